What follows belongs to an exercise in optimizing a design on an open flow for small area; a production flow would make more cautious choices. Where RTL was checked, it was by simulation tests only, not by an equivalence proof against the original. Runs are listed by start time; runs that overlapped did not see each other's results, and the first one shown may already differ from the original design. Not every run is shown, and edits may drop behaviour that the tests do not exercise. Function not checked in runs 3 to 5: the RTL went through the layout flow alone. The flow treats the clock pin as an ideal source, which a real chip does not have. Power is estimated from default activity; no workload was simulated.

==> design/flow/design.v <==
module uart_rx #(
    parameter  CLK_FREQ  = 50_000_000,    
    parameter  BAUD_RATE = 115200,        
    parameter  PARITY    = "NONE"         
)
(
      input             clk     ,
      input             rstn    ,         
      input             uart_rx ,
      output [7:0]      rx_data ,
      output            rx_en   ,
      output            rx_busy
);
localparam  BAUD_CYCLES      = ( (CLK_FREQ*10*2 + BAUD_RATE) / (BAUD_RATE*2) ) / 10 ;
localparam  BAUD_CYCLES_FRAC = ( (CLK_FREQ*10*2 + BAUD_RATE) / (BAUD_RATE*2) ) % 10 ;
localparam           HALF_BAUD_CYCLES =  BAUD_CYCLES    / 2;
localparam  THREE_QUARTER_BAUD_CYCLES = (BAUD_CYCLES*3) / 4;
localparam [9:0] ADDITION_CYCLES = (BAUD_CYCLES_FRAC == 0) ? 10'b0000000000 :
                                   (BAUD_CYCLES_FRAC == 1) ? 10'b0000010000 :
                                   (BAUD_CYCLES_FRAC == 2) ? 10'b0010000100 :
                                   (BAUD_CYCLES_FRAC == 3) ? 10'b0010010010 :
                                   (BAUD_CYCLES_FRAC == 4) ? 10'b0101001010 :
                                   (BAUD_CYCLES_FRAC == 5) ? 10'b0101010101 :
                                   (BAUD_CYCLES_FRAC == 6) ? 10'b1010110101 :
                                   (BAUD_CYCLES_FRAC == 7) ? 10'b1101101101 :
                                   (BAUD_CYCLES_FRAC == 8) ? 10'b1101111011 :
                                    10'b1111101111 ;
wire [31:0] cycles [9:0];
assign cycles[0] = BAUD_CYCLES + (ADDITION_CYCLES[0] ? 1 : 0);
assign cycles[1] = BAUD_CYCLES + (ADDITION_CYCLES[1] ? 1 : 0);
assign cycles[2] = BAUD_CYCLES + (ADDITION_CYCLES[2] ? 1 : 0);
assign cycles[3] = BAUD_CYCLES + (ADDITION_CYCLES[3] ? 1 : 0);
assign cycles[4] = BAUD_CYCLES + (ADDITION_CYCLES[4] ? 1 : 0);
assign cycles[5] = BAUD_CYCLES + (ADDITION_CYCLES[5] ? 1 : 0);
assign cycles[6] = BAUD_CYCLES + (ADDITION_CYCLES[6] ? 1 : 0);
assign cycles[7] = BAUD_CYCLES + (ADDITION_CYCLES[7] ? 1 : 0);
assign cycles[8] = BAUD_CYCLES + (ADDITION_CYCLES[8] ? 1 : 0);
assign cycles[9] = BAUD_CYCLES + (ADDITION_CYCLES[9] ? 1 : 0);
reg        rx_d1;
always @ (posedge clk)
    if (~rstn)
        rx_d1 <= 1'b0;
    else
        rx_d1 <= uart_rx;
reg [31:0] count1;
always @ (posedge clk)
    if (~rstn) begin
        count1 <= 0;
    end else begin
        if (rx_d1)
            count1 <= (count1 < 'hFFFFFFFF) ? (count1 + 1) : count1;
        else
            count1 <= 0;
    end
localparam [ 3:0] TOTAL_BITS_MINUS1 = (PARITY == "ODD" || PARITY == "EVEN") ? 4'd9 : 4'd8;
localparam [ 1:0] S_IDLE     = 2'd0 ,
                  S_RX       = 2'd1 ,
                  S_STOP_BIT = 2'd2 ;
reg        [ 1:0] state;
reg        [ 8:0] rxbits;
reg        [ 3:0] rxcnt;
reg        [31:0] cycle;
reg        [32:0] countp;        
wire              rxbit   = countp[32];             
wire [ 7:0] rbyte   = (PARITY == "ODD" ) ? rxbits[7:0] : 
                      (PARITY == "EVEN") ? rxbits[7:0] : 
                      rxbits[8:1] ;
wire parity_correct = (PARITY == "ODD" ) ? ((~(^(rbyte))) == rxbits[8]) : 
                      (PARITY == "EVEN") ? (  (^(rbyte))  == rxbits[8]) : 
                           1'b1                    ;
always @ (posedge clk)
    if (~rstn) begin
        state    <= S_IDLE;
        rxbits   <= 9'b0;
        rxcnt    <= 4'd0;
        cycle    <= 1;
        countp   <= 33'h1_0000_0000;
    end else begin
        case (state)
            S_IDLE : begin
                if ((count1 >= THREE_QUARTER_BAUD_CYCLES) && (rx_d1 == 1'b0))   
                    state <= S_RX;
                rxcnt  <= 4'd0;
                cycle  <= 2;                                                    
                countp <= (33'h1_0000_0000 - 33'd1);                            
            end
            S_RX :
                if ( cycle < cycles[rxcnt] ) begin                              
                    cycle  <= cycle + 1;
                    countp <= rx_d1 ? (countp + 33'd1) : (countp - 33'd1);
                end else begin
                    cycle  <= 1;                                                
                    countp <= 33'h1_0000_0000;                                  
                    if ( rxcnt < TOTAL_BITS_MINUS1 ) begin                      
                        rxcnt <= rxcnt + 4'd1;
                        if ((rxcnt == 4'd0) && (rxbit == 1'b1))                 
                            state <= S_IDLE;                                    
                    end else begin
                        rxcnt <= 4'd0;
                        state <= S_STOP_BIT;
                    end
                    rxbits <= {rxbit, rxbits[8:1]};                             
                end
            default :   
                if ( cycle < THREE_QUARTER_BAUD_CYCLES) begin                   
                    cycle <= cycle + 1;
                end else begin
                    cycle <= 1;                                                 
                    state <= S_IDLE;                                            
                end
        endcase
    end
reg       f_tvalid;
reg [7:0] f_tdata;
always @ (posedge clk)
    if (~rstn) begin
        f_tvalid <= 1'b0;
        f_tdata  <= 8'h0;
    end else begin
        if (state == S_IDLE) begin
            f_tvalid <= 1'b0;
        end 
        else if (state == S_RX) begin
            f_tvalid <= 1'b0;
            f_tdata  <= 8'h0;
        end 
        else if (state == S_STOP_BIT) begin
            if ( cycle < THREE_QUARTER_BAUD_CYCLES) begin
            end else begin
                if ((count1 >= HALF_BAUD_CYCLES) && parity_correct) begin   
                    f_tvalid <= 1'b1;
                    f_tdata  <= rbyte;                                      
                end
            end
        end
    end
assign rx_en   = f_tvalid;
assign rx_data = f_tdata;
assign rx_busy = (state == S_IDLE) ? 1'b0 : 1'b1;
endmodule
`timescale 1ns / 1ps
module uart_tx #(
    parameter           CLK_FREQ  = 50_000_000,    
    parameter           BAUD_RATE = 115200,        
    parameter           BPS_NUM  = 16'd434
)
(
    input          clk,          
    input          rstn,         
    input [7:0]    tx_data,      
    input          tx_pluse,     
    output reg     uart_tx,
    output         tx_busy          
);
    reg             tx_pluse_reg;
    reg	[2:0]	    tx_bit_cnt;	 
    reg	[2:0]	    tx_state;		 
    reg	[2:0]	    tx_state_n;	 
    reg	[3:0]	    pluse_delay_cnt;
    reg             tx_en;
    localparam  IDLE	   = 4'h0;	 
    localparam  SEND_START = 4'h1;	 
    localparam  SEND_DATA  = 4'h2;	 
    localparam  SEND_STOP  = 4'h3;	 
    localparam  SEND_END   = 4'h4;	 
    reg	[15:0]	  clk_div_cnt;	 
    assign tx_busy = (tx_state != IDLE);
    always @(posedge clk)
    begin
        tx_pluse_reg <=  tx_pluse;
    end
    always @(posedge clk)
    begin
        if (~rstn) 
            tx_en <= 1'b0;
        else if(~tx_pluse_reg & tx_pluse)
            tx_en <= 1'b1;
        else if(tx_state == SEND_END)
            tx_en <= 1'b0;
    end
    always @ (posedge clk)
    begin
        if (~rstn) begin
            clk_div_cnt   <=  16'h0;
        end 
        else if(clk_div_cnt == BPS_NUM || (~tx_pluse_reg & tx_pluse))
            clk_div_cnt   <=  16'h0;
        else
            clk_div_cnt   <=  clk_div_cnt + 16'h1;
    end
    always @ (posedge clk)
    begin
        if (~rstn)
            tx_bit_cnt    <=  3'h0;
        else if(!tx_en)
            tx_bit_cnt    <=  3'h0;
        else if((tx_bit_cnt == 3'h7) && (clk_div_cnt == BPS_NUM))
            tx_bit_cnt    <=  3'h0;
        else if((tx_state == SEND_DATA) && (clk_div_cnt == BPS_NUM))
            tx_bit_cnt    <=  tx_bit_cnt + 3'h1;
        else 
            tx_bit_cnt    <=  tx_bit_cnt;
    end
    always @(posedge clk)
    begin
        if (~rstn)
            tx_state <= IDLE;
        else 
            tx_state <= tx_state_n;
    end
    always @ (*)
    begin
      case(tx_state)
        IDLE   	:  
        begin
            if(~tx_pluse_reg & tx_pluse)    
    	        tx_state_n = SEND_START;
    	    else
    	        tx_state_n = tx_state;
    	end
        SEND_START	:  
        begin
            if(clk_div_cnt == BPS_NUM)                
    	        tx_state_n = SEND_DATA;
    	    else
    		    tx_state_n = tx_state;
    	end
        SEND_DATA	:  
        begin
            if(tx_bit_cnt == 3'h7 && clk_div_cnt == BPS_NUM)     
    	        tx_state_n = SEND_STOP;
    	    else
    		    tx_state_n = tx_state;
    	end
        SEND_STOP	:  
        begin
            if(clk_div_cnt == BPS_NUM)               
    	        tx_state_n = SEND_END;
    	    else
    		    tx_state_n = tx_state;
        end
        SEND_END	:  tx_state_n = IDLE;
        default	:  tx_state_n = IDLE;
      endcase
    end
    always @ (posedge clk)
    begin
      if (~rstn) begin
          uart_tx <=  1'h1;
      end 
      else if(tx_en)
      begin
          case(tx_state)
              IDLE       :  uart_tx  <=  1'h1;            
              SEND_START :  uart_tx  <=  1'h0;            
              SEND_DATA  :                                   
              begin
                  case(tx_bit_cnt)
                      3'h0  :  uart_tx  <=  tx_data[0];
                      3'h1  :  uart_tx  <=  tx_data[1];
                      3'h2  :  uart_tx  <=  tx_data[2];
                      3'h3  :  uart_tx  <=  tx_data[3];
                      3'h4  :  uart_tx  <=  tx_data[4];
                      3'h5  :  uart_tx  <=  tx_data[5];
                      3'h6  :  uart_tx  <=  tx_data[6];
                      3'h7  :  uart_tx  <=  tx_data[7];
                      default: uart_tx  <=  1'h1;
                  endcase
              end
              SEND_STOP  :  uart_tx  <=  1'h1;           
              default    :  uart_tx  <=  1'h1;           
          endcase
      end
      else
          uart_tx <=  1'h1;
    end
endmodule
module UartWrapper #(
   parameter CLK_FREQ = 50_000_000,
   parameter BAUD_RATE = 115200,
   parameter BPS_NUM = 16'd434  
) (
   input                            clk,
   input                            rstn,
   input                            uart_rx,
   output                           uart_tx,
   input                            bram_wr_start,
   output                           bram_wr_en,
   output      [9:0]                bram_wr_addr,
   output      [7:0]                bram_wr_data
);
reg bram_wr_start_d1;
always @(posedge clk) begin
   bram_wr_start_d1 <= (~rstn) ? 1'b0 : bram_wr_start; 
end
wire bram_wr_new_request;
assign bram_wr_new_request = (~bram_wr_start_d1) & bram_wr_start;
reg [9:0] uart_tx_data_idx;
wire [4:0] uart_tx_data_row;
wire [4:0] uart_tx_data_col;
assign uart_tx_data_row = uart_tx_data_idx[9:5];
assign uart_tx_data_col = uart_tx_data_idx[4:0];
wire uart_tx_packet_end;
assign uart_tx_packet_end = (uart_tx_data_idx == 10'h3ff) ? 1'b1 : 1'b0;
wire [7:0]     rx_data;         
wire           rx_en;           
reg            rx_en_d1;        
wire           rx_busy;         
uart_rx #(
   .CLK_FREQ            (  CLK_FREQ      ),
   .BAUD_RATE           (  BAUD_RATE     )
)
u_uart_rx (                        
   .clk                 (  clk           ), 
   .rstn                (  rstn          ), 
   .uart_rx             (  uart_rx       ), 
   .rx_data             (  rx_data       ), 
   .rx_en               (  rx_en         ), 
   .rx_busy             (  rx_busy       )  
);
always @(posedge clk) begin
   rx_en_d1 <= (~rstn) ? 1'b0 : rx_en;
end 
wire uart_new_received;
assign uart_new_received = (~rx_en_d1) & rx_en;
wire           tx_busy;          
reg            tx_busy_d1;       
reg     [7:0]  tx_data;          
reg            tx_en;     
uart_tx #(
   .CLK_FREQ            (  CLK_FREQ       ),
   .BPS_NUM             (  BPS_NUM        )
) 
u_uart_tx(
   .clk                 (  clk           ),   
   .rstn                (  rstn          ),   
   .tx_data             (  tx_data       ),   
   .tx_pluse            (  tx_en         ),   
   .uart_tx             (  uart_tx       ),   
   .tx_busy             (  tx_busy       )    
);   
always @(posedge clk) begin
   tx_busy_d1 <= (~rstn) ? 1'b0 : tx_busy;
end 
wire uart_tx_finished;
assign uart_tx_finished = (~tx_busy) & tx_busy_d1;
parameter UART_ENCODE_TX_ROW = 3'b000;
parameter UART_ENCODE_TX_COL = 3'b100;
parameter UART_ENCODE_TX_WAIT = 3'b111;
reg [2:0] uart_tx_cur_state;
reg [2:0] uart_tx_nxt_state;
always @(posedge clk) begin
   if (~rstn) begin
      uart_tx_cur_state <= UART_ENCODE_TX_WAIT;
   end 
   else begin
      uart_tx_cur_state <= uart_tx_nxt_state;
   end 
end 
always @(*) begin
   if (~rstn) begin
      uart_tx_nxt_state = UART_ENCODE_TX_WAIT;
   end 
   else begin
      case (uart_tx_cur_state)
         UART_ENCODE_TX_ROW: begin
            uart_tx_nxt_state = uart_tx_finished ? UART_ENCODE_TX_COL : UART_ENCODE_TX_ROW;
         end 
         UART_ENCODE_TX_COL: begin
            uart_tx_nxt_state = uart_tx_finished ? UART_ENCODE_TX_WAIT : UART_ENCODE_TX_COL;
         end 
         UART_ENCODE_TX_WAIT: begin
            if (bram_wr_new_request) uart_tx_nxt_state = UART_ENCODE_TX_ROW;
            else if (uart_new_received && (~uart_tx_packet_end)) uart_tx_nxt_state = UART_ENCODE_TX_ROW;
            else uart_tx_nxt_state = UART_ENCODE_TX_WAIT;
         end
         default: begin
            uart_tx_nxt_state = UART_ENCODE_TX_WAIT;
         end 
      endcase 
   end 
end 
always @(posedge clk) begin
   if (~rstn || bram_wr_new_request) begin
      uart_tx_data_idx <= 10'b0;
   end 
   else if (uart_new_received && (~uart_tx_packet_end)) begin 
      uart_tx_data_idx <= uart_tx_data_idx + 10'b1;
   end 
end 
always @(posedge clk) begin
   if ((~rstn) || (~bram_wr_start)) begin
      tx_data <= 8'b0;
   end 
   else if (uart_tx_cur_state == UART_ENCODE_TX_ROW) begin
      tx_data <= {UART_ENCODE_TX_ROW, uart_tx_data_row};
   end 
   else if (uart_tx_cur_state == UART_ENCODE_TX_COL) begin 
      tx_data <= {UART_ENCODE_TX_COL, uart_tx_data_col};
   end
end 
reg [7:0] uart_wait_cnt;
always @(posedge clk) begin
   if (~rstn) begin
      tx_en <= 1'b0;
      uart_wait_cnt <= 8'b1;
   end  
   else if (bram_wr_new_request || uart_tx_finished) begin
      tx_en <= 1'b0;
      uart_wait_cnt <= 8'b1;
   end 
   else begin
      if (uart_wait_cnt != 8'b0) begin
         tx_en <= 1'b0;
         uart_wait_cnt <= uart_wait_cnt + 8'b1;
      end  
      else begin
         tx_en <= (uart_tx_cur_state != UART_ENCODE_TX_WAIT) ? 1'b1 : 1'b0;
         uart_wait_cnt <= 8'b0;
      end 
   end
end 
reg         bram_wr_en_r;
reg [9:0]   bram_wr_addr_r;
reg [7:0]   bram_wr_data_r;
always @(posedge clk) begin
   if ((~rstn) || (~bram_wr_start)) begin
      bram_wr_en_r <= 1'b0;
      bram_wr_addr_r <= 10'b0;
      bram_wr_data_r <= 8'b0;
   end 
   else begin
      if (uart_new_received && bram_wr_start) begin
         bram_wr_en_r <= 1'b1;
         bram_wr_addr_r <= {uart_tx_data_row, uart_tx_data_col};
         bram_wr_data_r <= rx_data;
      end 
   end 
end
assign bram_wr_en = bram_wr_en_r;
assign bram_wr_data = bram_wr_data_r;
assign bram_wr_addr = bram_wr_addr_r;
endmodule
module KeyDebounce #(
    parameter CLK_FREQ = 50_000_000,   
    parameter KEY_CNT = 8              
) (
    input clk,
    input rstn,
    input [KEY_CNT-1:0] keys,          
    output reg [KEY_CNT-1:0] keys_stable
);
parameter STATE_IDLE     = 1'b0;       
parameter STATE_SAMPLING = 1'b1;       
reg current_state;
reg next_state;
parameter KEY_CLK_MAX = CLK_FREQ * 20 / 1000 - 1;   
reg [31:0] key_clk_cnt;
wire key_sampling_finished;                        
assign key_sampling_finished = (key_clk_cnt >= KEY_CLK_MAX);   
reg [KEY_CNT-1:0] key_prev;
wire [KEY_CNT-1:0] key_change;                     
assign key_change = keys ^ key_prev;                
always @(posedge clk) begin
    if (~rstn) current_state <= STATE_IDLE;
    else current_state <= next_state;                    
end
always @(*) begin
    case (current_state)
        STATE_IDLE: begin
            if (|key_change) begin                  
                next_state = STATE_SAMPLING;        
            end
            else begin
                next_state = STATE_IDLE;            
            end
        end
        STATE_SAMPLING: begin
            if (key_sampling_finished) begin        
                next_state = STATE_IDLE;            
            end
            else begin
                next_state = STATE_SAMPLING;        
            end
        end
        default: begin
            next_state = STATE_IDLE;                
        end
    endcase
end
always @(posedge clk) begin
    if (~rstn || current_state == STATE_IDLE || (|key_change)) begin
        key_clk_cnt <= 32'b0;
    end
    else if (current_state == STATE_SAMPLING) begin
        key_clk_cnt <= key_clk_cnt + 32'b1;
    end
end
always @(posedge clk) begin
    if (~rstn) key_prev <= {KEY_CNT{1'b1}};
    else key_prev <= keys;                              
end
always @(posedge clk) begin
    if (~rstn) begin
        keys_stable <= {KEY_CNT{1'b1}};
    end
    else if (current_state == STATE_SAMPLING && next_state == STATE_IDLE) begin
        keys_stable <= key_prev;                    
    end
end
endmodule
module Control #(
    parameter CLK_FREQ = 50_000_000
)
(
    input               clk,
    input               rstn,
    input               sw,
    input   [6:0]       keys,
    output  [7:0]       led,
    output              detect_start,
    input               detect_finish,
    input   [2:0]       detect_peak_num,
    output  [12:0]      detect_time,  
    output  [1:0]       disp_mode, 
    output  [2:0]       disp_peak_idx, 
    output              bram_wr_start
);
reg  [15:0] ms_cnt;         
wire        ms_tick;        
assign ms_tick = (ms_cnt == (CLK_FREQ/1000 - 1));
always @(posedge clk) begin
    if (~rstn) begin
        ms_cnt <= 16'b0;
    end 
    else if (ms_tick) begin
        ms_cnt <= 16'b0;
    end 
    else begin 
        ms_cnt <= ms_cnt + 16'b1;
    end 
end
reg  [5:0]  us_cnt;          
wire        us_tick;         
assign us_tick = (us_cnt == (CLK_FREQ/1000000 - 1));
always @(posedge clk) begin
    if (~rstn) begin
        us_cnt <= 6'b0;
    end 
    else if (ms_tick) begin
        us_cnt <= 6'b0;
    end 
    else begin 
        us_cnt <= us_cnt + 6'b1;
    end 
end
wire [7:0] keys_stable;
reg  [7:0] keys_d1;  
always @(posedge clk) begin
   keys_d1 <= keys_stable;
end
wire pressed_dw_key0      = keys_d1[0] & (~keys_stable[0]);
wire pressed_dw_key1      = keys_d1[1] & (~keys_stable[1]);
wire pressed_dw_key2      = keys_d1[2] & (~keys_stable[2]);
wire pressed_dw_key3      = keys_d1[3] & (~keys_stable[3]);
wire pressed_dw_key4      = keys_d1[4] & (~keys_stable[4]);
wire pressed_dw_key5      = keys_d1[5] & (~keys_stable[5]);
wire pressed_dw_key6      = keys_d1[6] & (~keys_stable[6]);
wire switch_on_loading;
assign switch_on_loading = ~keys_stable[7]; 
KeyDebounce #(
   .CLK_FREQ(CLK_FREQ),
   .KEY_CNT(8)
) u_key (
   .clk(clk), 
   .rstn(rstn),
   .keys({~sw, keys}),
   .keys_stable(keys_stable)
);
localparam STATE_INITED     = 3'b000;
localparam STATE_LOADING    = 3'b001;
localparam STATE_PENDING    = 3'b010;
localparam STATE_RUNNING    = 3'b011;
localparam STATE_DONE       = 3'b100;
reg [2:0] current_state;
reg [2:0] next_state;
always @(posedge clk) begin
    if (~rstn) begin
        current_state <= STATE_INITED;
    end 
    else begin 
        current_state <= next_state;
    end 
end
always @(*) begin 
    if (~rstn) next_state = STATE_INITED;
    else begin 
        case (current_state)
            STATE_INITED: begin
                next_state = STATE_PENDING;
            end 
            STATE_LOADING: begin
                next_state = switch_on_loading ? STATE_LOADING : STATE_PENDING;
            end 
            STATE_PENDING: begin
                if (switch_on_loading) next_state = STATE_LOADING;
                else next_state = pressed_dw_key0 ? STATE_RUNNING : STATE_PENDING;
            end 
            STATE_RUNNING: begin
                next_state = detect_finish ? STATE_DONE : STATE_RUNNING;
            end 
            STATE_DONE: begin
                if (pressed_dw_key0) next_state = STATE_PENDING;
                else next_state = STATE_DONE;
            end 
            default: begin
                next_state = STATE_INITED;
            end 
        endcase
    end 
end
assign bram_wr_start = (current_state == STATE_LOADING);
assign detect_start = (current_state == STATE_RUNNING);
reg [12:0] detect_time_us;
always @(posedge clk) begin
    if (~rstn || (current_state <= STATE_PENDING)) begin
        detect_time_us <= 13'b0;
    end 
    else if (us_tick && (current_state == STATE_RUNNING)) begin
        detect_time_us <= (detect_time_us < 13'h1fff) 
                        ? detect_time_us + 13'b1 : detect_time_us;
    end 
end 
assign detect_time = detect_time_us;
localparam SEG_MODE_NONE      = 2'b00; 
localparam SEG_MODE_TIME      = 2'b01; 
localparam SEG_MODE_POS       = 2'b10; 
localparam SEG_MODE_VAL       = 2'b11; 
reg [1:0] disp_mode_r;
reg [2:0] disp_peak_idx_r;
assign disp_mode = disp_mode_r;
assign disp_peak_idx = disp_peak_idx_r;
reg state_change;
always @(posedge clk) begin
    if (~rstn) begin 
        disp_mode_r <= SEG_MODE_NONE;
        disp_peak_idx_r <= 3'b111;
        state_change<=1'b0;
    end
    else if(rstn) begin
        if (current_state == STATE_DONE && next_state == STATE_DONE && !state_change) begin
            state_change <= 1'b1;
            disp_mode_r <= SEG_MODE_TIME;  
            disp_peak_idx_r <= 3'b000;     
        end
        else if (current_state != STATE_DONE) begin
            state_change <= 1'b0;
            disp_mode_r <= SEG_MODE_NONE;
            disp_peak_idx_r <= 3'b111;
        end
        else if (current_state == STATE_DONE) begin
            if (pressed_dw_key1) begin 
                disp_peak_idx_r <= 3'd0;
                disp_mode_r <= (disp_mode_r == SEG_MODE_POS) ? SEG_MODE_VAL : SEG_MODE_POS;
            end
            else if (pressed_dw_key2) begin 
                disp_peak_idx_r <= 3'd1;
                disp_mode_r <= (disp_mode_r == SEG_MODE_POS) ? SEG_MODE_VAL : SEG_MODE_POS;
            end
            else if (pressed_dw_key3) begin 
                disp_peak_idx_r <= 3'd2;
                disp_mode_r <= (disp_mode_r == SEG_MODE_POS) ? SEG_MODE_VAL : SEG_MODE_POS;
            end
            else if (pressed_dw_key4) begin 
                disp_peak_idx_r <= 3'd3;
                disp_mode_r <= (disp_mode_r == SEG_MODE_POS) ? SEG_MODE_VAL : SEG_MODE_POS;
            end
            else if (pressed_dw_key5) begin 
                disp_peak_idx_r <= 3'd4;
                disp_mode_r <= (disp_mode_r == SEG_MODE_POS) ? SEG_MODE_VAL : SEG_MODE_POS;
            end
            else if (pressed_dw_key6) begin 
                disp_peak_idx_r <= 3'd5;
                disp_mode_r <= (disp_mode_r == SEG_MODE_POS) ? SEG_MODE_VAL : SEG_MODE_POS;
            end
        end
    end
end 
reg [8:0] blink_ms;  
always @(posedge clk) begin
    if (~rstn) begin
        blink_ms <= 9'b0;
    end 
    else if (ms_tick) begin
        blink_ms <= (blink_ms < 9'd500)? blink_ms + 9'b1 : 9'b0;
    end
end
reg led7;
always @(posedge clk) begin
    if (~rstn) begin
        led7 <= 1'b0;
    end 
    else if (current_state == STATE_LOADING) begin
        led7 <= ((blink_ms == 9'd500) && ms_tick) ? ~led7 : led7;
    end 
    else begin
        led7 <= 1'b1;
    end
end
reg led0;
always @(posedge clk) begin
    if (~rstn) begin
        led0 <= 1'b0;
    end 
    else begin
        case (current_state)
            STATE_INITED: begin
                led0 <= 1'b0;
            end 
            STATE_LOADING: begin
                led0 <= 1'b0;
            end 
            STATE_PENDING: begin
                led0 <= 1'b0;
            end 
            STATE_RUNNING: begin
                if(ms_tick && (blink_ms == 9'd500)) begin
                    led0 <= ~led0;
                end
                else begin
                led0 <= 1'b1;
                end 
            end
            STATE_DONE: begin
                led0 <= 1'b1;
            end 
            default: begin
                led0 <= 1'b0;
            end
        endcase
    end
end
reg [5:0] peak_led;  
always @(posedge clk) begin
    if(~rstn)begin 
        peak_led<=6'b000_000;
    end
    else begin
        if(current_state==STATE_DONE)begin
            case(detect_peak_num)
                3'd0: peak_led<=6'b000_000;
                3'd1: peak_led<=6'b000_001;
                3'd2: peak_led<=6'b000_011;
                3'd3: peak_led<=6'b000_111;
                3'd4: peak_led<=6'b001_111;
                3'd5: peak_led<=6'b011_111;
                3'd6: peak_led<=6'b111_111;
                default: peak_led<=6'b000_000;
            endcase
        end
    end
end
assign led = {led7, peak_led, led0};
endmodule
module SegWrapper #(
   parameter CLK_FREQ = 50_000_000,
   parameter SEG_FLASH_DUR = 49_999
) (
   input                            clk,
   input                            rstn,
   input      [1:0]                 disp_mode, 
   input      [12:0]                detect_time,
   input      [2:0]                 disp_peak_idx,
   input      [4:0]                 disp_peak_row,
   input      [4:0]                 disp_peak_col,
   input      [7:0]                 disp_peak_val,
   output  reg[3:0]                 seg_sel,
   output  reg[7:0]                 seg_data
);
reg[19:0]scan_cnt;
always @(posedge clk) begin
   if(~rstn)begin 
      scan_cnt<=20'd0;
   end
   else if(scan_cnt==SEG_FLASH_DUR) begin
      scan_cnt<=20'd0;
   end
   else begin
      scan_cnt<=scan_cnt+20'd1;
   end
end
always @(posedge clk) begin 
   if(~rstn)begin
      seg_sel<=4'b0001;
   end
   else if(scan_cnt==SEG_FLASH_DUR) begin
      seg_sel<={seg_sel[2:0],seg_sel[3]};
   end
end
reg[3:0]display_numbers[0:3]; 
always @(*) begin
   case (disp_mode)
      2'b00: begin  
         display_numbers[0] = 4'd0;
         display_numbers[1] = 4'd0;
         display_numbers[2] = 4'd0;
         display_numbers[3] = 4'd0;
      end
      2'b01: begin  
         display_numbers[0] = detect_time/1000;            
         display_numbers[1] = (detect_time%1000)/100;   
         display_numbers[2] = (detect_time%100)/10;     
         display_numbers[3] = detect_time%10;             
      end
      2'b10: begin  
         display_numbers[0] = disp_peak_row / 10;   
         display_numbers[1] = disp_peak_row % 10;   
         display_numbers[2] = disp_peak_col / 10;   
         display_numbers[3] = disp_peak_col % 10;   
      end
      2'b11: begin  
         display_numbers[0] = disp_peak_val/1000; 
         display_numbers[1] = (disp_peak_val/100)%10;            
         display_numbers[2] = (disp_peak_val%100)/10;     
         display_numbers[3] = disp_peak_val%10;             
      end
      default: begin
         display_numbers[0] = 4'd0;
         display_numbers[1] = 4'd0;
         display_numbers[2] = 4'd0;
         display_numbers[3] = 4'd0;
      end
   endcase 
end
wire[7:0]seg_table[0:15];
assign seg_table[0] = 8'h3f;
assign seg_table[1] = 8'h06;
assign seg_table[2] = 8'h5b;
assign seg_table[3] = 8'h4f;
assign seg_table[4] = 8'h66;
assign seg_table[5] = 8'h6d;
assign seg_table[6] = 8'h7d;
assign seg_table[7] = 8'h07;
assign seg_table[8] = 8'h7f;
assign seg_table[9] = 8'h6f;
assign seg_table[10] = 8'h77;
assign seg_table[11] = 8'h7c;
assign seg_table[12] = 8'h39;
assign seg_table[13] = 8'h5e;
assign seg_table[14] = 8'h79;
assign seg_table[15] = 8'h71;
always @(posedge clk) begin
   if (~rstn) begin
      seg_data <= 8'h00;
   end 
   else begin
      case (seg_sel)
         4'b0001: seg_data <= seg_table[display_numbers[0]];
         4'b0010: seg_data <= seg_table[display_numbers[1]];
         4'b0100: seg_data <= seg_table[display_numbers[2]];
         4'b1000: seg_data <= seg_table[display_numbers[3]];
         default: seg_data <= 8'h00;
      endcase
   end
end
endmodule
module Core(
   input               clk,
   input               rstn,
   output  [9:0]       bram_rd_addr,
   input   [7:0]       bram_rd_data,
   input               detect_start,
   output              detect_finish,
   output  [2:0]       detect_peak_num,
   input   [2:0]       disp_peak_idx,
   output  [4:0]       disp_peak_row,
   output  [4:0]       disp_peak_col,  
   output  [7:0]       disp_peak_val
);
reg detect_start_d1;  
always @(posedge clk) begin
   if (~rstn) begin
      detect_start_d1 <= 1'b0;
   end 
   else begin
      detect_start_d1 <= detect_start;
   end 
end
wire detect_new_request;
assign detect_new_request = detect_start & (~detect_start_d1);
reg [15:0] wait_cnt;
always @(posedge clk) begin
   if (~rstn || detect_new_request) begin
      wait_cnt <= 16'b0;
   end 
   else if (detect_start && wait_cnt != 16'hff_ff) begin
      wait_cnt <= wait_cnt + 16'd1;
   end 
end 
assign detect_finish = (wait_cnt == 16'hff_ff); 
assign detect_peak_num = detect_finish ? 3'd6 : 3'b0; 
reg  [4:0]       disp_peak_row_r;
reg  [4:0]       disp_peak_col_r;
reg  [7:0]       disp_peak_val_r;
assign disp_peak_row = disp_peak_row_r;
assign disp_peak_col = disp_peak_col_r;
assign disp_peak_val = disp_peak_val_r;
always @(*) begin
   if (~rstn || ~detect_finish) begin
      disp_peak_row_r <= 5'b0;
      disp_peak_col_r <= 5'b0;
      disp_peak_val_r <= 8'b0;
   end 
   else begin
      case (disp_peak_idx)
         3'd0: begin
            disp_peak_row_r <= 5'd10;
            disp_peak_col_r <= 5'd15;
            disp_peak_val_r <= 8'd120;
         end 
         3'd1: begin
            disp_peak_row_r <= 5'd12;
            disp_peak_col_r <= 5'd18;
            disp_peak_val_r <= 8'd100;
         end 
         3'd2: begin
            disp_peak_row_r <= 5'd14;
            disp_peak_col_r <= 5'd20;
            disp_peak_val_r <= 8'd80;
         end 
         3'd3: begin
            disp_peak_row_r <= 5'd16;
            disp_peak_col_r <= 5'd25;
            disp_peak_val_r <= 8'd60;
         end 
         3'd4: begin
            disp_peak_row_r <= 5'd18;
            disp_peak_col_r <= 5'd30;
            disp_peak_val_r <= 8'd40;
         end 
         3'd5: begin
            disp_peak_row_r <= 5'd10;
            disp_peak_col_r <= 5'd31;
            disp_peak_val_r <= 8'd99;
         end
         default: begin
            disp_peak_row_r <= 5'b0;
            disp_peak_col_r <= 5'b0;
            disp_peak_val_r <= 8'b0;
         end 
      endcase
   end 
end 
assign bram_rd_addr = 10'b0; 
endmodule
module Top #(
    parameter CLK_FREQ = 32'd2_000_000
) (
    input             clk,
    input             rstn,
    input             sw,
    input      [6:0]  keys, 
    input             uart_rx,
    output            uart_tx,
    output     [7:0]  led,
    output     [3:0]  seg_sel,
    output     [7:0]  seg_data,
    output            bram_wr_en,
    output     [9:0]  bram_wr_addr,
    output     [7:0]  bram_wr_data
);
wire core_clk;
assign core_clk = clk;
wire sys_rstn;
assign sys_rstn = rstn;
wire detect_start;
wire detect_finish;
wire [2:0] detect_peak_num;
wire [12:0] detect_time;
wire [1:0] disp_mode;
wire [2:0] disp_peak_idx;
wire [4:0] disp_peak_row;
wire [4:0] disp_peak_col;
wire [7:0] disp_peak_val;
wire bram_wr_start;
Control #(
    .CLK_FREQ(CLK_FREQ)
) u_control (
    .clk    (clk),
    .rstn   (sys_rstn),
    .sw     (sw),
    .keys   (keys),
    .led    (led),
    .detect_start   (detect_start),
    .detect_finish  (detect_finish),
    .detect_peak_num(detect_peak_num),
    .detect_time    (detect_time),  
    .disp_mode      (disp_mode), 
    .disp_peak_idx  (disp_peak_idx),
    .bram_wr_start  (bram_wr_start)
);
wire [7:0] bram_rd_data;
wire [9:0] bram_rd_addr;
assign bram_rd_data = 8'b0;
SegWrapper #(
  .CLK_FREQ (CLK_FREQ),
  .SEG_FLASH_DUR (CLK_FREQ/1000 - 1)
) u_seg (
    .clk            (clk),
    .rstn           (sys_rstn),
    .disp_mode      (disp_mode), 
    .detect_time    (detect_time),
    .disp_peak_idx  (disp_peak_idx),
    .disp_peak_row  (disp_peak_row),
    .disp_peak_col  (disp_peak_col),
    .disp_peak_val  (disp_peak_val),
    .seg_sel        (seg_sel),
    .seg_data       (seg_data)
);
UartWrapper #(
   .CLK_FREQ (CLK_FREQ),
   .BPS_NUM  (CLK_FREQ/115200)
) u_uart_wrapper (
   .clk            (clk),
   .rstn           (sys_rstn),
   .uart_rx        (uart_rx),
   .uart_tx        (uart_tx),
   .bram_wr_start  (bram_wr_start),
   .bram_wr_en     (bram_wr_en),
   .bram_wr_addr   (bram_wr_addr),
   .bram_wr_data   (bram_wr_data)
);
reg [1:0] detect_start_d;
always @(posedge core_clk) begin
    if (~sys_rstn) begin
        detect_start_d <= 2'b0;
    end 
    else begin
        detect_start_d <= {detect_start_d[0], detect_start};
    end 
end
wire detect_finish_w;
reg [1:0] detect_finish_d;
assign detect_finish = detect_finish_d[1];
always @(posedge clk) begin
    if (~sys_rstn) begin
        detect_finish_d <= 2'b0;
    end 
    else begin
        detect_finish_d <= {detect_finish_d[0], detect_finish_w};
    end 
end
reg [2:0] detect_peak_num_d0;
reg [2:0] detect_peak_num_d1;
wire [2:0] detect_peak_num_w;
assign detect_peak_num = detect_peak_num_d1;
always @(posedge clk) begin
    if (~sys_rstn) begin
        detect_peak_num_d0 <= 3'b0;
        detect_peak_num_d1 <= 3'b0;
    end 
    else begin
        detect_peak_num_d0 <= detect_peak_num_w;
        detect_peak_num_d1 <= detect_peak_num_d0;
    end
end
reg [2:0] disp_peak_idx_d0;
reg [2:0] disp_peak_idx_d1;
always @(posedge core_clk) begin
    if (~sys_rstn) begin
        disp_peak_idx_d0 <= 3'b0;
        disp_peak_idx_d1 <= 3'b0;
    end 
    else begin
        disp_peak_idx_d0 <= disp_peak_idx;
        disp_peak_idx_d1 <= disp_peak_idx_d0;
    end
end
wire [5:0] disp_peak_row_w;
wire [5:0] disp_peak_col_w;
wire [7:0] disp_peak_val_w;
reg [5:0] disp_peak_row_d0;
reg [5:0] disp_peak_col_d0;
reg [7:0] disp_peak_val_d0;
reg [5:0] disp_peak_row_d1;
reg [5:0] disp_peak_col_d1;
reg [7:0] disp_peak_val_d1;
assign disp_peak_row = disp_peak_row_d1;
assign disp_peak_col = disp_peak_col_d1;
assign disp_peak_val = disp_peak_val_d1;
always @(posedge clk) begin
    if (~sys_rstn) begin
        disp_peak_row_d0 <= 6'b0;
        disp_peak_col_d0 <= 6'b0;
        disp_peak_val_d0 <= 8'b0;
        disp_peak_row_d1 <= 6'b0;
        disp_peak_col_d1 <= 6'b0;
        disp_peak_val_d1 <= 8'b0;
    end 
    else begin
        disp_peak_row_d0 <= disp_peak_row_w;
        disp_peak_col_d0 <= disp_peak_col_w;
        disp_peak_val_d0 <= disp_peak_val_w;
        disp_peak_row_d1 <= disp_peak_row_d0;
        disp_peak_col_d1 <= disp_peak_col_d0;
        disp_peak_val_d1 <= disp_peak_val_d0;
    end
end
Core u_core (
   .clk               (core_clk),
   .rstn              (sys_rstn),
   .bram_rd_addr      (bram_rd_addr),
   .bram_rd_data      (bram_rd_data),
   .detect_start      (detect_start_d[1]),
   .detect_finish     (detect_finish_w),
   .detect_peak_num   (detect_peak_num_w),
   .disp_peak_idx     (disp_peak_idx_d1),
   .disp_peak_row     (disp_peak_row_w),
   .disp_peak_col     (disp_peak_col_w),  
   .disp_peak_val     (disp_peak_val_w)
);  
endmodule
==> design/flow/run.sh <==
#!/bin/bash
# synth_recipe.tcl (not shown) runs the flow's synth.tcl, then flattens the netlist and writes it again
# the make line also repeats each setting of config.mk as NAME=value (left out here)
make -C /OpenROAD-flow-scripts/flow DESIGN_CONFIG=/design/flow/config.mk WORK_HOME=/design/flow/orfs CLKGATE_MAP_FILE= SYNTH_SCRIPT=/design/flow/synth_recipe.tcl finish
==> design/flow/config.mk <==
export PLATFORM = sky130hd
export DESIGN_NAME = Top
export DESIGN_NICKNAME = Top
export VERILOG_FILES = /design/flow/design.v
export SDC_FILE = /design/flow/constraint.sdc
export NUM_CORES = 4
export LEC_CHECK = 0
export CAP_MARGIN = 20
export CORE_MARGIN = 2
export CORE_UTILIZATION = 40
export SLEW_MARGIN = 20
==> design/flow/constraint.sdc <==
create_clock -name core_clock -period 12.0 [get_ports {clk}]
set_input_delay 2.4000 -clock core_clock [delete_from_list [all_inputs] [get_ports {clk}]]
set_output_delay 2.4000 -clock core_clock [all_outputs]
set_load 0.01 [all_outputs]
==> flow_summary.ini, run 1 <==
[yosys]
async_reset_ff_share_pct = 0
yosys_most_used_dff = dfxtp_1
synth.area.mux_share_pct = 2.77
synth_top_family_by_area = simple AND/OR/NAND/NOR gates
synthTopCellsByArea = dfxtp_1, nor2_1, nand2_1, xnor2_1, o21ai_0
ys_ff_latch = 391
yosys_warnings = 11
synth_top_cell_by_area = dfxtp_1
synth.yosys.seq_area_share_pct = 34.0
yosysUniqueCellTypes = 104
synth_edf_count = 0
synthXorXnorAreaFrac_pct = 8.39
netlist_instances = 2933
yosys.area_share.simple_pct = 26.0
yosysTopAreaCellShare_pct = 34.0
synthAdderAreaFrac_pct = 4.41
synth_compound_area_share_pct = 20.4
postSynthAreaPerCell_um2 = 7.85
synth.cell_area_um2 = 23000

[critical_path]
r2r_end = u_seg.seg_data[0]$_SDFF_PN0_
cp_max_fo = 14
arrival_ns = 11.76
reg2reg_from = u_control.detect_time_us[8]$_SDFFE_PP0P_
cp_slowest_cell = or4_4
reg2reg_depth = 42
cp-startpoint = u_control.detect_time_us[8]$_SDFFE_PP0P_
end_kind = flip-flop
required_ns = 12.42
rrSetupSlack_ns = 0.67
cp-endpoint = u_seg.seg_data[0]$_SDFF_PN0_
startpoint_type = flip-flop
crit_type = reg2reg
max_stage_delay_ns = 0.60
crit_path_frequent_cell = ha_1

[die]
initial_core_util_pct = 40.7
row_count = 87
die_h_um = 244
die_x_um = 244
dieArea_um2 = 59500
io_pins = 51
coreArea_um2 = 56600

[placed_design]
port_buffers = 49
dp_cells = 3659
gp_congestion = 0.903
hpwlAfterDp_um = 40600

[global_route]
grt_pass1_wl_um = 94800
grt_overflow = 0
grt_max_degree = 76
grt_pass1_vias = 19628
grt_antenna_before_repair = 0
grtUsageTotal_pct = 18.5

[final_layout]
largest_reg_flops = 33
fillers = 5718
insertedDiodeCount = 0
largest-register = u_uart_wrapper.u_uart_rx.countp
fin_util_pct = 45.1
area_delta_synth_final_pct = 11.0
final_cells = 3731
drive_above_1_share_pct = 5.24
fin_nets = 3031

[detailed_routing]
wl_per_cell_um = 15.0
via_per_inst = 5.54
remaining_drc_errors = 0
vias = 20670
finalWirelength_um = 56100
drtIter0Drc = 1224
drtAntennaViolNets = 0
first_pass_iters = 5

[power_and_ir_drop]
power_density_nw_per_um2 = 104
peakVddDrop_v = 0.000103
p_leak_nw = 9.37

[timing]
rsz0062_at_grt = no
drv_slew = 0
timing.final.crit_share_pct = 94.4
finClkSkew_ns = 0.0122
timing.fmax_mhz = 88.2
tns_ns = 0
hold_violations = 0
timing.slew.headroom_pct = 30.5
tightest_slew_ns = 1.04
finalSetupViolCount = 0
min_period_ns = 11.33

[clocking]
clock_sinks = 391
clk_latency_ns = 0.54
post_cts_buffers = 0
path_clk_slew_ns = 0.06
ctsLongestPathBuffers = 3
ctsHoldBuffers = 0
root_buffer = clkbuf_16
cts_inserted_buffers = 39
cts_tree = built
htreeDepth = 2

[status]
status = finished clean

[worst_hold_path]
hp-class = reg2reg

[run]
cap_violations = 0
==> through the flow <==
| stage | hold WS [ns] | setup WS [ns] | area (µm²) | total power [mW] |
|---|---|---|---|---|
| global placement | 0.334 | 1.03 | 24200 | 1.49 |
| floorplan | 0.324 | 1.46 | 23100 | 1.46 |
| detailed placement | 0.332 | 0.836 | 24200 | 1.49 |
| global route | 0.359 | 0.0596 | 25500 | 2.78 |
| finish | 0.351 | 0.667 | 25500 | 2.67 |
| CTS | 0.352 | 0.809 | 25500 | 2.71 |
==> critical path: cells and delay by family (launching register included) <==
kind	cells	cell delay (ns)
fa+ha+maj	3	0.75
flops	1	0.33
simple gates	12	3.90
mux	2	0.53
compound gates	22	5.34
buf+inv	3	0.39
==> area by class of cell <==
class	instances	area (µm²)	share of cell area, %
Multi-Input combinational cell	2341	14400	56.4
Sequential cell	391	7830	30.7
Clock buffer	64	1200	4.70
Tap cell	756	946	3.70
Timing Repair Buffer	81	743	2.91
Inverter	91	342	1.34
Clock inverter	7	75.1	0.294
==> power breakdown <==
group	switching, mW	total [mW]	internal [mW]
combinational	0.0701	0.125	0.0551
sequential	0.0156	1.34	1.32
clock	0.499	1.21	0.707
==> repair_timing <==
action	in CTS	in global routing
hold endpoints to repair	0	0
resized for setup	0	2
endpoints found under the setup margin	0	3
==> worst min path at each step <==
stage / depth (start not counted) / end / slack [ns] / start
finish: 0 / u_uart_wrapper.u_uart_tx.tx_pluse_reg$_DFF_P_ / 0.35 / u_uart_wrapper.tx_en$_SDFF_PP0_
global route: 0 / u_uart_wrapper.u_uart_tx.tx_pluse_reg$_DFF_P_ / 0.36 / u_uart_wrapper.tx_en$_SDFF_PP0_
floorplan: 0 / u_uart_wrapper.u_uart_tx.tx_pluse_reg$_DFF_P_ / 0.32 / u_uart_wrapper.tx_en$_SDFF_PP0_
global placement: 0 / u_uart_wrapper.u_uart_tx.tx_pluse_reg$_DFF_P_ / 0.33 / u_uart_wrapper.tx_en$_SDFF_PP0_
detailed placement: 0 / u_uart_wrapper.u_uart_tx.tx_pluse_reg$_DFF_P_ / 0.33 / u_uart_wrapper.tx_en$_SDFF_PP0_
CTS: 0 / u_uart_wrapper.u_uart_tx.tx_pluse_reg$_DFF_P_ / 0.35 / u_uart_wrapper.tx_en$_SDFF_PP0_
==> cells in the mapped netlist (all sizes together), types with 16 or more instances <==
master,number
dfxtp,391
and2,52
and3,58
nand4,42
buf,32
a21o,22
nor3,81
xnor2,113
a21oi,185
ha,74
nor2b,30
nand3,111
a211oi,37
o21ai,199
nor2,382
and4,16
o211ai,26
or3,34
xor2,105
inv,89
mux2i,51
nor4,40
a21boi,32
nand2b,34
a31oi,23
clkbuf,105
nand2,295
or2,16
o31ai,23
==> metal layers <==
metal / part of all wire (%) / GRT usage, % / vias to the layer above
met5: 0 / 0 / -
met4: 1.7 / 4.39 / 0
met3: 4.4 / 2.78 / 71
met2: 46 / 31.0 / 423
met1: 48 / 24.8 / 9761
li1: - / - / 10415
==> kinds of logic after synthesis <==
family          count (synthesis)
xor+xnor                      219
buf+inv                       228
other cells                     1
fa+ha+maj                      82
compound gates                715
simple gates                 1235
mux                            62
flops                         391
==> placed cells by master (no fill, tap or decap), types with 51 or more instances in the layout <==
| master | Yosys | routed |
|---|---|---|
| inv_1 | 89 | 89 |
| xor2_1 | 105 | 105 |
| o21ai_0 | 188 | 188 |
| nor3_1 | 78 | 78 |
| and3_1 | 57 | 57 |
| nor2_1 | 382 | 382 |
| mux2i_1 | 51 | 51 |
| nand3_1 | 110 | 110 |
| dfxtp_1 | 391 | 391 |
| ha_1 | 74 | 74 |
| and2_1 | 52 | 52 |
| xnor2_1 | 113 | 113 |
| a21oi_1 | 184 | 184 |
| nand2_1 | 295 | 295 |
==> run 2: changes to the inputs <==
==> design/flow/design.v (replaced) <==
module Top #(
    parameter CLK_FREQ = 32'd2_000_000
) (
    input             clk,
    input             rstn,
    input             sw,
    input      [6:0]  keys,
    input             uart_rx,
    output            uart_tx,
    output     [7:0]  led,
    output     [3:0]  seg_sel,
    output     [7:0]  seg_data,
    output            bram_wr_en,
    output     [9:0]  bram_wr_addr,
    output     [7:0]  bram_wr_data
);
wire rst = ~rstn;
reg  [10:0] ms_cnt;
wire ms_tick = &{ms_cnt[10:6], ms_cnt[3:0]};
wire us_tick = (ms_cnt[5:0] == 6'd1);
always @(posedge clk) begin
    if (rst | ms_tick) ms_cnt <= 11'd0;
    else               ms_cnt <= ms_cnt + 11'd1;
end
reg  [8:0] blink_ms;
wire blink_end = &{blink_ms[8:4], blink_ms[2]};    
wire blink_tick = blink_end & ms_tick;
always @(posedge clk) begin
    if (rst)          blink_ms <= 9'd0;
    else if (ms_tick) blink_ms <= blink_end ? 9'd0 : blink_ms + 9'd1;
end
wire [7:0] kin = {~sw, keys};
reg  [7:0] kprev;
reg  [7:0] kstab;
reg        ksamp;
reg [15:0] kcnt;
wire [7:0] kchg = kin ^ kprev;
wire       kany = |kchg;
wire       kfin = ksamp & (&{kcnt[15], kcnt[12:10], kcnt[5:0]});
always @(posedge clk) begin
    if (rst) begin
        ksamp <= 1'b0;
        kprev <= 8'hff;
        kstab <= 8'hff;
    end else begin
        ksamp <= ksamp ? ~kfin : kany;
        kprev <= kin;
        if (kfin) kstab <= kprev;
    end
end
always @(posedge clk) begin
    if (rst | ~ksamp | kany) kcnt <= 16'd0;
    else                     kcnt <= kcnt + 16'd1;
end
wire [6:0] kfall = {7{kfin}} & kstab[6:0] & ~kprev[6:0];
reg        press0;
reg  [2:0] pressk;        
always @(posedge clk) begin
    if (rst) begin
        press0 <= 1'b0;
        pressk <= 3'd0;
    end else begin
        press0 <= kfall[0];
        pressk <= kfall[1] ? 3'd1 : kfall[2] ? 3'd2 : kfall[3] ? 3'd3 :
                  kfall[4] ? 3'd4 : kfall[5] ? 3'd5 : kfall[6] ? 3'd6 : 3'd0;
    end
end
wire sw_on = ~kstab[7];
localparam S_PEND = 3'd0;
localparam S_LD1  = 3'd1;
localparam S_LD   = 3'd3;
localparam S_RUN  = 3'd2;
localparam S_DN1  = 3'd6;
localparam S_DN   = 3'd4;
reg  [2:0] state;
wire st_ld   = (state == S_LD1) | (state == S_LD);
wire st_run  = (state == S_RUN);
wire st_dn1  = (state == S_DN1);
wire st_dn   = (state == S_DN1) | (state == S_DN);
wire st_idle = (state == S_PEND) | st_ld;       
wire detect_finish;
always @(posedge clk) begin
    if (rst) state <= S_PEND;
    else case (state)
        S_PEND:       state <= sw_on ? S_LD1 : press0 ? S_RUN : S_PEND;
        S_LD1, S_LD:  state <= sw_on ? S_LD : S_PEND;
        S_RUN:        state <= detect_finish ? S_DN1 : S_RUN;
        default:      state <= press0 ? S_PEND : S_DN;
    endcase
end
reg       dt_th;
reg [3:0] dt_h, dt_t, dt_o;
always @(posedge clk) begin
    if (rst | st_idle) begin
        dt_th <= 1'b0; dt_h <= 4'd0; dt_t <= 4'd0; dt_o <= 4'd0;
    end else if (us_tick & st_run) begin
        if (dt_o != 4'd9) dt_o <= dt_o + 4'd1;
        else begin
            dt_o <= 4'd0;
            if (dt_t != 4'd9) dt_t <= dt_t + 4'd1;
            else begin
                dt_t <= 4'd0;
                if (dt_h != 4'd9) dt_h <= dt_h + 4'd1;
                else begin
                    dt_h <= 4'd0;
                    dt_th <= 1'b1;
                end
            end
        end
    end
end
reg [1:0] disp_mode;
reg [2:0] disp_idx;
always @(posedge clk) begin
    if (rst) begin
        disp_mode <= 2'b00;
        disp_idx  <= 3'b111;
    end else if (st_dn1 & ~press0) begin
        disp_mode <= 2'b01;
        disp_idx  <= 3'b000;
    end else if (~st_dn) begin
        disp_mode <= 2'b00;
        disp_idx  <= 3'b111;
    end else if (pressk != 3'd0) begin
        disp_idx  <= pressk - 3'd1;
        disp_mode <= (disp_mode == 2'b10) ? 2'b11 : 2'b10;
    end
end
reg led7, led0, peak;
always @(posedge clk) begin
    if (rst) begin
        led7 <= 1'b0;
        led0 <= 1'b0;
        peak <= 1'b0;
    end else begin
        led7 <= st_ld ? (led7 ^ blink_tick) : 1'b1;
        led0 <= st_run ? ~(blink_tick & led0) : st_dn;
        if (st_dn) peak <= detect_finish;
    end
end
assign led = {led7, {6{peak}}, led0};
reg        ds0, ds1, ds2;
reg [15:0] wait_cnt;
reg        fd0, fd1;
wire       new_req = ds1 & ~ds2;
wire       fin_w = &wait_cnt;
always @(posedge clk) begin
    if (rst) begin
        ds0 <= 1'b0; ds1 <= 1'b0; ds2 <= 1'b0;
        fd0 <= 1'b0; fd1 <= 1'b0;
    end else begin
        ds0 <= st_run; ds1 <= ds0; ds2 <= ds1;
        fd0 <= fin_w;  fd1 <= fd0;
    end
end
always @(posedge clk) begin
    if (rst | new_req)       wait_cnt <= 16'd0;
    else if (ds1 & ~fin_w)   wait_cnt <= wait_cnt + 16'd1;
end
assign detect_finish = fd1;
reg [2:0] ip0, ip1, ip2, ip3;
always @(posedge clk) begin
    ip0 <= disp_idx; ip1 <= ip0; ip2 <= ip1; ip3 <= ip2;
end
wire [2:0] pk = detect_finish ? ip3 : 3'd7;
reg [1:0] scan;
always @(posedge clk) begin
    if (rst)          scan <= 2'd0;
    else if (ms_tick) scan <= scan + 2'd1;
end
assign seg_sel = {scan == 2'd3, scan == 2'd2, scan == 2'd1, scan == 2'd0};
reg [3:0] pos_d, val_d;
always @(*) begin
    pos_d = 4'd0;
    val_d = 4'd0;
    case (pk)
        3'd0: begin pos_d = (scan==0)?4'd1:(scan==1)?4'd0:(scan==2)?4'd1:4'd5;
                    val_d = (scan==1)?4'd1:(scan==2)?4'd2:4'd0; end
        3'd1: begin pos_d = (scan==0)?4'd1:(scan==1)?4'd2:(scan==2)?4'd1:4'd8;
                    val_d = (scan==1)?4'd1:4'd0; end
        3'd2: begin pos_d = (scan==0)?4'd1:(scan==1)?4'd4:(scan==2)?4'd2:4'd0;
                    val_d = (scan==2)?4'd8:4'd0; end
        3'd3: begin pos_d = (scan==0)?4'd1:(scan==1)?4'd6:(scan==2)?4'd2:4'd5;
                    val_d = (scan==2)?4'd6:4'd0; end
        3'd4: begin pos_d = (scan==0)?4'd1:(scan==1)?4'd8:(scan==2)?4'd3:4'd0;
                    val_d = (scan==2)?4'd4:4'd0; end
        3'd5: begin pos_d = (scan==0)?4'd1:(scan==1)?4'd0:(scan==2)?4'd3:4'd1;
                    val_d = (scan==2)?4'd9:(scan==3)?4'd9:4'd0; end
        default: ;
    endcase
end
wire [3:0] time_d = (scan == 2'd0) ? {3'd0, dt_th} :
                    (scan == 2'd1) ? dt_h : (scan == 2'd2) ? dt_t : dt_o;
wire [3:0] digit = (disp_mode == 2'b01) ? time_d :
                   (disp_mode == 2'b10) ? pos_d :
                   (disp_mode == 2'b11) ? val_d : 4'd0;
reg [7:0] seg_pat;
always @(*) begin
    case (digit)
        4'd0: seg_pat = 8'h3f;
        4'd1: seg_pat = 8'h06;
        4'd2: seg_pat = 8'h5b;
        4'd3: seg_pat = 8'h4f;
        4'd4: seg_pat = 8'h66;
        4'd5: seg_pat = 8'h6d;
        4'd6: seg_pat = 8'h7d;
        4'd7: seg_pat = 8'h07;
        4'd8: seg_pat = 8'h7f;
        default: seg_pat = 8'h6f;
    endcase
end
reg [7:0] seg_q;
always @(posedge clk) begin
    if (rst) seg_q <= 8'h00;
    else     seg_q <= seg_pat;
end
assign seg_data = seg_q;
localparam R_IDLE = 2'd0;
localparam R_RX   = 2'd1;
localparam R_STOP = 2'd2;
localparam R_VAL  = 2'd3;      
reg        rx_d1;
reg  [3:0] ones;               
reg  [1:0] rstate;
reg  [3:0] rxcnt;
reg  [4:0] rcyc;
reg  [3:0] zeros;              
reg  [7:0] rbits;
wire rx_en = (rstate == R_VAL);
wire rxbit = ~(zeros[3] & zeros[0]);
wire long_bit = (rxcnt == 4'd1) | (rxcnt == 4'd3) | (rxcnt == 4'd6) | (rxcnt == 4'd8);
wire bit_end = long_bit ? (rcyc == 5'd18) : (rcyc == 5'd17);
always @(posedge clk) begin
    if (rst) begin
        rx_d1 <= 1'b0;
        ones  <= 4'd0;
    end else begin
        rx_d1 <= uart_rx;
        ones  <= ~rx_d1 ? 4'd0 : (ones[3] & ones[2]) ? ones : ones + 4'd1;
    end
end
always @(posedge clk) begin
    if (rst) rstate <= R_IDLE;
    else case (rstate)
        R_RX: begin
            if (bit_end) begin
                if (rxcnt == 4'd8)                 rstate <= R_STOP;
                else if ((rxcnt == 4'd0) & rxbit) rstate <= R_IDLE;
            end
        end
        R_STOP: begin
            if (rcyc[3] & rcyc[2]) rstate <= ones[3] ? R_VAL : R_IDLE;
        end
        default: begin
            if (ones[3] & ones[2] & ~rx_d1) rstate <= R_RX;
            else                            rstate <= R_IDLE;
        end
    endcase
end
always @(posedge clk) begin
    case (rstate)
        R_RX: begin
            if (bit_end) begin
                rcyc  <= 5'd1;
                zeros <= 4'd0;
                rxcnt <= (rxcnt == 4'd8) ? 4'd0 : rxcnt + 4'd1;
                rbits <= {rxbit, rbits[7:1]};
            end else begin
                rcyc  <= rcyc + 5'd1;
                zeros <= (~rx_d1 & ~(zeros[3] & zeros[0])) ? zeros + 4'd1 : zeros;
            end
        end
        R_STOP: begin
            rcyc <= (rcyc[3] & rcyc[2]) ? 5'd1 : rcyc + 5'd1;
        end
        default: begin
            rxcnt <= 4'd0;
            rcyc  <= 5'd2;
            zeros <= 4'd1;
        end
    endcase
end
wire bram_start = st_ld;
wire bram_new   = (state == S_LD1);
reg  [9:0] req_idx;
wire       req_end = &req_idx;
always @(posedge clk) begin
    if (rst | bram_new)         req_idx <= 10'd0;
    else if (rx_en & ~req_end)  req_idx <= req_idx + 10'd1;
end
reg       wr_en;
reg [9:0] wr_addr;
reg [7:0] wr_data;
always @(posedge clk) begin
    if (rst | ~bram_start) wr_en <= 1'b0;
    else if (rx_en)        wr_en <= 1'b1;
end
always @(posedge clk) begin
    if (rx_en & bram_start) begin
        wr_addr <= req_idx;
        wr_data <= rbits;
    end
end
assign bram_wr_en   = wr_en;
assign bram_wr_addr = wr_addr;
assign bram_wr_data = wr_data;
localparam E_WAIT = 2'd0;
localparam E_ROW  = 2'd1;
localparam E_COL  = 2'd2;
localparam T_IDLE = 3'd0;
localparam T_FIN  = 3'd1;    
localparam T_PRE  = 3'd2;    
localparam T_STRT = 3'd3;
localparam T_DATA = 3'd4;
localparam T_STOP = 3'd5;
localparam T_END  = 3'd6;
reg  [1:0] estate;
reg  [2:0] tstate;
reg  [7:0] wcnt;
reg  [4:0] dcnt;
reg  [2:0] bcnt;
reg        tbit;
reg        tx_q;
wire tx_fin  = (tstate == T_FIN);
wire d_end   = (dcnt == 5'd17);
wire tx_cond = ~bram_new & ~tx_fin & (wcnt == 8'd0) & (estate != E_WAIT);
always @(posedge clk) begin
    if (rst) estate <= E_WAIT;
    else case (estate)
        E_ROW:   if (tx_fin) estate <= E_COL;
        E_COL:   if (tx_fin) estate <= E_WAIT;
        default: if (bram_new | (rx_en & ~req_end)) estate <= E_ROW;
    endcase
end
always @(posedge clk) begin
    if (rst | bram_new | tx_fin) wcnt <= 8'd1;
    else if (wcnt != 8'd0)       wcnt <= wcnt + 8'd1;
end
always @(posedge clk) begin
    if (rst) tstate <= T_IDLE;
    else case (tstate)
        T_IDLE:  if (tx_cond) tstate <= T_PRE;
        T_FIN:   tstate <= T_IDLE;
        T_PRE:   tstate <= T_STRT;
        T_STRT:  if (d_end) tstate <= T_DATA;
        T_DATA:  if (d_end & (bcnt == 3'd7)) tstate <= T_STOP;
        T_STOP:  if (d_end) tstate <= T_END;
        default: tstate <= T_FIN;
    endcase
end
always @(posedge clk) begin
    if ((tstate == T_PRE) | d_end) dcnt <= 5'd0;
    else                           dcnt <= dcnt + 5'd1;
end
wire [2:0] bcnt_n = bcnt + {2'd0, (tstate == T_DATA) & d_end};
always @(posedge clk) begin
    if (rst) bcnt <= 3'd0;
    else     bcnt <= bcnt_n;
end
wire       is_col = (estate == E_COL);
wire [7:0] req_byte = {is_col, 2'b00, is_col ? req_idx[4:0] : req_idx[9:5]};
always @(posedge clk) begin
    tbit <= bram_start & req_byte[bcnt_n];
end
always @(posedge clk) begin
    if (rst) tx_q <= 1'b1;
    else     tx_q <= (tstate == T_STRT) ? 1'b0 : (tstate == T_DATA) ? tbit : 1'b1;
end
assign uart_tx = tx_q;
endmodule
==> run 2 against run 1 <==
Still clean on timing, DRC and antenna. Die area fell by 60%. Worst setup slack better by 6.8 ns. Critical endpoint is now seg_sel[2]. Count of clock-buffer cells in the layout fell by 33. Largest power group is now the clock network. Final cell count is 66% lower. Clock skew decreased by 0.0044 ns. Sequential share of layout area rose by 11 points. Largest cell class is now registers. Critical path type is now reg2out.
==> flow_summary.ini, run 2 <==
[die]
dieArea_um2 = 24000
die_h_um = 155
die_x_um = 155
initial_core_util_pct = 40.4
row_count = 55
io_pins = 51
coreArea_um2 = 22500

[final_layout]
insertedDiodeCount = 0
fin_nets = 1033
largestRegisters = kcnt (16), wait_cnt (16), ms_cnt (11)
final_cell_mix = dfxtp_1, nor2_1, nand2_1
final_common_cell = dfxtp_1
area_delta_synth_final_pct = 16.5
final_cells = 1284
drive_above_1_share_pct = 7.11

[critical_path]
cp_max_fo = 12
required_ns = 9.60
timing.critical_path.cells = inv_1 -> ha_1 -> clkdlybuf4s50_1
max_stage_delay_ns = 0.63
r2r_end = seg_q[4]$_SDFF_PN0_
end_kind = primary output
arrival_ns = 2.13
startpoint_type = flip-flop
crit_type = reg2out
cp_top_family = buffers and inverters
reg2reg_from = scan[0]$_SDFFE_PN0P_
critPathBufInv = 2
cp_slowest_cell = clkdlybuf4s50_1
reg2reg_depth = 12
rrSetupSlack_ns = 9.04

[timing]
rsz0062_at_grt = no
timing.final.crit_share_pct = 37.8
timing.slew.headroom_pct = 51.4
min_period_ns = 4.53
finClkSkew_ns = 0.00779
timing.fmax_mhz = 221
drv_slew = 0
tns_ns = 0
hold_violations = 0
finalSetupViolCount = 0
tightest_slew_ns = 0.723

[clocking]
cts_inserted_buffers = 24
root_buffer = clkbuf_16
cts_tree = built
post_cts_buffers = 0
htreeDepth = 1
clk_latency_ns = 0.51
path_clk_slew_ns = 0.06
ctsHoldBuffers = 0
clock_sinks = 203
ctsLongestPathBuffers = 3
postCtsResizedCells = 0

[power_and_ir_drop]
clock_power_share_pct = 47.4
finalPower_mw = 1.55
pwr-share-comb_pct = 5.5
peakVddDrop_v = 0.0000982
power_density_nw_per_um2 = 146
switchingPower_mw = 0.343
p_int_mw = 1.21
p_leak_nw = 3.76
power_frac_seq_pct = 47.1
netSwitchingFraction_pct = 22.1

[yosys]
ys_ff_latch = 203
synth.cell_area_um2 = 9090
yosys_warnings = 1
yosysMostFrequentCell = dfxtp_1
synth_edf_count = 34
postSynthAreaPerCell_um2 = 9.76
yosys_most_used_dff = dfxtp_1
synthTopCellsByArea = dfxtp_1, edfxtp_1, ha_1, nor2_1, xor2_1
netlist_instances = 932
yosysUniqueCellTypes = 80
synth.yosys.seq_area_share_pct = 48.4
synth_top_cell_by_area = dfxtp_1
synth_common_cells = dfxtp_1, nor2_1, nand2_1
async_reset_ff_share_pct = 0
yosysTopAreaCellShare_pct = 37.2

[placed_design]
gp_congestion = 0.758
dp_cells = 1240
port_buffers = 49
hpwlAfterDp_um = 11500

[worst_hold_path]
min_delay_worst_endpoint = ip1[2]$_DFF_P_
hp-class = reg2reg
hold_start = ip0[2]$_DFF_P_
whs_path_depth = 0

[detailed_routing]
remaining_drc_errors = 0
via_per_inst = 5.00
finalWirelength_um = 16800
wl_per_cell_um = 13.0
drtIter0Drc = 314
drtAntennaViolNets = 0
vias = 6426
first_pass_iters = 4

[global_route]
grt_pass1_vias = 5977
grt_overflow = 0
grt_max_degree = 43
grtUsageTotal_pct = 13.9
grt_pass1_wl_um = 28400
grt_antenna_before_repair = 0

[run]
cap_violations = 0

[status]
status = finished clean
## run 2: cell count changes after synthesis, moves of 56 or more
cell,before,now
a21oi_1,184,40
clkbuf_1,105,12
dfxtp_1,391,169
nand2_1,295,62
nand3_1,110,47
nor2_1,382,128
nor3_1,78,18
o21ai_0,188,24
xnor2_1,113,34
xor2_1,105,49
## run 2: worst max-delay path by stage
stage                         start                   end  slack (ns)  cells past startpoint
3_3_place_gp                keys[4]    kcnt[8]$_SDFF_PP0_        7.88                      6
4_1_cts        scan[0]$_SDFFE_PN0P_            seg_sel[2]        7.44                      3
3_5_place_dp                     sw   kcnt[11]$_SDFF_PP0_        7.83                      6
2_1_floorplan                  rstn  pressk[2]$_SDFF_PP0_        8.57                      3
6_report       scan[0]$_SDFFE_PN0P_            seg_sel[2]        7.47                      3
5_1_grt        scan[0]$_SDFFE_PN0P_            seg_sel[2]        7.35                      3
## run 2: kinds of logic after synthesis
group	count (synthesis)	synth area share, %
AOI/OAI and AO/OA	119	8.64
xor gates and xnor gates	83	8.00
buffers and inverters	68	3.61
adders and majority gates	41	5.64
muxes	28	3.43
other	1	0.0412
and+or+nand+nor	389	22.2
DFF	203	48.4
## run 2: power by group through the flow
stage	combinational, mW	sequential [mW]	clock [mW]
after global routing	0.0994	0.735	0.785
after floorplan	0.0671	0.740	0
after CTS	0.0870	0.731	0.756
after detailed placement	0.0869	0.746	0
after global placement	0.0855	0.745	0
final	0.0856	0.731	0.735
## run 2: per-layer routing
layer  vias to the layer above  track usage (%)  wire length (µm)
li1                       3335                -                 -
met1                      2987             19.3              8510
met2                        78             22.3              7310
met3                        26             2.63               624
met4                         0             3.88               309
met5                         -                0                 0
## run 2: metrics by stage
stage                     hold WS [ns]  area [µm²]  setup WS, ns  utilization (%)
after global routing             0.333       10600          7.35             47.1
after global placement           0.310        9780          7.88             43.5
final                            0.323       10600          7.47             47.1
after floorplan                  0.310        9090          8.57                -
after detailed placement         0.312        9780          7.83             43.5
after CTS                        0.322       10600          7.44             47.1
## run 2: area by class of cell
| cell class | instances | area (µm²) |
|---|---|---|
| timing repair buffer | 54 | 523 |
| fill | 2103 | 11900 |
| clock inverter | 13 | 139 |
| sequential | 203 | 4400 |
| multi-input combinational | 661 | 4360 |
| clock buffer | 31 | 669 |
| tap | 285 | 357 |
| inverter | 37 | 139 |
==> run 3: changes to the inputs <==
--- a/design/flow/design.v
+++ b/design/flow/design.v
@@ -141,21 +141,10 @@
 assign led = {led7, {6{peak}}, led0};
-reg        ds0, ds1, ds2;
-reg [15:0] wait_cnt;
-reg        fd0, fd1;
-wire       new_req = ds1 & ~ds2;
-wire       fin_w = &wait_cnt;
+reg  [16:0] run_cnt;
+wire        run_post = run_cnt[16] & (run_cnt[3] | (run_cnt[2] & run_cnt[1]));   
+wire        run_last = run_cnt[16] & run_cnt[3] & run_cnt[0];                     
 always @(posedge clk) begin
-    if (rst) begin
-        ds0 <= 1'b0; ds1 <= 1'b0; ds2 <= 1'b0;
-        fd0 <= 1'b0; fd1 <= 1'b0;
-    end else begin
-        ds0 <= st_run; ds1 <= ds0; ds2 <= ds1;
-        fd0 <= fin_w;  fd1 <= fd0;
-    end
+    if (rst | run_last)        run_cnt <= 17'd0;
+    else if (st_run | run_post) run_cnt <= run_cnt + 17'd1;
 end
-always @(posedge clk) begin
-    if (rst | new_req)       wait_cnt <= 16'd0;
-    else if (ds1 & ~fin_w)   wait_cnt <= wait_cnt + 16'd1;
-end
-assign detect_finish = fd1;
+assign detect_finish = run_cnt[16] & (run_cnt[3] | run_cnt[2]);
 reg [2:0] ip0, ip1, ip2, ip3;
@@ -196,23 +185,13 @@
                    (disp_mode == 2'b11) ? val_d : 4'd0;
-reg [7:0] seg_pat;
-always @(*) begin
-    case (digit)
-        4'd0: seg_pat = 8'h3f;
-        4'd1: seg_pat = 8'h06;
-        4'd2: seg_pat = 8'h5b;
-        4'd3: seg_pat = 8'h4f;
-        4'd4: seg_pat = 8'h66;
-        4'd5: seg_pat = 8'h6d;
-        4'd6: seg_pat = 8'h7d;
-        4'd7: seg_pat = 8'h07;
-        4'd8: seg_pat = 8'h7f;
-        default: seg_pat = 8'h6f;
-    endcase
-end
-reg [7:0] seg_q;
+reg [3:0] dq;
 always @(posedge clk) begin
-    if (rst) seg_q <= 8'h00;
-    else     seg_q <= seg_pat;
+    if (rst) dq <= 4'd15;
+    else     dq <= digit;
 end
-assign seg_data = seg_q;
+wire [7:0] seg_pat = (dq == 4'd0) ? 8'h3f : (dq == 4'd1) ? 8'h06 :
+                     (dq == 4'd2) ? 8'h5b : (dq == 4'd3) ? 8'h4f :
+                     (dq == 4'd4) ? 8'h66 : (dq == 4'd5) ? 8'h6d :
+                     (dq == 4'd6) ? 8'h7d : (dq == 4'd7) ? 8'h07 :
+                     (dq == 4'd8) ? 8'h7f : (dq == 4'd9) ? 8'h6f : 8'h00;
+assign seg_data = seg_pat;
 localparam R_IDLE = 2'd0;
@@ -318,10 +297,12 @@
 reg  [2:0] tstate;
-reg  [7:0] wcnt;
-reg  [4:0] dcnt;
-reg  [2:0] bcnt;
+reg  [8:0] tcnt;
 reg        tbit;
 reg        tx_q;
-wire tx_fin  = (tstate == T_FIN);
-wire d_end   = (dcnt == 5'd17);
-wire tx_cond = ~bram_new & ~tx_fin & (wcnt == 8'd0) & (estate != E_WAIT);
+wire [4:0] dcnt   = tcnt[4:0];
+wire [2:0] bcnt   = tcnt[7:5];
+wire       d_end  = &dcnt;
+wire       w_done = &tcnt;
+wire       tx_fin = (tstate == T_FIN);
+wire       tx_cond = ~bram_new & w_done & (estate != E_WAIT);
+wire [8:0] tcnt_inc = d_end ? {tcnt[8:5] + 4'd1, 5'd14} : {tcnt[8:5], dcnt + 5'd1};
 always @(posedge clk) begin
@@ -335,6 +316,2 @@
 always @(posedge clk) begin
-    if (rst | bram_new | tx_fin) wcnt <= 8'd1;
-    else if (wcnt != 8'd0)       wcnt <= wcnt + 8'd1;
-end
-always @(posedge clk) begin
     if (rst) tstate <= T_IDLE;
@@ -345,3 +322,3 @@
         T_STRT:  if (d_end) tstate <= T_DATA;
-        T_DATA:  if (d_end & (bcnt == 3'd7)) tstate <= T_STOP;
+        T_DATA:  if (d_end & (bcnt == 3'd0)) tstate <= T_STOP;
         T_STOP:  if (d_end) tstate <= T_END;
@@ -350,15 +327,11 @@
 end
-always @(posedge clk) begin
-    if ((tstate == T_PRE) | d_end) dcnt <= 5'd0;
-    else                           dcnt <= dcnt + 5'd1;
-end
-wire [2:0] bcnt_n = bcnt + {2'd0, (tstate == T_DATA) & d_end};
-always @(posedge clk) begin
-    if (rst) bcnt <= 3'd0;
-    else     bcnt <= bcnt_n;
-end
+wire [8:0] tcnt_n = (rst | tx_fin | ((tstate == T_IDLE) & bram_new)) ? {1'b0, 3'd1, 5'd28} :
+                    (tstate == T_PRE) ? {4'd0, 5'd14} :
+                    ((tstate == T_IDLE) & w_done) ? tcnt : tcnt_inc;
+always @(posedge clk) tcnt <= tcnt_n;
 wire       is_col = (estate == E_COL);
 wire [7:0] req_byte = {is_col, 2'b00, is_col ? req_idx[4:0] : req_idx[9:5]};
+wire [7:0] req_rot  = {req_byte[6:0], req_byte[7]};
 always @(posedge clk) begin
-    tbit <= bram_start & req_byte[bcnt_n];
+    tbit <= bram_start & req_rot[tcnt_n[7:5]];
 end
==> run 3 against run 2 <==
Power decreased by 18%. Combinational power decreased by 41%. Sequential cell count decreased by 14. Clock power decreased by 24%. First-iteration DRC count decreased by 7.3%. Area after synthesis decreased by 7.7%. Synthesized cell count decreased by 3.3%. Global-route usage increased by 0.48 points. Hold slack improved by 0.0044 ns. Fmax decreased by 4.0%. Worst setup slack got worse by 0.19 ns. Die area decreased by 7.5%. Largest cell class unchanged.
==> flow_summary.ini, run 3 <==
[timing]
finalSetupViolCount = 0
rsz0062_at_grt = no
tightest_slew_ns = 0.940
hold_violations = 0
timing.fmax_mhz = 212
min_period_ns = 4.72
hold-worst-slack_ns = 0.328
timing.slew.headroom_pct = 36.9
finClkSkew_ns = 0.0104
tns_ns = 0
setup_ws_ns = 7.28
timing.final.crit_share_pct = 39.3
drv_slew = 0

[critical_path]
crit_type = in2reg
timing.critical_path.cells = buf_2 -> buf_4 -> clkinv_1 -> o31a_1 -> a211oi_2 -> mux4_2 -> nand3b_1 -> a31oi_1
startpoint_type = input pin
required_ns = 12.32
cp_slowest_cell = clkinv_1
cp_max_fo = 40
max_stage_delay_ns = 0.60
end_kind = flip-flop
r2r_end = tbit$_DFF_P_
reg2reg_depth = 8
reg2reg_from = tcnt[1]$_SDFFE_PP0P_
rrSetupSlack_ns = 9.47
arrival_ns = 5.03

[final_layout]
area_delta_synth_final_pct = 15.0
insertedDiodeCount = 0
fin_util_pct = 47.2
final_common_cell = dfxtp_1
fillers = 1990
final_cells = 1219
final_cell_mix = dfxtp_1, nor2_1, nand2_1
multi_input_area_um2 = 3970
largestRegisters = run_cnt (17), kcnt (16), ms_cnt (11)
final_design_area_no_fill_um2 = 9650
largest_reg_flops = 17
fin_nets = 976
largest-register = run_cnt
drive_above_1_share_pct = 5.16
register_area_um2 = 4120

[power_and_ir_drop]
p_leak_nw = 3.34
power_density_nw_per_um2 = 131
finalPower_mw = 1.27
peakVddDrop_v = 0.0000829

[clocking]
root_buffer = clkbuf_16
cts_inserted_buffers = 17
postCtsResizedCells = 0
clock_sinks = 189
post_cts_buffers = 0
htreeDepth = 4
ctsHoldBuffers = 0
ctsLongestPathBuffers = 2
clk_latency_ns = 0.43
path_clk_slew_ns = 0.07
cts_tree = built

[placed_design]
pre_cts_ws_ns = 6.84
place_area_um2 = 9060
gp_congestion = 0.775
port_buffers = 49
dp_cells = 1187
hpwlAfterDp_um = 10700

[global_route]
grt_pass1_wl_um = 26100
grt_pass1_vias = 5547
grtUsageTotal_pct = 14.4
grt_overflow = 0
grt_max_degree = 41
grt_antenna_before_repair = 0

[die]
dieArea_um2 = 22200
row_count = 52
coreArea_um2 = 20400
die_h_um = 149
die_x_um = 149
initial_core_util_pct = 41.1
io_pins = 51

[detailed_routing]
remaining_drc_errors = 0
via_per_inst = 4.97
finalWirelength_um = 15400
drtIter0Drc = 291
first_pass_iters = 5
vias = 6063
drtAntennaViolNets = 0
wl_per_cell_um = 12.6

[worst_hold_path]
whs_path_depth = 0
hp-class = reg2reg
hold_start = ip2[2]$_DFF_P_
min_delay_worst_endpoint = ip3[2]$_DFF_P_

[yosys]
netlist_instances = 901
synthTopCellsByArea = dfxtp_1, edfxtp_1, nor2_1, ha_1, xnor2_1
synth_common_cells = dfxtp_1, nor2_1, nand2_1
synth.cell_area_um2 = 8390
synth_edf_count = 34
yosysUniqueCellTypes = 66
yosys_warnings = 1
synth.yosys.seq_area_share_pct = 49.1
async_reset_ff_share_pct = 0
yosys_most_used_dff = dfxtp_1
yosysTopAreaCellShare_pct = 37.0
yosysMostFrequentCell = dfxtp_1
synth_top_cell_by_area = dfxtp_1
ys_ff_latch = 189
postSynthAreaPerCell_um2 = 9.32

[status]
status = finished clean

[run]
cap_violations = 0
run 3: cell count changes after synthesis, moves of 10 or more:
| cell | previous run | this run |
|---|---|---|
| nand2_1 | 62 | 76 |
| a21oi_1 | 40 | 52 |
| nand3_1 | 47 | 37 |
| mux2i_1 | 24 | 14 |
| clkbuf_1 | 12 | 25 |
| xor2_1 | 49 | 35 |
| o21ai_0 | 24 | 41 |
| nor2_1 | 128 | 118 |
| ha_1 | 41 | 29 |
| dfxtp_1 | 169 | 155 |
run 3: how the worst max path moves through the flow:
stage	from	endpoint
floorplan	rstn	tbit$_DFF_P_
global placement	rstn	tbit$_DFF_P_
detailed placement	rstn	tbit$_DFF_P_
CTS	rstn	tbit$_DFF_P_
global route	rstn	tbit$_DFF_P_
finish	rstn	tbit$_DFF_P_
run 3: routing by layer:
| metal | vias up | GRT usage [%] | routed length [µm] |
|---|---|---|---|
| li1 | 3184 | - | - |
| met1 | 2798 | 20.4 | 8080 |
| met2 | 70 | 22.2 | 6780 |
| met3 | 11 | 3.39 | 397 |
| met4 | 0 | 3.86 | 132 |
| met5 | - | 0 | 0 |
run 3: layout make-up:
type / count / area share (%)
clock buffer: 19 / 4.75
inverter: 34 / 1.32
timing repair buffer: 52 / 5.27
multi-input combinational: 642 / 41.1
clock inverter: 13 / 1.32
tap: 270 / 3.50
sequential: 189 / 42.7
run 3: where the power goes:
| group | total, mW | switching, mW | leakage, nW | internal, mW |
|---|---|---|---|---|
| sequential | 0.661 | 0.00977 | 1.51 | 0.651 |
| combinational | 0.0506 | 0.0266 | 1.56 | 0.0241 |
| clock | 0.557 | 0.252 | 0.280 | 0.305 |
run 3: cell families after synthesis:
| kind of cell | after synthesis | share of synthesized area, % |
|---|---|---|
| buffers and inverters | 70 | 3.62 |
| multiplexers | 17 | 2.37 |
| adder cells (fa/ha/maj) | 29 | 4.32 |
| flip-flops | 189 | 49.1 |
| other | 1 | 0.0447 |
| AO/OA/AOI/OAI | 151 | 11.1 |
| AND/OR/NAND/NOR | 372 | 21.9 |
| XOR/XNOR | 72 | 7.51 |
run 3: critical path: cells and delay by family:
family | cells | cell delay [ns]
compound gates | 3 | 0.90
buf+inv | 3 | 1.09
mux | 1 | 0.54
simple gates | 1 | 0.09
==> run 4: changes to the inputs <==
--- a/design/flow/design.v
+++ b/design/flow/design.v
@@ -25,3 +25,3 @@
 reg  [8:0] blink_ms;
-wire blink_end = &{blink_ms[8:4], blink_ms[2]};    
+wire blink_end = (blink_ms == 9'd67);
 wire blink_tick = blink_end & ms_tick;
@@ -29,3 +29,3 @@
     if (rst)          blink_ms <= 9'd0;
-    else if (ms_tick) blink_ms <= blink_end ? 9'd0 : blink_ms + 9'd1;
+    else if (ms_tick) blink_ms <= blink_end ? 9'd0 : {blink_ms[7:0], ~(blink_ms[8] ^ blink_ms[4])};
 end
@@ -38,3 +38,3 @@
 wire       kany = |kchg;
-wire       kfin = ksamp & (&{kcnt[15], kcnt[12:10], kcnt[5:0]});
+wire       kfin = ksamp & (kcnt == 16'hff2f);
 always @(posedge clk) begin
@@ -52,3 +52,3 @@
     if (rst | ~ksamp | kany) kcnt <= 16'd0;
-    else                     kcnt <= kcnt + 16'd1;
+    else                     kcnt <= {kcnt[14:0], ~(kcnt[15] ^ kcnt[13] ^ kcnt[12] ^ kcnt[10])};
 end
--- a/design/flow/config.mk
+++ b/design/flow/config.mk
@@ -10,2 +10,3 @@
 export CORE_UTILIZATION = 40
+export CTS_BUF_LIST = sky130_fd_sc_hd__clkbuf_8
 export SLEW_MARGIN = 20
==> run 4 against run 3 <==
Area after synthesis down 1.0%. Die area down 0.99%. Final cell count down 2.4%. Still clean. Critical path depth down 2. Synthesized cell count down 2.7%. Sequential cell count unchanged. Sequential share of layout area up 1.2 points. Fmax up 4.1%. Count of clock-buffer cells in the layout down 1. Non-clock buffer count up 2.
==> flow_summary.ini, run 4 <==
[timing]
min_period_ns = 4.53
rsz0062_at_grt = no
timing.fmax_mhz = 221
drv_slew = 0
hold-worst-slack_ns = 0.333
timing.final.crit_share_pct = 37.8
tightest_slew_ns = 0.831
tns_ns = 0
hold_violations = 0
timing.slew.headroom_pct = 44.6
finClkSkew_ns = 0.0169
finalSetupViolCount = 0

[clocking]
cts_tree = built
root_buffer = clkbuf_8
ctsHoldBuffers = 0
postCtsResizedCells = 0
clk_latency_ns = 0.46
clock_sinks = 189
path_clk_slew_ns = 0.10
cts_inserted_buffers = 17
ctsLongestPathBuffers = 2
htreeDepth = 4
post_cts_buffers = 0

[detailed_routing]
drtAntennaViolNets = 0
vias = 5894
drtIter0Drc = 278
remaining_drc_errors = 0
wl_per_cell_um = 12.7
via_per_inst = 4.95
finalWirelength_um = 15100
first_pass_iters = 6

[yosys]
async_reset_ff_share_pct = 0
synthTopCellsByArea = dfxtp_1, edfxtp_1, ha_1, nor2_1, xnor2_1
synth_edf_count = 34
ys_ff_latch = 189
yosys_warnings = 1
synth.cell_area_um2 = 8310
netlist_instances = 877
yosysMostFrequentCell = dfxtp_1
synth.yosys.seq_area_share_pct = 49.6
synth_common_cells = dfxtp_1, nor2_1, nand2_1
yosysUniqueCellTypes = 61
postSynthAreaPerCell_um2 = 9.47
synth_top_cell_by_area = dfxtp_1
yosys_most_used_dff = dfxtp_1
yosysTopAreaCellShare_pct = 37.3

[critical_path]
max_stage_delay_ns = 0.55
cp_max_fo = 12
reg2reg_from = tcnt[0]$_SDFFE_PP0N_
required_ns = 9.60
arrival_ns = 2.13
end_kind = primary output
r2r_end = tbit$_DFF_P_
timing.critical_path.cells = or2_2 -> nor2_1 -> a21oi_1 -> a21oi_1 -> a21oi_1 -> clkdlybuf4s50_1
rrSetupSlack_ns = 9.37
crit_path_frequent_cell = a21oi_1
cp_slowest_cell = clkdlybuf4s50_1
crit_type = reg2out
reg2reg_depth = 9
startpoint_type = flip-flop

[run]
cap_violations = 0

[final_layout]
final_cells = 1190
drive_above_1_share_pct = 5.00
largest-register = run_cnt
largest_reg_flops = 17
final_common_cell = dfxtp_1
final_cell_mix = dfxtp_1, nor2_1, nand2_1
final_design_area_no_fill_um2 = 9380
area_delta_synth_final_pct = 12.9
insertedDiodeCount = 0
largestRegisters = run_cnt (17), kcnt (16), ms_cnt (11)
fin_nets = 945
fillers = 1993

[global_route]
grt_max_degree = 65
grt_overflow = 0
grt_pass1_vias = 5363
grtUsageTotal_pct = 14.2
grt_pass1_wl_um = 25700
grt_antenna_before_repair = 0

[die]
die_h_um = 148
coreArea_um2 = 20300
initial_core_util_pct = 40.9
dieArea_um2 = 21900
die_x_um = 148
row_count = 52
io_pins = 51

[placed_design]
port_buffers = 49
place_area_um2 = 8980
dp_cells = 1158
hpwlAfterDp_um = 10300
gp_congestion = 0.790

[power_and_ir_drop]
power_density_nw_per_um2 = 119
finalPower_mw = 1.11
peakVddDrop_v = 0.0000880
p_leak_nw = 3.23

[worst_hold_path]
hold_start = ip2[0]$_DFF_P_
whs_path_depth = 0
min_delay_worst_endpoint = ip3[0]$_DFF_P_
hp-class = reg2reg

[status]
status = finished clean
run 4: metrics by stage:
step | worst slack [ns] | util (%)
after detailed placement | 7.57 | 44.2
after floorplan | 8.25 | -
after global routing | 7.30 | 46.2
after global placement | 7.35 | 44.2
final | 7.47 | 46.2
after CTS | 7.42 | 46.2
run 4: layer usage:
metal,track usage (%),up-vias,share of wire [%]
met4,3.71,0,1.0
met3,4.45,11,4.2
met2,21.1,86,43
li1,-,3101,-
met5,0,-,0
met1,20.2,2696,52
run 4: layout make-up:
cell class | instances | area [µm²] | area share (%)
well taps | 270 | 338 | 3.60
multi-input cells | 613 | 3880 | 41.4
repair buffers | 54 | 523 | 5.58
clock buffers | 18 | 248 | 2.64
flip-flops and latches | 189 | 4120 | 44.0
clock inverters | 14 | 143 | 1.52
inverters | 32 | 120 | 1.28
run 4: kinds of logic (layout without fill, tap and decap cells):
group	Yosys count	after routing	synth area share [%]
mux	28	28	3.55
xor+xnor	57	57	6.01
flops	189	189	49.6
buf+inv	75	118	3.83
simple gates	356	356	22.2
other cells	1	1	0.0451
compound gates	144	144	10.7
fa+ha+maj	27	27	4.07
run 4: where the power goes:
| part | switching, mW | internal [mW] |
|---|---|---|
| sequential | 0.00782 | 0.649 |
| combinational | 0.0214 | 0.0204 |
| clock | 0.222 | 0.191 |
| total | 0.252 | 0.860 |
run 4: worst max-delay path by stage:
stage / slack, ns / to / depth (start not counted) / from
floorplan: 8.25 / tbit$_DFF_P_ / 6 / rstn
global placement: 7.35 / kcnt[0]$_SDFF_PP0_ / 5 / sw
detailed placement: 7.57 / tbit$_DFF_P_ / 7 / rstn
CTS: 7.42 / seg_data[3] / 6 / dq[2]$_SDFF_PN1_
global route: 7.30 / seg_data[3] / 6 / dq[2]$_SDFF_PN1_
finish: 7.47 / seg_data[3] / 6 / dq[2]$_SDFF_PN1_
run 4: worst max-delay path: cells and delay by family, from the launching register on:
kind                   cells  cell delay, ns
DFF                        1            0.53
buffers and inverters      1            0.55
and+or+nand+nor            2            0.26
AOI/OAI and AO/OA          3            0.33
==> run 5: changes to the inputs <==
--- a/design/flow/config.mk
+++ b/design/flow/config.mk
@@ -9,4 +9,4 @@
 export CORE_MARGIN = 2
-export CORE_UTILIZATION = 40
-export CTS_BUF_LIST = sky130_fd_sc_hd__clkbuf_8
+export CORE_UTILIZATION = 60
+export CTS_BUF_LIST = sky130_fd_sc_hd__clkbuf_4 sky130_fd_sc_hd__clkbuf_16
 export SLEW_MARGIN = 20
==> run 5 against run 4 <==
Still clean. First-iteration DRC count increased by 34%. Via count up 3.8%. Clock skew is 0.0071 ns lower. Worst setup slack improved by 0.011 ns. Sequential share of layout area shrank 0.37 points. Sequential power hardly changed. Fmax is 0.25% higher. Sequential cell count stayed put. Combinational power rose by 1%. Critical path type unchanged. Largest cell class unchanged.
==> flow_summary.ini, run 5 <==
[yosys]
synth.yosys.seq_area_share_pct = 49.6
synth_top_cell_by_area = dfxtp_1
yosys_warnings = 1
synth_edf_count = 34
yosys_most_used_dff = dfxtp_1
async_reset_ff_share_pct = 0
postSynthAreaPerCell_um2 = 9.47
synth.cell_area_um2 = 8310
yosysUniqueCellTypes = 61
yosysMostFrequentCell = dfxtp_1
synthTopCellsByArea = dfxtp_1, edfxtp_1, ha_1, nor2_1, xnor2_1
ys_ff_latch = 189
synth_common_cells = dfxtp_1, nor2_1, nand2_1
yosysTopAreaCellShare_pct = 37.3
netlist_instances = 877

[timing]
tns_ns = 0
timing.fmax_mhz = 221
drv_slew = 0
timing.slew.headroom_pct = 43.3
rsz0062_at_grt = no
hold-worst-slack_ns = 0.323
timing.final.crit_share_pct = 37.7
hold_violations = 0
min_period_ns = 4.52
tightest_slew_ns = 0.851
finalSetupViolCount = 0
finClkSkew_ns = 0.00983

[critical_path]
cp_max_fo = 12
arrival_ns = 2.12
end_kind = primary output
required_ns = 9.60
startpoint_type = flip-flop
crit_type = reg2out

[power_and_ir_drop]
power_frac_seq_pct = 52.7
power_density_nw_per_um2 = 132
p_int_mw = 0.950
netSwitchingFraction_pct = 23.7
p_leak_nw = 3.31
pwr-share-comb_pct = 3.4
switchingPower_mw = 0.295
clock_power_share_pct = 43.9
peakVddDrop_v = 0.000115

[clocking]
cts_tree = built
cts_inserted_buffers = 17
ctsHoldBuffers = 0
ctsLongestPathBuffers = 2
clk_latency_ns = 0.43
path_clk_slew_ns = 0.08
clock_sinks = 189
htreeDepth = 4
post_cts_buffers = 0
postCtsResizedCells = 0
root_buffer = clkbuf_16

[global_route]
grt_antenna_before_repair = 0
grt_pass1_vias = 5744
grtUsageTotal_pct = 21.8
grt_max_degree = 65
grt_overflow = 0
grt_pass1_wl_um = 26300

[placed_design]
hpwlAfterDp_um = 10700
gp_congestion = 0.840
port_buffers = 49

[detailed_routing]
drtIter0Drc = 373
via_per_inst = 5.58
finalWirelength_um = 15200
remaining_drc_errors = 0
vias = 6116
drtAntennaViolNets = 0
first_pass_iters = 5
wl_per_cell_um = 13.9

[die]
row_count = 42
io_pins = 51
die_x_um = 122
initial_core_util_pct = 62.0
die_h_um = 122
dieArea_um2 = 14800
coreArea_um2 = 13400

[final_layout]
fin_nets = 945
area_delta_synth_final_pct = 13.8
multi_input_area_um2 = 3880
fillers = 1012
insertedDiodeCount = 0
final_common_cell = dfxtp_1
drive_above_1_share_pct = 5.22
largestRegisters = run_cnt (17), kcnt (16), ms_cnt (11)
register_area_um2 = 4120
final_cell_mix = dfxtp_1, nor2_1, nand2_1
largest_reg_flops = 17
largest-register = run_cnt

[status]
status = finished clean

[worst_hold_path]
hp-class = reg2reg

[run]
cap_violations = 0
==> run 5: cell types whose count changed in the layout (fill, tap and decap cells not counted), sizes merged <==
cell      previous run  this run
inv                 39        42
bufinv               2         0
clkbuf              18        17
clkinv               4         5
clkinvlp             1         0
==> run 5: worst paths after layout <==
path | startpoint | endpoint | slack, ns | cells past startpoint
setup / recovery | dq[2]$_SDFF_PN1_ | seg_data[3] | 7.48 | 6
hold / removal | ip2[1]$_DFF_P_ | ip3[1]$_DFF_P_ | 0.32 | 0
setup reg to reg | tcnt[0]$_SDFFE_PP0N_ | tbit$_DFF_P_ | 9.29 | 9
hold reg to reg | ip2[1]$_DFF_P_ | ip3[1]$_DFF_P_ | 0.32 | 0
==> run 5: cell type report <==
type	count	area share [%]
clock inverters	15	1.71
clock buffers	17	4.50
inverters	32	1.27
well taps	176	2.33
repair buffers	54	5.53
multi-input cells	613	41.1
flip-flops and latches	189	43.6
==> run 5: cell families (layout without fill, tap and decap cells) <==
group | Yosys count | in the layout | synth area share, %
AOI/OAI and AO/OA | 144 | 144 | 10.7
xor gates and xnor gates | 57 | 57 | 6.01
adders and majority gates | 27 | 27 | 4.07
buffers and inverters | 75 | 118 | 3.83
DFF | 189 | 189 | 49.6
muxes | 28 | 28 | 3.55
other | 1 | 1 | 0.0451
and+or+nand+nor | 356 | 356 | 22.2
==> run 5: metal layers <==
layer  share of wire, %  track usage (%)  vias up
li1                   -                -     3107
met4               0.98             5.89        0
met1                 50             29.7     2877
met3                3.3             5.20       15
met5                  0                0        -
met2                 46             35.1      117
==> run 5: worst max-delay path: stages (launching register included) <==
cell and delay (ns):
dfxtp_1 0.41, or2_2 0.35, nor2_1 0.17, a21oi_1 0.06
a21oi_1 0.17, a21oi_1 0.06, clkdlybuf4s50_1 0.49
==> run 5: through the flow <==
step	total power [mW]	instances	worst slack [ns]	area, µm²	util, %
2_1_floorplan	0.699	877	8.25	8310	-
3_3_place_gp	0.711	1064	7.54	8860	66.1
3_5_place_dp	0.713	1064	7.39	8860	66.1
4_1_cts	1.26	1096	7.51	9450	70.5
5_1_grt	1.29	1096	7.35	9460	70.6
6_report	1.25	1096	7.48	9460	70.6
==> run 5: power groups by stage <==
stage               sequential [mW]  clock [mW]  combinational (mW)
floorplan                     0.668           0              0.0304
global placement              0.671           0              0.0405
detailed placement            0.672           0              0.0418
CTS                           0.657       0.559              0.0423
global route                  0.658       0.584              0.0475
finish                        0.657       0.547              0.0422
==> run 6: changes to the inputs <==
--- a/design/flow/design.v
+++ b/design/flow/design.v
@@ -196,9 +196,4 @@
 assign seg_data = seg_pat;
-localparam R_IDLE = 2'd0;
-localparam R_RX   = 2'd1;
-localparam R_STOP = 2'd2;
-localparam R_VAL  = 2'd3;      
 reg        rx_d1;
 reg  [3:0] ones;               
-reg  [1:0] rstate;
 reg  [3:0] rxcnt;
@@ -207,6 +202,9 @@
 reg  [7:0] rbits;
-wire rx_en = (rstate == R_VAL);
-wire rxbit = ~(zeros[3] & zeros[0]);
-wire long_bit = (rxcnt == 4'd1) | (rxcnt == 4'd3) | (rxcnt == 4'd6) | (rxcnt == 4'd8);
-wire bit_end = long_bit ? (rcyc == 5'd18) : (rcyc == 5'd17);
+wire r_idle  = rxcnt[3] & rxcnt[2];
+wire rx_en   = r_idle & rxcnt[0];
+wire r_stop  = rxcnt[3] & ~rxcnt[2] & rxcnt[0];
+wire r_end   = rcyc[4] & rcyc[1];
+wire rxbit   = ~(zeros[3] & zeros[0]);
+wire r_last  = rxcnt[3];                    
+wire nx_long = (rxcnt == 4'd0) | (rxcnt == 4'd2) | (rxcnt == 4'd5) | (rxcnt == 4'd7);
 always @(posedge clk) begin
@@ -221,41 +219,25 @@
 always @(posedge clk) begin
-    if (rst) rstate <= R_IDLE;
-    else case (rstate)
-        R_RX: begin
-            if (bit_end) begin
-                if (rxcnt == 4'd8)                 rstate <= R_STOP;
-                else if ((rxcnt == 4'd0) & rxbit) rstate <= R_IDLE;
-            end
-        end
-        R_STOP: begin
-            if (rcyc[3] & rcyc[2]) rstate <= ones[3] ? R_VAL : R_IDLE;
-        end
-        default: begin
-            if (ones[3] & ones[2] & ~rx_d1) rstate <= R_RX;
-            else                            rstate <= R_IDLE;
-        end
-    endcase
-end
-always @(posedge clk) begin
-    case (rstate)
-        R_RX: begin
-            if (bit_end) begin
-                rcyc  <= 5'd1;
-                zeros <= 4'd0;
-                rxcnt <= (rxcnt == 4'd8) ? 4'd0 : rxcnt + 4'd1;
-                rbits <= {rxbit, rbits[7:1]};
-            end else begin
-                rcyc  <= rcyc + 5'd1;
-                zeros <= (~rx_d1 & ~(zeros[3] & zeros[0])) ? zeros + 4'd1 : zeros;
-            end
-        end
-        R_STOP: begin
-            rcyc <= (rcyc[3] & rcyc[2]) ? 5'd1 : rcyc + 5'd1;
-        end
-        default: begin
-            rxcnt <= 4'd0;
-            rcyc  <= 5'd2;
-            zeros <= 4'd1;
-        end
-    endcase
+    if (rst) rxcnt <= 4'd12;
+    else if (r_idle) rxcnt <= (ones[3] & ones[2] & ~rx_d1) ? 4'd0 : 4'd12;
+    else if (r_end) begin
+        if (r_stop)                           rxcnt <= ones[3] ? 4'd13 : 4'd12;
+        else if (r_last)                      rxcnt <= 4'd9;
+        else if ((rxcnt == 4'd0) & rxbit)     rxcnt <= 4'd12;
+        else                                  rxcnt <= rxcnt + 4'd1;
+    end
+end
+always @(posedge clk) begin
+    if (r_idle) begin
+        rcyc  <= 5'd3;
+        zeros <= 4'd1;
+    end else if (r_end) begin
+        rcyc  <= r_last ? 5'd7 : nx_long ? 5'd1 : 5'd2;
+        zeros <= 4'd0;
+    end else begin
+        rcyc  <= rcyc + 5'd1;
+        zeros <= (~rx_d1 & ~(zeros[3] & zeros[0])) ? zeros + 4'd1 : zeros;
+    end
+end
+always @(posedge clk) begin
+    if (~r_idle & ~r_stop & r_end) rbits <= {rxbit, rbits[7:1]};
 end
@@ -263,10 +245,18 @@
 wire bram_new   = (state == S_LD1);
-reg  [9:0] req_idx;
-wire       req_end = &req_idx;
+reg  [9:0] idx_q;
+reg        idx_inc, idx_zero;
+wire [9:0] req_idx = {10{~idx_zero}} & (idx_q + {9'd0, idx_inc});
+wire       req_end = ~idx_zero & (&idx_q[9:1]) & (idx_q[0] ^ idx_inc);
 always @(posedge clk) begin
-    if (rst | bram_new)         req_idx <= 10'd0;
-    else if (rx_en & ~req_end)  req_idx <= req_idx + 10'd1;
+    if (rst) begin
+        idx_q    <= 10'd0;
+        idx_inc  <= 1'b0;
+        idx_zero <= 1'b0;
+    end else if (bram_new | rx_en) begin
+        idx_q    <= req_idx;
+        idx_inc  <= ~bram_new & ~req_end;
+        idx_zero <= bram_new;
+    end
 end
 reg       wr_en;
-reg [9:0] wr_addr;
 reg [7:0] wr_data;
@@ -277,9 +267,7 @@
 always @(posedge clk) begin
-    if (rx_en & bram_start) begin
-        wr_addr <= req_idx;
-        wr_data <= rbits;
-    end
+    if (rx_en & bram_start) wr_data <= rbits;
 end
 assign bram_wr_en   = wr_en;
-assign bram_wr_addr = wr_addr;
+assign bram_wr_data = wr_data;
+assign bram_wr_addr = idx_q;
 assign bram_wr_data = wr_data;
--- a/design/flow/config.mk
+++ b/design/flow/config.mk
@@ -9,4 +9,4 @@
 export CORE_MARGIN = 2
-export CORE_UTILIZATION = 60
-export CTS_BUF_LIST = sky130_fd_sc_hd__clkbuf_4 sky130_fd_sc_hd__clkbuf_16
+export CORE_UTILIZATION = 40
+export CTS_BUF_LIST = sky130_fd_sc_hd__clkbuf_8
 export SLEW_MARGIN = 20
==> run 6 against run 5 <==
Combinational power is 32% higher. Critical endpoint unchanged. Sequential share of layout area shrank 2.4 points. Global-route usage decreased by 6.8 points. Sequential cell count fell by 10. Area after synthesis fell by 3.4%. Highest routed layer unchanged. Die area rose by 43%. Register-to-register slack barely moved.
==> flow_summary.ini, run 6 <==
[status]
status = finished clean

[final_layout]
largest-register = run_cnt
final_design_area_no_fill_um2 = 9080
drive_above_1_share_pct = 5.37
final_common_cell = dfxtp_1
largest_reg_flops = 17
final_cell_mix = dfxtp_1, nor2_1, nand2_1
area_delta_synth_final_pct = 13.2
insertedDiodeCount = 0
largestRegisters = run_cnt (17), kcnt (16), ms_cnt (11)
fin_nets = 955

[power_and_ir_drop]
finalPower_mw = 1.09
switchingPower_mw = 0.253
pwr-share-comb_pct = 5.1
clock_power_share_pct = 38.2
p_int_mw = 0.839
power_density_nw_per_um2 = 120
peakVddDrop_v = 0.0000705
p_leak_nw = 3.27
power_frac_seq_pct = 56.7
netSwitchingFraction_pct = 23.1

[global_route]
grt_pass1_wl_um = 26700
grt_antenna_before_repair = 0
grt_pass1_vias = 5497
grt_overflow = 0
grtUsageTotal_pct = 15.0
grt_max_degree = 42

[yosys]
ys_ff_latch = 179
synth.yosys.seq_area_share_pct = 46.6
synth_top_cell_by_area = dfxtp_1
yosysMostFrequentCell = dfxtp_1
synth_common_cells = dfxtp_1, nor2_1, nand2_1
yosysTopAreaCellShare_pct = 40.7
async_reset_ff_share_pct = 0
synth.cell_area_um2 = 8030
yosysUniqueCellTypes = 73
yosys_most_used_dff = dfxtp_1
postSynthAreaPerCell_um2 = 9.02
yosys_warnings = 1
synthTopCellsByArea = dfxtp_1, edfxtp_1, nor2_1, a21oi_1, ha_1
synth_edf_count = 16
netlist_instances = 890

[critical_path]
cp_max_fo = 12
startpoint_type = flip-flop
timing.critical_path.cells = or2_2 -> nor2_1 -> a21oi_1 -> a21oi_1 -> a21oi_1 -> clkdlybuf4s50_1
crit_path_frequent_cell = a21oi_1
cp-startpoint = dq[2]$_SDFF_PN1_
arrival_ns = 2.10
crit_type = reg2out
critPathBufInv = 1
max_stage_delay_ns = 0.55
reg2reg_from = tcnt[0]$_SDFFE_PP0N_
cp_slowest_cell = clkdlybuf4s50_1
cp_top_family = buffers and inverters
required_ns = 9.60
end_kind = primary output

[clocking]
ctsLongestPathBuffers = 2
cts_inserted_buffers = 17
htreeDepth = 4
clk_latency_ns = 0.45
path_clk_slew_ns = 0.09
postCtsResizedCells = 0
clock_sinks = 179
root_buffer = clkbuf_8
post_cts_buffers = 0
cts_tree = built
ctsHoldBuffers = 0

[timing]
hold_violations = 0
tightest_slew_ns = 0.976
drv_slew = 0
timing.fmax_mhz = 222
rsz0062_at_grt = no
timing.slew.headroom_pct = 34.7
finClkSkew_ns = 0.0147
timing.final.crit_share_pct = 37.5
tns_ns = 0
min_period_ns = 4.50
finalSetupViolCount = 0

[worst_hold_path]
hold_start = ip1[2]$_DFF_P_
hp-class = reg2reg

[die]
row_count = 51
coreArea_um2 = 19600
initial_core_util_pct = 41.0
io_pins = 51
dieArea_um2 = 21200
die_x_um = 146
die_h_um = 146

[detailed_routing]
vias = 6029
finalWirelength_um = 15500
first_pass_iters = 5
remaining_drc_errors = 0
drtIter0Drc = 336
via_per_inst = 5.04
drtAntennaViolNets = 0
wl_per_cell_um = 12.9

[placed_design]
place_area_um2 = 8680
gp_congestion = 0.824
port_buffers = 49
hpwlAfterDp_um = 10600

[run]
cap_violations = 0
## run 6: cell count changes after synthesis, sizes merged, moves of 5 or more
cell    before  now
buf         11   16
dfxtp      155  163
nor2        90  108
o21ai       39   30
o211ai       3   12
and3        15   10
edfxtp      34   16
nand2       69   77
a21oi       47   68
inv         32   24
## run 6: path summary, 6_finish.rpt
kind,cells past startpoint,to,slack (ns)
setup / recovery,6,seg_data[3],7.50
hold / removal,0,ip2[2]$_DFF_P_,0.33
setup reg to reg,9,tbit$_DFF_P_,9.28
hold reg to reg,0,ip2[2]$_DFF_P_,0.33
## run 6: metal layers
| metal | routed length (µm) | track usage [%] | vias up |
|---|---|---|---|
| met5 | 0 | 0 | - |
| li1 | - | - | 3160 |
| met4 | 88 | 4.07 | 0 |
| met2 | 6710 | 22.7 | 97 |
| met1 | 8070 | 21.2 | 2768 |
| met3 | 611 | 4.08 | 4 |
## run 6: logic make-up after synthesis
kind of cell	synth area share, %
other cells	0.0467
compound gates	13.5
fa+ha+maj	4.05
buf+inv	3.74
simple gates	22.7
flops	46.6
xor+xnor	6.44
mux	2.88
## run 6: power groups by stage
stage               Sequential [mW]  Clock (mW)  Combinational [mW]
finish                        0.619       0.416              0.0558
global route                  0.621       0.457              0.0639
CTS                           0.619       0.433              0.0562
detailed placement            0.633           0              0.0560
global placement              0.633           0              0.0553
floorplan                     0.629           0              0.0410
## run 6: through the flow
stage / hold WS [ns] / utilization [%] / cells / setup slack (ns)
finish: 0.332 / 46.4 / 1196 / 7.50
CTS: 0.334 / 46.4 / 1196 / 7.46
floorplan: 0.310 / - / 890 / 8.45
global placement: 0.311 / 44.3 / 1164 / 7.51
global route: 0.338 / 46.4 / 1196 / 7.28
detailed placement: 0.312 / 44.3 / 1164 / 7.80
## run 6: final cells by class
cell class | count | area [µm²]
clock inverters | 12 | 129
flip-flops and latches | 179 | 3740
clock buffers | 20 | 275
repair buffers | 53 | 515
inverters | 25 | 93.8
multi-input cells | 642 | 3990
fillers | 1933 | 10500
well taps | 265 | 332
==> run 7: changes to the inputs <==
==> design/flow/flow/run.sh (new file) <==
#!/bin/bash
# Layout flow: the standard synthesis, then an area-oriented re-mapping
# of the combinational logic only (every register cell of the standard
# synthesis is kept as it is, with its name and type), then the standard
# ORFS layout with single-cell port buffers and a clock tree of clkbuf_8
# without dummy loads. Each tool's output goes to a log file here.
set -euo pipefail
HERE=$(pwd)
LIB=$FLOW_HOME/platforms/$FLOW_PLATFORM/lib/sky130_fd_sc_hd__tt_025C_1v80.lib
RES=$HERE/orfs/results/$FLOW_PLATFORM/Top/base

# 1. standard synthesis
bash standard.sh synth > synth_standard.log 2>&1

# 2. re-map the combinational logic for area
cp $RES/1_2_yosys.v $HERE/netlist_standard.v
DU=$(sed -n '/^export DONT_USE_CELLS/,/^$/p' $FLOW_HOME/platforms/$FLOW_PLATFORM/config.mk \
     | grep -o 'sky130_fd_sc_hd__[a-z0-9_]*' | sort -u | sed 's/^/-dont_use /' | tr '\n' ' ')
cat > $HERE/reopt.ys <<EOT
read_liberty -ignore_miss_func $LIB
setattr -mod -set keep_hierarchy 1 sky130_fd_sc_hd__df* sky130_fd_sc_hd__edf* sky130_fd_sc_hd__sdf* sky130_fd_sc_hd__sedf* sky130_fd_sc_hd__dlx* sky130_fd_sc_hd__dlr* sky130_fd_sc_hd__dlclkp* sky130_fd_sc_hd__sdlclkp*
read_verilog $HERE/netlist_standard.v
hierarchy -top $FLOW_TOP
flatten
opt_clean -purge
abc -liberty $LIB $DU -script $HERE/flow/area.abc
opt_clean -purge
hilomap -singleton -hicell sky130_fd_sc_hd__conb_1 HI -locell sky130_fd_sc_hd__conb_1 LO
splitnets
opt_clean -purge
insbuf -buf sky130_fd_sc_hd__buf_1 A X
read_liberty -overwrite -lib $LIB
hierarchy -top $FLOW_TOP
check -assert
stat -liberty $LIB
write_verilog -noattr -noexpr -nohex -nodec $HERE/netlist_reopt.v
EOT
YOSYS=$FLOW_HOME/../tools/install/yosys/bin/yosys
[[ -x $YOSYS ]] || YOSYS=yosys
$YOSYS -s $HERE/reopt.ys > reopt_yosys.log 2>&1
cp $HERE/netlist_reopt.v $RES/1_2_yosys.v
rm -f $RES/1_synth.odb $RES/1_synth.sdc

# 3. the rest of the standard layout
export BUFFER_PORTS_ARGS="-buffer_cell sky130_fd_sc_hd__buf_1"
export CTS_ARGS="-sink_clustering_enable -repair_clock_nets -buf_list sky130_fd_sc_hd__clkbuf_8 -dont_use_dummy_load"
bash standard.sh finish > layout_standard.log 2>&1
==> design/flow/flow/area.abc (new file) <==
&get -n
&st
&dch -f
&nf -a -R 1000
&put
mfs2 -W 4
strash
&get -n
&st
&syn2
&dch -f
&nf -a -R 1000
&put
mfs2 -W 4
strash
&get -n
&st
&dch -f
&nf -a -R 1000
&put
topo
==> design/flow/standard.sh (new file) <==
#!/bin/bash
# synth_recipe.tcl (not shown) runs the flow's synth.tcl, then flattens the netlist and writes it again
# the make line also repeats each setting of config.mk as NAME=value (left out here)
make -C /OpenROAD-flow-scripts/flow DESIGN_CONFIG=/design/flow/config.mk WORK_HOME=/design/flow/orfs CLKGATE_MAP_FILE= SYNTH_SCRIPT=/design/flow/synth_recipe.tcl "${@:-finish}"
--- a/design/flow/config.mk
+++ b/design/flow/config.mk
@@ -10,3 +10,2 @@
 export CORE_UTILIZATION = 40
-export CTS_BUF_LIST = sky130_fd_sc_hd__clkbuf_8
 export SLEW_MARGIN = 20
removed: design/flow/run.sh
==> run 7 against run 6 <==
Synthesized cell count decreased by 16%. First-iteration DRC count grew 21%. Worst setup slack better by 0.024 ns. Non-clock buffer count is 3 lower. Still clean. Largest cell class is now registers. Combinational power decreased by 48%. Register-to-register slack got worse by 1.0 ns.
==> flow_summary.ini, run 7 <==
[status]
status = finished clean

[clocking]
cts_tree = built
root_buffer = clkbuf_8
clock_sinks = 179
cts_inserted_buffers = 17
clk_latency_ns = 0.46
path_clk_slew_ns = 0.09
postCtsResizedCells = 0
htreeDepth = 4
ctsHoldBuffers = 0
ctsLongestPathBuffers = 2
post_cts_buffers = 0

[critical_path]
reg2reg_from = state[1]$_SDFF_PN0_
cp_top_family = buffers and inverters
cp_max_fo = 38
end_kind = flip-flop
max_stage_delay_ns = 0.71
reg2reg_depth = 14
critPathBufInv = 3
cp-endpoint = pressk[2]$_SDFF_PP0_
timing.critical_path.cells = clkbuf_2 -> buf_4 -> clkinv_1 -> or2_0 -> a2111oi_0
r2r_end = run_cnt[15]$_SDFFE_PP0P_
worst-path-stages = 5
crit_type = in2reg
arrival_ns = 4.77
rrSetupSlack_ns = 8.26
startpoint_type = input pin
required_ns = 12.29
cp-startpoint = rstn
cp_slowest_cell = clkinv_1

[yosys]
synth.cell_area_um2 = 6880
netlist_instances = 744
postSynthAreaPerCell_um2 = 9.24
yosys_warnings = 1

[die]
initial_core_util_pct = 41.2
dieArea_um2 = 18300
io_pins = 51
coreArea_um2 = 16700
row_count = 47
die_x_um = 135
die_h_um = 135

[detailed_routing]
drtIter0Drc = 405
first_pass_iters = 4
wl_per_cell_um = 13.9
via_per_inst = 5.42
finalWirelength_um = 14100
drtAntennaViolNets = 0
vias = 5486
remaining_drc_errors = 0

[final_layout]
final_common_cell = dfxtp_1
final_cell_mix = dfxtp_1, nor2_1, a21oi_1
fin_nets = 806
drive_above_1_share_pct = 2.40
largest-register = run_cnt
insertedDiodeCount = 0
largest_reg_flops = 17
area_delta_synth_final_pct = 9.23
largestRegisters = run_cnt (17), kcnt (16), ms_cnt (11)

[global_route]
globalRouteMet3Util_pct = 3.34
grt_overflow = 0
grtUsageTotal_pct = 16.1
use_met2_pct = 27.0
grtUsageMet1_pct = 20.1
grt.busiest_layer = met2
grt_antenna_before_repair = 0
grt_max_degree = 39
grt_pass1_vias = 5227
grt_pass1_wl_um = 24000

[placed_design]
gp_congestion = 0.858
pre_cts_ws_ns = 7.01
port_buffers = 49
hpwlAfterDp_um = 10100

[timing]
finalSetupViolCount = 0
min_period_ns = 4.48
rsz0062_at_grt = no
hold_violations = 0
finClkSkew_ns = 0.0286
tightest_slew_ns = 0.804
tns_ns = 0
timing.final.crit_share_pct = 37.3
setup_ws_ns = 7.52
timing.slew.headroom_pct = 46.3
drv_slew = 0
timing.fmax_mhz = 223

[power_and_ir_drop]
power_density_nw_per_um2 = 126
finalPower_mw = 0.945
p_leak_nw = 2.59
peakVddDrop_v = 0.0000713

[run]
cap_violations = 0

[worst_hold_path]
hp-class = reg2reg
run 7: stage by stage:
step | instances | hold WS (ns) | utilization (%) | area [µm²]
after global placement | 996 | 0.311 | 43.6 | 7280
after floorplan | 744 | 0.310 | - | 6880
after global routing | 1013 | 0.305 | 45.0 | 7510
after CTS | 1013 | 0.312 | 45.0 | 7510
final | 1013 | 0.314 | 45.0 | 7510
after detailed placement | 996 | 0.312 | 43.6 | 7280
run 7: worst register-to-register path, delay by kind of cell (launching register included):
kind	cells	cell delay, ns
AOI/OAI and AO/OA	3	0.47
and+or+nand+nor	11	2.76
DFF	1	0.43
run 7: worst min path at each step:
stage	from	to	slack, ns	depth (start not counted)
6_report	ip0[2]$_DFF_P_	ip1[2]$_DFF_P_	0.31	0
5_1_grt	ip0[2]$_DFF_P_	ip1[2]$_DFF_P_	0.31	0
4_1_cts	ip0[2]$_DFF_P_	ip1[2]$_DFF_P_	0.31	0
3_5_place_dp	ip2[1]$_DFF_P_	ip3[1]$_DFF_P_	0.31	0
3_3_place_gp	ip2[2]$_DFF_P_	ip3[2]$_DFF_P_	0.31	0
2_1_floorplan	ip0[0]$_DFF_P_	ip1[0]$_DFF_P_	0.31	0
run 7: per-layer routing:
layer,up-vias,routed length [µm]
met5,-,0
met4,0,286
met3,20,426
li1,2779,-
met1,2595,6730
met2,92,6650
run 7: area by class of cell:
| class | count | area, µm² |
|---|---|---|
| inverters | 21 | 78.8 |
| flip-flops and latches | 179 | 3740 |
| multi-input cells | 526 | 2990 |
| clock buffers | 17 | 234 |
| repair buffers | 50 | 193 |
| fillers | 1651 | 9190 |
| well taps | 220 | 275 |
run 7: power breakdown:
group,switching (mW),internal (mW)
logic,0.0184,0.0106
registers,0.00591,0.607
clock network,0.178,0.125
==> run 8: changes to the inputs <==
--- a/design/flow/flow/run.sh
+++ b/design/flow/flow/run.sh
@@ -24,2 +24,3 @@
 flatten
+rename -hide w:*.*
 opt_clean -purge
==> run 8 against run 7 <==
Count of clock-buffer cells in the layout is the same. Register-to-register slack is essentially flat. Sequential share of layout area is essentially flat. First-iteration DRC count grew 3.7%. Combinational power is essentially flat. Global-route usage shrank 0.70 points. Utilization grew 0.15 points. Wire length shrank 1.4%. Fmax shrank 1.6%. Critical path type unchanged. Critical endpoint is now tbit$_DFF_P_. Largest power group unchanged. Highest routed layer unchanged.
==> flow_summary.ini, run 8 <==
[detailed_routing]
via_per_inst = 5.42
first_pass_iters = 5
drtAntennaViolNets = 0
remaining_drc_errors = 0
finalWirelength_um = 13900
drtIter0Drc = 420
wl_per_cell_um = 13.7
vias = 5490

[final_layout]
drive_above_1_share_pct = 2.27
largest-register = run_cnt
area_delta_synth_final_pct = 9.69
final_cell_mix = dfxtp_1, nor2_1, a21oi_1
final_common_cell = dfxtp_1
insertedDiodeCount = 0
largest_reg_flops = 17
fin_nets = 806
largestRegisters = run_cnt (17), kcnt (16), ms_cnt (11)

[die]
coreArea_um2 = 16600
io_pins = 51
row_count = 47
die_h_um = 135
dieArea_um2 = 18200
die_x_um = 135
initial_core_util_pct = 41.1

[critical_path]
required_ns = 12.36
cp_slowest_cell = or4b_1
critPathBufInv = 2
crit_type = in2reg
timing.critical_path.cells = buf_1 -> buf_4 -> o21ai_0 -> o21ai_0 -> o21ai_0 -> o31a_1 -> or4b_1 -> o21ai_0
cp_top_family = compound AO/OA/AOI/OAI gates
end_kind = flip-flop
max_stage_delay_ns = 0.51
cp_max_fo = 38
crit_path_frequent_cell = o21ai_0
startpoint_type = input pin
arrival_ns = 4.91

[clocking]
post_cts_buffers = 0
cts_inserted_buffers = 17
root_buffer = clkbuf_8
ctsHoldBuffers = 0
clock_sinks = 179
ctsLongestPathBuffers = 2
path_clk_slew_ns = 0.08
postCtsResizedCells = 0
htreeDepth = 4
clk_latency_ns = 0.44
cts_tree = built

[yosys]
postSynthAreaPerCell_um2 = 9.30
netlist_instances = 736
yosys_warnings = 1
synth.cell_area_um2 = 6850

[run]
cap_violations = 0

[global_route]
grt_overflow = 0
grt_pass1_vias = 5040
grtUsageTotal_pct = 15.4
grt_antenna_before_repair = 0
grt_pass1_wl_um = 22900
grt_max_degree = 39

[worst_hold_path]
hp-class = reg2reg

[timing]
finClkSkew_ns = 0.0241
min_period_ns = 4.55
finalSetupViolCount = 0
tightest_slew_ns = 0.859
rsz0062_at_grt = no
drv_slew = 0
timing.final.crit_share_pct = 37.9
hold_violations = 0
tns_ns = 0
timing.fmax_mhz = 220
timing.slew.headroom_pct = 42.7

[power_and_ir_drop]
p_leak_nw = 2.59
finalPower_mw = 0.944
peakVddDrop_v = 0.0000759
power_density_nw_per_um2 = 126

[placed_design]
gp_congestion = 0.853
port_buffers = 49
hpwlAfterDp_um = 9920

[status]
status = finished clean
==> run 8: cell type report <==
cell class,count,area (µm²)
sequential,179,3740
tap,220,275
multi-input combinational,526,2990
fill,1573,9130
timing repair buffer,50,191
clock buffer,17,234
inverter,21,78.8
==> run 8: final timing paths <==
check / startpoint / endpoint / slack (ns) / cells past startpoint
worst max register to register: state[1]$_SDFF_PN0_ / run_cnt[15]$_SDFFE_PP0P_ / 8.25 / 14
worst min register to register: ip0[1]$_DFF_P_ / ip1[1]$_DFF_P_ / 0.32 / 0
worst max-delay path: rstn / tbit$_DFF_P_ / 7.45 / 8
worst min-delay path: ip0[1]$_DFF_P_ / ip1[1]$_DFF_P_ / 0.32 / 0
==> run 8: power by group <==
part | switching, mW | internal (mW)
clock | 0.177 | 0.125
sequential | 0.00569 | 0.607
combinational | 0.0184 | 0.0105
==> run 8: metrics by stage <==
stage	worst slack (ns)	cell area [µm²]	util (%)	hold WS (ns)	instances
floorplan	7.96	6850	-	0.310	736
global placement	7.19	7270	43.7	0.310	996
detailed placement	7.03	7270	43.7	0.313	996
CTS	7.50	7510	45.1	0.319	1013
global route	7.13	7510	45.1	0.320	1013
finish	7.45	7510	45.1	0.322	1013
==> run 8: per-layer routing <==
layer	up-vias	track usage [%]	share of wire, %
met3	22	3.27	4.3
met4	0	6.55	1.8
met1	2555	19.4	47
met2	136	25.5	47
li1	2777	-	-
met5	-	0	0
==> run 9: changes to the inputs <==
--- a/design/flow/flow/run.sh
+++ b/design/flow/flow/run.sh
@@ -46,3 +46,3 @@
 export BUFFER_PORTS_ARGS="-buffer_cell sky130_fd_sc_hd__buf_1"
-export CTS_ARGS="-sink_clustering_enable -repair_clock_nets -buf_list sky130_fd_sc_hd__clkbuf_8 -dont_use_dummy_load"
+export CTS_ARGS="-sink_clustering_enable -repair_clock_nets -buf_list sky130_fd_sc_hd__clkbuf_8 -sink_clustering_size 30 -sink_clustering_max_diameter 80 -dont_use_dummy_load"
 bash standard.sh finish > layout_standard.log 2>&1
==> run 9 against run 8 <==
Still clean on timing, DRC and antenna. Highest routed layer unchanged. Utilization did not move. Combinational power barely moved. Clock skew did not move. Largest cell class unchanged. Non-clock buffer count did not move. Critical path type unchanged.
==> flow_summary.ini, run 9 <==
[run]
cap_violations = 0

[timing]
timing.slew.headroom_pct = 42.7
tns_ns = 0
timing.final.crit_share_pct = 37.9
rsz0062_at_grt = no
hold_violations = 0
tightest_slew_ns = 0.859
finClkSkew_ns = 0.0241
min_period_ns = 4.55
timing.fmax_mhz = 220
finalSetupViolCount = 0
drv_slew = 0

[placed_design]
place_area_um2 = 7270
port_buffers = 49
hpwlAfterDp_um = 9920
gp_congestion = 0.853
dp_cells = 996

[critical_path]
crit_path_frequent_cell = o21ai_0
max_stage_delay_ns = 0.51
arrival_ns = 4.91
cp_max_fo = 38
timing.critical_path.cells = buf_1 -> buf_4 -> o21ai_0 -> o21ai_0 -> o21ai_0 -> o31a_1 -> or4b_1 -> o21ai_0
required_ns = 12.36
startpoint_type = input pin
cp_slowest_cell = or4b_1
crit_type = in2reg
end_kind = flip-flop

[detailed_routing]
first_pass_iters = 5
via_per_inst = 5.42
wl_per_cell_um = 13.7
vias = 5490
finalWirelength_um = 13900
drtIter0Drc = 420
remaining_drc_errors = 0
drtAntennaViolNets = 0

[final_layout]
insertedDiodeCount = 0
area_delta_synth_final_pct = 9.69
fin_nets = 806
final_cell_mix = dfxtp_1, nor2_1, a21oi_1
fillers = 1573
largest-register = run_cnt
drive_above_1_share_pct = 2.27
final_common_cell = dfxtp_1
final_design_area_no_fill_um2 = 7510
largestRegisters = run_cnt (17), kcnt (16), ms_cnt (11)
fin_util_pct = 45.1
final_cells = 1013
largest_reg_flops = 17

[worst_hold_path]
hp-class = reg2reg

[clocking]
ctsLongestPathBuffers = 2
cts_tree = built
postCtsResizedCells = 0
root_buffer = clkbuf_8
htreeDepth = 4
ctsHoldBuffers = 0
clk_latency_ns = 0.44
clock_sinks = 179
path_clk_slew_ns = 0.08
cts_inserted_buffers = 17
post_cts_buffers = 0

[die]
io_pins = 51
dieArea_um2 = 18200
initial_core_util_pct = 41.1
coreArea_um2 = 16600
row_count = 47
die_x_um = 135
die_h_um = 135

[yosys]
yosys_warnings = 1
synth.cell_area_um2 = 6850
postSynthAreaPerCell_um2 = 9.30
netlist_instances = 736

[power_and_ir_drop]
peakVddDrop_v = 0.0000759
p_leak_nw = 2.59
power_density_nw_per_um2 = 126

[status]
status = finished clean

[global_route]
grt_pass1_wl_um = 22900
grt_pass1_vias = 5040
grt_overflow = 0
grtUsageTotal_pct = 15.4
grt_max_degree = 39
grt_antenna_before_repair = 0
## run 9: worst max-delay path: cells and delay by family
family | cells | cell delay, ns
buffers and inverters | 2 | 0.42
AO/OA/AOI/OAI | 5 | 1.55
AND/OR/NAND/NOR | 1 | 0.51
## run 9: metrics by stage
stage                     total power [mW]  worst slack (ns)  hold WS, ns
after CTS                            0.956              7.50        0.319
final                                0.944              7.45        0.322
after global placement               0.654              7.19        0.310
after detailed placement             0.655              7.03        0.313
after global routing                 0.984              7.13        0.320
after floorplan                      0.644              7.96        0.310
## run 9: final cells by class
type / instances / area [µm²] / share of cell area (%)
Sequential cell: 179 / 3740 / 49.9
Timing Repair Buffer: 50 / 191 / 2.55
Inverter: 21 / 78.8 / 1.05
Clock buffer: 17 / 234 / 3.12
Multi-Input combinational cell: 526 / 2990 / 39.8
Tap cell: 220 / 275 / 3.67
## run 9: per-layer routing
layer | wire (µm) | track usage, % | vias to the layer above
met2 | 6500 | 25.5 | 136
met1 | 6560 | 19.4 | 2555
met5 | 0 | 0 | -
met3 | 600 | 3.27 | 22
met4 | 244 | 6.55 | 0
li1 | - | - | 2777
## run 9: path summary, 6_finish.rpt
kind | from | depth (start not counted) | slack, ns | end
max | rstn | 8 | 7.45 | tbit$_DFF_P_
min | ip0[1]$_DFF_P_ | 0 | 0.32 | ip1[1]$_DFF_P_
max reg2reg | state[1]$_SDFF_PN0_ | 14 | 8.25 | run_cnt[15]$_SDFFE_PP0P_
min reg2reg | ip0[1]$_DFF_P_ | 0 | 0.32 | ip1[1]$_DFF_P_
## run 9: power breakdown
| part | switching [mW] | total [mW] | leakage, nW | internal [mW] |
|---|---|---|---|---|
| Clock | 0.177 | 0.303 | 0.122 | 0.125 |
| Combinational | 0.0184 | 0.0289 | 1.06 | 0.0105 |
| Sequential | 0.00569 | 0.613 | 1.41 | 0.607 |
==> run 10: changes to the inputs <==
--- a/design/flow/flow/run.sh
+++ b/design/flow/flow/run.sh
@@ -46,3 +46,3 @@
 export BUFFER_PORTS_ARGS="-buffer_cell sky130_fd_sc_hd__buf_1"
-export CTS_ARGS="-sink_clustering_enable -repair_clock_nets -buf_list sky130_fd_sc_hd__clkbuf_8 -sink_clustering_size 30 -sink_clustering_max_diameter 80 -dont_use_dummy_load"
+export CTS_ARGS="-sink_clustering_enable -repair_clock_nets -buf_list sky130_fd_sc_hd__clkbuf_8 -dont_use_dummy_load"
 bash standard.sh finish > layout_standard.log 2>&1
--- a/design/flow/flow/area.abc
+++ b/design/flow/flow/area.abc
@@ -1 +1,5 @@
+&get -n
+&st
+&deepsyn -T 60
+&put
 &get -n
@@ -17,2 +21,6 @@
 &st
+&deepsyn -T 60
+&put
+&get -n
+&st
 &dch -f
==> run 10 against run 9 <==
Area after synthesis is 0.51% lower. Sequential cell count unchanged. Utilization shrank 0.16 points. Sequential share of layout area rose by 0.18 points. Clock power down 1%. Register-to-register slack improved by 0.37 ns. Critical path type unchanged. Largest cell class unchanged. Sequential power about the same. Design area down 0.35%. First-iteration DRC count is 12% lower. Critical endpoint unchanged. Fmax up 3.1%. Via count is 4.8% lower.
==> flow_summary.ini, run 10 <==
[status]
status = finished clean

[timing]
timing.fmax_mhz = 227
finClkSkew_ns = 0.0227
drv_slew = 0
hold-worst-slack_ns = 0.327
rsz0062_at_grt = no
hold_violations = 0
min_period_ns = 4.41
tightest_slew_ns = 0.869
finalSetupViolCount = 0
tns_ns = 0
timing.slew.headroom_pct = 41.9
timing.final.crit_share_pct = 36.8

[critical_path]
startpoint_type = input pin
required_ns = 12.36
arrival_ns = 4.78
crit_type = in2reg
cp_max_fo = 46
end_kind = flip-flop

[global_route]
grt_max_degree = 47
grt_pass1_wl_um = 22100
grt_pass1_vias = 4858
grtUsageTotal_pct = 14.8
grt_overflow = 0
grt_antenna_before_repair = 0

[final_layout]
fillers = 1592
final_design_area_no_fill_um2 = 7480
largestRegisters = run_cnt (17), kcnt (16), ms_cnt (11)
final_cell_mix = dfxtp_1, nand2_1, a21oi_1
largest-register = run_cnt
insertedDiodeCount = 0
largest_reg_flops = 17
drive_above_1_share_pct = 2.55
fin_nets = 798
area_delta_synth_final_pct = 9.87
final_common_cell = dfxtp_1

[die]
die_x_um = 134
die_h_um = 134
io_pins = 51
coreArea_um2 = 16600
dieArea_um2 = 18100
row_count = 47
initial_core_util_pct = 40.9

[detailed_routing]
via_per_inst = 5.20
drtIter0Drc = 371
remaining_drc_errors = 0
drtAntennaViolNets = 0
first_pass_iters = 5
wl_per_cell_um = 12.9
finalWirelength_um = 12900
vias = 5224

[clocking]
cts_inserted_buffers = 17
clock_sinks = 179
post_cts_buffers = 0
ctsLongestPathBuffers = 2
cts_tree = built
ctsHoldBuffers = 0
clk_latency_ns = 0.45
htreeDepth = 4
root_buffer = clkbuf_8
postCtsResizedCells = 0
path_clk_slew_ns = 0.06

[placed_design]
hpwlAfterDp_um = 9250
port_buffers = 49
place_area_um2 = 7250
gp_congestion = 0.828

[yosys]
yosys_warnings = 1
synth.cell_area_um2 = 6810
netlist_instances = 727
postSynthAreaPerCell_um2 = 9.37

[run]
cap_violations = 0

[power_and_ir_drop]
power_density_nw_per_um2 = 126
p_leak_nw = 2.64
peakVddDrop_v = 0.0000621

[worst_hold_path]
hp-class = reg2reg
## run 10: path summary, 6_finish.rpt
check / start / endpoint / slack [ns] / cells after the start
setup / recovery: rstn / tbit$_DFF_P_ / 7.59 / 10
hold / removal: ip2[1]$_DFF_P_ / ip3[1]$_DFF_P_ / 0.33 / 0
setup reg to reg: state[0]$_SDFF_PN0_ / run_cnt[15]$_SDFFE_PP0P_ / 8.62 / 13
hold reg to reg: ip2[1]$_DFF_P_ / ip3[1]$_DFF_P_ / 0.33 / 0
## run 10: stage by stage
| stage | setup slack (ns) | std cells | total power, mW | utilization (%) |
|---|---|---|---|---|
| CTS | 7.63 | 1005 | 0.955 | 45.0 |
| global placement | 7.29 | 988 | 0.654 | 43.6 |
| global route | 7.34 | 1005 | 0.980 | 45.0 |
| detailed placement | 7.18 | 988 | 0.656 | 43.6 |
| finish | 7.59 | 1005 | 0.942 | 45.0 |
| floorplan | 8.10 | 727 | 0.645 | - |
## run 10: worst max-delay path, cell delays in order
cell	delay (ns)
clkbuf_2	0.07
buf_4	0.38
o21ai_0	0.34
o21a_1	0.29
or2_0	0.34
a2111oi_0	0.46
o21ai_0	0.15
a21oi_1	0.15
a31oi_1	0.05
nor2_1	0.10
## run 10: layout make-up
class | instances | area, µm² | share of cell area (%)
inverter | 16 | 60.1 | 0.803
sequential | 179 | 3740 | 50.0
clock buffer | 17 | 234 | 3.13
multi-input combinational | 522 | 2970 | 39.7
timing repair buffer | 51 | 200 | 2.68
tap | 220 | 275 | 3.68
## run 10: layer usage
metal | vias to the layer above | global-route usage (%) | wire (µm)
met2 | 97 | 24.0 | 5990
met3 | 15 | 3.49 | 438
met4 | 0 | 5.67 | 192
met5 | - | 0 | 0
li1 | 2709 | - | -
met1 | 2403 | 19.3 | 6320
## run 10: power breakdown
part	total [mW]	internal, mW	switching [mW]
clock	0.299	0.125	0.174
sequential	0.611	0.606	0.00503
combinational	0.0308	0.0120	0.0188
total	0.942	0.744	0.198
==> run 11: changes to the inputs <==
--- a/design/flow/flow/run.sh
+++ b/design/flow/flow/run.sh
@@ -5,3 +5,4 @@
 # ORFS layout with single-cell port buffers and a clock tree of clkbuf_8
-# without dummy loads. Each tool's output goes to a log file here.
+# without dummy loads, whose buffers are then sized down where the clock
+# slew allows (flow/post_cts.tcl). Each tool's output goes to a log file here.
 set -euo pipefail
@@ -46,2 +47,3 @@
 export BUFFER_PORTS_ARGS="-buffer_cell sky130_fd_sc_hd__buf_1"
+export POST_CTS_TCL=$HERE/flow/post_cts.tcl
 export CTS_ARGS="-sink_clustering_enable -repair_clock_nets -buf_list sky130_fd_sc_hd__clkbuf_8 -dont_use_dummy_load"
==> design/flow/flow/post_cts.tcl (new file) <==
proc my_worst_clk_slew {} {
  set worst 0.0
  foreach pin [get_pins -hierarchical */CLK] {
    set s [get_property $pin slew_max]
    if {$s > $worst} { set worst $s }
  }
  return $worst
}
estimate_parasitics -placement
puts "clock buffer sizing: worst clock-pin slew before [my_worst_clk_slew]"
foreach inst [get_cells clkbuf_*] {
  set old [get_property $inst ref_name]
  if {$old != "sky130_fd_sc_hd__clkbuf_8"} { continue }
  replace_cell $inst sky130_fd_sc_hd__clkbuf_4
  estimate_parasitics -placement
  set w [my_worst_clk_slew]
  if {$w > 0.105} {
    replace_cell $inst $old
    estimate_parasitics -placement
  } else {
    puts "clock buffer sizing: [get_name $inst] -> clkbuf_4 (worst slew $w)"
  }
}
puts "clock buffer sizing: worst clock-pin slew after [my_worst_clk_slew]"
--- a/design/flow/config.mk
+++ b/design/flow/config.mk
@@ -9,3 +9,3 @@
 export CORE_MARGIN = 2
-export CORE_UTILIZATION = 40
+export CORE_UTILIZATION = 60
 export SLEW_MARGIN = 20
==> run 11 against run 10 <==
Via count grew 1.2%. Utilization grew 22 points. Worst setup slack gained 0.041 ns. Non-clock buffer count is the same. Fmax grew 0.93%. Clock power shrank about 10%. Critical path depth shrank 4. Power shrank 3.4%. First-iteration DRC count grew 17%. Sequential power is essentially flat. Final cell count shrank 7.9%. Sequential cell count is the same. Largest power group unchanged. Highest routed layer unchanged.
==> flow_summary.ini, run 11 <==
[yosys]
netlist_instances = 727
yosys_warnings = 1
synth.cell_area_um2 = 6810
postSynthAreaPerCell_um2 = 9.37

[power_and_ir_drop]
p_int_mw = 0.718
netSwitchingFraction_pct = 21.1
pwr-share-comb_pct = 3.4
power_frac_seq_pct = 67.2
clock_power_share_pct = 29.4
switchingPower_mw = 0.191
power_density_nw_per_um2 = 124
peakVddDrop_v = 0.000113
p_leak_nw = 2.62

[critical_path]
timing.critical_path.cells = o21a_1 -> or2_0 -> a21oi_1 -> nor2b_1 -> a21oi_1 -> buf_1
r2r_end = run_cnt[16]$_SDFFE_PP0P_
arrival_ns = 1.97
crit_type = reg2out
startpoint_type = flip-flop
required_ns = 9.60
rrSetupSlack_ns = 8.55
cp_max_fo = 7
max_stage_delay_ns = 0.37
reg2reg_depth = 14
crit_path_frequent_cell = a21oi_1
reg2reg_from = state[0]$_SDFF_PN0_
cp_slowest_cell = dfxtp_1
end_kind = primary output

[final_layout]
fin_nets = 798
fin_util_pct = 67.1
largest_reg_flops = 17
final_design_area_no_fill_um2 = 7340
final_common_cell = dfxtp_1
area_delta_synth_final_pct = 7.79
largestRegisters = run_cnt (17), kcnt (16), ms_cnt (11)
fillers = 925
largest-register = run_cnt
drive_above_1_share_pct = 2.55
final_cell_mix = dfxtp_1, nand2_1, a21oi_1

[timing]
rsz0062_at_grt = no
timing.fmax_mhz = 229
hold_violations = 0
tightest_slew_ns = 0.808
finClkSkew_ns = 0.0311
min_period_ns = 4.37
timing.slew.headroom_pct = 46.1
tns_ns = 0
finalSetupViolCount = 0
timing.final.crit_share_pct = 36.4
drv_slew = 0

[die]
row_count = 38
io_pins = 51
die_h_um = 111
die_x_um = 111
coreArea_um2 = 10900
dieArea_um2 = 12200
initial_core_util_pct = 62.3

[clocking]
clock_sinks = 179
path_clk_slew_ns = 0.09
clk_latency_ns = 0.57
cts_tree = built

[status]
status = finished clean

[placed_design]
hpwlAfterDp_um = 9040
port_buffers = 49
place_area_um2 = 7150
gp_congestion = 0.834

[detailed_routing]
finalWirelength_um = 12700
drtAntennaViolNets = 0
first_pass_iters = 5
drtIter0Drc = 433
via_per_inst = 5.71
wl_per_cell_um = 13.7
remaining_drc_errors = 0
vias = 5288

[worst_hold_path]
whs_path_depth = 0
min_delay_worst_endpoint = ip1[2]$_DFF_P_
hold_start = ip0[2]$_DFF_P_
hp-class = reg2reg

[global_route]
grt_pass1_wl_um = 21900
grt_max_degree = 47
grt_antenna_before_repair = 1
grt_overflow = 0
grt_pass1_vias = 4953
grtUsageTotal_pct = 21.4

[run]
cap_violations = 0
## run 11: layout make-up
| class | count | area [µm²] | share of cell area [%] |
|---|---|---|---|
| multi-input combinational | 522 | 2970 | 40.4 |
| antenna | 1 | 2.50 | 0.0341 |
| clock buffer | 17 | 190 | 2.59 |
| timing repair buffer | 51 | 200 | 2.73 |
| sequential | 179 | 3740 | 51.0 |
| inverter | 16 | 60.1 | 0.818 |
| tap | 140 | 175 | 2.39 |
## run 11: power groups by stage
stage	Combinational (mW)	Clock (mW)	Sequential, mW
3_3_place_gp	0.0294	0	0.625
2_1_floorplan	0.0210	0	0.624
3_5_place_dp	0.0304	0	0.625
5_1_grt	0.0345	0.301	0.612
6_report	0.0305	0.268	0.611
## run 11: how the worst max path moves through the flow
stage                           from                     to  cells after the start
floorplan                       rstn           tbit$_DFF_P_                      9
global placement                rstn           tbit$_DFF_P_                     10
detailed placement              rstn  idx_q[9]$_SDFFE_PN0P_                      8
global route        dq[2]$_SDFF_PN1_            seg_data[1]                      6
finish              dq[2]$_SDFF_PN1_            seg_data[1]                      6
## run 11: layer usage
| layer | up-vias | wire length [µm] | global-route usage (%) |
|---|---|---|---|
| met3 | 15 | 540 | 6.70 |
| li1 | 2706 | - | - |
| met2 | 84 | 5920 | 33.9 |
| met5 | - | 0 | 0 |
| met4 | 0 | 184 | 7.50 |
| met1 | 2483 | 6030 | 27.9 |
## run 11: through the flow
stage	hold slack (ns)	instances	total power [mW]	setup slack, ns
after floorplan	0.310	727	0.645	8.10
after global placement	0.310	908	0.654	7.27
after detailed placement	0.312	908	0.655	7.18
after global routing	0.340	926	0.947	7.48
final	0.326	926	0.909	7.63
## run 11: critical path: cells and delay by family, from the launching register on
| family | cells | cell delay, ns |
|---|---|---|
| AOI/OAI and AO/OA | 3 | 0.47 |
| buffers and inverters | 1 | 0.13 |
| DFF | 1 | 0.37 |
| and+or+nand+nor | 2 | 0.43 |
==> run 12: changes to the inputs <==
==> design/flow/flow/post_cts.tcl (replaced) <==
proc my_worst_clk_slew {} {
  set worst 0.0
  foreach pin [get_pins -hierarchical */CLK] {
    set s [get_property $pin slew_max]
    if {$s > $worst} { set worst $s }
  }
  return $worst
}
estimate_parasitics -placement
puts "clock buffer sizing: worst clock-pin slew before [my_worst_clk_slew]"
foreach {from to} {sky130_fd_sc_hd__clkbuf_8 sky130_fd_sc_hd__clkbuf_4 sky130_fd_sc_hd__clkbuf_4 sky130_fd_sc_hd__clkbuf_2} {
  foreach inst [get_cells clkbuf_*] {
    set old [get_property $inst ref_name]
    if {$old != $from} { continue }
    replace_cell $inst $to
    estimate_parasitics -placement
    set w [my_worst_clk_slew]
    if {$w > 0.105} {
      replace_cell $inst $old
      estimate_parasitics -placement
    } else {
      puts "clock buffer sizing: [get_name $inst] -> $to (worst slew $w)"
    }
  }
}
puts "clock buffer sizing: worst clock-pin slew after [my_worst_clk_slew]"
--- a/design/flow/config.mk
+++ b/design/flow/config.mk
@@ -9,3 +9,3 @@
 export CORE_MARGIN = 2
-export CORE_UTILIZATION = 60
+export CORE_UTILIZATION = 75
 export SLEW_MARGIN = 20
==> run 12 against run 11 <==
Worst setup slack got worse by 0.068 ns. Combinational power is essentially flat. Register-to-register slack hardly changed. Clock skew rose by 0.015 ns. Non-clock buffer count unchanged. Sequential cell count unchanged. Clock power is 11% higher. Utilization up 17 points. Largest cell class unchanged. Highest routed layer unchanged.
==> flow_summary.ini, run 12 <==
[critical_path]
arrival_ns = 4.79
crit_type = in2reg
startpoint_type = input pin
max_stage_delay_ns = 0.46
end_kind = flip-flop
crit_path_frequent_cell = o21ai_0
critPathBufInv = 2
required_ns = 12.35
cp_slowest_cell = a2111oi_0
timing.critical_path.cells = clkbuf_2 -> buf_4 -> o21ai_0 -> o21a_1 -> or2_0 -> a2111oi_0 -> o21ai_0 -> a21oi_1 -> a31oi_1 -> nor2_1
cp_top_family = compound AO/OA/AOI/OAI gates
cp_max_fo = 46

[final_layout]
final_common_cell = dfxtp_1
insertedDiodeCount = 0
largestRegisters = run_cnt (17), kcnt (16), ms_cnt (11)
fillers = 561
area_delta_synth_final_pct = 7.81
drive_above_1_share_pct = 2.55
fin_nets = 798
largest_reg_flops = 17
largest-register = run_cnt
final_cell_mix = dfxtp_1, nand2_1, a21oi_1

[detailed_routing]
vias = 5444
drtAntennaViolNets = 0
wl_per_cell_um = 14.9
first_pass_iters = 4
remaining_drc_errors = 0
via_per_inst = 6.10
drtIter0Drc = 229
finalWirelength_um = 13300

[global_route]
grt_pass1_wl_um = 22100
grt_pass1_vias = 5118
grt_antenna_before_repair = 0
grt_overflow = 0
grt_max_degree = 47
grtUsageTotal_pct = 27.5

[die]
io_pins = 51
dieArea_um2 = 9860
die_x_um = 99.3
die_h_um = 99.3
coreArea_um2 = 8760
initial_core_util_pct = 77.7
row_count = 34

[yosys]
netlist_instances = 727
postSynthAreaPerCell_um2 = 9.37
yosys_warnings = 1
synth.cell_area_um2 = 6810

[timing]
timing.slew.headroom_pct = 44.8
setup_ws_ns = 7.56
hold_violations = 0
finalSetupViolCount = 0
finClkSkew_ns = 0.0465
tns_ns = 0
drv_slew = 0
tightest_slew_ns = 0.826
min_period_ns = 4.44
rsz0062_at_grt = no
timing.fmax_mhz = 225
timing.final.crit_share_pct = 37.0

[clocking]
clk_latency_ns = 0.46
clock_sinks = 179
path_clk_slew_ns = 0.06
cts_tree = built

[power_and_ir_drop]
p_leak_nw = 2.64
power_frac_seq_pct = 65.0
power_density_nw_per_um2 = 128
netSwitchingFraction_pct = 20.9
clock_power_share_pct = 31.7
p_int_mw = 0.744
peakVddDrop_v = 0.000106
switchingPower_mw = 0.196
pwr-share-comb_pct = 3.3

[placed_design]
hpwlAfterDp_um = 9200
port_buffers = 49
pre_cts_ws_ns = 7.21
gp_congestion = 0.898

[status]
status = finished clean

[worst_hold_path]
hp-class = reg2reg

[run]
cap_violations = 0
run 12: area by class of cell:
class                           instances  area (µm²)  share of cell area [%]
Inverter                               16        60.1                   0.818
Sequential cell                       179        3740                    51.0
Clock buffer                           17         234                    3.19
Tap cell                              108         135                    1.84
Multi-Input combinational cell        522        2970                    40.4
Timing Repair Buffer                   51         200                    2.73
run 12: worst register-to-register path, delay by kind of cell (launching register included):
family | cells | cell delay (ns)
AO/OA/AOI/OAI | 1 | 0.32
flip-flops | 1 | 0.44
AND/OR/NAND/NOR | 13 | 2.67
run 12: routing by layer:
| layer | global-route usage (%) | up-vias | part of all wire [%] |
|---|---|---|---|
| met5 | 0 | - | 0 |
| met4 | 8.22 | 0 | 0.97 |
| met3 | 6.89 | 17 | 4.3 |
| met2 | 48.7 | 134 | 50 |
| met1 | 33.3 | 2582 | 44 |
| li1 | - | 2711 | - |
run 12: final timing paths:
kind	from	to	slack, ns	cells past startpoint
max	rstn	tbit$_DFF_P_	7.56	10
min	ip2[0]$_DFF_P_	ip3[0]$_DFF_P_	0.33	0
max reg2reg	state[1]$_SDFF_PN0_	run_cnt[16]$_SDFFE_PP0P_	8.55	14
min reg2reg	ip2[0]$_DFF_P_	ip3[0]$_DFF_P_	0.33	0
run 12: stage by stage:
stage               hold WS [ns]  cell area [µm²]  std cells  power (mW)  util, %
floorplan                  0.310             6810        727       0.645        -
global placement           0.310             7110        876       0.654     81.1
detailed placement         0.312             7110        876       0.655     81.1
global route               0.335             7340        893       0.971     83.8
finish                     0.328             7340        893       0.940     83.8
run 12: power groups by stage:
stage          combinational, mW  sequential [mW]  clock [mW]
6_report                  0.0308            0.612       0.298
5_1_grt                   0.0346            0.612       0.325
3_5_place_dp              0.0304            0.625           0
3_3_place_gp              0.0290            0.625           0
2_1_floorplan             0.0210            0.624           0
==> run 13: changes to the inputs <==
--- a/design/flow/flow/post_cts.tcl
+++ b/design/flow/flow/post_cts.tcl
@@ -17,3 +17,3 @@
     set w [my_worst_clk_slew]
-    if {$w > 0.105} {
+    if {$w > 0.118} {
       replace_cell $inst $old
--- a/design/flow/config.mk
+++ b/design/flow/config.mk
@@ -9,3 +9,3 @@
 export CORE_MARGIN = 2
-export CORE_UTILIZATION = 75
+export CORE_UTILIZATION = 60
 export SLEW_MARGIN = 20
==> run 13 against run 12 <==
Clock skew decreased by 0.0037 ns. Register-to-register slack got worse by 0.04 ns. Clock power decreased by 13%. Sequential share of layout area increased by 0.32 points. Power increased by 4.5%. Hold slack improved by 0.0021 ns. Synthesized cell count decreased by 1.2%. Count of clock-buffer cells in the layout unchanged. Critical endpoint is now seg_data[6]. Largest cell class unchanged.
==> flow_summary.ini, run 13 <==
[status]
status = finished clean

[die]
coreArea_um2 = 10900
io_pins = 51
die_x_um = 110
dieArea_um2 = 12200
initial_core_util_pct = 62.1
die_h_um = 110
row_count = 38

[final_layout]
insertedDiodeCount = 0
area_delta_synth_final_pct = 7.40
largest-register = run_cnt
final_cell_mix = dfxtp_1, nor2_1, a21oi_1
largestRegisters = run_cnt (17), kcnt (16), ms_cnt (11)
largest_reg_flops = 17
final_common_cell = dfxtp_1
drive_above_1_share_pct = 2.58
fin_nets = 789

[critical_path]
cp_max_fo = 4
arrival_ns = 1.91
crit_path_frequent_cell = nor2_1
reg2reg_depth = 13
rrSetupSlack_ns = 8.51
r2r_end = run_cnt[15]$_SDFFE_PP0P_
end_kind = primary output
crit_type = reg2out
max_stage_delay_ns = 0.34
timing.critical_path.cells = or2_0 -> nand2b_1 -> nor2_1 -> nor2_1 -> nor2b_1 -> nor3_1 -> buf_1
required_ns = 9.60
reg2reg_from = state[1]$_SDFF_PN0_
cp_slowest_cell = dfxtp_1
startpoint_type = flip-flop

[clocking]
cts_tree = built
clk_latency_ns = 0.58
path_clk_slew_ns = 0.09
clock_sinks = 179

[global_route]
grt_pass1_vias = 4992
grt_antenna_before_repair = 0
grt_max_degree = 35
grt_overflow = 0
grtUsageTotal_pct = 22.1
grt_pass1_wl_um = 22500

[detailed_routing]
finalWirelength_um = 12900
drtAntennaViolNets = 0
first_pass_iters = 5
via_per_inst = 5.77
drtIter0Drc = 322
vias = 5284
wl_per_cell_um = 14.1
remaining_drc_errors = 0

[run]
cap_violations = 0

[placed_design]
gp_congestion = 0.865
hpwlAfterDp_um = 9230
pre_cts_ws_ns = 7.34
port_buffers = 49

[power_and_ir_drop]
p_int_mw = 0.742
pwr-share-comb_pct = 9.1
power_density_nw_per_um2 = 135
netSwitchingFraction_pct = 24.5
power_frac_seq_pct = 64.7
p_leak_nw = 2.52
peakVddDrop_v = 0.0000974
switchingPower_mw = 0.240
clock_power_share_pct = 26.3

[yosys]
synth.cell_area_um2 = 6790
yosys_warnings = 1
netlist_instances = 718
postSynthAreaPerCell_um2 = 9.46

[timing]
tightest_slew_ns = 0.796
rsz0062_at_grt = no
setup_ws_ns = 7.69
drv_slew = 0
timing.fmax_mhz = 232
timing.slew.headroom_pct = 46.8
hold_violations = 0
min_period_ns = 4.31
timing.final.crit_share_pct = 36.0
finClkSkew_ns = 0.0428
tns_ns = 0
finalSetupViolCount = 0

[worst_hold_path]
whs_path_depth = 0
hp-class = reg2reg
hold_start = ip2[0]$_DFF_P_
min_delay_worst_endpoint = ip3[0]$_DFF_P_
## run 13: power groups by stage
| stage | Clock [mW] | Combinational, mW | Sequential [mW] |
|---|---|---|---|
| after floorplan | 0 | 0.0686 | 0.643 |
| after global placement | 0 | 0.0841 | 0.647 |
| after detailed placement | 0 | 0.0889 | 0.649 |
| after global routing | 0.290 | 0.103 | 0.638 |
| final | 0.258 | 0.0890 | 0.635 |
## run 13: stage by stage
stage	utilization [%]	hold slack (ns)	area, µm²	total power [mW]	instances
floorplan	-	0.310	6790	0.712	718
global placement	65.1	0.310	7120	0.731	898
detailed placement	65.1	0.312	7120	0.738	898
global route	66.7	0.340	7300	1.03	916
finish	66.7	0.330	7300	0.982	916
## run 13: cell type report
cell class	count	area, µm²
clock buffers	17	169
fillers	934	3640
inverters	14	52.6
multi-input cells	515	2960
flip-flops and latches	179	3740
well taps	140	175
repair buffers	51	196
## run 13: layer usage
layer / up-vias / global-route usage [%] / part of all wire, %
met5: - / 0 / 0
met3: 12 / 6.15 / 4.3
met4: 0 / 7.42 / 1.0
met2: 108 / 35.4 / 47
li1: 2681 / - / -
met1: 2483 / 29.0 / 48
## run 13: how the worst max path moves through the flow
| stage | slack [ns] | depth (start not counted) | to | from |
|---|---|---|---|---|
| floorplan | 8.15 | 8 | tbit$_DFF_P_ | rstn |
| global placement | 7.48 | 10 | tbit$_DFF_P_ | rstn |
| detailed placement | 7.34 | 10 | tbit$_DFF_P_ | rstn |
| global route | 7.44 | 6 | seg_data[6] | dq[2]$_SDFF_PN1_ |
| finish | 7.69 | 7 | seg_data[6] | dq[1]$_SDFF_PN1_ |
## run 13: critical path: cells and delay by family (launching register included)
| family | cells | cell delay (ns) |
|---|---|---|
| buf+inv | 1 | 0.17 |
| flops | 1 | 0.34 |
| simple gates | 6 | 0.84 |
==> run 14: changes to the inputs <==
--- a/design/flow/design.v
+++ b/design/flow/design.v
@@ -111,17 +111,21 @@
 end
-reg [1:0] disp_mode;
+reg       disp_val;
 reg [2:0] disp_idx;
+wire      disp_peak = (disp_idx[2:1] != 2'b11);
+wire      mode_time = (disp_idx == 3'd6);
+wire      mode_pos  = disp_peak & ~disp_val;
+wire      mode_val  = disp_peak & disp_val;
 always @(posedge clk) begin
     if (rst) begin
-        disp_mode <= 2'b00;
-        disp_idx  <= 3'b111;
+        disp_val <= 1'b0;
+        disp_idx <= 3'd7;
     end else if (st_dn1 & ~press0) begin
-        disp_mode <= 2'b01;
-        disp_idx  <= 3'b000;
+        disp_val <= 1'b0;
+        disp_idx <= 3'd6;
     end else if (~st_dn) begin
-        disp_mode <= 2'b00;
-        disp_idx  <= 3'b111;
+        disp_val <= 1'b0;
+        disp_idx <= 3'd7;
     end else if (pressk != 3'd0) begin
-        disp_idx  <= pressk - 3'd1;
-        disp_mode <= (disp_mode == 2'b10) ? 2'b11 : 2'b10;
+        disp_idx <= pressk - 3'd1;
+        disp_val <= mode_pos;
     end
@@ -165,3 +169,3 @@
     case (pk)
-        3'd0: begin pos_d = (scan==0)?4'd1:(scan==1)?4'd0:(scan==2)?4'd1:4'd5;
+        3'd0, 3'd6: begin pos_d = (scan==0)?4'd1:(scan==1)?4'd0:(scan==2)?4'd1:4'd5;
                     val_d = (scan==1)?4'd1:(scan==2)?4'd2:4'd0; end
@@ -182,5 +186,3 @@
                     (scan == 2'd1) ? dt_h : (scan == 2'd2) ? dt_t : dt_o;
-wire [3:0] digit = (disp_mode == 2'b01) ? time_d :
-                   (disp_mode == 2'b10) ? pos_d :
-                   (disp_mode == 2'b11) ? val_d : 4'd0;
+wire [3:0] digit = mode_time ? time_d : mode_pos ? pos_d : mode_val ? val_d : 4'd0;
 reg [3:0] dq;
@@ -273,5 +275,2 @@
 assign bram_wr_data = wr_data;
-localparam E_WAIT = 2'd0;
-localparam E_ROW  = 2'd1;
-localparam E_COL  = 2'd2;
 localparam T_IDLE = 3'd0;
@@ -283,3 +282,4 @@
 localparam T_END  = 3'd6;
-reg  [1:0] estate;
+localparam T_WAIT = 3'd7;    
+reg        ecol;
 reg  [2:0] tstate;
@@ -288,22 +288,18 @@
 reg        tx_q;
-wire [4:0] dcnt   = tcnt[4:0];
-wire [2:0] bcnt   = tcnt[7:5];
-wire       d_end  = &dcnt;
-wire       w_done = &tcnt;
-wire       tx_fin = (tstate == T_FIN);
-wire       tx_cond = ~bram_new & w_done & (estate != E_WAIT);
+wire [4:0] dcnt    = tcnt[4:0];
+wire [2:0] bcnt    = tcnt[7:5];
+wire       d_end   = &dcnt;
+wire       w_done  = &tcnt;
+wire       e_wait  = (tstate == T_WAIT);
+wire       tx_idle = (tstate == T_IDLE) | e_wait;
+wire       tx_fin  = (tstate == T_FIN);
 wire [8:0] tcnt_inc = d_end ? {tcnt[8:5] + 4'd1, 5'd14} : {tcnt[8:5], dcnt + 5'd1};
 always @(posedge clk) begin
-    if (rst) estate <= E_WAIT;
-    else case (estate)
-        E_ROW:   if (tx_fin) estate <= E_COL;
-        E_COL:   if (tx_fin) estate <= E_WAIT;
-        default: if (bram_new | (rx_en & ~req_end)) estate <= E_ROW;
-    endcase
-end
-always @(posedge clk) begin
-    if (rst) tstate <= T_IDLE;
-    else case (tstate)
-        T_IDLE:  if (tx_cond) tstate <= T_PRE;
-        T_FIN:   tstate <= T_IDLE;
+    if (rst) begin
+        ecol   <= 1'b1;
+        tstate <= T_WAIT;
+    end else case (tstate)
+        T_WAIT:  if (bram_new | (rx_en & ~req_end)) begin ecol <= 1'b0; tstate <= T_IDLE; end
+        T_IDLE:  if (~bram_new & w_done) tstate <= T_PRE;
+        T_FIN:   begin ecol <= 1'b1; tstate <= ecol ? T_WAIT : T_IDLE; end
         T_PRE:   tstate <= T_STRT;
@@ -315,7 +311,7 @@
 end
-wire [8:0] tcnt_n = (rst | tx_fin | ((tstate == T_IDLE) & bram_new)) ? {1'b0, 3'd1, 5'd28} :
+wire [8:0] tcnt_n = (rst | tx_fin | (tx_idle & bram_new)) ? {1'b0, 3'd1, 5'd28} :
                     (tstate == T_PRE) ? {4'd0, 5'd14} :
-                    ((tstate == T_IDLE) & w_done) ? tcnt : tcnt_inc;
+                    (tx_idle & w_done) ? tcnt : tcnt_inc;
 always @(posedge clk) tcnt <= tcnt_n;
-wire       is_col = (estate == E_COL);
+wire       is_col = ecol;
 wire [7:0] req_byte = {is_col, 2'b00, is_col ? req_idx[4:0] : req_idx[9:5]};
--- a/design/flow/flow/post_cts.tcl
+++ b/design/flow/flow/post_cts.tcl
@@ -17,3 +17,3 @@
     set w [my_worst_clk_slew]
-    if {$w > 0.118} {
+    if {$w > 0.112} {
       replace_cell $inst $old
==> run 14 against run 13 <==
Wire length decreased by 2.1%. Count of clock-buffer cells in the layout unchanged. Sequential share of layout area decreased by 0.28 points. Via count increased by 0.23%. Sequential power about the same. Combinational power decreased by 6.7%. Fmax decreased by 4.6%. Clock skew decreased by 0.0048 ns. Critical path depth increased by 5. Register-to-register slack got worse by 0.24 ns. Non-clock buffer count increased by 1. First-iteration DRC count decreased by 13%. Critical path type is now in2reg. Critical endpoint is now tbit$_DFF_P_. Highest routed layer unchanged.
==> flow_summary.ini, run 14 <==
[critical_path]
required_ns = 12.46
r2r_end = run_cnt[16]$_SDFFE_PP0P_
reg2reg_from = state[1]$_SDFF_PN0_
max_stage_delay_ns = 0.54
rrSetupSlack_ns = 8.27
timing.critical_path.cells = buf_1 -> buf_4 -> nand2_1 -> a21oi_1 -> o21ai_0 -> or3_1 -> o32ai_1 -> nand2_1 -> a31oi_1 -> nor2_1 -> a41oi_1 -> nor2_1
reg2reg_depth = 16
arrival_ns = 4.98
cp_max_fo = 30
critPathBufInv = 2
crit_type = in2reg
startpoint_type = input pin
cp_slowest_cell = or3_1
end_kind = flip-flop
cp_top_family = compound AO/OA/AOI/OAI gates

[status]
status = finished clean

[timing]
timing.fmax_mhz = 221
finalSetupViolCount = 0
hold_violations = 0
tns_ns = 0
timing.final.crit_share_pct = 37.7
tightest_slew_ns = 0.817
rsz0062_at_grt = no
min_period_ns = 4.52
timing.slew.headroom_pct = 45.4
drv_slew = 0
finClkSkew_ns = 0.0380

[final_layout]
fin_util_pct = 66.7
final_design_area_no_fill_um2 = 7260
final_cells = 917
final_common_cell = dfxtp_1
largest_reg_flops = 17
insertedDiodeCount = 0
final_cell_mix = dfxtp_1, nand2_1, nor2_1
drive_above_1_share_pct = 2.57
largestRegisters = run_cnt (17), kcnt (16), ms_cnt (11)
fin_nets = 790
area_delta_synth_final_pct = 7.85
largest-register = run_cnt

[clocking]
clock_sinks = 177
path_clk_slew_ns = 0.09
cts_tree = built
clk_latency_ns = 0.60

[detailed_routing]
drtAntennaViolNets = 0
remaining_drc_errors = 0
finalWirelength_um = 12700
drtIter0Drc = 280
via_per_inst = 5.78
first_pass_iters = 4
wl_per_cell_um = 13.8
vias = 5296

[global_route]
grt_max_degree = 31
grtUsageTotal_pct = 22.4
grt_overflow = 0
grt_pass1_wl_um = 21300
grt_pass1_vias = 4856
grt_antenna_before_repair = 0

[die]
initial_core_util_pct = 61.8
coreArea_um2 = 10900
row_count = 38
io_pins = 51
dieArea_um2 = 12100
die_h_um = 110
die_x_um = 110

[worst_hold_path]
min_delay_worst_endpoint = ip3[1]$_DFF_P_
hp-class = reg2reg
whs_path_depth = 0
hold_start = ip2[1]$_DFF_P_

[run]
cap_violations = 0

[placed_design]
hpwlAfterDp_um = 8840
port_buffers = 49
dp_cells = 900
gp_congestion = 0.883
place_area_um2 = 7070

[yosys]
postSynthAreaPerCell_um2 = 9.37
synth.cell_area_um2 = 6730
netlist_instances = 718
yosys_warnings = 1

[power_and_ir_drop]
power_density_nw_per_um2 = 136
peakVddDrop_v = 0.000152
p_leak_nw = 2.60
-- run 14: final cells by class --
type                            instances  area [µm²]
Clock buffer                           17         184
Fill cell                             890        3630
Inverter                               16        60.1
Multi-Input combinational cell        515        2930
Sequential cell                       177        3700
Tap cell                              140         175
Timing Repair Buffer                   52         206
-- run 14: per-stage QoR --
step	setup slack (ns)	hold WS, ns	power, mW
finish	7.48	0.311	0.984
global route	7.32	0.318	1.03
detailed placement	6.98	0.315	0.731
global placement	7.11	0.310	0.727
floorplan	7.82	0.310	0.706
-- run 14: worst max path at each step --
stage,startpoint,endpoint,slack [ns],cells after the start
6_report,rstn,tbit$_DFF_P_,7.48,12
3_5_place_dp,rstn,tbit$_DFF_P_,6.98,12
5_1_grt,rstn,tbit$_DFF_P_,7.32,12
2_1_floorplan,rstn,tbit$_DFF_P_,7.82,10
3_3_place_gp,rstn,tbit$_DFF_P_,7.11,12
-- run 14: per-layer routing --
metal | track usage [%] | wire (µm) | vias to the layer above
li1 | - | - | 2685
met1 | 28.2 | 6120 | 2509
met2 | 36.6 | 5920 | 83
met3 | 6.34 | 454 | 19
met4 | 7.96 | 182 | 0
met5 | 0 | 0 | -
-- run 14: report_power, final --
group | internal (mW) | switching [mW] | leakage (nW)
clock network | 0.0961 | 0.169 | 0.102
registers | 0.611 | 0.0241 | 1.45
logic | 0.0350 | 0.0480 | 1.05
total | 0.742 | 0.242 | 2.60
==> run 15: changes to the inputs <==
--- a/design/flow/design.v
+++ b/design/flow/design.v
@@ -34,3 +34,2 @@
 reg  [7:0] kstab;
-reg        ksamp;
 reg [15:0] kcnt;
@@ -38,6 +37,5 @@
 wire       kany = |kchg;
-wire       kfin = ksamp & (kcnt == 16'hff2f);
+wire       kfin = (kcnt == 16'hff2f);
 always @(posedge clk) begin
     if (rst) begin
-        ksamp <= 1'b0;
         kprev <= 8'hff;
@@ -45,3 +43,2 @@
     end else begin
-        ksamp <= ksamp ? ~kfin : kany;
         kprev <= kin;
@@ -51,4 +48,5 @@
 always @(posedge clk) begin
-    if (rst | ~ksamp | kany) kcnt <= 16'd0;
-    else                     kcnt <= {kcnt[14:0], ~(kcnt[15] ^ kcnt[13] ^ kcnt[12] ^ kcnt[10])};
+    if (rst | kfin) kcnt <= 16'hffff;
+    else if (kany)  kcnt <= 16'd0;
+    else            kcnt <= {kcnt[14:0], ~(kcnt[15] ^ kcnt[13] ^ kcnt[12] ^ kcnt[10])};
 end
==> run 15 against run 14 <==
Fmax is 3.7% higher. Critical endpoint is now seg_data[1]. Sequential power is 0.6% lower. Clock skew is 0.0050 ns lower. Non-clock buffer count is 1 lower. Global-route usage is 0.25 points lower. Via count is 0.47% lower. Count of clock-buffer cells in the layout stayed put. Power is 0.77% lower. Critical path depth is 6 lower. Highest routed layer unchanged. Sequential cell count is 1 lower.
==> flow_summary.ini, run 15 <==
[critical_path]
arrival_ns = 1.96
crit_type = reg2out
required_ns = 9.60
startpoint_type = flip-flop
cp-startpoint = dq[2]$_SDFF_PN1_
end_kind = primary output
max_stage_delay_ns = 0.36
cp_top_family = compound AO/OA/AOI/OAI gates
cp_max_fo = 7
cp_slowest_cell = dfxtp_1
timing.critical_path.cells = o21a_1 -> or2_0 -> a21oi_1 -> nor2b_1 -> a21oi_1 -> buf_1
reg2reg_from = run_cnt[2]$_SDFFE_PP0P_
critPathBufInv = 1
crit_path_frequent_cell = a21oi_1

[detailed_routing]
drtIter0Drc = 360
remaining_drc_errors = 0
finalWirelength_um = 12600
vias = 5271
wl_per_cell_um = 13.8
via_per_inst = 5.77
first_pass_iters = 5
drtAntennaViolNets = 0

[die]
coreArea_um2 = 10800
dieArea_um2 = 12000
io_pins = 51
row_count = 38
die_x_um = 110
die_h_um = 110
initial_core_util_pct = 61.6

[run]
cap_violations = 0

[power_and_ir_drop]
p_leak_nw = 2.63
finalPower_mw = 0.976
power_density_nw_per_um2 = 135
peakVddDrop_v = 0.0000993

[worst_hold_path]
hp-class = reg2reg
hold_start = ip2[1]$_DFF_P_

[global_route]
grt_overflow = 0
grt_antenna_before_repair = 1
grtUsageTotal_pct = 22.1
grt_pass1_vias = 4699
grt_pass1_wl_um = 20700
grt_max_degree = 31

[final_layout]
largestRegisters = run_cnt (17), kcnt (16), ms_cnt (11)
final_cells = 914
largest_reg_flops = 17
final_cell_mix = dfxtp_1, nor2_1, nand2_1, a21oi_1, o21ai_0
final_common_cell = dfxtp_1
drive_above_1_share_pct = 2.46
fin_nets = 786
area_delta_synth_final_pct = 7.89
fin_util_pct = 66.5
fillers = 948
largest-register = run_cnt

[placed_design]
port_buffers = 49
gp_congestion = 0.877
hpwlAfterDp_um = 9010
pre_cts_ws_ns = 7.19
dp_cells = 896

[yosys]
netlist_instances = 714
yosys_warnings = 1
synth.cell_area_um2 = 6680
postSynthAreaPerCell_um2 = 9.35

[timing]
timing.fmax_mhz = 229
timing.final.crit_share_pct = 36.3
drv_slew = 0
hold_violations = 0
min_period_ns = 4.36
rsz0062_at_grt = no
setup_ws_ns = 7.64
finalSetupViolCount = 0
timing.slew.headroom_pct = 32.9
tns_ns = 0
finClkSkew_ns = 0.0330
tightest_slew_ns = 0.996

[clocking]
path_clk_slew_ns = 0.08
clock_sinks = 176
clk_latency_ns = 0.58
cts_tree = built

[status]
status = finished clean
==> run 15: cell type report <==
type | instances | area [µm²] | share of cell area (%)
Antenna cell | 1 | 2.50 | 0.0347
Sequential cell | 176 | 3680 | 51.1
Tap cell | 140 | 175 | 2.43
Timing Repair Buffer | 51 | 199 | 2.76
Multi-Input combinational cell | 513 | 2900 | 40.3
Inverter | 16 | 60.1 | 0.833
Clock buffer | 17 | 184 | 2.55
==> run 15: report_power, final <==
group / internal [mW] / total, mW / leakage, nW / switching (mW)
clock network: 0.0961 / 0.263 / 0.102 / 0.167
registers: 0.610 / 0.631 / 1.45 / 0.0210
logic: 0.0339 / 0.0830 / 1.08 / 0.0491
==> run 15: final timing paths <==
kind,slack (ns),cells past startpoint,end
setup / recovery,7.64,6,seg_data[1]
hold / removal,0.33,0,ip3[1]$_DFF_P_
setup reg to reg,8.59,15,run_cnt[16]$_SDFFE_PP0P_
hold reg to reg,0.33,0,ip3[1]$_DFF_P_
==> run 15: metal layers <==
metal,wire length (µm),vias to the layer above,global-route usage [%]
met3,481,14,6.28
met2,5990,96,35.7
met1,5980,2454,28.0
met5,0,-,0
met4,174,0,8.86
li1,-,2707,-
==> run 15: through the flow <==
| step | instance area (µm²) | hold WS [ns] |
|---|---|---|
| 2_1_floorplan | 6680 | 0.310 |
| 3_3_place_gp | 7020 | 0.310 |
| 3_5_place_dp | 7020 | 0.314 |
| 5_1_grt | 7210 | 0.350 |
| 6_report | 7210 | 0.333 |

==> port drivers added, routing unchanged <==
In the flow no input, the clock included, has a driving cell. The finished layouts below were timed again as built, in two steps.
Step 1: set_driving_cell puts a clkbuf_16 on clk and a buf_2 on each other input, an assumption about the parent block.
Step 2 moves the port delays by t, midway between the first and last clock arrival at a register: inputs arrive t later, outputs are due t later. That takes back most of the time a late clock gives input paths.
Slacks: ideal ports / drivers / drivers and shift; pairs: ideal ports / drivers.
| run | t, ns | setup slack, ns | worst slew at a driven data input, ns |
|---|---|---|---|
| run 1 | 0.587 | 0.667 / 0.667 / 0.667 | 0.06 |
| run 2 | 0.545 | 7.467 / 7.426 / 7.862 | 0.04 |
| run 3 | 0.466 | 7.280 / 7.299 / 6.833 | 0.04 |
| run 4 | 0.489 | 7.465 / 7.428 / 7.582 | 0.03 |
| run 5 | 0.462 | 7.477 / 7.437 / 7.565 | 0.03 |
| run 6 | 0.482 | 7.497 / 7.456 / 7.809 | 0.05 |
| run 7 | 0.477 | 7.520 / 7.530 / 7.053 | 0.03 |
| run 8 | 0.466 | 7.450 / 7.460 / 6.994 | 0.03 |
| run 9 | 0.466 | 7.450 / 7.460 / 6.994 | 0.03 |
| run 10 | 0.468 | 7.586 / 7.600 / 7.132 | 0.03 |
| run 11 | 0.597 | 7.627 / 7.588 / 7.151 | 0.03 |
| run 12 | 0.469 | 7.559 / 7.562 / 7.093 | 0.03 |
| run 13 | 0.589 | 7.685 / 7.651 / 7.291 | 0.03 |
| run 14 | 0.612 | 7.475 / 7.484 / 6.872 | 0.03 |
| run 15 | 0.601 | 7.638 / 7.602 / 7.184 | 0.03 |
After both steps setup and hold are still met in every run listed. For run 14, which loses most, drivers alone change the setup slack by +0.009 ns; drivers and shift together by -0.603 ns.
